Background: an optimization exercise with open tools, aiming at small area and a short achievable clock period. Do not read the settings as production practice.
Where RTL was checked, it was by simulation tests only, not by an equivalence proof against the original.
Order is by start time. A run may have started before the one above it ended, and the first run may already hold edits.
The series may have gaps, and a smaller design here may also do less where the tests do not look.
No functional check of the RTL was part of runs 2 to 11 and 13.
In runs 6 to 15 the design's own scripts or RTL, not TritonCTS, make the clock network.
No driver is modelled on the clock port, so clock power and skew are understated where the tree is cut down; a real chip needs a root buffer or a tree.

`flow/design.v`:
```
module fibonacci(clk,rstn,val);
input clk;
input rstn;
output reg [31:0] val;
reg [31:0] prev,curr;
always@(posedge clk or negedge rstn)
begin
    if(!rstn)
    begin
        prev <= 32'd0;
        curr <= 32'd1;
        val <= 32'd0;
    end
    else
    begin
        val = prev + curr;
        prev = curr;
        curr = val;
    end
end
endmodule        
```
`flow/run.sh`:
```
#!/bin/bash
# synth_recipe.tcl (not shown) runs the flow's synth.tcl, then flattens the netlist and writes it again
# the make line also repeats each setting of config.mk as NAME=value (left out here)
make -C /OpenROAD-flow-scripts/flow DESIGN_CONFIG=/design/flow/config.mk WORK_HOME=/design/flow/orfs CLKGATE_MAP_FILE= SYNTH_SCRIPT=/design/flow/synth_recipe.tcl finish
```
`flow/config.mk`:
```
export PLATFORM = sky130hd
export DESIGN_NAME = fibonacci
export DESIGN_NICKNAME = fibonacci
export VERILOG_FILES = /design/flow/design.v
export SDC_FILE = /design/flow/constraint.sdc
export NUM_CORES = 4
export LEC_CHECK = 0
export CAP_MARGIN = 20
export CORE_MARGIN = 2
export CORE_UTILIZATION = 40
export SLEW_MARGIN = 20
```
`flow/constraint.sdc`:
```
create_clock -name core_clock -period 5.0 [get_ports {clk}]
set_input_delay 1.0000 -clock core_clock [delete_from_list [all_inputs] [get_ports {clk}]]
set_output_delay 1.0000 -clock core_clock [all_outputs]
set_load 0.01 [all_outputs]
```
==> results_dict.tcl, run 1 <==
set metrics [dict create \
    slowest_stage "dfstp_2" \
    core_sq_um 8721 \
    ys_seq_area_share_pct 45.11 \
    fin_crit_sh_pct 51.61 \
    criticalPathCategory "register to register" \
    dp_hpwl_microns 4703 \
    dieWidth_microns 98.98 \
    wl_per_cell_microns 14.47 \
    syn2layout_area_growth_pct 9.952 \
    cts_resized 0 \
    startpoint_type "register" \
    ff2ff_path_depth 9 \
    maxSlewHeadroom_pct 47.15 \
    hold_depth 0 \
    die_y_microns 98.98 \
    viasPerCell 5.313 \
    rsz0062_at_grt "false" \
    drive_above_1_share_pct 6.957 \
    synth-edff-count 0 \
    clock_sinks 65 \
    worst_ep_arrival_time_ps 2840 \
    finClkSkew_ps 10.28 \
    grt_pass1_vias 2437 \
    synth_area_leader_cell "dfrtp_1" \
    portBuffers 33 \
    setup_tns_ps 0 \
    avgSynthCellArea_sq_um 10.74 \
    synth_ff_type "dfrtp_1" \
    cpPeakStageDelay_ps 530 \
    cts.path.max_buffers 2 \
    synth_area_sq_um 3608 \
    start_util_pct 41.38 \
    rows 34 \
    synth_area_leaders "dfrtp_1 44%, ha_1 11%, buf_4 6.4%" \
    clk_pin_slew_ps 70 \
    cp_max_fo 4 \
    vias 2407 \
    status "complete, no violations" \
    routed_wl_microns 6554 \
    yosysWarnings 1 \
    cts_buffers 9 \
    slew_violations 0 \
    critPathTopFamily "compound AO/OA/AOI/OAI gates" \
    io-pin-count 34 \
    worst_path_most_repeated_cell "nand3_1" \
    cts_hold_buffers 0 \
    post_cts_buffers 0 \
    dr.pass1.iters 4 \
    diodes 0 \
    cts_tree "built" \
    min_path_type "register to register" \
    path_cells "ha_1 -> fa_1 -> a21o_1 -> a31o_1 -> nand3_1 -> a21oi_1 -> nand3_1 -> a311oi_1 -> xor2_1" \
    die_area_sq_um 9797 \
    final_nets 374 \
    clk_latency_ps 340 \
    fin_crit_ps 2580 \
    cap_viol_max_count 0 \
    synth_seq_cells 65 \
    synthDistinctLibCells 54 \
    syn_nets 370 \
    netlist_instances 336 \
    grt_max_degree 66 \
    path_depth 9 \
    grt_first_pass_wirelength_microns 11540 \
    setup_viol 0 \
    grt_overflow_total 0 \
    end_kind "register" \
    critical_path_buf_inv_count 0 \
    max_freq_mhz 387.5 \
    drcViolationCount 0 \
    drtAntennaViolNets 0 \
    hold_viol 0 \
    worst_slew_pin_slew_ps 792.7 \
    antenna_found_initial 0 \
    required_ps 5250 \
    drt_iter0_markers 84 \
    synth_top_area_share_pct 44.38 \
    synthArstFlopShare_pct 100.0 \
    gp_congestion 0.8127 \
    root_buffer "clkbuf_8" \
    grt_use_total_pct 14.81 \
    htree_num_levels 3 \
]
[registers in the layout, summed over array words and instances (netlist names)]
name	flops
curr	31
val	2
prev	32
[per-layer routing]
metal,global-route usage (%),share of wire (%),up-vias
met1,21.24,52,1161
met2,20.84,42,41
met4,6.533,2.0,0
met5,0,0,-
met3,4.113,3.6,11
li1,-,-,1194
[final cells by class]
class	instances	area, sq um
Tap cell	108	135.1
Clock inverter	3	17.52
Multi-Input combinational cell	224	1683
Inverter	6	22.52
Clock buffer	13	148.9
Fill cell	801	4753
Timing Repair Buffer	34	332.8
Sequential cell	65	1628
[layout by cell type, fill, tap and decap left out, types with 3 or more instances in the layout]
cell type and instances:
nor3_1 4, nor2_1 12, inv_1 5, a21oi_1 29, nand4_1 7, a21o_1 19, a31oi_1 3, o21ai_0 7
dfrtp_1 64, xnor2_1 13, clkbuf_1 3, xor2_1 15, a211oi_1 3, nand3_1 10, o21bai_1 4, nand2_1 19
o21ai_1 7, clkdlybuf4s50_1 32, ha_1 31, clkbuf_8 10
[worst register-to-register path, cell delays in order (launching register included)]
cell and delay (ps):
dfstp_2 530, ha_1 190, fa_1 220, a21o_1 170, a31o_1 240, nand3_1 120
a21oi_1 340, nand3_1 160, a311oi_1 340, xor2_1 190
[synthesized netlist by cell type (all sizes together), types with 2 or more instances]
cell type / count
clkbuf: 6
xnor2: 13
buf: 35
nand4: 7
mux2i: 2
a211oi: 3
and3: 2
nor3: 4
nand2b: 2
nand2: 19
a311oi: 2
or2: 3
o21bai: 5
nand3: 10
ha: 31
dfrtp: 64
a21o: 19
a21oi: 29
o211ai: 3
o311ai: 2
nor2: 12
inv: 6
o21a: 2
a31oi: 4
o221ai: 2
o21ai: 15
xor2: 15
[worst paths after layout]
kind	slack (ps)	from	endpoint
min in group asynchronous	830	rstn	curr[9]
worst min-delay path	400	curr[30]	prev[30]
worst max register to register	2420	curr[0]	curr[18]
max in group asynchronous	3650	rstn	prev[17]
worst min register to register	400	curr[30]	prev[30]
worst max-delay path	2420	curr[0]	curr[18]
[stage by stage]
stage	hold slack (ps)	std cells	utilization [%]	setup slack, ps	cell area (sq um)
2_1_floorplan	381.0	336	-	2712	3608
3_3_place_gp	385.2	437	43.59	2482	3801
3_5_place_dp	393.3	437	43.59	2433	3801
4_1_cts	407.9	453	45.50	2398	3968
5_1_grt	418.2	453	45.50	2204	3968
6_report	404.2	453	45.50	2420	3968
[cells by family after synthesis]
kind of cell,share of synthesized area (%)
AO/OA/AOI/OAI,19.21
XOR/XNOR,6.796
adder cells (fa/ha/maj),11.30
buffers and inverters,8.252
flip-flops,45.11
multiplexers,0.5548
AND/OR/NAND/NOR,8.773
Power of run 1 is not shown: the default activity estimate is doubtful for this run.
==> run 2: changes to the inputs <==
==> flow/design.v (replaced) <==
module fibonacci(clk,rstn,val);
input clk;
input rstn;
output [31:0] val;
reg [15:0] pl, vl, vh, ph;
reg c, f;
wire [16:0] lo = {1'b0, vl} + {1'b0, pl} + {16'd0, f};
wire [15:0] hi = vh + ph + {15'd0, c};
assign val = {vh, pl};
always @(posedge clk or negedge rstn)
begin
    if (!rstn) begin
        pl <= 16'd0;
        vl <= 16'd1;
        vh <= 16'd0;
        ph <= 16'd0;
        c  <= 1'b0;
        f  <= 1'b1;
    end else begin
        vl <= lo[15:0];
        c  <= lo[16];
        pl <= vl;
        vh <= hi;
        ph <= vh;
        f  <= 1'b0;
    end
end
endmodule
==> run 2 against run 1 <==
Net effect: first-iteration DRC count is 27% higher; count of clock-buffer cells in the layout unchanged; sequential share of layout area increased by 0.57 points; synthesized cell count shrank 8.0%; critical path depth fell by 1; global-route usage increased by 0.75 points; critical path type unchanged; critical endpoint is now vh[14]; highest routed layer unchanged.
==> results_dict.tcl, run 2 <==
set metrics [dict create \
    status "complete, no violations" \
    hold_depth 0 \
    syn2layout_area_growth_pct 18.85 \
    drcViolationCount 0 \
    worst_ep_arrival_time_ps 2770 \
    cts.path.max_buffers 2 \
    min_path_type "register to register" \
    dp_hpwl_microns 4608 \
    slew_violations 0 \
    setup_viol 0 \
    synth_most_common_cell "dfrtp_1" \
    grt_use_total_pct 15.56 \
    drive_above_1_share_pct 5.158 \
    ys_seq_area_share_pct 49.44 \
    stdcell_area_sq_um 3976 \
    core_sq_um 8175 \
    final_cell_mix "64 x dfrtp_1, 32 x clkdlybuf4s50_1, 30 x a21oi_1, 29 x ha_1, 18 x nor2_1" \
    vias 2405 \
    die_area_sq_um 9112 \
    viasPerCell 5.297 \
    postLayoutCoreUtil_pct 48.64 \
    synth_area_sq_um 3346 \
    start_util_pct 40.92 \
    synth_seq_cells 66 \
    synth_ff_type "dfrtp_1" \
    cts_hold_buffers 0 \
    cts_resized 0 \
    worst_slew_pin_slew_ps 942.7 \
    cp_max_fo 4 \
    antenna_found_initial 0 \
    rows 33 \
    cts_buffers 9 \
    avgSynthCellArea_sq_um 10.83 \
    layout_commonest_cell "dfrtp_1" \
    synth-edff-count 0 \
    synth_top_area_share_pct 47.87 \
    final_nets 379 \
    criticalPathCategory "register to register" \
    routed_wl_microns 6369 \
    drt_iter0_markers 107 \
    yosysWarnings 1 \
    clk_latency_ps 330 \
    diodes 0 \
    finClkSkew_ps 10.29 \
    die_y_microns 95.46 \
    wl_per_cell_microns 14.03 \
    root_buffer "clkbuf_8" \
    grt_first_pass_wirelength_microns 10920 \
    cts_tree "built" \
    ff2ff_path_depth 8 \
    portBuffers 33 \
    post_cts_buffers 0 \
    synthArstFlopShare_pct 100.0 \
    synth_area_leader_cell "dfrtp_1" \
    gp_congestion 0.7889 \
    fin_crit_sh_pct 50.14 \
    clk_pin_slew_ps 70 \
    syn_nets 344 \
    io-pin-count 34 \
    hold_ws_ps 374.3 \
    grt_max_degree 44 \
    max_freq_mhz 398.9 \
    synth_common_cells "64 x dfrtp_1, 30 x a21oi_1, 29 x ha_1" \
    synthDistinctLibCells 46 \
    dieWidth_microns 95.46 \
    grt_pass1_vias 2305 \
    dr.pass1.iters 4 \
    drtAntennaViolNets 0 \
    fin_crit_ps 2507 \
    cap_viol_max_count 0 \
    startpoint_type "register" \
    htree_num_levels 3 \
    netlist_instances 309 \
    place_area_sq_um 3772 \
    rsz0062_at_grt "false" \
    end_kind "register" \
    grt_overflow_total 0 \
    synth_area_leaders "dfrtp_1 48%, ha_1 11%, a21oi_1 4.5%" \
    maxSlewHeadroom_pct 37.15 \
    hold_viol 0 \
    required_ps 5270 \
    setup_tns_ps 0 \
    clock_sinks 66 \
]
-- run 2: cell types whose count changed after synthesis, moves of 5 or more --
| cell | change |
|---|---|
| inv_1 | +5 |
| xor2_1 | -8 |
| nand2_1 | -5 |
| o21ai_1 | -7 |
| buf_4 | -31 |
| o21ai_0 | +10 |
| a21o_1 | -13 |
| nor2_1 | +6 |
-- run 2: logic make-up after synthesis --
group,count (synthesis),share of synthesized area (%)
compound gates,88,16.68
simple gates,79,12.42
flops,66,49.44
fa+ha+maj,33,13.24
buf+inv,20,2.244
xor+xnor,19,4.974
mux,3,0.8976
other cells,1,0.1121
-- run 2: worst paths after layout --
check | slack, ps | to | start
max | 2490 | vh[14] | vh[0]
min | 370 | pl[13] | vl[13]
max reg2reg | 2490 | vh[14] | vh[0]
min reg2reg | 370 | pl[13] | vl[13]
max in group asynchronous | 3310 | vl[6] | rstn
min in group asynchronous | 810 | pl[4] | rstn
-- run 2: critical path, cell delays in order (launching register included) --
cell	delay, ps
dfrtp_1	410
fa_1	450
inv_1	90
fa_1	250
nor2b_4	60
o31a_1	290
o31a_1	290
or4_1	510
nand3_1	90
-- run 2: layout make-up --
cell class	instances	area [sq um]
Clock inverter	3	65.06
Inverter	10	37.54
Sequential cell	66	1654
Fill cell	758	4199
Multi-Input combinational cell	223	1617
Clock buffer	13	138.9
Tap cell	105	131.4
Timing Repair Buffer	34	332.8
-- run 2: stage by stage --
| step | cells | setup slack, ps |
|---|---|---|
| after floorplan | 309 | 2627 |
| after global placement | 438 | 2582 |
| after detailed placement | 438 | 2529 |
| after CTS | 454 | 2493 |
| after global routing | 454 | 2338 |
| final | 454 | 2493 |
-- run 2: routing by layer --
metal	wire, microns	vias up	track usage [%]
met5	0	-	0
met4	86	0	5.357
met3	351	8	4.822
met2	2737	51	22.54
met1	3194	1145	22.10
li1	-	1201	-
Power of run 2 is left out: the tool's default activity adds up to more than one toggle a clock period on the data nets, which glitch-free logic cannot reach.
==> run 3: changes to the inputs <==
==> flow/flow/run.sh (new file) <==
#!/bin/bash
# Own layout flow: the standard ORFS flow (standard.sh, standard synthesis),
# with small fast buffers on the ports and no CTS dummy loads.
# ORFS writes each step's full log under orfs/logs/; make's own output goes to
# flow_make.log here.
set -euo pipefail
cd "$(dirname "$0")/.."
bash standard.sh \
  "BUFFER_PORTS_ARGS=-buffer_cell sky130_fd_sc_hd__buf_1" \
  "CTS_ARGS=-sink_clustering_enable -repair_clock_nets -dont_use_dummy_load" \
  finish > flow_make.log 2>&1
==> flow/standard.sh (new file) <==
#!/bin/bash
# synth_recipe.tcl (not shown) runs the flow's synth.tcl, then flattens the netlist and writes it again
# the make line also repeats each setting of config.mk as NAME=value (left out here)
make -C /OpenROAD-flow-scripts/flow DESIGN_CONFIG=/design/flow/config.mk WORK_HOME=/design/flow/orfs CLKGATE_MAP_FILE= SYNTH_SCRIPT=/design/flow/synth_recipe.tcl "${@:-finish}"
--- a/flow/config.mk
+++ b/flow/config.mk
@@ -8,4 +8,5 @@
 export CAP_MARGIN = 20
 export CORE_MARGIN = 2
 export CORE_UTILIZATION = 40
+export SETUP_SLACK_MARGIN = 3.0
 export SLEW_MARGIN = 20
removed: flow/run.sh
==> run 3 against run 2 <==
Net effect: global-route usage up 0.051 points; die area unchanged; via count up 4.6%; sequential share of layout area up 0.21 points; synthesized area unchanged; setup slack better by 290 ps; non-clock buffer count up 14; critical path type unchanged.
==> results_dict.tcl, run 3 <==
set metrics [dict create \
    status "complete, no violations" \
    setup_viol 0 \
    hold_depth 0 \
    root_buffer "clkbuf_8" \
    synth_area_sq_um 3346 \
    slew_violations 0 \
    final_nets 393 \
    io-pin-count 34 \
    synthDistinctLibCells 46 \
    rsz0062_at_grt "true" \
    grt_max_degree 35 \
    stdcell_area_sq_um 3956 \
    hold_ws_ps 365.9 \
    dieWidth_microns 95.46 \
    synth_top_area_share_pct 47.87 \
    min_path_type "register to register" \
    grt_pass1_vias 2463 \
    hold_end "pl[2]" \
    reg2reg_to "vh[14]" \
    end_kind "register" \
    clk_pin_slew_ps 70 \
    drt_iter0_markers 85 \
    drtAntennaViolNets 0 \
    multiInputGateArea_sq_um 1753 \
    cts.path.max_buffers 2 \
    cts_hold_buffers 0 \
    routed_wl_microns 6712 \
    max_freq_mhz 451.0 \
    worstHoldStart "vl[2]" \
    synth_area_leaders "dfrtp_1 48%, ha_1 11%, a21oi_1 4.5%" \
    htree_num_levels 3 \
    cts_buffers 9 \
    hold_viol 0 \
    rr_startpoint "c" \
    synth_area_leader_cell "dfrtp_1" \
    grt_first_pass_wirelength_microns 10990 \
    setup_ws_ps 2783 \
    synth_ff_type "dfrtp_1" \
    final_cell_mix "64 x dfrtp_1, 32 x buf_1, 29 x ha_1, 24 x a21oi_1, 16 x nor2_1" \
    die_y_microns 95.46 \
    dr.pass1.iters 4 \
    setup_tns_ps 0 \
    maxSlewHeadroom_pct 49.97 \
    layout_commonest_cell "dfrtp_1" \
    cap_viol_max_count 0 \
    synth_most_common_cell "dfrtp_1" \
    antenna_found_initial 0 \
    ff2ff_path_depth 8 \
    fillers 777 \
    portBuffers 33 \
    worst_slew_pin_slew_ps 750.4 \
    ys_seq_area_share_pct 49.44 \
    clk_latency_ps 340 \
    core_sq_um 8175 \
    fin_crit_sh_pct 44.34 \
    place_area_sq_um 3586 \
    diodes 0 \
    grt_overflow_total 0 \
    required_ps 5270 \
    syn_nets 344 \
    drive_above_1_share_pct 16.01 \
    vias 2516 \
    start_util_pct 40.92 \
    synth-edff-count 0 \
    die_area_sq_um 9112 \
    place_ws_ps 2661 \
    worst_ep_arrival_time_ps 2480 \
    criticalPathCategory "register to register" \
    dp_hpwl_microns 4514 \
    syn2layout_area_growth_pct 18.25 \
    wl_per_cell_microns 14.56 \
    regArea_sq_um 1654 \
    startpoint_type "register" \
    finClkSkew_ps 23.77 \
    cts_tree "built" \
    clock_sinks 66 \
    gp_congestion 0.8077 \
    yosysWarnings 1 \
    synthArstFlopShare_pct 100.0 \
    synth_common_cells "64 x dfrtp_1, 30 x a21oi_1, 29 x ha_1" \
    avgSynthCellArea_sq_um 10.83 \
    viasPerCell 5.458 \
    fin_crit_ps 2217 \
    rows 33 \
    synth_seq_cells 66 \
    grt_use_total_pct 15.61 \
    r2r_setup_slack_ps 2780 \
    netlist_instances 309 \
    cp_max_fo 2 \
    drcViolationCount 0 \
]
## run 3: cell types whose count changed in the layout (fill, tap and decap cells not counted), moves of 4 or more
cell	previous run	this run
a21oi_1	30	24
a21oi_2	0	5
buf_1	0	32
buf_4	1	10
buf_6	0	5
clkbuf_1	4	0
clkdlybuf4s50_1	32	0
fa_1	4	0
fa_2	0	4
## run 3: kinds of logic (layout without fill, tap and decap cells)
logic type	Yosys count	in the layout	synth area share (%)
flip-flops	66	66	49.44
AO/OA/AOI/OAI	88	88	16.68
AND/OR/NAND/NOR	79	79	12.42
XOR/XNOR	19	19	4.974
other	1	1	0.1121
multiplexers	3	3	0.8976
buffers and inverters	20	67	2.244
adder cells (fa/ha/maj)	33	33	13.24
## run 3: area by class of cell
cell class / count / area share (%)
tap: 105 / 3.321
clock buffer: 9 / 3.131
timing repair buffer: 48 / 6.483
sequential: 66 / 41.81
inverter: 10 / 0.9488
multi-input combinational: 223 / 44.31
## run 3: worst max-delay path by stage
stage | from | end | depth (start not counted)
after floorplan | vh[0] | vh[14] | 8
after global placement | c | vh[14] | 8
after detailed placement | c | vh[14] | 8
after CTS | ph[0] | vh[14] | 8
after global routing | ph[0] | vh[10] | 10
final | c | vh[14] | 8
## run 3: timing repair
| item | in CTS | in global routing |
|---|---|---|
| pin swaps | 9 | 13 |
| setup buffers | 8 | 6 |
| setup endpoints to repair | 11 | 20 |
| gates resized for setup | 14 | 20 |
## run 3: critical path: stages (launching register included)
cell and delay, ps:
dfrtp_1 390, fa_2 410, inv_2 60, fa_2 220, nor2b_4 50, o31a_1 270
o31a_1 280, or4_1 400, nand3_1 80
## run 3: per-stage QoR
stage | utilization [%] | instances
6_report | 48.39 | 461
5_1_grt | 48.39 | 461
4_1_cts | 46.82 | 455
3_5_place_dp | 43.86 | 438
3_3_place_gp | 43.86 | 438
2_1_floorplan | - | 309
## run 3: layer usage
| metal | global-route usage [%] | share of wire, % | vias up | wire length [microns] |
|---|---|---|---|---|
| li1 | - | - | 1230 | - |
| met5 | 0 | 0 | - | 0 |
| met2 | 24.53 | 47 | 53 | 3133 |
| met4 | 6.905 | 2.8 | 0 | 185 |
| met1 | 19.68 | 46 | 1214 | 3084 |
| met3 | 5.059 | 4.6 | 19 | 309 |
Power of run 3 is left out for the same reason.
==> run 4: changes to the inputs <==
==> flow/design.v (replaced) <==
module fibonacci(clk, rstn, val);
input clk;
input rstn;
output [31:0] val;
reg [15:0] pl, vl;
reg [15:0] vh, ph;
reg c, f;
wire [15:0] lo;
wire lo_c;
wire [15:0] hi;
wire hi_c;
fib_add_lo u_lo (.a(vl), .b(pl), .ci(f), .s(lo), .co(lo_c));
fib_add_lo u_hi (.a(vh), .b(ph), .ci(c), .s(hi), .co(hi_c));
assign val = {vh, pl};
always @(posedge clk or negedge rstn)
begin
    if (!rstn) begin
        pl <= 16'd0;
        vl <= 16'd1;
        vh <= 16'd0;
        ph <= 16'd0;
        c  <= 1'b0;
        f  <= 1'b1;
    end else begin
        vl <= lo;
        c  <= lo_c;
        pl <= vl;
        vh <= hi;
        ph <= vh;
        f  <= 1'b0;
    end
end
endmodule
module fib_add_lo(a, b, ci, s, co);
    input [15:0] a, b;
    input ci;
    output [15:0] s;
    output co;
    wire w1, w2, w3, w4, w5, w6, w7, w8, w9, w10, w11, w12, w13, w14, w15, w16, w17, w18, w19, w20, w21, w22, w23, w24, w25, w26, w27, w28, w29, w30, w31, w32, w33, w34, w35, w36, w37, w38, w39, w40, w41, w42, w43, w44, w45, w46, w47, w48, w49, w50, w51, w52, w53, w54, w55, w56, w57, w58, w59, w60, w61, w62, w63, w64, w65, w66, w67, w68, w69, w70, w71, w72, w73, w74, w75, w76, w77, w78, w79, w80, w81, w82, w83, w84, w85, w86, w87, w88, w89, w90, w91, w92, w93, w94, w95, w96, w97, w98, w99, w100, w101, w102, w103, w104, w105, w106, w107, w108, w109, w110, w111, w112, w113, w114, w115, w116;
    fib_nand2 g1 (.a(a[0]), .b(b[0]), .y(w1));
    fib_nor2 g2 (.a(a[0]), .b(b[0]), .y(w2));
    fib_xor2 g3 (.a(a[0]), .b(b[0]), .y(w3));
    fib_nand2 g4 (.a(a[1]), .b(b[1]), .y(w4));
    fib_nor2 g5 (.a(a[1]), .b(b[1]), .y(w5));
    fib_xor2 g6 (.a(a[1]), .b(b[1]), .y(w6));
    fib_nand2 g7 (.a(a[2]), .b(b[2]), .y(w7));
    fib_nor2 g8 (.a(a[2]), .b(b[2]), .y(w8));
    fib_xor2 g9 (.a(a[2]), .b(b[2]), .y(w9));
    fib_nand2 g10 (.a(a[3]), .b(b[3]), .y(w10));
    fib_nor2 g11 (.a(a[3]), .b(b[3]), .y(w11));
    fib_xor2 g12 (.a(a[3]), .b(b[3]), .y(w12));
    fib_nand2 g13 (.a(a[4]), .b(b[4]), .y(w13));
    fib_nor2 g14 (.a(a[4]), .b(b[4]), .y(w14));
    fib_xor2 g15 (.a(a[4]), .b(b[4]), .y(w15));
    fib_nand2 g16 (.a(a[5]), .b(b[5]), .y(w16));
    fib_nor2 g17 (.a(a[5]), .b(b[5]), .y(w17));
    fib_xor2 g18 (.a(a[5]), .b(b[5]), .y(w18));
    fib_nand2 g19 (.a(a[6]), .b(b[6]), .y(w19));
    fib_nor2 g20 (.a(a[6]), .b(b[6]), .y(w20));
    fib_xor2 g21 (.a(a[6]), .b(b[6]), .y(w21));
    fib_nand2 g22 (.a(a[7]), .b(b[7]), .y(w22));
    fib_nor2 g23 (.a(a[7]), .b(b[7]), .y(w23));
    fib_xor2 g24 (.a(a[7]), .b(b[7]), .y(w24));
    fib_nand2 g25 (.a(a[8]), .b(b[8]), .y(w25));
    fib_nor2 g26 (.a(a[8]), .b(b[8]), .y(w26));
    fib_xor2 g27 (.a(a[8]), .b(b[8]), .y(w27));
    fib_nand2 g28 (.a(a[9]), .b(b[9]), .y(w28));
    fib_nor2 g29 (.a(a[9]), .b(b[9]), .y(w29));
    fib_xor2 g30 (.a(a[9]), .b(b[9]), .y(w30));
    fib_nand2 g31 (.a(a[10]), .b(b[10]), .y(w31));
    fib_nor2 g32 (.a(a[10]), .b(b[10]), .y(w32));
    fib_xor2 g33 (.a(a[10]), .b(b[10]), .y(w33));
    fib_nand2 g34 (.a(a[11]), .b(b[11]), .y(w34));
    fib_nor2 g35 (.a(a[11]), .b(b[11]), .y(w35));
    fib_xor2 g36 (.a(a[11]), .b(b[11]), .y(w36));
    fib_nand2 g37 (.a(a[12]), .b(b[12]), .y(w37));
    fib_nor2 g38 (.a(a[12]), .b(b[12]), .y(w38));
    fib_xor2 g39 (.a(a[12]), .b(b[12]), .y(w39));
    fib_nand2 g40 (.a(a[13]), .b(b[13]), .y(w40));
    fib_nor2 g41 (.a(a[13]), .b(b[13]), .y(w41));
    fib_xor2 g42 (.a(a[13]), .b(b[13]), .y(w42));
    fib_nand2 g43 (.a(a[14]), .b(b[14]), .y(w43));
    fib_nor2 g44 (.a(a[14]), .b(b[14]), .y(w44));
    fib_xor2 g45 (.a(a[14]), .b(b[14]), .y(w45));
    fib_nand2 g46 (.a(a[15]), .b(b[15]), .y(w46));
    fib_nor2 g47 (.a(a[15]), .b(b[15]), .y(w47));
    fib_xor2 g48 (.a(a[15]), .b(b[15]), .y(w48));
    fib_inv g49 (.a(ci), .y(w49));
    fib_oai21 g50 (.a(w2), .b(w49), .c(w1), .y(w50));
    fib_oai21 g51 (.a(w8), .b(w4), .c(w7), .y(w51));
    fib_nor2 g52 (.a(w8), .b(w5), .y(w52));
    fib_oai21 g53 (.a(w14), .b(w10), .c(w13), .y(w53));
    fib_nor2 g54 (.a(w14), .b(w11), .y(w54));
    fib_oai21 g55 (.a(w20), .b(w16), .c(w19), .y(w55));
    fib_nor2 g56 (.a(w20), .b(w17), .y(w56));
    fib_oai21 g57 (.a(w26), .b(w22), .c(w25), .y(w57));
    fib_nor2 g58 (.a(w26), .b(w23), .y(w58));
    fib_oai21 g59 (.a(w32), .b(w28), .c(w31), .y(w59));
    fib_nor2 g60 (.a(w32), .b(w29), .y(w60));
    fib_oai21 g61 (.a(w38), .b(w34), .c(w37), .y(w61));
    fib_nor2 g62 (.a(w38), .b(w35), .y(w62));
    fib_oai21 g63 (.a(w44), .b(w40), .c(w43), .y(w63));
    fib_nor2 g64 (.a(w44), .b(w41), .y(w64));
    fib_inv g65 (.a(w50), .y(w65));
    fib_oai21 g66 (.a(w5), .b(w65), .c(w4), .y(w66));
    fib_aoi21 g67 (.a(w52), .b(w50), .c(w51), .y(w67));
    fib_inv g68 (.a(w53), .y(w68));
    fib_inv g69 (.a(w54), .y(w69));
    fib_oai21 g70 (.a(w17), .b(w68), .c(w16), .y(w70));
    fib_nor2 g71 (.a(w17), .b(w69), .y(w71));
    fib_aoi21 g72 (.a(w56), .b(w53), .c(w55), .y(w72));
    fib_nand2 g73 (.a(w56), .b(w54), .y(w73));
    fib_inv g74 (.a(w57), .y(w74));
    fib_inv g75 (.a(w58), .y(w75));
    fib_oai21 g76 (.a(w29), .b(w74), .c(w28), .y(w76));
    fib_nor2 g77 (.a(w29), .b(w75), .y(w77));
    fib_aoi21 g78 (.a(w60), .b(w57), .c(w59), .y(w78));
    fib_nand2 g79 (.a(w60), .b(w58), .y(w79));
    fib_inv g80 (.a(w61), .y(w80));
    fib_inv g81 (.a(w62), .y(w81));
    fib_oai21 g82 (.a(w41), .b(w80), .c(w40), .y(w82));
    fib_nor2 g83 (.a(w41), .b(w81), .y(w83));
    fib_aoi21 g84 (.a(w64), .b(w61), .c(w63), .y(w84));
    fib_nand2 g85 (.a(w64), .b(w62), .y(w85));
    fib_oai21 g86 (.a(w11), .b(w67), .c(w10), .y(w86));
    fib_inv g87 (.a(w67), .y(w87));
    fib_aoi21 g88 (.a(w54), .b(w87), .c(w53), .y(w88));
    fib_inv g89 (.a(w67), .y(w89));
    fib_aoi21 g90 (.a(w71), .b(w89), .c(w70), .y(w90));
    fib_oai21 g91 (.a(w73), .b(w67), .c(w72), .y(w91));
    fib_oai21 g92 (.a(w35), .b(w78), .c(w34), .y(w92));
    fib_nor2 g93 (.a(w35), .b(w79), .y(w93));
    fib_inv g94 (.a(w78), .y(w94));
    fib_inv g95 (.a(w79), .y(w95));
    fib_aoi21 g96 (.a(w62), .b(w94), .c(w61), .y(w96));
    fib_nand2 g97 (.a(w62), .b(w95), .y(w97));
    fib_inv g98 (.a(w78), .y(w98));
    fib_inv g99 (.a(w79), .y(w99));
    fib_aoi21 g100 (.a(w83), .b(w98), .c(w82), .y(w100));
    fib_nand2 g101 (.a(w83), .b(w99), .y(w101));
    fib_oai21 g102 (.a(w85), .b(w78), .c(w84), .y(w102));
    fib_nor2 g103 (.a(w85), .b(w79), .y(w103));
    fib_inv g104 (.a(w91), .y(w104));
    fib_oai21 g105 (.a(w23), .b(w104), .c(w22), .y(w105));
    fib_aoi21 g106 (.a(w58), .b(w91), .c(w57), .y(w106));
    fib_aoi21 g107 (.a(w77), .b(w91), .c(w76), .y(w107));
    fib_inv g108 (.a(w91), .y(w108));
    fib_oai21 g109 (.a(w79), .b(w108), .c(w78), .y(w109));
    fib_aoi21 g110 (.a(w93), .b(w91), .c(w92), .y(w110));
    fib_inv g111 (.a(w91), .y(w111));
    fib_oai21 g112 (.a(w97), .b(w111), .c(w96), .y(w112));
    fib_inv g113 (.a(w91), .y(w113));
    fib_oai21 g114 (.a(w101), .b(w113), .c(w100), .y(w114));
    fib_aoi21 g115 (.a(w103), .b(w91), .c(w102), .y(w115));
    fib_oai21 g116 (.a(w47), .b(w115), .c(w46), .y(w116));
    fib_xor2 g117 (.a(w3), .b(ci), .y(s[0]));
    fib_xor2 g118 (.a(w6), .b(w50), .y(s[1]));
    fib_xor2 g119 (.a(w9), .b(w66), .y(s[2]));
    fib_xnor2 g120 (.a(w12), .b(w67), .y(s[3]));
    fib_xor2 g121 (.a(w15), .b(w86), .y(s[4]));
    fib_xnor2 g122 (.a(w18), .b(w88), .y(s[5]));
    fib_xnor2 g123 (.a(w21), .b(w90), .y(s[6]));
    fib_xor2 g124 (.a(w24), .b(w91), .y(s[7]));
    fib_xor2 g125 (.a(w27), .b(w105), .y(s[8]));
    fib_xnor2 g126 (.a(w30), .b(w106), .y(s[9]));
    fib_xnor2 g127 (.a(w33), .b(w107), .y(s[10]));
    fib_xor2 g128 (.a(w36), .b(w109), .y(s[11]));
    fib_xnor2 g129 (.a(w39), .b(w110), .y(s[12]));
    fib_xor2 g130 (.a(w42), .b(w112), .y(s[13]));
    fib_xor2 g131 (.a(w45), .b(w114), .y(s[14]));
    fib_xnor2 g132 (.a(w48), .b(w115), .y(s[15]));
    assign co = w116;
endmodule
module fib_inv(a, y);
    input a;
    output y;
    assign y = ~a;
endmodule
module fib_nand2(a, b, y);
    input a, b;
    output y;
    assign y = ~(a & b);
endmodule
module fib_nor2(a, b, y);
    input a, b;
    output y;
    assign y = ~(a | b);
endmodule
module fib_xor2(a, b, y);
    input a, b;
    output y;
    assign y = a ^ b;
endmodule
module fib_xnor2(a, b, y);
    input a, b;
    output y;
    assign y = ~(a ^ b);
endmodule
module fib_aoi21(a, b, c, y);
    input a, b, c;
    output y;
    assign y = ~((a & b) | c);
endmodule
module fib_oai21(a, b, c, y);
    input a, b, c;
    output y;
    assign y = ~((a | b) & c);
endmodule
--- a/flow/config.mk
+++ b/flow/config.mk
@@ -8,5 +8,6 @@
 export CAP_MARGIN = 20
 export CORE_MARGIN = 2
 export CORE_UTILIZATION = 40
-export SETUP_SLACK_MARGIN = 3.0
+export SETUP_SLACK_MARGIN = 3.1
 export SLEW_MARGIN = 20
+export SYNTH_HIERARCHICAL = 1
==> run 4 against run 3 <==
Net effect: largest cell class is now registers; die area shrank 6.2%; fmax grew 18%; critical path type is now register to output pin; final area shrank 2.9%; worst hold slack gained 50 ps; first-iteration DRC count shrank 49%; setup slack gained 350 ps; global-route usage shrank 1.1 points; still clean on timing, DRC and antenna.
==> results_dict.tcl, run 4 <==
set metrics [dict create \
    status "complete, no violations" \
    fin_crit_ps 1872 \
    finClkSkew_ps 18.93 \
    dieWidth_microns 92.45 \
    hold_viol 0 \
    htree_num_levels 3 \
    final_cell_mix "64 x dfrtp_1, 55 x nor2_1, 50 x xor2_1, 41 x nand2_1, 38 x o21ai_1" \
    routed_wl_microns 5475 \
    slew_violations 0 \
    grt_first_pass_wirelength_microns 9915 \
    rr_startpoint "pl[0]" \
    portBuffers 33 \
    diodes 0 \
    critical_path_buf_inv_count 1 \
    netlist_instances 328 \
    criticalPathCategory "register to output pin" \
    viasPerCell 4.534 \
    startpoint_type "register" \
    layout_commonest_cell "dfrtp_1" \
    critPathTopFamily "flip-flops" \
    cap_viol_max_count 0 \
    root_buffer "clkbuf_8" \
    final_nets 408 \
    cts.path.max_buffers 2 \
    maxSlewHeadroom_pct 46.25 \
    slowest_stage "dfrtp_1" \
    worstHoldStart "vh[15]" \
    end_kind "output pin" \
    synth_area_sq_um 3129 \
    cts_tree "built" \
    cts_hold_buffers 0 \
    worst_ep_arrival_time_ps 870 \
    drt_iter0_markers 43 \
    grt_use_total_pct 14.56 \
    drcViolationCount 0 \
    clk_pin_slew_ps 60 \
    cp_max_fo 4 \
    fin_crit_sh_pct 37.44 \
    syn_nets 330 \
    drive_above_1_share_pct 23.51 \
    gp_congestion 0.7864 \
    grt_overflow_total 0 \
    cts_buffers 9 \
    drtAntennaViolNets 0 \
    max_freq_mhz 534.2 \
    path_cells "clkbuf_2" \
    die_y_microns 92.45 \
    vias 2294 \
    start_util_pct 40.92 \
    r2r_setup_slack_ps 3240 \
    worst_slew_pin_slew_ps 806.2 \
    grt_pass1_vias 2261 \
    io-pin-count 34 \
    grt_max_degree 67 \
    clock_sinks 66 \
    clk_latency_ps 330 \
    dp_hpwl_microns 3551 \
    cp-startpoint "pl[6]" \
    cpPeakStageDelay_ps 410 \
    syn2layout_area_growth_pct 22.71 \
    wl_per_cell_microns 10.82 \
    die_area_sq_um 8547 \
    avgSynthCellArea_sq_um 9.540 \
    rsz0062_at_grt "true" \
    core_sq_um 7647 \
    yosysWarnings 7 \
    min_path_type "register to register" \
    setup_tns_ps 0 \
    required_ps 4000 \
    dr.pass1.iters 4 \
    setup_viol 0 \
    antenna_found_initial 0 \
    rows 32 \
]
run 4: per-layer routing:
layer	track usage [%]	routed length [microns]
met1	17.52	2484
met2	24.27	2684
met3	5.452	275
met4	4.478	29
met5	0	0
run 4: layout make-up:
cell class	instances	area, sq um
Clock buffer	9	123.9
Fill cell	714	3807
Inverter	36	135.1
Multi-Input combinational cell	226	1366
Sequential cell	66	1654
Tap cell	102	127.6
Timing Repair Buffer	67	432.9
run 4: what timing repair did:
item | in CTS | in global routing
pin swaps | 1 | 1
gates resized for setup | 18 | 12
setup buffers | 29 | 4
setup endpoints to repair | 48 | 20
run 4: worst reg2reg max path: cells and delay by family (launching register included):
family / cells / cell delay, ps
buf+inv: 2 / 310
simple gates: 1 / 120
compound gates: 5 / 830
flops: 1 / 380
run 4: final timing paths:
path | depth (start not counted) | to
min in group asynchronous | 2 | vh[5]
max in group asynchronous | 2 | pl[10]
min reg2reg | 0 | ph[15]
max reg2reg | 8 | c
min | 0 | ph[15]
max | 1 | val[6]
run 4: through the flow:
stage,worst slack (ps),util [%],hold WS [ps],cells,area [sq um]
after detailed placement,2951,44.37,403.4,464,3393
after global routing,3071,50.21,434.5,506,3840
after CTS,3080,49.25,416.7,502,3766
final,3128,50.21,415.7,506,3840
after floorplan,3186,-,409.2,328,3133
after global placement,3012,44.37,397.5,464,3393
Power of run 4 is left out for the same reason.
==> run 5: changes to the inputs <==
==> flow/design.v (replaced) <==
module fibonacci(clk, rstn, val);
input clk;
input rstn;
output [31:0] val;
reg [15:0] pl, vl;
reg [15:0] vh, ph;
reg c, f;
wire [15:0] lo;
wire lo_c;
wire [15:0] hi;
wire hi_c;
fib_add_lo u_lo (.a(vl), .b(pl), .ci(f), .s(lo), .co(lo_c));
fib_add_lo u_hi (.a(vh), .b(ph), .ci(c), .s(hi), .co(hi_c));
assign val = {vh, pl};
always @(posedge clk or negedge rstn)
begin
    if (!rstn) begin
        pl <= 16'd0;
        vl <= 16'd1;
        vh <= 16'd0;
        ph <= 16'd0;
        c  <= 1'b0;
        f  <= 1'b1;
    end else begin
        vl <= lo;
        c  <= lo_c;
        pl <= vl;
        vh <= hi;
        ph <= vh;
        f  <= 1'b0;
    end
end
endmodule
module fib_add_lo(a, b, ci, s, co);
    input [15:0] a, b;
    input ci;
    output [15:0] s;
    output co;
    wire w1, w2, w3, w4, w5, w6, w7, w8, w9, w10, w11, w12, w13, w14, w15, w16, w17, w18, w19, w20, w21, w22, w23, w24, w25, w26, w27, w28, w29, w30, w31, w32, w33, w34, w35, w36, w37, w38, w39, w40, w41, w42, w43, w44, w45, w46, w47, w48, w49, w50, w51, w52, w53, w54, w55, w56, w57, w58, w59, w60, w61, w62, w63, w64, w65, w66, w67, w68, w69, w70, w71, w72, w73, w74, w75, w76;
    fib_nand2 g1 (.a(a[0]), .b(b[0]), .y(w1));
    fib_xnor2 g2 (.a(a[0]), .b(b[0]), .y(w2));
    fib_nand2 g3 (.a(a[1]), .b(b[1]), .y(w3));
    fib_xnor2 g4 (.a(a[1]), .b(b[1]), .y(w4));
    fib_nand2 g5 (.a(a[2]), .b(b[2]), .y(w5));
    fib_xnor2 g6 (.a(a[2]), .b(b[2]), .y(w6));
    fib_nand2 g7 (.a(a[3]), .b(b[3]), .y(w7));
    fib_xnor2 g8 (.a(a[3]), .b(b[3]), .y(w8));
    fib_nand2 g9 (.a(a[4]), .b(b[4]), .y(w9));
    fib_xnor2 g10 (.a(a[4]), .b(b[4]), .y(w10));
    fib_nand2 g11 (.a(a[5]), .b(b[5]), .y(w11));
    fib_xnor2 g12 (.a(a[5]), .b(b[5]), .y(w12));
    fib_nand2 g13 (.a(a[6]), .b(b[6]), .y(w13));
    fib_xnor2 g14 (.a(a[6]), .b(b[6]), .y(w14));
    fib_nand2 g15 (.a(a[7]), .b(b[7]), .y(w15));
    fib_xnor2 g16 (.a(a[7]), .b(b[7]), .y(w16));
    fib_nand2 g17 (.a(a[8]), .b(b[8]), .y(w17));
    fib_xnor2 g18 (.a(a[8]), .b(b[8]), .y(w18));
    fib_nand2 g19 (.a(a[9]), .b(b[9]), .y(w19));
    fib_xnor2 g20 (.a(a[9]), .b(b[9]), .y(w20));
    fib_nand2 g21 (.a(a[10]), .b(b[10]), .y(w21));
    fib_xnor2 g22 (.a(a[10]), .b(b[10]), .y(w22));
    fib_nand2 g23 (.a(a[11]), .b(b[11]), .y(w23));
    fib_xnor2 g24 (.a(a[11]), .b(b[11]), .y(w24));
    fib_nand2 g25 (.a(a[12]), .b(b[12]), .y(w25));
    fib_xnor2 g26 (.a(a[12]), .b(b[12]), .y(w26));
    fib_nand2 g27 (.a(a[13]), .b(b[13]), .y(w27));
    fib_xnor2 g28 (.a(a[13]), .b(b[13]), .y(w28));
    fib_nand2 g29 (.a(a[14]), .b(b[14]), .y(w29));
    fib_xnor2 g30 (.a(a[14]), .b(b[14]), .y(w30));
    fib_nand2 g31 (.a(a[15]), .b(b[15]), .y(w31));
    fib_xnor2 g32 (.a(a[15]), .b(b[15]), .y(w32));
    fib_inv g33 (.a(ci), .y(w33));
    fib_oai21 g34 (.a(w2), .b(w33), .c(w1), .y(w34));
    fib_oai21 g35 (.a(w6), .b(w3), .c(w5), .y(w35));
    fib_nor2 g36 (.a(w6), .b(w4), .y(w36));
    fib_oai21 g37 (.a(w10), .b(w7), .c(w9), .y(w37));
    fib_nor2 g38 (.a(w10), .b(w8), .y(w38));
    fib_oai21 g39 (.a(w14), .b(w11), .c(w13), .y(w39));
    fib_nor2 g40 (.a(w14), .b(w12), .y(w40));
    fib_oai21 g41 (.a(w18), .b(w15), .c(w17), .y(w41));
    fib_nor2 g42 (.a(w18), .b(w16), .y(w42));
    fib_oai21 g43 (.a(w22), .b(w19), .c(w21), .y(w43));
    fib_nor2 g44 (.a(w22), .b(w20), .y(w44));
    fib_oai21 g45 (.a(w26), .b(w23), .c(w25), .y(w45));
    fib_nor2 g46 (.a(w26), .b(w24), .y(w46));
    fib_oai21 g47 (.a(w30), .b(w27), .c(w29), .y(w47));
    fib_nor2 g48 (.a(w30), .b(w28), .y(w48));
    fib_aoi21 g49 (.a(w36), .b(w34), .c(w35), .y(w49));
    fib_aoi21 g50 (.a(w40), .b(w37), .c(w39), .y(w50));
    fib_nand2 g51 (.a(w40), .b(w38), .y(w51));
    fib_aoi21 g52 (.a(w44), .b(w41), .c(w43), .y(w52));
    fib_nand2 g53 (.a(w44), .b(w42), .y(w53));
    fib_aoi21 g54 (.a(w48), .b(w45), .c(w47), .y(w54));
    fib_nand2 g55 (.a(w48), .b(w46), .y(w55));
    fib_oai21 g56 (.a(w51), .b(w49), .c(w50), .y(w56));
    fib_oai21 g57 (.a(w55), .b(w52), .c(w54), .y(w57));
    fib_nor2 g58 (.a(w55), .b(w53), .y(w58));
    fib_aoi21 g59 (.a(w58), .b(w56), .c(w57), .y(w59));
    fib_inv g60 (.a(w56), .y(w60));
    fib_oai21 g61 (.a(w53), .b(w60), .c(w52), .y(w61));
    fib_inv g62 (.a(w49), .y(w62));
    fib_aoi21 g63 (.a(w38), .b(w62), .c(w37), .y(w63));
    fib_aoi21 g64 (.a(w42), .b(w56), .c(w41), .y(w64));
    fib_aoi21 g65 (.a(w46), .b(w61), .c(w45), .y(w65));
    fib_inv g66 (.a(w34), .y(w66));
    fib_oai21 g67 (.a(w4), .b(w66), .c(w3), .y(w67));
    fib_oai21 g68 (.a(w8), .b(w49), .c(w7), .y(w68));
    fib_oai21 g69 (.a(w12), .b(w63), .c(w11), .y(w69));
    fib_inv g70 (.a(w56), .y(w70));
    fib_oai21 g71 (.a(w16), .b(w70), .c(w15), .y(w71));
    fib_oai21 g72 (.a(w20), .b(w64), .c(w19), .y(w72));
    fib_inv g73 (.a(w61), .y(w73));
    fib_oai21 g74 (.a(w24), .b(w73), .c(w23), .y(w74));
    fib_oai21 g75 (.a(w28), .b(w65), .c(w27), .y(w75));
    fib_oai21 g76 (.a(w32), .b(w59), .c(w31), .y(w76));
    fib_xnor2 g77 (.a(w2), .b(ci), .y(s[0]));
    fib_xnor2 g78 (.a(w4), .b(w34), .y(s[1]));
    fib_xnor2 g79 (.a(w6), .b(w67), .y(s[2]));
    fib_xor2 g80 (.a(w8), .b(w49), .y(s[3]));
    fib_xnor2 g81 (.a(w10), .b(w68), .y(s[4]));
    fib_xor2 g82 (.a(w12), .b(w63), .y(s[5]));
    fib_xnor2 g83 (.a(w14), .b(w69), .y(s[6]));
    fib_xnor2 g84 (.a(w16), .b(w56), .y(s[7]));
    fib_xnor2 g85 (.a(w18), .b(w71), .y(s[8]));
    fib_xor2 g86 (.a(w20), .b(w64), .y(s[9]));
    fib_xnor2 g87 (.a(w22), .b(w72), .y(s[10]));
    fib_xnor2 g88 (.a(w24), .b(w61), .y(s[11]));
    fib_xnor2 g89 (.a(w26), .b(w74), .y(s[12]));
    fib_xor2 g90 (.a(w28), .b(w65), .y(s[13]));
    fib_xnor2 g91 (.a(w30), .b(w75), .y(s[14]));
    fib_xor2 g92 (.a(w32), .b(w59), .y(s[15]));
    assign co = w76;
endmodule
module fib_inv(a, y);
    input a;
    output y;
    assign y = ~a;
endmodule
module fib_nand2(a, b, y);
    input a, b;
    output y;
    assign y = ~(a & b);
endmodule
module fib_nor2(a, b, y);
    input a, b;
    output y;
    assign y = ~(a | b);
endmodule
module fib_xor2(a, b, y);
    input a, b;
    output y;
    assign y = a ^ b;
endmodule
module fib_xnor2(a, b, y);
    input a, b;
    output y;
    assign y = ~(a ^ b);
endmodule
module fib_aoi21(a, b, c, y);
    input a, b, c;
    output y;
    assign y = ~((a & b) | c);
endmodule
module fib_oai21(a, b, c, y);
    input a, b, c;
    output y;
    assign y = ~((a | b) & c);
endmodule
==> run 5 against run 4 <==
Net effect: utilization is 2.4 points higher; count of clock-buffer cells in the layout unchanged; fmax is 1.5% lower; die area shrank 10%; final area down 7.5%; still clean; wire length is 16% lower; register-to-register slack lost 50 ps; non-clock buffer count is 2 lower; highest routed layer unchanged; critical path depth unchanged; critical path type unchanged; first-iteration DRC count down 33%; global-route usage decreased by 0.92 points; sequential share of layout area increased by 3.5 points.
==> results_dict.tcl, run 5 <==
set metrics [dict create \
    dpl.cell_count 363 \
    dp_hpwl_microns 2999 \
    required_ps 4000 \
    maxSlewHeadroom_pct 52.61 \
    gp_congestion 0.7477 \
    status "complete, no violations" \
    io-pin-count 34 \
    dieWidth_microns 87.48 \
    cts_hold_buffers 0 \
    grt_pass1_vias 1903 \
    start_util_pct 41.26 \
    clk_latency_ps 330 \
    die_area_sq_um 7653 \
    critical_path_buf_inv_count 1 \
    die_y_microns 87.48 \
    critPathTopFamily "flip-flops" \
    root_buffer "clkbuf_8" \
    routed_wl_microns 4613 \
    clk_pin_slew_ps 70 \
    slew_violations 0 \
    grt_max_degree 35 \
    vias 1871 \
    final_cell_mix "64 x dfrtp_1, 47 x xnor2_1, 37 x nand2_1, 32 x buf_4, 29 x o21ai_1" \
    layout_commonest_cell "dfrtp_1" \
    worst_slew_pin_slew_ps 710.9 \
    final_nets 327 \
    cts_tree "built" \
    hold_viol 0 \
    wl_per_cell_microns 11.45 \
    htree_num_levels 3 \
    fin_crit_ps 1901 \
    min_path_type "register to register" \
    cpPeakStageDelay_ps 420 \
    slowest_stage "dfrtp_1" \
    grt_first_pass_wirelength_microns 8038 \
    drtAntennaViolNets 0 \
    cts_buffers 9 \
    viasPerCell 4.643 \
    setup_viol 0 \
    yosysWarnings 7 \
    netlist_instances 249 \
    clock_sinks 66 \
    path_cells "buf_2" \
    core_sq_um 6756 \
    antenna_found_initial 0 \
    syn_nets 251 \
    portBuffers 33 \
    cts.path.max_buffers 2 \
    startpoint_type "register" \
    avgSynthCellArea_sq_um 11.20 \
    postLayoutCoreUtil_pct 52.59 \
    drt_iter0_markers 29 \
    finClkSkew_ps 18.84 \
    drive_above_1_share_pct 32.20 \
    dr.pass1.iters 4 \
    setup_tns_ps 0 \
    cap_viol_max_count 0 \
    synth_area_sq_um 2788 \
    grt_use_total_pct 13.64 \
    worst_ep_arrival_time_ps 900 \
    stdcell_area_sq_um 3553 \
    max_freq_mhz 526.1 \
    diodes 0 \
    drcViolationCount 0 \
    syn2layout_area_growth_pct 27.47 \
    criticalPathCategory "register to output pin" \
    fin_crit_sh_pct 38.02 \
    instances_no_fill 403 \
    end_kind "output pin" \
    rsz0062_at_grt "true" \
    grt_overflow_total 0 \
    cp_max_fo 4 \
    rows 30 \
    place_area_sq_um 3035 \
]
run 5: routing by layer:
| metal | global-route usage, % | routed length [microns] |
|---|---|---|
| met5 | 0 | 0 |
| met4 | 4.336 | 55 |
| met3 | 6.161 | 253 |
| met2 | 22.45 | 2211 |
| met1 | 15.91 | 2093 |
run 5: stage by stage:
stage / setup WS (ps) / hold slack (ps)
2_1_floorplan: 3076 / 393.2
3_3_place_gp: 2880 / 395.6
3_5_place_dp: 2861 / 404.0
4_1_cts: 3061 / 406.7
5_1_grt: 3043 / 427.5
6_report: 3099 / 411.8
run 5: worst paths after layout:
path,depth (start not counted),endpoint,start,slack [ps]
setup / recovery,1,val[27],vh[11],3100
hold / removal,0,pl[13],vl[13],410
setup reg to reg,9,vl[14],vl[0],3190
hold reg to reg,0,pl[13],vl[13],410
max in group asynchronous,2,vl[0],rstn,3360
min in group asynchronous,1,ph[10],rstn,720
run 5: area by class of cell:
class,instances,area [sq um]
Sequential cell,66,1654
Timing Repair Buffer,65,419.2
Inverter,12,45.04
Fill cell,625,3203
Tap cell,80,100.1
Multi-Input combinational cell,171,1211
Clock buffer,9,123.9
run 5: what timing repair did:
action,in CTS,in global routing
resized for setup,19,31
endpoints found under the setup margin,25,64
pin swaps,2,7
cloned,0,0
hold endpoints to repair,0,0
setup buffers,18,13
Power of run 5 is left out for the same reason.
==> run 6: changes to the inputs <==
==> flow/flow/run.sh (replaced) <==
#!/bin/bash
# Own layout flow: the standard ORFS flow (standard.sh, with the standard
# synthesis), with these changes:
#  - ports get the small buffer buf_1 (timing repair may size it up);
#  - after floorplan, logic cells start at their smallest size (downsize.tcl),
#    so that timing repair sizes up only what needs it;
#  - after CTS, the clock tree is replaced with a flat one (clock.tcl): the
#    clock port drives a few clock buffers, each driving a group of flip-flops.
# ORFS writes each step's full log under orfs/logs/; make's own output goes to
# flow_make.log in the work folder.
set -euo pipefail
cd "$(dirname "$0")/.."
W=$PWD
export CLK_PORT=clk
export CLK_NBUF=${CLK_NBUF:-4}
export CLK_BUF=${CLK_BUF:-sky130_fd_sc_hd__clkbuf_16}
bash standard.sh \
  "BUFFER_PORTS_ARGS=-buffer_cell sky130_fd_sc_hd__buf_1" \
  "CTS_ARGS=-sink_clustering_enable -repair_clock_nets -dont_use_dummy_load" \
  "POST_FLOORPLAN_TCL=$W/flow/downsize.tcl" \
  "POST_CTS_TCL=$W/flow/clock.tcl" \
  finish > flow_make.log 2>&1
==> flow/flow/clock.tcl (new file) <==
# POST_CTS hook: replace the clock tree that CTS built with a flat one.
# The clock port drives CLK_NBUF buffers (CLK_BUF) straight, each of which
# drives the clock pins of one group of flip-flops; the groups split the
# flip-flops by place, by halving the longer side in turn. Every flip-flop is
# one buffer from the port, the same number of stages as all the others.
set block [ord::get_db_block]
set db [ord::get_db]
set nbuf [expr {[info exists ::env(CLK_NBUF)] ? $::env(CLK_NBUF) : 4}]
set bufname [expr {[info exists ::env(CLK_BUF)] ? $::env(CLK_BUF) : "sky130_fd_sc_hd__clkbuf_16"}]
set bufm [$db findMaster $bufname]
set clknet [[$block findBTerm $::env(CLK_PORT)] getNet]

# the flip-flops' clock pins
set sinks {}
foreach inst [$block getInsts] {
  if {[[$inst getMaster] isSequential]} {
    set it [$inst findITerm CLK]
    if {$it ne "NULL"} { lappend sinks $it }
  }
}
# the clock tree's cells: everything reachable from the port net that is not a flip-flop
set tree {}
set nets [list $clknet]
set seen [dict create]
while {[llength $nets]} {
  set net [lindex $nets 0]
  set nets [lrange $nets 1 end]
  foreach it [$net getITerms] {
    set inst [$it getInst]
    if {[[$inst getMaster] isSequential]} continue
    if {![$it isInputSignal]} continue
    set n [$inst getName]
    if {[dict exists $seen $n]} continue
    dict set seen $n 1
    lappend tree $inst
    foreach o [$inst getITerms] {
      if {[$o isOutputSignal] && [$o getNet] ne "NULL"} { lappend nets [$o getNet] }
    }
  }
}
puts "clock.tcl: [llength $sinks] flip-flops, removing [llength $tree] clock tree cells"
foreach it $sinks { $it disconnect }
set oldnets {}
foreach inst $tree {
  foreach o [$inst getITerms] {
    if {[$o isOutputSignal] && [$o getNet] ne "NULL"} { lappend oldnets [$o getNet] }
  }
  odb::dbInst_destroy $inst
}
foreach net [lsort -unique $oldnets] {
  if {$net ne $clknet && [llength [$net getITerms]] == 0 && [llength [$net getBTerms]] == 0} { odb::dbNet_destroy $net }
}

proc loc {it} {
  set b [[$it getInst] getBBox]
  return [list [expr {([$b xMin] + [$b xMax]) / 2}] [expr {([$b yMin] + [$b yMax]) / 2}]]
}
# split groups by halving until there are nbuf of them
set groups [list $sinks]
while {[llength $groups] < $nbuf} {
  # split the largest group
  set bi 0
  for {set i 0} {$i < [llength $groups]} {incr i} {
    if {[llength [lindex $groups $i]] > [llength [lindex $groups $bi]]} { set bi $i }
  }
  set g [lindex $groups $bi]
  set pts {}
  foreach it $g { lappend pts [concat [loc $it] [list $it]] }
  set xs [lsort -integer [lmap p $pts {lindex $p 0}]]
  set ys [lsort -integer [lmap p $pts {lindex $p 1}]]
  set dx [expr {[lindex $xs end] - [lindex $xs 0]}]
  set dy [expr {[lindex $ys end] - [lindex $ys 0]}]
  set k [expr {$dx >= $dy ? 0 : 1}]
  set pts [lsort -integer -index $k $pts]
  set h [expr {[llength $pts] / 2}]
  set a [lmap p [lrange $pts 0 [expr {$h - 1}]] {lindex $p 2}]
  set b [lmap p [lrange $pts $h end] {lindex $p 2}]
  set groups [lreplace $groups $bi $bi $a $b]
}
set i 0
foreach g $groups {
  set sx 0; set sy 0
  foreach it $g { lassign [loc $it] x y; incr sx $x; incr sy $y }
  set cx [expr {$sx / [llength $g]}]
  set cy [expr {$sy / [llength $g]}]
  set inst [odb::dbInst_create $block $bufm "clkbuf_flat_$i"]
  set net [odb::dbNet_create $block "clknet_flat_$i"]
  $net setSigType CLOCK
  $inst setLocation [expr {$cx - [$bufm getWidth] / 2}] [expr {$cy - [$bufm getHeight] / 2}]
  $inst setPlacementStatus PLACED
  [$inst findITerm A] connect $clknet
  [$inst findITerm X] connect $net
  foreach it $g { $it connect $net }
  puts "clock.tcl: buffer $i drives [llength $g] flip-flops at ($cx, $cy)"
  incr i
}
$clknet setSigType CLOCK
detailed_placement
check_placement -verbose
estimate_parasitics -placement
set_propagated_clock [all_clocks]
report_clock_skew
report_checks -path_delay max -format end -group_path_count 5
==> flow/flow/downsize.tcl (new file) <==
# POST_FLOORPLAN hook: set every logic cell to the smallest cell of its kind
# (same function, other drive strength), so that later timing repair sizes up
# only the cells that need it.
set db [ord::get_db]
set block [ord::get_db_block]
set masters [dict create]
foreach lib [$db getLibs] {
  foreach m [$lib getMasters] {
    set n [$m getName]
    if {[regexp {^(sky130_fd_sc_hd__[a-z0-9]+)_([0-9]+)$} $n -> base drive]} {
      dict lappend masters $base $m
    }
  }
}
set dont [expr {[info exists ::env(DONT_USE_CELLS)] ? $::env(DONT_USE_CELLS) : ""}]
set changed 0
foreach inst [$block getInsts] {
  set m [$inst getMaster]
  if {[$m isSequential]} continue
  set n [$m getName]
  if {![regexp {^(sky130_fd_sc_hd__[a-z0-9]+)_([0-9]+)$} $n -> base drive]} continue
  if {![dict exists $masters $base]} continue
  set best $m
  foreach c [dict get $masters $base] {
    if {[lsearch -exact $dont [$c getName]] >= 0} continue
    if {[$c getWidth] < [$best getWidth]} { set best $c }
  }
  if {$best ne $m} {
    $inst swapMaster $best
    incr changed
  }
}
puts "downsize.tcl: $changed cells set to their smallest size"
==> run 6 against run 5 <==
Net effect: register-to-register slack about the same; clock skew down 13 ps; largest cell class unchanged; critical path depth is 7 higher; utilization down 1.7 points; sequential share of layout area up 1.6 points; worst hold slack improved by 4.4 ps; wire length grew 2.9%; critical path type is now register to register; synthesized area is the same; still clean on timing, DRC and antenna; setup slack better by 81 ps; first-iteration DRC count increased by 140%.
==> results_dict.tcl, run 6 <==
set metrics [dict create \
    gp_congestion 0.7329 \
    fin_crit_ps 1820 \
    grt_pass1_vias 1854 \
    rsz0062_at_grt "true" \
    fin_crit_sh_pct 36.40 \
    grt_max_degree 35 \
    end_kind "register" \
    diodes 0 \
    setup_tns_ps 0 \
    start_util_pct 41.26 \
    max_freq_mhz 549.5 \
    grt_use_met1_pct 16.83 \
    antenna_found_initial 0 \
    clk_pin_slew_ps 70 \
    drcViolationCount 0 \
    setup_ws_ps 3180 \
    criticalPathCategory "register to register" \
    avgSynthCellArea_sq_um 11.20 \
    clock_sinks 66 \
    required_ps 5020 \
    die_y_microns 87.48 \
    syn_nets 251 \
    min_path_type "register to register" \
    io-pin-count 34 \
    viasPerCell 4.772 \
    grt_first_pass_wirelength_microns 7921 \
    portBuffers 33 \
    vias 1861 \
    grt_overflow_total 0 \
    met2_usage_pct 21.69 \
    status "complete, no violations" \
    wl_per_cell_microns 12.18 \
    clk_latency_ps 140 \
    busiest_layer "met2" \
    grt_use_total_pct 13.01 \
    netlist_instances 249 \
    core_sq_um 6756 \
    final_cell_mix "64 x dfrtp_1, 40 x xnor2_1, 37 x nand2_1, 28 x o21ai_1, 24 x buf_4" \
    drtAntennaViolNets 0 \
    layout_commonest_cell "dfrtp_1" \
    dieWidth_microns 87.48 \
    cap_viol_max_count 0 \
    place_ws_ps 2434 \
    drt_iter0_markers 70 \
    syn2layout_area_growth_pct 23.29 \
    met3_usage_pct 2.749 \
    worst_ep_arrival_time_ps 1830 \
    dr.pass1.iters 4 \
    finClkSkew_ps 6.039 \
    hold_viol 0 \
    setup_viol 0 \
    slew_violations 0 \
    yosysWarnings 7 \
    routed_wl_microns 4749 \
    rows 30 \
    startpoint_type "register" \
    final_nets 314 \
    die_area_sq_um 7653 \
    dp_hpwl_microns 3058 \
    synth_area_sq_um 2788 \
    cp_max_fo 3 \
    drive_above_1_share_pct 25.48 \
]
run 6: layer usage:
metal  vias to the layer above  wire [microns]
met4                         0              70
met5                         -               0
met2                        28            2366
li1                        932               -
met1                       896            2131
met3                         5             181
run 6: worst paths after layout:
check	start	endpoint	slack, ps	depth (start not counted)
worst max-delay path	vh[8]	vh[14]	3180	8
worst min-delay path	vl[12]	pl[12]	420	0
worst max register to register	vh[8]	vh[14]	3180	8
worst min register to register	vl[12]	pl[12]	420	0
max in group asynchronous	rstn	f	3350	2
min in group asynchronous	rstn	vh[5]	830	1
run 6: final cells by class:
type / count / area [sq um]
repair buffers: 57 / 329.1
well taps: 80 / 100.1
flip-flops and latches: 66 / 1654
inverters: 12 / 45.04
plain buffers: 4 / 100.1
multi-input cells: 171 / 1209
fillers: 613 / 3319
run 6: worst max-delay path, stage by stage, from the launching register on:
cell	delay, ps
dfrtp_1	370
buf_4	140
xnor2_1	280
o21ai_1	160
a21oi_2	240
o21ai_4	100
a21oi_2	200
o21ai_2	70
xnor2_1	140
run 6: metrics by stage:
step	area, sq um	cells	utilization [%]	hold WS, ps
6_report	3437	390	50.87	416.3
5_1_grt	3437	390	50.87	431.3
3_5_place_dp	2960	363	43.81	400.9
3_3_place_gp	2960	363	43.81	394.8
2_1_floorplan	2803	249	-	393.2
Power of run 6 is left out for the same reason.
==> run 7: changes to the inputs <==
--- a/flow/design.v
+++ b/flow/design.v
@@ -2,36 +2,139 @@
 input clk;
 input rstn;
 output [31:0] val;
-reg [15:0] pl, vl;
+reg [15:0] pl;
+reg [15:1] vl;
+reg vl0_n;
 reg [15:0] vh, ph;
-reg c, f;
-wire [15:0] lo;
+reg c, f_n;
+wire [15:0] lo;   
 wire lo_c;
 wire [15:0] hi;
 wire hi_c;
-fib_add_lo u_lo (.a(vl), .b(pl), .ci(f), .s(lo), .co(lo_c));
-fib_add_lo u_hi (.a(vh), .b(ph), .ci(c), .s(hi), .co(hi_c));
+fib_add_lo u_lo (.a({vl, vl0_n}), .b(pl), .ci(f_n), .s(lo), .co(lo_c));
+fib_add_hi u_hi (.a(vh), .b(ph), .ci(c), .s(hi), .co(hi_c));
 assign val = {vh, pl};
 always @(posedge clk or negedge rstn)
 begin
     if (!rstn) begin
-        pl <= 16'd0;
-        vl <= 16'd1;
-        vh <= 16'd0;
-        ph <= 16'd0;
-        c  <= 1'b0;
-        f  <= 1'b1;
+        pl    <= 16'd0;
+        vl    <= 15'd0;
+        vl0_n <= 1'b0;
+        vh    <= 16'd0;
+        ph    <= 16'd0;
+        c     <= 1'b0;
+        f_n   <= 1'b0;
     end else begin
-        vl <= lo;
-        c  <= lo_c;
-        pl <= vl;
-        vh <= hi;
-        ph <= vh;
-        f  <= 1'b0;
+        vl    <= lo[15:1];
+        vl0_n <= lo[0];
+        c     <= lo_c;
+        pl    <= {vl, ~vl0_n};
+        vh    <= hi;
+        ph    <= vh;
+        f_n   <= 1'b1;
     end
 end
 endmodule
 module fib_add_lo(a, b, ci, s, co);
+    input [15:0] a, b;
+    input ci;
+    output [15:0] s;
+    output co;
+    wire w1, w2, w3, w4, w5, w6, w7, w8, w9, w10, w11, w12, w13, w14, w15, w16, w17, w18, w19, w20, w21, w22, w23, w24, w25, w26, w27, w28, w29, w30, w31, w32, w33, w34, w35, w36, w37, w38, w39, w40, w41, w42, w43, w44, w45, w46, w47, w48, w49, w50, w51, w52, w53, w54, w55, w56, w57, w58, w59, w60, w61, w62, w63, w64, w65, w66, w67, w68, w69, w70, w71, w72, w73, w74, w75;
+    fib_nand2b g1 (.a(a[0]), .b(b[0]), .y(w1));
+    fib_xor2 g2 (.a(a[0]), .b(b[0]), .y(w2));
+    fib_nand2 g3 (.a(a[1]), .b(b[1]), .y(w3));
+    fib_xnor2 g4 (.a(a[1]), .b(b[1]), .y(w4));
+    fib_nand2 g5 (.a(a[2]), .b(b[2]), .y(w5));
+    fib_xnor2 g6 (.a(a[2]), .b(b[2]), .y(w6));
+    fib_nand2 g7 (.a(a[3]), .b(b[3]), .y(w7));
+    fib_xnor2 g8 (.a(a[3]), .b(b[3]), .y(w8));
+    fib_nand2 g9 (.a(a[4]), .b(b[4]), .y(w9));
+    fib_xnor2 g10 (.a(a[4]), .b(b[4]), .y(w10));
+    fib_nand2 g11 (.a(a[5]), .b(b[5]), .y(w11));
+    fib_xnor2 g12 (.a(a[5]), .b(b[5]), .y(w12));
+    fib_nand2 g13 (.a(a[6]), .b(b[6]), .y(w13));
+    fib_xnor2 g14 (.a(a[6]), .b(b[6]), .y(w14));
+    fib_nand2 g15 (.a(a[7]), .b(b[7]), .y(w15));
+    fib_xnor2 g16 (.a(a[7]), .b(b[7]), .y(w16));
+    fib_nand2 g17 (.a(a[8]), .b(b[8]), .y(w17));
+    fib_xnor2 g18 (.a(a[8]), .b(b[8]), .y(w18));
+    fib_nand2 g19 (.a(a[9]), .b(b[9]), .y(w19));
+    fib_xnor2 g20 (.a(a[9]), .b(b[9]), .y(w20));
+    fib_nand2 g21 (.a(a[10]), .b(b[10]), .y(w21));
+    fib_xnor2 g22 (.a(a[10]), .b(b[10]), .y(w22));
+    fib_nand2 g23 (.a(a[11]), .b(b[11]), .y(w23));
+    fib_xnor2 g24 (.a(a[11]), .b(b[11]), .y(w24));
+    fib_nand2 g25 (.a(a[12]), .b(b[12]), .y(w25));
+    fib_xnor2 g26 (.a(a[12]), .b(b[12]), .y(w26));
+    fib_nand2 g27 (.a(a[13]), .b(b[13]), .y(w27));
+    fib_xnor2 g28 (.a(a[13]), .b(b[13]), .y(w28));
+    fib_nand2 g29 (.a(a[14]), .b(b[14]), .y(w29));
+    fib_xnor2 g30 (.a(a[14]), .b(b[14]), .y(w30));
+    fib_nand2 g31 (.a(a[15]), .b(b[15]), .y(w31));
+    fib_xnor2 g32 (.a(a[15]), .b(b[15]), .y(w32));
+    fib_oai21 g33 (.a(w2), .b(ci), .c(w1), .y(w33));
+    fib_oai21 g34 (.a(w6), .b(w3), .c(w5), .y(w34));
+    fib_nor2 g35 (.a(w6), .b(w4), .y(w35));
+    fib_oai21 g36 (.a(w10), .b(w7), .c(w9), .y(w36));
+    fib_nor2 g37 (.a(w10), .b(w8), .y(w37));
+    fib_oai21 g38 (.a(w14), .b(w11), .c(w13), .y(w38));
+    fib_nor2 g39 (.a(w14), .b(w12), .y(w39));
+    fib_oai21 g40 (.a(w18), .b(w15), .c(w17), .y(w40));
+    fib_nor2 g41 (.a(w18), .b(w16), .y(w41));
+    fib_oai21 g42 (.a(w22), .b(w19), .c(w21), .y(w42));
+    fib_nor2 g43 (.a(w22), .b(w20), .y(w43));
+    fib_oai21 g44 (.a(w26), .b(w23), .c(w25), .y(w44));
+    fib_nor2 g45 (.a(w26), .b(w24), .y(w45));
+    fib_oai21 g46 (.a(w30), .b(w27), .c(w29), .y(w46));
+    fib_nor2 g47 (.a(w30), .b(w28), .y(w47));
+    fib_aoi21 g48 (.a(w35), .b(w33), .c(w34), .y(w48));
+    fib_aoi21 g49 (.a(w39), .b(w36), .c(w38), .y(w49));
+    fib_nand2 g50 (.a(w39), .b(w37), .y(w50));
+    fib_aoi21 g51 (.a(w43), .b(w40), .c(w42), .y(w51));
+    fib_nand2 g52 (.a(w43), .b(w41), .y(w52));
+    fib_aoi21 g53 (.a(w47), .b(w44), .c(w46), .y(w53));
+    fib_nand2 g54 (.a(w47), .b(w45), .y(w54));
+    fib_oai21 g55 (.a(w50), .b(w48), .c(w49), .y(w55));
+    fib_oai21 g56 (.a(w54), .b(w51), .c(w53), .y(w56));
+    fib_nor2 g57 (.a(w54), .b(w52), .y(w57));
+    fib_aoi21 g58 (.a(w57), .b(w55), .c(w56), .y(w58));
+    fib_inv g59 (.a(w55), .y(w59));
+    fib_oai21 g60 (.a(w52), .b(w59), .c(w51), .y(w60));
+    fib_inv g61 (.a(w48), .y(w61));
+    fib_aoi21 g62 (.a(w37), .b(w61), .c(w36), .y(w62));
+    fib_aoi21 g63 (.a(w41), .b(w55), .c(w40), .y(w63));
+    fib_aoi21 g64 (.a(w45), .b(w60), .c(w44), .y(w64));
+    fib_inv g65 (.a(w33), .y(w65));
+    fib_oai21 g66 (.a(w4), .b(w65), .c(w3), .y(w66));
+    fib_oai21 g67 (.a(w8), .b(w48), .c(w7), .y(w67));
+    fib_oai21 g68 (.a(w12), .b(w62), .c(w11), .y(w68));
+    fib_inv g69 (.a(w55), .y(w69));
+    fib_oai21 g70 (.a(w16), .b(w69), .c(w15), .y(w70));
+    fib_oai21 g71 (.a(w20), .b(w63), .c(w19), .y(w71));
+    fib_inv g72 (.a(w60), .y(w72));
+    fib_oai21 g73 (.a(w24), .b(w72), .c(w23), .y(w73));
+    fib_oai21 g74 (.a(w28), .b(w64), .c(w27), .y(w74));
+    fib_oai21 g75 (.a(w32), .b(w58), .c(w31), .y(w75));
+    fib_xnor2 g76 (.a(w2), .b(ci), .y(s[0]));
+    fib_xnor2 g77 (.a(w4), .b(w33), .y(s[1]));
+    fib_xnor2 g78 (.a(w6), .b(w66), .y(s[2]));
+    fib_xor2 g79 (.a(w8), .b(w48), .y(s[3]));
+    fib_xnor2 g80 (.a(w10), .b(w67), .y(s[4]));
+    fib_xor2 g81 (.a(w12), .b(w62), .y(s[5]));
+    fib_xnor2 g82 (.a(w14), .b(w68), .y(s[6]));
+    fib_xnor2 g83 (.a(w16), .b(w55), .y(s[7]));
+    fib_xnor2 g84 (.a(w18), .b(w70), .y(s[8]));
+    fib_xor2 g85 (.a(w20), .b(w63), .y(s[9]));
+    fib_xnor2 g86 (.a(w22), .b(w71), .y(s[10]));
+    fib_xnor2 g87 (.a(w24), .b(w60), .y(s[11]));
+    fib_xnor2 g88 (.a(w26), .b(w73), .y(s[12]));
+    fib_xor2 g89 (.a(w28), .b(w64), .y(s[13]));
+    fib_xnor2 g90 (.a(w30), .b(w74), .y(s[14]));
+    fib_xor2 g91 (.a(w32), .b(w58), .y(s[15]));
+    assign co = w75;
+endmodule
+module fib_add_hi(a, b, ci, s, co);
     input [15:0] a, b;
     input ci;
     output [15:0] s;
@@ -156,6 +259,11 @@
     output y;
     assign y = ~(a ^ b);
 endmodule
+module fib_nand2b(a, b, y);
+    input a, b;
+    output y;
+    assign y = ~(~a & b);
+endmodule
 module fib_aoi21(a, b, c, y);
     input a, b, c;
     output y;
--- a/flow/config.mk
+++ b/flow/config.mk
@@ -8,6 +8,6 @@
 export CAP_MARGIN = 20
 export CORE_MARGIN = 2
 export CORE_UTILIZATION = 40
-export SETUP_SLACK_MARGIN = 3.1
+export SETUP_SLACK_MARGIN = 3.3
 export SLEW_MARGIN = 20
 export SYNTH_HIERARCHICAL = 1
==> run 7 against run 6 <==
Net effect: clock skew down 0.92 ps; critical path type unchanged; critical endpoint is now vl[12]; final area up 13%; fmax down 2.4%; die area unchanged.
==> results_dict.tcl, run 7 <==
set metrics [dict create \
    path_cells "buf_6 -> xor2_4 -> o21ai_2 -> a21oi_2 -> o21ai_2 -> inv_1 -> o21ai_2 -> buf_4 -> inv_2 -> o21ai_2 -> xnor2_1" \
    worst_path_most_repeated_cell "o21ai_2" \
    cap_viol_max_count 0 \
    netlist_instances 249 \
    ff2ff_path_depth 11 \
    yosysWarnings 7 \
    status "complete, no violations" \
    worst_ep_arrival_time_ps 1880 \
    avgSynthCellArea_sq_um 11.20 \
    max_freq_mhz 536.3 \
    grt_pass1_vias 1899 \
    end_kind "register" \
    die_area_sq_um 7653 \
    wl_met3_microns 179 \
    portBuffers 33 \
    r2r_setup_slack_ps 3140 \
    min_path_type "register to register" \
    top_layer "met4" \
    syn_nets 251 \
    startpoint_type "register" \
    grt_first_pass_wirelength_microns 8169 \
    diodes 0 \
    clock_sinks 66 \
    final_cell_mix "61 x dfrtp_1, 37 x buf_4, 35 x nand2_1, 32 x xnor2_1, 20 x o21ai_1" \
    fin_crit_sh_pct 37.29 \
    clk_pin_slew_ps 70 \
    drcViolationCount 0 \
    dp_hpwl_microns 3132 \
    worstHoldStart "vh[15]" \
    slew_violations 0 \
    vias 1942 \
    rsz0062_at_grt "true" \
    rr_startpoint "pl[0]" \
    reg2reg_to "vl[12]" \
    grt_overflow_total 0 \
    critical_path_buf_inv_count 4 \
    wl_per_cell_microns 13.09 \
    grt_use_total_pct 13.65 \
    start_util_pct 41.26 \
    drt_iter0_markers 23 \
    antenna_found_initial 0 \
    required_ps 5020 \
    cp-startpoint "pl[0]" \
    dr.pass1.iters 3 \
    fin_crit_ps 1865 \
    io-pin-count 34 \
    layout_commonest_cell "dfrtp_1" \
    hold_end "ph[15]" \
    drive_above_1_share_pct 43.33 \
    regArea_sq_um 1658 \
    fillers 570 \
    viasPerCell 4.737 \
    core_sq_um 6756 \
    routed_wl_microns 5368 \
    final_nets 334 \
    synth_area_sq_um 2788 \
    die_y_microns 87.48 \
    multiInputGateArea_sq_um 1421 \
    gp_congestion 0.7860 \
    grt_max_degree 35 \
    setup_viol 0 \
    drt-met1-wl_microns 2393 \
    slowest_stage "dfrtp_2" \
    criticalPathCategory "register to register" \
    rows 30 \
    cpPeakStageDelay_ps 420 \
    clk_latency_ps 140 \
    critPathTopFamily "compound AO/OA/AOI/OAI gates" \
    top_regs "ph: 16 flops, pl: 16 flops, vh: 16 flops" \
    finClkSkew_ps 5.121 \
    hold_depth 0 \
    route.met2.wl_microns 2710 \
    dieWidth_microns 87.48 \
    setup_tns_ps 0 \
    syn2layout_area_growth_pct 39.81 \
    cp_max_fo 3 \
    drtAntennaViolNets 0 \
    hold_viol 0 \
]
-- run 7: per-stage QoR --
stage | std cells | worst slack, ps | utilization, % | hold WS, ps | area [sq um]
floorplan | 249 | 3187 | - | 393.2 | 2828
global placement | 363 | 2503 | 43.85 | 395.6 | 2963
detailed placement | 363 | 2406 | 43.85 | 404.1 | 2963
global route | 410 | 3064 | 57.69 | 433.4 | 3897
finish | 410 | 3135 | 57.69 | 422.1 | 3897
-- run 7: area by class of cell --
class	count	area share, %
inverters	12	1.156
well taps	80	2.568
plain buffers	4	2.568
multi-input cells	171	36.47
flip-flops and latches	66	42.54
repair buffers	77	14.70
-- run 7: metal layers --
metal | vias to the layer above | GRT usage (%)
li1 | 967 | -
met1 | 945 | 17.38
met2 | 23 | 22.66
met3 | 7 | 2.844
met4 | 0 | 5.455
met5 | - | 0
-- run 7: how the worst max path moves through the flow --
stage                     endpoint  cells after the start
final                       vl[12]                     11
after global routing        vl[12]                     11
after detailed placement    vh[14]                      9
after global placement      vh[14]                      9
after floorplan             vl[14]                      9
Power of run 7 is left out for the same reason.
==> run 8: changes to the inputs <==
==> flow/design.v (replaced) <==
    module fibonacci(clk, rstn, val);
    input clk;
    input rstn;
    output [31:0] val;
    reg [15:0] pl, vl;
    reg [15:0] vh, ph;
    reg c, f;
    wire [15:0] lo;
    wire lo_c;
    wire [15:0] hi;
    wire hi_c;
    fib_add_lo u_lo (.a(vl), .b(pl), .ci(f), .s(lo), .co(lo_c));
    fib_add_lo u_hi (.a(vh), .b(ph), .ci(c), .s(hi), .co(hi_c));
    assign val = {vh, pl};
    always @(posedge clk or negedge rstn)
    begin
        if (!rstn) begin
            pl <= 16'd0;
            vl <= 16'd1;
            vh <= 16'd0;
            ph <= 16'd0;
            c  <= 1'b0;
            f  <= 1'b1;
        end else begin
            vl <= lo;
            c  <= lo_c;
            pl <= vl;
            vh <= hi;
            ph <= vh;
            f  <= 1'b0;
        end
    end
    endmodule
module fib_add_lo(a, b, ci, s, co);
    input [15:0] a, b;
    input ci;
    output [15:0] s;
    output co;
    wire w1, w2, w3, w4, w5, w6, w7, w8, w9, w10, w11, w12, w13, w14, w15, w16, w17, w18, w19, w20, w21, w22, w23, w24, w25, w26, w27, w28, w29, w30, w31, w32, w33, w34, w35, w36, w37, w38, w39, w40, w41, w42, w43, w44, w45, w46, w47, w48, w49, w50, w51, w52, w53, w54, w55, w56, w57, w58, w59, w60, w61, w62, w63, w64, w65, w66, w67, w68, w69, w70, w71, w72, w73, w74, w75, w76, w77, w78, w79, w80, w81, w82, w83, w84, w85, w86, w87, w88, w89, w90, w91, w92;
    fib_nand2 g1 (.a(a[0]), .b(b[0]), .y(w1));
    fib_nor2 g2 (.a(a[0]), .b(b[0]), .y(w2));
    fib_xor2 g3 (.a(a[0]), .b(b[0]), .y(w3));
    fib_nand2 g4 (.a(a[1]), .b(b[1]), .y(w4));
    fib_nor2 g5 (.a(a[1]), .b(b[1]), .y(w5));
    fib_xor2 g6 (.a(a[1]), .b(b[1]), .y(w6));
    fib_nand2 g7 (.a(a[2]), .b(b[2]), .y(w7));
    fib_nor2 g8 (.a(a[2]), .b(b[2]), .y(w8));
    fib_xor2 g9 (.a(a[2]), .b(b[2]), .y(w9));
    fib_nand2 g10 (.a(a[3]), .b(b[3]), .y(w10));
    fib_nor2 g11 (.a(a[3]), .b(b[3]), .y(w11));
    fib_xor2 g12 (.a(a[3]), .b(b[3]), .y(w12));
    fib_nand2 g13 (.a(a[4]), .b(b[4]), .y(w13));
    fib_nor2 g14 (.a(a[4]), .b(b[4]), .y(w14));
    fib_xor2 g15 (.a(a[4]), .b(b[4]), .y(w15));
    fib_nand2 g16 (.a(a[5]), .b(b[5]), .y(w16));
    fib_nor2 g17 (.a(a[5]), .b(b[5]), .y(w17));
    fib_xor2 g18 (.a(a[5]), .b(b[5]), .y(w18));
    fib_nand2 g19 (.a(a[6]), .b(b[6]), .y(w19));
    fib_nor2 g20 (.a(a[6]), .b(b[6]), .y(w20));
    fib_xor2 g21 (.a(a[6]), .b(b[6]), .y(w21));
    fib_nand2 g22 (.a(a[7]), .b(b[7]), .y(w22));
    fib_nor2 g23 (.a(a[7]), .b(b[7]), .y(w23));
    fib_xor2 g24 (.a(a[7]), .b(b[7]), .y(w24));
    fib_nand2 g25 (.a(a[8]), .b(b[8]), .y(w25));
    fib_nor2 g26 (.a(a[8]), .b(b[8]), .y(w26));
    fib_xor2 g27 (.a(a[8]), .b(b[8]), .y(w27));
    fib_nand2 g28 (.a(a[9]), .b(b[9]), .y(w28));
    fib_nor2 g29 (.a(a[9]), .b(b[9]), .y(w29));
    fib_xor2 g30 (.a(a[9]), .b(b[9]), .y(w30));
    fib_nand2 g31 (.a(a[10]), .b(b[10]), .y(w31));
    fib_nor2 g32 (.a(a[10]), .b(b[10]), .y(w32));
    fib_xor2 g33 (.a(a[10]), .b(b[10]), .y(w33));
    fib_nand2 g34 (.a(a[11]), .b(b[11]), .y(w34));
    fib_nor2 g35 (.a(a[11]), .b(b[11]), .y(w35));
    fib_xor2 g36 (.a(a[11]), .b(b[11]), .y(w36));
    fib_nand2 g37 (.a(a[12]), .b(b[12]), .y(w37));
    fib_nor2 g38 (.a(a[12]), .b(b[12]), .y(w38));
    fib_xor2 g39 (.a(a[12]), .b(b[12]), .y(w39));
    fib_nand2 g40 (.a(a[13]), .b(b[13]), .y(w40));
    fib_nor2 g41 (.a(a[13]), .b(b[13]), .y(w41));
    fib_xor2 g42 (.a(a[13]), .b(b[13]), .y(w42));
    fib_nand2 g43 (.a(a[14]), .b(b[14]), .y(w43));
    fib_nor2 g44 (.a(a[14]), .b(b[14]), .y(w44));
    fib_xor2 g45 (.a(a[14]), .b(b[14]), .y(w45));
    fib_nand2 g46 (.a(a[15]), .b(b[15]), .y(w46));
    fib_nor2 g47 (.a(a[15]), .b(b[15]), .y(w47));
    fib_xor2 g48 (.a(a[15]), .b(b[15]), .y(w48));
    fib_inv g49 (.a(ci), .y(w49));
    fib_oai21 g50 (.a(w2), .b(w49), .c(w1), .y(w50));
    fib_oai21 g51 (.a(w8), .b(w4), .c(w7), .y(w51));
    fib_nor2 g52 (.a(w8), .b(w5), .y(w52));
    fib_oai21 g53 (.a(w14), .b(w10), .c(w13), .y(w53));
    fib_nor2 g54 (.a(w14), .b(w11), .y(w54));
    fib_oai21 g55 (.a(w20), .b(w16), .c(w19), .y(w55));
    fib_nor2 g56 (.a(w20), .b(w17), .y(w56));
    fib_oai21 g57 (.a(w26), .b(w22), .c(w25), .y(w57));
    fib_nor2 g58 (.a(w26), .b(w23), .y(w58));
    fib_oai21 g59 (.a(w32), .b(w28), .c(w31), .y(w59));
    fib_nor2 g60 (.a(w32), .b(w29), .y(w60));
    fib_oai21 g61 (.a(w38), .b(w34), .c(w37), .y(w61));
    fib_nor2 g62 (.a(w38), .b(w35), .y(w62));
    fib_oai21 g63 (.a(w44), .b(w40), .c(w43), .y(w63));
    fib_nor2 g64 (.a(w44), .b(w41), .y(w64));
    fib_aoi21 g65 (.a(w52), .b(w50), .c(w51), .y(w65));
    fib_aoi21 g66 (.a(w56), .b(w53), .c(w55), .y(w66));
    fib_nand2 g67 (.a(w56), .b(w54), .y(w67));
    fib_aoi21 g68 (.a(w60), .b(w57), .c(w59), .y(w68));
    fib_nand2 g69 (.a(w60), .b(w58), .y(w69));
    fib_aoi21 g70 (.a(w64), .b(w61), .c(w63), .y(w70));
    fib_nand2 g71 (.a(w64), .b(w62), .y(w71));
    fib_oai21 g72 (.a(w67), .b(w65), .c(w66), .y(w72));
    fib_oai21 g73 (.a(w71), .b(w68), .c(w70), .y(w73));
    fib_nor2 g74 (.a(w71), .b(w69), .y(w74));
    fib_aoi21 g75 (.a(w74), .b(w72), .c(w73), .y(w75));
    fib_inv g76 (.a(w72), .y(w76));
    fib_oai21 g77 (.a(w69), .b(w76), .c(w68), .y(w77));
    fib_inv g78 (.a(w65), .y(w78));
    fib_aoi21 g79 (.a(w54), .b(w78), .c(w53), .y(w79));
    fib_aoi21 g80 (.a(w58), .b(w72), .c(w57), .y(w80));
    fib_aoi21 g81 (.a(w62), .b(w77), .c(w61), .y(w81));
    fib_inv g82 (.a(w50), .y(w82));
    fib_oai21 g83 (.a(w5), .b(w82), .c(w4), .y(w83));
    fib_oai21 g84 (.a(w11), .b(w65), .c(w10), .y(w84));
    fib_oai21 g85 (.a(w17), .b(w79), .c(w16), .y(w85));
    fib_inv g86 (.a(w72), .y(w86));
    fib_oai21 g87 (.a(w23), .b(w86), .c(w22), .y(w87));
    fib_oai21 g88 (.a(w29), .b(w80), .c(w28), .y(w88));
    fib_inv g89 (.a(w77), .y(w89));
    fib_oai21 g90 (.a(w35), .b(w89), .c(w34), .y(w90));
    fib_oai21 g91 (.a(w41), .b(w81), .c(w40), .y(w91));
    fib_oai21 g92 (.a(w47), .b(w75), .c(w46), .y(w92));
    fib_xor2 g93 (.a(w3), .b(ci), .y(s[0]));
    fib_xor2 g94 (.a(w6), .b(w50), .y(s[1]));
    fib_xor2 g95 (.a(w9), .b(w83), .y(s[2]));
    fib_xnor2 g96 (.a(w12), .b(w65), .y(s[3]));
    fib_xor2 g97 (.a(w15), .b(w84), .y(s[4]));
    fib_xnor2 g98 (.a(w18), .b(w79), .y(s[5]));
    fib_xor2 g99 (.a(w21), .b(w85), .y(s[6]));
    fib_xor2 g100 (.a(w24), .b(w72), .y(s[7]));
    fib_xor2 g101 (.a(w27), .b(w87), .y(s[8]));
    fib_xnor2 g102 (.a(w30), .b(w80), .y(s[9]));
    fib_xor2 g103 (.a(w33), .b(w88), .y(s[10]));
    fib_xor2 g104 (.a(w36), .b(w77), .y(s[11]));
    fib_xor2 g105 (.a(w39), .b(w90), .y(s[12]));
    fib_xnor2 g106 (.a(w42), .b(w81), .y(s[13]));
    fib_xor2 g107 (.a(w45), .b(w91), .y(s[14]));
    fib_xnor2 g108 (.a(w48), .b(w75), .y(s[15]));
    assign co = w92;
endmodule
module fib_inv(a, y);
    input a;
    output y;
    assign y = ~a;
endmodule
module fib_nand2(a, b, y);
    input a, b;
    output y;
    assign y = ~(a & b);
endmodule
module fib_nor2(a, b, y);
    input a, b;
    output y;
    assign y = ~(a | b);
endmodule
module fib_xor2(a, b, y);
    input a, b;
    output y;
    assign y = a ^ b;
endmodule
module fib_xnor2(a, b, y);
    input a, b;
    output y;
    assign y = ~(a ^ b);
endmodule
module fib_nand2b(a, b, y);
    input a, b;
    output y;
    assign y = ~(~a & b);
endmodule
module fib_aoi21(a, b, c, y);
    input a, b, c;
    output y;
    assign y = ~((a & b) | c);
endmodule
module fib_oai21(a, b, c, y);
    input a, b, c;
    output y;
    assign y = ~((a | b) & c);
endmodule
==> run 8 against run 7 <==
Net effect: still clean on timing, DRC and antenna; sequential share of layout area up 0.19 points; synthesized cell count up 12%; worst hold slack better by 3.7 ps; setup slack better by 84 ps.
==> results_dict.tcl, run 8 <==
set metrics [dict create \
    core_sq_um 7137 \
    drcViolationCount 0 \
    dr.pass1.iters 4 \
    rows 31 \
    die_area_sq_um 7958 \
    status "complete, no violations" \
    place_ws_ps 2388 \
    setup_viol 0 \
    fin_crit_sh_pct 35.61 \
    worst_slew_pin_slew_ps 582.5 \
    die_y_microns 89.21 \
    setup_ws_ps 3220 \
    gp_congestion 0.7349 \
    grt_pass1_vias 2000 \
    portBuffers 33 \
    cp_max_fo 2 \
    criticalPathCategory "register to output pin" \
    cap_viol_max_count 0 \
    antenna_found_initial 0 \
    end_kind "output pin" \
    syn2layout_area_growth_pct 33.30 \
    drive_above_1_share_pct 32.98 \
    start_util_pct 40.69 \
    maxSlewHeadroom_pct 61.17 \
    required_ps 4000 \
    worstHoldStart "vl[0]" \
    reg2reg_to "vl[12]" \
    r2r_setup_slack_ps 3280 \
    viasPerCell 4.428 \
    syn_nets 282 \
    worst_ep_arrival_time_ps 780 \
    rr_startpoint "pl[3]" \
    hold_end "pl[0]" \
    grt_max_degree 67 \
    rsz0062_at_grt "true" \
    drtAntennaViolNets 0 \
    hold_viol 0 \
    finClkSkew_ps 3.920 \
    grt_overflow_total 0 \
    slew_violations 0 \
    fin_crit_ps 1780 \
    wl_per_cell_microns 11.45 \
    setup_tns_ps 0 \
    drt_iter0_markers 56 \
    max_freq_mhz 561.7 \
    dp_hpwl_microns 3138 \
    min_path_type "register to register" \
    io-pin-count 34 \
    final_nets 377 \
    final_cell_mix "64 x dfrtp_1, 54 x xor2_1, 50 x buf_4, 37 x nand2_1, 31 x nor2_1" \
    yosysWarnings 7 \
    routed_wl_microns 5405 \
    grt_first_pass_wirelength_microns 8638 \
    startpoint_type "register" \
    clk_latency_ps 140 \
    ff2ff_path_depth 11 \
    clk_pin_slew_ps 70 \
    vias 2090 \
    synth_area_sq_um 2904 \
    clock_sinks 66 \
    grt_use_total_pct 14.02 \
    diodes 0 \
    avgSynthCellArea_sq_um 10.37 \
    hold_depth 0 \
    netlist_instances 280 \
    dieWidth_microns 89.21 \
    layout_commonest_cell "dfrtp_1" \
]
==> run 8: cell types whose count changed in the layout (fill, tap and decap cells not counted), moves of 5 or more <==
cell     change
buf_1        +7
buf_4       +13
buf_6        -6
dfrtp_2      -5
nor2_1      +20
nor2_2       +5
nor2_4       +6
o21ai_1      +5
xnor2_1     -23
xnor2_2     -17
xor2_1      +44
==> run 8: how the worst max path moves through the flow <==
| stage | slack [ps] | cells past startpoint | start | end |
|---|---|---|---|---|
| 2_1_floorplan | 3220 | 9 | vl[0] | vl[14] |
| 3_3_place_gp | 2470 | 9 | vl[0] | vl[14] |
| 3_5_place_dp | 2390 | 9 | vl[0] | vl[14] |
| 5_1_grt | 3110 | 10 | pl[3] | vl[14] |
| 6_report | 3220 | 2 | vh[3] | val[19] |
==> run 8: area by class of cell <==
cell class / instances / area, sq um
Fill cell: 636 / 3266
Sequential cell: 66 / 1654
Multi-Input combinational cell: 202 / 1331
Timing Repair Buffer: 89 / 616.8
Tap cell: 99 / 123.9
Buffer: 4 / 100.1
Inverter: 12 / 45.04
==> run 8: critical path, stage by stage, from the launching register on <==
cell     delay [ps]
dfrtp_1         400
buf_4           130
buf_1           110
==> run 8: through the flow <==
| step | hold WS, ps | instance area [sq um] | util (%) | instances |
|---|---|---|---|---|
| floorplan | 411.6 | 2929 | - | 280 |
| global placement | 395.1 | 3100 | 43.44 | 413 |
| detailed placement | 407.6 | 3100 | 43.44 | 413 |
| global route | 436.3 | 3871 | 54.24 | 472 |
| finish | 425.7 | 3871 | 54.24 | 472 |
==> run 8: metal layers <==
metal	part of all wire, %	track usage, %	vias to the layer above	routed length (microns)
li1	-	-	1077	-
met1	45	17.51	985	2424
met2	51	24.24	23	2772
met3	2.2	2.216	5	117
met4	1.7	5.699	0	91
met5	0	0	-	0
Power of run 8 is left out for the same reason.
==> run 9: changes to the inputs <==
==> flow/design.v (replaced) <==
    module fibonacci(clk, rstn, val);
    input clk;
    input rstn;
    output [31:0] val;
    reg [15:0] pl, vl;
    reg [15:0] vh, ph;
    reg c, f;
    wire [15:0] lo;
    wire lo_c;
    wire [15:0] hi;
    wire hi_c;
    fib_add_lo u_lo (.a(vl), .b(pl), .ci(f), .s(lo), .co(lo_c));
    fib_add_lo u_hi (.a(vh), .b(ph), .ci(c), .s(hi), .co(hi_c));
    assign val = {vh, pl};
    always @(posedge clk or negedge rstn)
    begin
        if (!rstn) begin
            pl <= 16'd0;
            vl <= 16'd1;
            vh <= 16'd0;
            ph <= 16'd0;
            c  <= 1'b0;
            f  <= 1'b1;
        end else begin
            vl <= lo;
            c  <= lo_c;
            pl <= vl;
            vh <= hi;
            ph <= vh;
            f  <= 1'b0;
        end
    end
    endmodule
module fib_add_lo(a, b, ci, s, co);
    input [15:0] a, b;
    input ci;
    output [15:0] s;
    output co;
    wire w1, w2, w3, w4, w5, w6, w7, w8, w9, w10, w11, w12, w13, w14, w15, w16, w17, w18, w19, w20, w21, w22, w23, w24, w25, w26, w27, w28, w29, w30, w31, w32, w33, w34, w35, w36, w37, w38, w39, w40, w41, w42, w43, w44, w45, w46, w47, w48, w49, w50, w51, w52, w53, w54, w55, w56, w57, w58, w59, w60, w61, w62, w63, w64, w65, w66, w67, w68, w69, w70, w71, w72, w73, w74, w75, w76;
    fib_nand2 g1 (.a(a[0]), .b(b[0]), .y(w1));
    fib_xnor2 g2 (.a(a[0]), .b(b[0]), .y(w2));
    fib_nand2 g3 (.a(a[1]), .b(b[1]), .y(w3));
    fib_xnor2 g4 (.a(a[1]), .b(b[1]), .y(w4));
    fib_nand2 g5 (.a(a[2]), .b(b[2]), .y(w5));
    fib_xnor2 g6 (.a(a[2]), .b(b[2]), .y(w6));
    fib_nand2 g7 (.a(a[3]), .b(b[3]), .y(w7));
    fib_xnor2 g8 (.a(a[3]), .b(b[3]), .y(w8));
    fib_nand2 g9 (.a(a[4]), .b(b[4]), .y(w9));
    fib_xnor2 g10 (.a(a[4]), .b(b[4]), .y(w10));
    fib_nand2 g11 (.a(a[5]), .b(b[5]), .y(w11));
    fib_xnor2 g12 (.a(a[5]), .b(b[5]), .y(w12));
    fib_nand2 g13 (.a(a[6]), .b(b[6]), .y(w13));
    fib_xnor2 g14 (.a(a[6]), .b(b[6]), .y(w14));
    fib_nand2 g15 (.a(a[7]), .b(b[7]), .y(w15));
    fib_xnor2 g16 (.a(a[7]), .b(b[7]), .y(w16));
    fib_nand2 g17 (.a(a[8]), .b(b[8]), .y(w17));
    fib_xnor2 g18 (.a(a[8]), .b(b[8]), .y(w18));
    fib_nand2 g19 (.a(a[9]), .b(b[9]), .y(w19));
    fib_xnor2 g20 (.a(a[9]), .b(b[9]), .y(w20));
    fib_nand2 g21 (.a(a[10]), .b(b[10]), .y(w21));
    fib_xnor2 g22 (.a(a[10]), .b(b[10]), .y(w22));
    fib_nand2 g23 (.a(a[11]), .b(b[11]), .y(w23));
    fib_xnor2 g24 (.a(a[11]), .b(b[11]), .y(w24));
    fib_nand2 g25 (.a(a[12]), .b(b[12]), .y(w25));
    fib_xnor2 g26 (.a(a[12]), .b(b[12]), .y(w26));
    fib_nand2 g27 (.a(a[13]), .b(b[13]), .y(w27));
    fib_xnor2 g28 (.a(a[13]), .b(b[13]), .y(w28));
    fib_nand2 g29 (.a(a[14]), .b(b[14]), .y(w29));
    fib_xnor2 g30 (.a(a[14]), .b(b[14]), .y(w30));
    fib_nand2 g31 (.a(a[15]), .b(b[15]), .y(w31));
    fib_xnor2 g32 (.a(a[15]), .b(b[15]), .y(w32));
    fib_inv g33 (.a(ci), .y(w33));
    fib_oai21 g34 (.a(w2), .b(w33), .c(w1), .y(w34));
    fib_oai21 g35 (.a(w6), .b(w3), .c(w5), .y(w35));
    fib_nor2 g36 (.a(w6), .b(w4), .y(w36));
    fib_oai21 g37 (.a(w10), .b(w7), .c(w9), .y(w37));
    fib_nor2 g38 (.a(w10), .b(w8), .y(w38));
    fib_oai21 g39 (.a(w14), .b(w11), .c(w13), .y(w39));
    fib_nor2 g40 (.a(w14), .b(w12), .y(w40));
    fib_oai21 g41 (.a(w18), .b(w15), .c(w17), .y(w41));
    fib_nor2 g42 (.a(w18), .b(w16), .y(w42));
    fib_oai21 g43 (.a(w22), .b(w19), .c(w21), .y(w43));
    fib_nor2 g44 (.a(w22), .b(w20), .y(w44));
    fib_oai21 g45 (.a(w26), .b(w23), .c(w25), .y(w45));
    fib_nor2 g46 (.a(w26), .b(w24), .y(w46));
    fib_oai21 g47 (.a(w30), .b(w27), .c(w29), .y(w47));
    fib_nor2 g48 (.a(w30), .b(w28), .y(w48));
    fib_aoi21 g49 (.a(w36), .b(w34), .c(w35), .y(w49));
    fib_aoi21 g50 (.a(w40), .b(w37), .c(w39), .y(w50));
    fib_nand2 g51 (.a(w40), .b(w38), .y(w51));
    fib_aoi21 g52 (.a(w44), .b(w41), .c(w43), .y(w52));
    fib_nand2 g53 (.a(w44), .b(w42), .y(w53));
    fib_aoi21 g54 (.a(w48), .b(w45), .c(w47), .y(w54));
    fib_nand2 g55 (.a(w48), .b(w46), .y(w55));
    fib_oai21 g56 (.a(w51), .b(w49), .c(w50), .y(w56));
    fib_oai21 g57 (.a(w55), .b(w52), .c(w54), .y(w57));
    fib_nor2 g58 (.a(w55), .b(w53), .y(w58));
    fib_aoi21 g59 (.a(w58), .b(w56), .c(w57), .y(w59));
    fib_inv g60 (.a(w56), .y(w60));
    fib_oai21 g61 (.a(w53), .b(w60), .c(w52), .y(w61));
    fib_inv g62 (.a(w49), .y(w62));
    fib_aoi21 g63 (.a(w38), .b(w62), .c(w37), .y(w63));
    fib_aoi21 g64 (.a(w42), .b(w56), .c(w41), .y(w64));
    fib_aoi21 g65 (.a(w46), .b(w61), .c(w45), .y(w65));
    fib_inv g66 (.a(w34), .y(w66));
    fib_oai21 g67 (.a(w4), .b(w66), .c(w3), .y(w67));
    fib_oai21 g68 (.a(w8), .b(w49), .c(w7), .y(w68));
    fib_oai21 g69 (.a(w12), .b(w63), .c(w11), .y(w69));
    fib_inv g70 (.a(w56), .y(w70));
    fib_oai21 g71 (.a(w16), .b(w70), .c(w15), .y(w71));
    fib_oai21 g72 (.a(w20), .b(w64), .c(w19), .y(w72));
    fib_inv g73 (.a(w61), .y(w73));
    fib_oai21 g74 (.a(w24), .b(w73), .c(w23), .y(w74));
    fib_oai21 g75 (.a(w28), .b(w65), .c(w27), .y(w75));
    fib_oai21 g76 (.a(w32), .b(w59), .c(w31), .y(w76));
    fib_xnor2 g77 (.a(w2), .b(ci), .y(s[0]));
    fib_xnor2 g78 (.a(w4), .b(w34), .y(s[1]));
    fib_xnor2 g79 (.a(w6), .b(w67), .y(s[2]));
    fib_xor2 g80 (.a(w8), .b(w49), .y(s[3]));
    fib_xnor2 g81 (.a(w10), .b(w68), .y(s[4]));
    fib_xor2 g82 (.a(w12), .b(w63), .y(s[5]));
    fib_xnor2 g83 (.a(w14), .b(w69), .y(s[6]));
    fib_xnor2 g84 (.a(w16), .b(w56), .y(s[7]));
    fib_xnor2 g85 (.a(w18), .b(w71), .y(s[8]));
    fib_xor2 g86 (.a(w20), .b(w64), .y(s[9]));
    fib_xnor2 g87 (.a(w22), .b(w72), .y(s[10]));
    fib_xnor2 g88 (.a(w24), .b(w61), .y(s[11]));
    fib_xnor2 g89 (.a(w26), .b(w74), .y(s[12]));
    fib_xor2 g90 (.a(w28), .b(w65), .y(s[13]));
    fib_xnor2 g91 (.a(w30), .b(w75), .y(s[14]));
    fib_xor2 g92 (.a(w32), .b(w59), .y(s[15]));
    assign co = w76;
endmodule
module fib_inv(a, y);
    input a;
    output y;
    assign y = ~a;
endmodule
module fib_nand2(a, b, y);
    input a, b;
    output y;
    assign y = ~(a & b);
endmodule
module fib_nor2(a, b, y);
    input a, b;
    output y;
    assign y = ~(a | b);
endmodule
module fib_xor2(a, b, y);
    input a, b;
    output y;
    assign y = a ^ b;
endmodule
module fib_xnor2(a, b, y);
    input a, b;
    output y;
    assign y = ~(a ^ b);
endmodule
module fib_nand2b(a, b, y);
    input a, b;
    output y;
    assign y = ~(~a & b);
endmodule
module fib_nor2b(a, b, y);
    input a, b;
    output y;
    assign y = ~(a | ~b);
endmodule
module fib_aoi21(a, b, c, y);
    input a, b, c;
    output y;
    assign y = ~((a & b) | c);
endmodule
module fib_oai21(a, b, c, y);
    input a, b, c;
    output y;
    assign y = ~((a | b) & c);
endmodule
--- a/flow/flow/run.sh
+++ b/flow/flow/run.sh
@@ -2,6 +2,7 @@
 # Own layout flow: the standard ORFS flow (standard.sh, with the standard
 # synthesis), with these changes:
 #  - ports get the small buffer buf_1 (timing repair may size it up);
+#  - timing repair only sizes cells up and swaps pins (SETUP_MOVE_SEQUENCE);
 #  - after floorplan, logic cells start at their smallest size (downsize.tcl),
 #    so that timing repair sizes up only what needs it;
 #  - after CTS, the clock tree is replaced with a flat one (clock.tcl): the
@@ -14,9 +15,12 @@
 export CLK_PORT=clk
 export CLK_NBUF=${CLK_NBUF:-4}
 export CLK_BUF=${CLK_BUF:-sky130_fd_sc_hd__clkbuf_16}
+# timing repair only resizes cells and swaps pins: no new buffers
+SEQ=${SEQ:-sizeup,swap}
 bash standard.sh \
   "BUFFER_PORTS_ARGS=-buffer_cell sky130_fd_sc_hd__buf_1" \
   "CTS_ARGS=-sink_clustering_enable -repair_clock_nets -dont_use_dummy_load" \
   "POST_FLOORPLAN_TCL=$W/flow/downsize.tcl" \
   "POST_CTS_TCL=$W/flow/clock.tcl" \
+  "SETUP_MOVE_SEQUENCE=$SEQ" \
   finish > flow_make.log 2>&1
==> run 9 against run 8 <==
Net effect: first-iteration DRC count is 48% lower; via count shrank 16%; cell count decreased by 22%; still clean; die area is 3.8% lower; critical path depth up 7.
==> results_dict.tcl, run 9 <==
set metrics [dict create \
    clk_latency_ps 140 \
    drive_above_1_share_pct 29.62 \
    dieWidth_microns 87.48 \
    avgSynthCellArea_sq_um 11.20 \
    netlist_instances 249 \
    hold_depth 0 \
    dp_hpwl_microns 3016 \
    rsz0062_at_grt "true" \
    die_area_sq_um 7653 \
    grt_overflow_total 0 \
    min_path_type "register to register" \
    clock_sinks 66 \
    path_cells "xnor2_2 -> o21ai_2 -> a21oi_4 -> o21ai_4 -> inv_1 -> o21ai_2 -> a21oi_2 -> o21ai_1 -> xnor2_1" \
    final_nets 291 \
    yosysWarnings 7 \
    grt_pass1_vias 1718 \
    cap_viol_max_count 0 \
    syn2layout_area_growth_pct 22.22 \
    cpPeakStageDelay_ps 560 \
    rows 30 \
    diodes 0 \
    status "complete, no violations" \
    routed_wl_microns 4389 \
    viasPerCell 4.782 \
    criticalPathCategory "register to register" \
    io-pin-count 34 \
    fillers 606 \
    slew_violations 0 \
    synth_area_sq_um 2788 \
    drtAntennaViolNets 0 \
    syn_nets 251 \
    die_y_microns 87.48 \
    layout_commonest_cell "dfrtp_1" \
    fin_crit_ps 1926 \
    worst_path_most_repeated_cell "o21ai_2" \
    grt_first_pass_wirelength_microns 7500 \
    grt_use_total_pct 12.54 \
    critical_path_buf_inv_count 1 \
    worst_ep_arrival_time_ps 1940 \
    finClkSkew_ps 3.822 \
    startpoint_type "register" \
    drcViolationCount 0 \
    grt_max_degree 40 \
    start_util_pct 41.26 \
    required_ps 5020 \
    setup_viol 0 \
    antenna_found_initial 0 \
    setup_tns_ps 0 \
    gp_congestion 0.7674 \
    vias 1755 \
    clk_pin_slew_ps 70 \
    dr.pass1.iters 4 \
    max_freq_mhz 519.2 \
    drt_iter0_markers 29 \
    fin_crit_sh_pct 38.52 \
    end_kind "register" \
    path_depth 9 \
    ff2ff_path_depth 9 \
    critPathTopFamily "compound AO/OA/AOI/OAI gates" \
    hold_viol 0 \
    final_cell_mix "60 x dfrtp_1, 37 x nand2_1, 37 x xnor2_1, 24 x o21ai_1, 20 x buf_2" \
    cp_max_fo 5 \
    slowest_stage "dfstp_2" \
    wl_per_cell_microns 11.96 \
    portBuffers 33 \
    core_sq_um 6756 \
]
run 9: path summary, 6_finish.rpt:
kind | end | startpoint | slack (ps)
max in group asynchronous | f | rstn | 3500
worst min-delay path | pl[11] | vl[11] | 420
worst max-delay path | vl[14] | vl[0] | 3070
min in group asynchronous | ph[2] | rstn | 800
worst max register to register | vl[14] | vl[0] | 3070
worst min register to register | pl[11] | vl[11] | 420
run 9: layer usage:
metal | share of wire (%) | global-route usage (%) | vias to the layer above
li1 | - | - | 884
met5 | 0 | 0 | -
met3 | 4.3 | 4.171 | 3
met1 | 46 | 16.08 | 845
met2 | 48 | 20.39 | 23
met4 | 0.98 | 3.357 | 0
run 9: final cells by class:
type	instances	area (sq um)	share of cell area, %
flip-flops and latches	66	1659	48.70
repair buffers	34	222.7	6.537
plain buffers	4	100.1	2.938
multi-input cells	171	1280	37.57
inverters	12	45.04	1.322
well taps	80	100.1	2.938
run 9: stage by stage:
stage	hold slack, ps	worst slack, ps	cell area, sq um	cells	utilization (%)
after global routing	429.8	2963	3407	367	50.43
after detailed placement	403.0	2318	2962	363	43.83
after global placement	395.2	2454	2962	363	43.83
after floorplan	393.2	3162	2826	249	-
final	415.6	3074	3407	367	50.43
Power of run 9 is left out for the same reason.
==> run 10: changes to the inputs <==
==> flow/design.v (replaced) <==
    module fibonacci(clk, rstn, val);
    input clk;
    input rstn;
    output [31:0] val;
    reg [15:0] pl, vl;
    reg [15:0] vh, ph;
    reg c, f;
    wire [15:0] lo;
    wire lo_c;
    wire [15:0] hi;
    wire hi_c;
    fib_add_lo u_lo (.a(vl), .b(pl), .ci(f), .s(lo), .co(lo_c));
    fib_add_lo u_hi (.a(vh), .b(ph), .ci(c), .s(hi), .co(hi_c));
    assign val = {vh, pl};
    always @(posedge clk or negedge rstn)
    begin
        if (!rstn) begin
            pl <= 16'd0;
            vl <= 16'd1;
            vh <= 16'd0;
            ph <= 16'd0;
            c  <= 1'b0;
            f  <= 1'b1;
        end else begin
            vl <= lo;
            c  <= lo_c;
            pl <= vl;
            vh <= hi;
            ph <= vh;
            f  <= 1'b0;
        end
    end
    endmodule
module fib_add_lo(a, b, ci, s, co);
    input [15:0] a, b;
    input ci;
    output [15:0] s;
    output co;
    wire w1, w2, w3, w4, w5, w6, w7, w8, w9, w10, w11, w12, w13, w14, w15, w16, w17, w18, w19, w20, w21, w22, w23, w24, w25, w26, w27, w28, w29, w30, w31, w32, w33, w34, w35, w36, w37, w38, w39, w40, w41, w42, w43, w44, w45, w46, w47, w48, w49, w50, w51, w52, w53, w54, w55, w56, w57, w58, w59, w60, w61, w62, w63, w64, w65, w66, w67, w68, w69, w70, w71, w72, w73, w74, w75, w76, w77, w78, w79, w80, w81, w82, w83, w84, w85, w86, w87, w88, w89, w90, w91, w92;
    fib_nand2 g1 (.a(a[0]), .b(b[0]), .y(w1));
    fib_nor2 g2 (.a(a[0]), .b(b[0]), .y(w2));
    fib_xor2 g3 (.a(a[0]), .b(b[0]), .y(w3));
    fib_nand2 g4 (.a(a[1]), .b(b[1]), .y(w4));
    fib_nor2 g5 (.a(a[1]), .b(b[1]), .y(w5));
    fib_xor2 g6 (.a(a[1]), .b(b[1]), .y(w6));
    fib_nand2 g7 (.a(a[2]), .b(b[2]), .y(w7));
    fib_nor2 g8 (.a(a[2]), .b(b[2]), .y(w8));
    fib_xor2 g9 (.a(a[2]), .b(b[2]), .y(w9));
    fib_nand2 g10 (.a(a[3]), .b(b[3]), .y(w10));
    fib_nor2 g11 (.a(a[3]), .b(b[3]), .y(w11));
    fib_xor2 g12 (.a(a[3]), .b(b[3]), .y(w12));
    fib_nand2 g13 (.a(a[4]), .b(b[4]), .y(w13));
    fib_nor2 g14 (.a(a[4]), .b(b[4]), .y(w14));
    fib_xor2 g15 (.a(a[4]), .b(b[4]), .y(w15));
    fib_nand2 g16 (.a(a[5]), .b(b[5]), .y(w16));
    fib_nor2 g17 (.a(a[5]), .b(b[5]), .y(w17));
    fib_xor2 g18 (.a(a[5]), .b(b[5]), .y(w18));
    fib_nand2 g19 (.a(a[6]), .b(b[6]), .y(w19));
    fib_nor2 g20 (.a(a[6]), .b(b[6]), .y(w20));
    fib_xor2 g21 (.a(a[6]), .b(b[6]), .y(w21));
    fib_nand2 g22 (.a(a[7]), .b(b[7]), .y(w22));
    fib_nor2 g23 (.a(a[7]), .b(b[7]), .y(w23));
    fib_xor2 g24 (.a(a[7]), .b(b[7]), .y(w24));
    fib_nand2 g25 (.a(a[8]), .b(b[8]), .y(w25));
    fib_nor2 g26 (.a(a[8]), .b(b[8]), .y(w26));
    fib_xor2 g27 (.a(a[8]), .b(b[8]), .y(w27));
    fib_nand2 g28 (.a(a[9]), .b(b[9]), .y(w28));
    fib_nor2 g29 (.a(a[9]), .b(b[9]), .y(w29));
    fib_xor2 g30 (.a(a[9]), .b(b[9]), .y(w30));
    fib_nand2 g31 (.a(a[10]), .b(b[10]), .y(w31));
    fib_nor2 g32 (.a(a[10]), .b(b[10]), .y(w32));
    fib_xor2 g33 (.a(a[10]), .b(b[10]), .y(w33));
    fib_nand2 g34 (.a(a[11]), .b(b[11]), .y(w34));
    fib_nor2 g35 (.a(a[11]), .b(b[11]), .y(w35));
    fib_xor2 g36 (.a(a[11]), .b(b[11]), .y(w36));
    fib_nand2 g37 (.a(a[12]), .b(b[12]), .y(w37));
    fib_nor2 g38 (.a(a[12]), .b(b[12]), .y(w38));
    fib_xor2 g39 (.a(a[12]), .b(b[12]), .y(w39));
    fib_nand2 g40 (.a(a[13]), .b(b[13]), .y(w40));
    fib_nor2 g41 (.a(a[13]), .b(b[13]), .y(w41));
    fib_xor2 g42 (.a(a[13]), .b(b[13]), .y(w42));
    fib_nand2 g43 (.a(a[14]), .b(b[14]), .y(w43));
    fib_nor2 g44 (.a(a[14]), .b(b[14]), .y(w44));
    fib_xor2 g45 (.a(a[14]), .b(b[14]), .y(w45));
    fib_nand2 g46 (.a(a[15]), .b(b[15]), .y(w46));
    fib_nor2 g47 (.a(a[15]), .b(b[15]), .y(w47));
    fib_xor2 g48 (.a(a[15]), .b(b[15]), .y(w48));
    fib_inv g49 (.a(ci), .y(w49));
    fib_oai21 g50 (.a(w2), .b(w49), .c(w1), .y(w50));
    fib_oai21 g51 (.a(w8), .b(w4), .c(w7), .y(w51));
    fib_nor2 g52 (.a(w8), .b(w5), .y(w52));
    fib_oai21 g53 (.a(w14), .b(w10), .c(w13), .y(w53));
    fib_nor2 g54 (.a(w14), .b(w11), .y(w54));
    fib_oai21 g55 (.a(w20), .b(w16), .c(w19), .y(w55));
    fib_nor2 g56 (.a(w20), .b(w17), .y(w56));
    fib_oai21 g57 (.a(w26), .b(w22), .c(w25), .y(w57));
    fib_nor2 g58 (.a(w26), .b(w23), .y(w58));
    fib_oai21 g59 (.a(w32), .b(w28), .c(w31), .y(w59));
    fib_nor2 g60 (.a(w32), .b(w29), .y(w60));
    fib_oai21 g61 (.a(w38), .b(w34), .c(w37), .y(w61));
    fib_nor2 g62 (.a(w38), .b(w35), .y(w62));
    fib_oai21 g63 (.a(w44), .b(w40), .c(w43), .y(w63));
    fib_nor2 g64 (.a(w44), .b(w41), .y(w64));
    fib_aoi21 g65 (.a(w52), .b(w50), .c(w51), .y(w65));
    fib_aoi21 g66 (.a(w56), .b(w53), .c(w55), .y(w66));
    fib_nand2 g67 (.a(w56), .b(w54), .y(w67));
    fib_aoi21 g68 (.a(w60), .b(w57), .c(w59), .y(w68));
    fib_nand2 g69 (.a(w60), .b(w58), .y(w69));
    fib_aoi21 g70 (.a(w64), .b(w61), .c(w63), .y(w70));
    fib_nand2 g71 (.a(w64), .b(w62), .y(w71));
    fib_oai21 g72 (.a(w67), .b(w65), .c(w66), .y(w72));
    fib_oai21 g73 (.a(w71), .b(w68), .c(w70), .y(w73));
    fib_nor2 g74 (.a(w71), .b(w69), .y(w74));
    fib_aoi21 g75 (.a(w74), .b(w72), .c(w73), .y(w75));
    fib_inv g76 (.a(w72), .y(w76));
    fib_oai21 g77 (.a(w69), .b(w76), .c(w68), .y(w77));
    fib_inv g78 (.a(w65), .y(w78));
    fib_aoi21 g79 (.a(w54), .b(w78), .c(w53), .y(w79));
    fib_aoi21 g80 (.a(w58), .b(w72), .c(w57), .y(w80));
    fib_aoi21 g81 (.a(w62), .b(w77), .c(w61), .y(w81));
    fib_inv g82 (.a(w50), .y(w82));
    fib_oai21 g83 (.a(w5), .b(w82), .c(w4), .y(w83));
    fib_oai21 g84 (.a(w11), .b(w65), .c(w10), .y(w84));
    fib_oai21 g85 (.a(w17), .b(w79), .c(w16), .y(w85));
    fib_inv g86 (.a(w72), .y(w86));
    fib_oai21 g87 (.a(w23), .b(w86), .c(w22), .y(w87));
    fib_oai21 g88 (.a(w29), .b(w80), .c(w28), .y(w88));
    fib_inv g89 (.a(w77), .y(w89));
    fib_oai21 g90 (.a(w35), .b(w89), .c(w34), .y(w90));
    fib_oai21 g91 (.a(w41), .b(w81), .c(w40), .y(w91));
    fib_oai21 g92 (.a(w47), .b(w75), .c(w46), .y(w92));
    fib_xor2 g93 (.a(w3), .b(ci), .y(s[0]));
    fib_xor2 g94 (.a(w6), .b(w50), .y(s[1]));
    fib_xor2 g95 (.a(w9), .b(w83), .y(s[2]));
    fib_xnor2 g96 (.a(w12), .b(w65), .y(s[3]));
    fib_xor2 g97 (.a(w15), .b(w84), .y(s[4]));
    fib_xnor2 g98 (.a(w18), .b(w79), .y(s[5]));
    fib_xor2 g99 (.a(w21), .b(w85), .y(s[6]));
    fib_xor2 g100 (.a(w24), .b(w72), .y(s[7]));
    fib_xor2 g101 (.a(w27), .b(w87), .y(s[8]));
    fib_xnor2 g102 (.a(w30), .b(w80), .y(s[9]));
    fib_xor2 g103 (.a(w33), .b(w88), .y(s[10]));
    fib_xor2 g104 (.a(w36), .b(w77), .y(s[11]));
    fib_xor2 g105 (.a(w39), .b(w90), .y(s[12]));
    fib_xnor2 g106 (.a(w42), .b(w81), .y(s[13]));
    fib_xor2 g107 (.a(w45), .b(w91), .y(s[14]));
    fib_xnor2 g108 (.a(w48), .b(w75), .y(s[15]));
    assign co = w92;
endmodule
module fib_inv(a, y);
    input a;
    output y;
    assign y = ~a;
endmodule
module fib_nand2(a, b, y);
    input a, b;
    output y;
    assign y = ~(a & b);
endmodule
module fib_nor2(a, b, y);
    input a, b;
    output y;
    assign y = ~(a | b);
endmodule
module fib_xor2(a, b, y);
    input a, b;
    output y;
    assign y = a ^ b;
endmodule
module fib_xnor2(a, b, y);
    input a, b;
    output y;
    assign y = ~(a ^ b);
endmodule
module fib_nand2b(a, b, y);
    input a, b;
    output y;
    assign y = ~(~a & b);
endmodule
module fib_nor2b(a, b, y);
    input a, b;
    output y;
    assign y = ~(a | ~b);
endmodule
module fib_aoi21(a, b, c, y);
    input a, b, c;
    output y;
    assign y = ~((a & b) | c);
endmodule
module fib_oai21(a, b, c, y);
    input a, b, c;
    output y;
    assign y = ~((a | b) & c);
endmodule
==> run 10 against run 9 <==
Net effect: first-iteration DRC count is 130% higher; critical endpoint unchanged; via count is 7.1% higher; critical path depth stayed put; final area is 2.6% higher.
==> results_dict.tcl, run 10 <==
set metrics [dict create \
    criticalPathCategory "register to register" \
    status "complete, no violations" \
    rsz0062_at_grt "true" \
    final_nets 322 \
    ff2ff_path_depth 9 \
    end_kind "register" \
    final_cell_mix "54 x xor2_1, 52 x dfrtp_1, 39 x nor2_1, 37 x nand2_1, 26 x o21ai_1" \
    grt_pass1_vias 1748 \
    die_area_sq_um 7958 \
    required_ps 5060 \
    startpoint_type "register" \
    hold_viol 0 \
    drt_iter0_markers 66 \
    grt_first_pass_wirelength_microns 7831 \
    critical_path_buf_inv_count 1 \
    clk_latency_ps 140 \
    grt_overflow_total 0 \
    synth_area_sq_um 2904 \
    clk_pin_slew_ps 70 \
    place_area_sq_um 3100 \
    netlist_instances 280 \
    place_ws_ps 2388 \
    rows 31 \
    max_freq_mhz 540.9 \
    fin_crit_sh_pct 36.98 \
    core_sq_um 7137 \
    slew_violations 0 \
    setup_tns_ps 0 \
    grt_use_total_pct 12.70 \
    drtAntennaViolNets 0 \
    clock_sinks 66 \
    reg2reg_to "vl[14]" \
    cpPeakStageDelay_ps 570 \
    gp_congestion 0.7349 \
    min_path_type "register to register" \
    avgSynthCellArea_sq_um 10.37 \
    drive_above_1_share_pct 25.47 \
    rr_startpoint "vl[0]" \
    cp-startpoint "vl[0]" \
    dr.pass1.iters 2 \
    drcViolationCount 0 \
    stdcell_area_sq_um 3497 \
    die_y_microns 89.21 \
    fillers 690 \
    critPathTopFamily "compound AO/OA/AOI/OAI gates" \
    fin_crit_ps 1849 \
    path_cells "nor2_2 -> o21ai_2 -> a21oi_4 -> o21ai_4 -> inv_2 -> o21ai_4 -> a21oi_2 -> o21ai_2 -> xor2_1" \
    slowest_stage "dfstp_2" \
    cp_max_fo 5 \
    antenna_found_initial 0 \
    hold_depth 0 \
    yosysWarnings 7 \
    dieWidth_microns 89.21 \
    diodes 0 \
    worst_slew_pin_slew_ps 577.8 \
    r2r_setup_slack_ps 3150 \
    vias 1879 \
    layout_commonest_cell "xor2_1" \
    setup_ws_ps 3151 \
    routed_wl_microns 4786 \
    grt_max_degree 67 \
    wl_per_cell_microns 11.48 \
    viasPerCell 4.506 \
    io-pin-count 34 \
    maxSlewHeadroom_pct 61.48 \
    worst_ep_arrival_time_ps 1910 \
    syn_nets 282 \
    setup_viol 0 \
    syn2layout_area_growth_pct 20.42 \
    start_util_pct 40.69 \
    hold_end "ph[15]" \
    hold_ws_ps 421.2 \
    worstHoldStart "vh[15]" \
    portBuffers 33 \
    dp_hpwl_microns 3138 \
    cap_viol_max_count 0 \
    finClkSkew_ps 4.060 \
]
-- run 10: per-layer routing --
layer / up-vias / GRT usage [%] / wire length [microns]
met4: 0 / 3.664 / 59
met1: 882 / 16.58 / 2293
li1: 969 / - / -
met2: 23 / 20.54 / 2272
met3: 5 / 3.878 / 160
met5: - / 0 / 0
-- run 10: worst max-delay path by stage --
| stage | endpoint | slack [ps] | cells after the start |
|---|---|---|---|
| floorplan | vl[14] | 3220 | 9 |
| global placement | vl[14] | 2470 | 9 |
| detailed placement | vl[14] | 2390 | 9 |
| global route | vl[14] | 2980 | 9 |
| finish | vl[14] | 3150 | 9 |
-- run 10: final cells by class --
class	count	area (sq um)	area share, %
sequential	66	1669	47.73
timing repair buffer	34	270.3	7.728
inverter	12	45.04	1.288
tap	99	123.9	3.542
buffer	4	100.1	2.862
multi-input combinational	202	1289	36.85
-- run 10: per-stage QoR --
stage / util [%] / std cells
final: 49.00 / 417
after global routing: 49.00 / 417
after detailed placement: 43.44 / 413
after global placement: 43.44 / 413
after floorplan: - / 280
Power of run 10 is not shown: the default activity estimate is doubtful for this run.
==> run 11: changes to the inputs <==
==> flow/design.v (replaced) <==
module fibonacci(clk, rstn, val);
input clk;
input rstn;
output [31:0] val;
reg [15:0] pl;
reg [15:1] vl;
reg vl0_n;
reg [15:0] vh, ph;
reg c, f_n;
wire [15:0] lo;   
wire lo_c;
wire [15:0] hi;
wire hi_c;
fib_add_lo u_lo (.a({vl, vl0_n}), .b(pl), .ci(f_n), .s(lo), .co(lo_c));
fib_add_hi u_hi (.a(vh), .b(ph), .ci(c), .s(hi), .co(hi_c));
assign val = {vh, pl};
always @(posedge clk or negedge rstn)
begin
    if (!rstn) begin
        pl    <= 16'd0;
        vl    <= 15'd0;
        vl0_n <= 1'b0;
        vh    <= 16'd0;
        ph    <= 16'd0;
        c     <= 1'b0;
        f_n   <= 1'b0;
    end else begin
        vl    <= lo[15:1];
        vl0_n <= lo[0];
        c     <= lo_c;
        pl    <= {vl, ~vl0_n};
        vh    <= hi;
        ph    <= vh;
        f_n   <= 1'b1;
    end
end
endmodule
module fib_add_lo(a, b, ci, s, co);
    input [15:0] a, b;
    input ci;
    output [15:0] s;
    output co;
    wire w1, w2, w3, w4, w5, w6, w7, w8, w9, w10, w11, w12, w13, w14, w15, w16, w17, w18, w19, w20, w21, w22, w23, w24, w25, w26, w27, w28, w29, w30, w31, w32, w33, w34, w35, w36, w37, w38, w39, w40, w41, w42, w43, w44, w45, w46, w47, w48, w49, w50, w51, w52, w53, w54, w55, w56, w57, w58, w59, w60, w61, w62, w63, w64, w65, w66, w67, w68, w69, w70, w71, w72, w73, w74, w75, w76, w77, w78, w79, w80, w81, w82, w83, w84, w85, w86, w87, w88, w89, w90, w91, w92, w93, w94, w95, w96, w97, w98, w99, w100, w101, w102, w103, w104, w105, w106, w107, w108, w109, w110, w111, w112, w113, w114, w115;
    fib_nand2b g1 (.a(a[0]), .b(b[0]), .y(w1));
    fib_nor2b g2 (.a(b[0]), .b(a[0]), .y(w2));
    fib_xnor2 g3 (.a(a[0]), .b(b[0]), .y(w3));
    fib_nand2 g4 (.a(a[1]), .b(b[1]), .y(w4));
    fib_nor2 g5 (.a(a[1]), .b(b[1]), .y(w5));
    fib_xor2 g6 (.a(a[1]), .b(b[1]), .y(w6));
    fib_nand2 g7 (.a(a[2]), .b(b[2]), .y(w7));
    fib_nor2 g8 (.a(a[2]), .b(b[2]), .y(w8));
    fib_xor2 g9 (.a(a[2]), .b(b[2]), .y(w9));
    fib_nand2 g10 (.a(a[3]), .b(b[3]), .y(w10));
    fib_nor2 g11 (.a(a[3]), .b(b[3]), .y(w11));
    fib_xor2 g12 (.a(a[3]), .b(b[3]), .y(w12));
    fib_nand2 g13 (.a(a[4]), .b(b[4]), .y(w13));
    fib_nor2 g14 (.a(a[4]), .b(b[4]), .y(w14));
    fib_xor2 g15 (.a(a[4]), .b(b[4]), .y(w15));
    fib_nand2 g16 (.a(a[5]), .b(b[5]), .y(w16));
    fib_nor2 g17 (.a(a[5]), .b(b[5]), .y(w17));
    fib_xor2 g18 (.a(a[5]), .b(b[5]), .y(w18));
    fib_nand2 g19 (.a(a[6]), .b(b[6]), .y(w19));
    fib_nor2 g20 (.a(a[6]), .b(b[6]), .y(w20));
    fib_xor2 g21 (.a(a[6]), .b(b[6]), .y(w21));
    fib_nand2 g22 (.a(a[7]), .b(b[7]), .y(w22));
    fib_nor2 g23 (.a(a[7]), .b(b[7]), .y(w23));
    fib_xor2 g24 (.a(a[7]), .b(b[7]), .y(w24));
    fib_nand2 g25 (.a(a[8]), .b(b[8]), .y(w25));
    fib_nor2 g26 (.a(a[8]), .b(b[8]), .y(w26));
    fib_xor2 g27 (.a(a[8]), .b(b[8]), .y(w27));
    fib_nand2 g28 (.a(a[9]), .b(b[9]), .y(w28));
    fib_nor2 g29 (.a(a[9]), .b(b[9]), .y(w29));
    fib_xor2 g30 (.a(a[9]), .b(b[9]), .y(w30));
    fib_nand2 g31 (.a(a[10]), .b(b[10]), .y(w31));
    fib_nor2 g32 (.a(a[10]), .b(b[10]), .y(w32));
    fib_xor2 g33 (.a(a[10]), .b(b[10]), .y(w33));
    fib_nand2 g34 (.a(a[11]), .b(b[11]), .y(w34));
    fib_nor2 g35 (.a(a[11]), .b(b[11]), .y(w35));
    fib_xor2 g36 (.a(a[11]), .b(b[11]), .y(w36));
    fib_nand2 g37 (.a(a[12]), .b(b[12]), .y(w37));
    fib_nor2 g38 (.a(a[12]), .b(b[12]), .y(w38));
    fib_xor2 g39 (.a(a[12]), .b(b[12]), .y(w39));
    fib_nand2 g40 (.a(a[13]), .b(b[13]), .y(w40));
    fib_nor2 g41 (.a(a[13]), .b(b[13]), .y(w41));
    fib_xor2 g42 (.a(a[13]), .b(b[13]), .y(w42));
    fib_nand2 g43 (.a(a[14]), .b(b[14]), .y(w43));
    fib_nor2 g44 (.a(a[14]), .b(b[14]), .y(w44));
    fib_xor2 g45 (.a(a[14]), .b(b[14]), .y(w45));
    fib_nand2 g46 (.a(a[15]), .b(b[15]), .y(w46));
    fib_nor2 g47 (.a(a[15]), .b(b[15]), .y(w47));
    fib_xor2 g48 (.a(a[15]), .b(b[15]), .y(w48));
    fib_oai21 g49 (.a(w2), .b(ci), .c(w1), .y(w49));
    fib_oai21 g50 (.a(w8), .b(w4), .c(w7), .y(w50));
    fib_nor2 g51 (.a(w8), .b(w5), .y(w51));
    fib_oai21 g52 (.a(w14), .b(w10), .c(w13), .y(w52));
    fib_nor2 g53 (.a(w14), .b(w11), .y(w53));
    fib_oai21 g54 (.a(w20), .b(w16), .c(w19), .y(w54));
    fib_nor2 g55 (.a(w20), .b(w17), .y(w55));
    fib_oai21 g56 (.a(w26), .b(w22), .c(w25), .y(w56));
    fib_nor2 g57 (.a(w26), .b(w23), .y(w57));
    fib_oai21 g58 (.a(w32), .b(w28), .c(w31), .y(w58));
    fib_nor2 g59 (.a(w32), .b(w29), .y(w59));
    fib_oai21 g60 (.a(w38), .b(w34), .c(w37), .y(w60));
    fib_nor2 g61 (.a(w38), .b(w35), .y(w61));
    fib_oai21 g62 (.a(w44), .b(w40), .c(w43), .y(w62));
    fib_nor2 g63 (.a(w44), .b(w41), .y(w63));
    fib_inv g64 (.a(w49), .y(w64));
    fib_oai21 g65 (.a(w5), .b(w64), .c(w4), .y(w65));
    fib_aoi21 g66 (.a(w51), .b(w49), .c(w50), .y(w66));
    fib_inv g67 (.a(w52), .y(w67));
    fib_inv g68 (.a(w53), .y(w68));
    fib_oai21 g69 (.a(w17), .b(w67), .c(w16), .y(w69));
    fib_nor2 g70 (.a(w17), .b(w68), .y(w70));
    fib_aoi21 g71 (.a(w55), .b(w52), .c(w54), .y(w71));
    fib_nand2 g72 (.a(w55), .b(w53), .y(w72));
    fib_inv g73 (.a(w56), .y(w73));
    fib_inv g74 (.a(w57), .y(w74));
    fib_oai21 g75 (.a(w29), .b(w73), .c(w28), .y(w75));
    fib_nor2 g76 (.a(w29), .b(w74), .y(w76));
    fib_aoi21 g77 (.a(w59), .b(w56), .c(w58), .y(w77));
    fib_nand2 g78 (.a(w59), .b(w57), .y(w78));
    fib_inv g79 (.a(w60), .y(w79));
    fib_inv g80 (.a(w61), .y(w80));
    fib_oai21 g81 (.a(w41), .b(w79), .c(w40), .y(w81));
    fib_nor2 g82 (.a(w41), .b(w80), .y(w82));
    fib_aoi21 g83 (.a(w63), .b(w60), .c(w62), .y(w83));
    fib_nand2 g84 (.a(w63), .b(w61), .y(w84));
    fib_oai21 g85 (.a(w11), .b(w66), .c(w10), .y(w85));
    fib_inv g86 (.a(w66), .y(w86));
    fib_aoi21 g87 (.a(w53), .b(w86), .c(w52), .y(w87));
    fib_inv g88 (.a(w66), .y(w88));
    fib_aoi21 g89 (.a(w70), .b(w88), .c(w69), .y(w89));
    fib_oai21 g90 (.a(w72), .b(w66), .c(w71), .y(w90));
    fib_oai21 g91 (.a(w35), .b(w77), .c(w34), .y(w91));
    fib_nor2 g92 (.a(w35), .b(w78), .y(w92));
    fib_inv g93 (.a(w77), .y(w93));
    fib_inv g94 (.a(w78), .y(w94));
    fib_aoi21 g95 (.a(w61), .b(w93), .c(w60), .y(w95));
    fib_nand2 g96 (.a(w61), .b(w94), .y(w96));
    fib_inv g97 (.a(w77), .y(w97));
    fib_inv g98 (.a(w78), .y(w98));
    fib_aoi21 g99 (.a(w82), .b(w97), .c(w81), .y(w99));
    fib_nand2 g100 (.a(w82), .b(w98), .y(w100));
    fib_oai21 g101 (.a(w84), .b(w77), .c(w83), .y(w101));
    fib_nor2 g102 (.a(w84), .b(w78), .y(w102));
    fib_inv g103 (.a(w90), .y(w103));
    fib_oai21 g104 (.a(w23), .b(w103), .c(w22), .y(w104));
    fib_aoi21 g105 (.a(w57), .b(w90), .c(w56), .y(w105));
    fib_aoi21 g106 (.a(w76), .b(w90), .c(w75), .y(w106));
    fib_inv g107 (.a(w90), .y(w107));
    fib_oai21 g108 (.a(w78), .b(w107), .c(w77), .y(w108));
    fib_aoi21 g109 (.a(w92), .b(w90), .c(w91), .y(w109));
    fib_inv g110 (.a(w90), .y(w110));
    fib_oai21 g111 (.a(w96), .b(w110), .c(w95), .y(w111));
    fib_inv g112 (.a(w90), .y(w112));
    fib_oai21 g113 (.a(w100), .b(w112), .c(w99), .y(w113));
    fib_aoi21 g114 (.a(w102), .b(w90), .c(w101), .y(w114));
    fib_oai21 g115 (.a(w47), .b(w114), .c(w46), .y(w115));
    fib_xor2 g116 (.a(w3), .b(ci), .y(s[0]));
    fib_xor2 g117 (.a(w6), .b(w49), .y(s[1]));
    fib_xor2 g118 (.a(w9), .b(w65), .y(s[2]));
    fib_xnor2 g119 (.a(w12), .b(w66), .y(s[3]));
    fib_xor2 g120 (.a(w15), .b(w85), .y(s[4]));
    fib_xnor2 g121 (.a(w18), .b(w87), .y(s[5]));
    fib_xnor2 g122 (.a(w21), .b(w89), .y(s[6]));
    fib_xor2 g123 (.a(w24), .b(w90), .y(s[7]));
    fib_xor2 g124 (.a(w27), .b(w104), .y(s[8]));
    fib_xnor2 g125 (.a(w30), .b(w105), .y(s[9]));
    fib_xnor2 g126 (.a(w33), .b(w106), .y(s[10]));
    fib_xor2 g127 (.a(w36), .b(w108), .y(s[11]));
    fib_xnor2 g128 (.a(w39), .b(w109), .y(s[12]));
    fib_xor2 g129 (.a(w42), .b(w111), .y(s[13]));
    fib_xor2 g130 (.a(w45), .b(w113), .y(s[14]));
    fib_xnor2 g131 (.a(w48), .b(w114), .y(s[15]));
    assign co = w115;
endmodule
module fib_add_hi(a, b, ci, s, co);
    input [15:0] a, b;
    input ci;
    output [15:0] s;
    output co;
    wire w1, w2, w3, w4, w5, w6, w7, w8, w9, w10, w11, w12, w13, w14, w15, w16, w17, w18, w19, w20, w21, w22, w23, w24, w25, w26, w27, w28, w29, w30, w31, w32, w33, w34, w35, w36, w37, w38, w39, w40, w41, w42, w43, w44, w45, w46, w47, w48, w49, w50, w51, w52, w53, w54, w55, w56, w57, w58, w59, w60, w61, w62, w63, w64, w65, w66, w67, w68, w69, w70, w71, w72, w73, w74, w75, w76, w77, w78, w79, w80, w81, w82, w83, w84, w85, w86, w87, w88, w89, w90, w91, w92, w93, w94, w95, w96, w97, w98, w99, w100, w101, w102, w103, w104, w105, w106, w107, w108, w109, w110, w111, w112, w113, w114, w115, w116;
    fib_nand2 g1 (.a(a[0]), .b(b[0]), .y(w1));
    fib_nor2 g2 (.a(a[0]), .b(b[0]), .y(w2));
    fib_xor2 g3 (.a(a[0]), .b(b[0]), .y(w3));
    fib_nand2 g4 (.a(a[1]), .b(b[1]), .y(w4));
    fib_nor2 g5 (.a(a[1]), .b(b[1]), .y(w5));
    fib_xor2 g6 (.a(a[1]), .b(b[1]), .y(w6));
    fib_nand2 g7 (.a(a[2]), .b(b[2]), .y(w7));
    fib_nor2 g8 (.a(a[2]), .b(b[2]), .y(w8));
    fib_xor2 g9 (.a(a[2]), .b(b[2]), .y(w9));
    fib_nand2 g10 (.a(a[3]), .b(b[3]), .y(w10));
    fib_nor2 g11 (.a(a[3]), .b(b[3]), .y(w11));
    fib_xor2 g12 (.a(a[3]), .b(b[3]), .y(w12));
    fib_nand2 g13 (.a(a[4]), .b(b[4]), .y(w13));
    fib_nor2 g14 (.a(a[4]), .b(b[4]), .y(w14));
    fib_xor2 g15 (.a(a[4]), .b(b[4]), .y(w15));
    fib_nand2 g16 (.a(a[5]), .b(b[5]), .y(w16));
    fib_nor2 g17 (.a(a[5]), .b(b[5]), .y(w17));
    fib_xor2 g18 (.a(a[5]), .b(b[5]), .y(w18));
    fib_nand2 g19 (.a(a[6]), .b(b[6]), .y(w19));
    fib_nor2 g20 (.a(a[6]), .b(b[6]), .y(w20));
    fib_xor2 g21 (.a(a[6]), .b(b[6]), .y(w21));
    fib_nand2 g22 (.a(a[7]), .b(b[7]), .y(w22));
    fib_nor2 g23 (.a(a[7]), .b(b[7]), .y(w23));
    fib_xor2 g24 (.a(a[7]), .b(b[7]), .y(w24));
    fib_nand2 g25 (.a(a[8]), .b(b[8]), .y(w25));
    fib_nor2 g26 (.a(a[8]), .b(b[8]), .y(w26));
    fib_xor2 g27 (.a(a[8]), .b(b[8]), .y(w27));
    fib_nand2 g28 (.a(a[9]), .b(b[9]), .y(w28));
    fib_nor2 g29 (.a(a[9]), .b(b[9]), .y(w29));
    fib_xor2 g30 (.a(a[9]), .b(b[9]), .y(w30));
    fib_nand2 g31 (.a(a[10]), .b(b[10]), .y(w31));
    fib_nor2 g32 (.a(a[10]), .b(b[10]), .y(w32));
    fib_xor2 g33 (.a(a[10]), .b(b[10]), .y(w33));
    fib_nand2 g34 (.a(a[11]), .b(b[11]), .y(w34));
    fib_nor2 g35 (.a(a[11]), .b(b[11]), .y(w35));
    fib_xor2 g36 (.a(a[11]), .b(b[11]), .y(w36));
    fib_nand2 g37 (.a(a[12]), .b(b[12]), .y(w37));
    fib_nor2 g38 (.a(a[12]), .b(b[12]), .y(w38));
    fib_xor2 g39 (.a(a[12]), .b(b[12]), .y(w39));
    fib_nand2 g40 (.a(a[13]), .b(b[13]), .y(w40));
    fib_nor2 g41 (.a(a[13]), .b(b[13]), .y(w41));
    fib_xor2 g42 (.a(a[13]), .b(b[13]), .y(w42));
    fib_nand2 g43 (.a(a[14]), .b(b[14]), .y(w43));
    fib_nor2 g44 (.a(a[14]), .b(b[14]), .y(w44));
    fib_xor2 g45 (.a(a[14]), .b(b[14]), .y(w45));
    fib_nand2 g46 (.a(a[15]), .b(b[15]), .y(w46));
    fib_nor2 g47 (.a(a[15]), .b(b[15]), .y(w47));
    fib_xor2 g48 (.a(a[15]), .b(b[15]), .y(w48));
    fib_inv g49 (.a(ci), .y(w49));
    fib_oai21 g50 (.a(w2), .b(w49), .c(w1), .y(w50));
    fib_oai21 g51 (.a(w8), .b(w4), .c(w7), .y(w51));
    fib_nor2 g52 (.a(w8), .b(w5), .y(w52));
    fib_oai21 g53 (.a(w14), .b(w10), .c(w13), .y(w53));
    fib_nor2 g54 (.a(w14), .b(w11), .y(w54));
    fib_oai21 g55 (.a(w20), .b(w16), .c(w19), .y(w55));
    fib_nor2 g56 (.a(w20), .b(w17), .y(w56));
    fib_oai21 g57 (.a(w26), .b(w22), .c(w25), .y(w57));
    fib_nor2 g58 (.a(w26), .b(w23), .y(w58));
    fib_oai21 g59 (.a(w32), .b(w28), .c(w31), .y(w59));
    fib_nor2 g60 (.a(w32), .b(w29), .y(w60));
    fib_oai21 g61 (.a(w38), .b(w34), .c(w37), .y(w61));
    fib_nor2 g62 (.a(w38), .b(w35), .y(w62));
    fib_oai21 g63 (.a(w44), .b(w40), .c(w43), .y(w63));
    fib_nor2 g64 (.a(w44), .b(w41), .y(w64));
    fib_inv g65 (.a(w50), .y(w65));
    fib_oai21 g66 (.a(w5), .b(w65), .c(w4), .y(w66));
    fib_aoi21 g67 (.a(w52), .b(w50), .c(w51), .y(w67));
    fib_inv g68 (.a(w53), .y(w68));
    fib_inv g69 (.a(w54), .y(w69));
    fib_oai21 g70 (.a(w17), .b(w68), .c(w16), .y(w70));
    fib_nor2 g71 (.a(w17), .b(w69), .y(w71));
    fib_aoi21 g72 (.a(w56), .b(w53), .c(w55), .y(w72));
    fib_nand2 g73 (.a(w56), .b(w54), .y(w73));
    fib_inv g74 (.a(w57), .y(w74));
    fib_inv g75 (.a(w58), .y(w75));
    fib_oai21 g76 (.a(w29), .b(w74), .c(w28), .y(w76));
    fib_nor2 g77 (.a(w29), .b(w75), .y(w77));
    fib_aoi21 g78 (.a(w60), .b(w57), .c(w59), .y(w78));
    fib_nand2 g79 (.a(w60), .b(w58), .y(w79));
    fib_inv g80 (.a(w61), .y(w80));
    fib_inv g81 (.a(w62), .y(w81));
    fib_oai21 g82 (.a(w41), .b(w80), .c(w40), .y(w82));
    fib_nor2 g83 (.a(w41), .b(w81), .y(w83));
    fib_aoi21 g84 (.a(w64), .b(w61), .c(w63), .y(w84));
    fib_nand2 g85 (.a(w64), .b(w62), .y(w85));
    fib_oai21 g86 (.a(w11), .b(w67), .c(w10), .y(w86));
    fib_inv g87 (.a(w67), .y(w87));
    fib_aoi21 g88 (.a(w54), .b(w87), .c(w53), .y(w88));
    fib_inv g89 (.a(w67), .y(w89));
    fib_aoi21 g90 (.a(w71), .b(w89), .c(w70), .y(w90));
    fib_oai21 g91 (.a(w73), .b(w67), .c(w72), .y(w91));
    fib_oai21 g92 (.a(w35), .b(w78), .c(w34), .y(w92));
    fib_nor2 g93 (.a(w35), .b(w79), .y(w93));
    fib_inv g94 (.a(w78), .y(w94));
    fib_inv g95 (.a(w79), .y(w95));
    fib_aoi21 g96 (.a(w62), .b(w94), .c(w61), .y(w96));
    fib_nand2 g97 (.a(w62), .b(w95), .y(w97));
    fib_inv g98 (.a(w78), .y(w98));
    fib_inv g99 (.a(w79), .y(w99));
    fib_aoi21 g100 (.a(w83), .b(w98), .c(w82), .y(w100));
    fib_nand2 g101 (.a(w83), .b(w99), .y(w101));
    fib_oai21 g102 (.a(w85), .b(w78), .c(w84), .y(w102));
    fib_nor2 g103 (.a(w85), .b(w79), .y(w103));
    fib_inv g104 (.a(w91), .y(w104));
    fib_oai21 g105 (.a(w23), .b(w104), .c(w22), .y(w105));
    fib_aoi21 g106 (.a(w58), .b(w91), .c(w57), .y(w106));
    fib_aoi21 g107 (.a(w77), .b(w91), .c(w76), .y(w107));
    fib_inv g108 (.a(w91), .y(w108));
    fib_oai21 g109 (.a(w79), .b(w108), .c(w78), .y(w109));
    fib_aoi21 g110 (.a(w93), .b(w91), .c(w92), .y(w110));
    fib_inv g111 (.a(w91), .y(w111));
    fib_oai21 g112 (.a(w97), .b(w111), .c(w96), .y(w112));
    fib_inv g113 (.a(w91), .y(w113));
    fib_oai21 g114 (.a(w101), .b(w113), .c(w100), .y(w114));
    fib_aoi21 g115 (.a(w103), .b(w91), .c(w102), .y(w115));
    fib_oai21 g116 (.a(w47), .b(w115), .c(w46), .y(w116));
    fib_xor2 g117 (.a(w3), .b(ci), .y(s[0]));
    fib_xor2 g118 (.a(w6), .b(w50), .y(s[1]));
    fib_xor2 g119 (.a(w9), .b(w66), .y(s[2]));
    fib_xnor2 g120 (.a(w12), .b(w67), .y(s[3]));
    fib_xor2 g121 (.a(w15), .b(w86), .y(s[4]));
    fib_xnor2 g122 (.a(w18), .b(w88), .y(s[5]));
    fib_xnor2 g123 (.a(w21), .b(w90), .y(s[6]));
    fib_xor2 g124 (.a(w24), .b(w91), .y(s[7]));
    fib_xor2 g125 (.a(w27), .b(w105), .y(s[8]));
    fib_xnor2 g126 (.a(w30), .b(w106), .y(s[9]));
    fib_xnor2 g127 (.a(w33), .b(w107), .y(s[10]));
    fib_xor2 g128 (.a(w36), .b(w109), .y(s[11]));
    fib_xnor2 g129 (.a(w39), .b(w110), .y(s[12]));
    fib_xor2 g130 (.a(w42), .b(w112), .y(s[13]));
    fib_xor2 g131 (.a(w45), .b(w114), .y(s[14]));
    fib_xnor2 g132 (.a(w48), .b(w115), .y(s[15]));
    assign co = w116;
endmodule
module fib_inv(a, y);
    input a;
    output y;
    assign y = ~a;
endmodule
module fib_nand2(a, b, y);
    input a, b;
    output y;
    assign y = ~(a & b);
endmodule
module fib_nor2(a, b, y);
    input a, b;
    output y;
    assign y = ~(a | b);
endmodule
module fib_xor2(a, b, y);
    input a, b;
    output y;
    assign y = a ^ b;
endmodule
module fib_xnor2(a, b, y);
    input a, b;
    output y;
    assign y = ~(a ^ b);
endmodule
module fib_nand2b(a, b, y);
    input a, b;
    output y;
    assign y = ~(~a & b);
endmodule
module fib_nor2b(a, b, y);
    input a, b;
    output y;
    assign y = ~(a | ~b);
endmodule
module fib_aoi21(a, b, c, y);
    input a, b, c;
    output y;
    assign y = ~((a & b) | c);
endmodule
module fib_oai21(a, b, c, y);
    input a, b, c;
    output y;
    assign y = ~((a | b) & c);
endmodule
==> run 11 against run 10 <==
Net effect: utilization decreased by 2.0 points; register-to-register slack better by 230 ps; synthesized cell count up 17%; critical endpoint is now val[23]; largest cell class unchanged; highest routed layer unchanged; fmax is 6.5% higher; wire length rose by 7.4%; clock skew is 2.7 ps higher; first-iteration DRC count is 1.5% lower; worst hold slack better by 5.6 ps.
==> results_dict.tcl, run 11 <==
set metrics [dict create \
    fin_crit_sh_pct 34.70 \
    slew_violations 0 \
    portBuffers 33 \
    dr.pass1.iters 4 \
    yosysWarnings 7 \
    drcViolationCount 0 \
    fin_crit_ps 1735 \
    setup_viol 0 \
    setup_tns_ps 0 \
    diodes 0 \
    netlist_instances 328 \
    start_util_pct 41.05 \
    syn_nets 330 \
    startpoint_type "register" \
    routed_wl_microns 5140 \
    drive_above_1_share_pct 16.12 \
    max_freq_mhz 576.3 \
    antenna_found_initial 0 \
    rr_startpoint "vl0_n" \
    avgSynthCellArea_sq_um 9.571 \
    grt_use_total_pct 13.32 \
    finClkSkew_ps 6.801 \
    min_path_type "register to register" \
    cp_max_fo 5 \
    viasPerCell 4.577 \
    cpPeakStageDelay_ps 440 \
    critPathTopFamily "flip-flops" \
    dp_hpwl_microns 3569 \
    die_area_sq_um 8573 \
    rows 32 \
    core_sq_um 7647 \
    gp_congestion 0.7772 \
    final_nets 370 \
    final_cell_mix "60 x dfrtp_1, 53 x nor2_1, 49 x xor2_1, 40 x nand2_1, 35 x inv_1" \
    hold_viol 0 \
    dpl.cell_count 464 \
    grt_overflow_total 0 \
    cp-startpoint "vh[7]" \
    syn2layout_area_growth_pct 14.47 \
    rsz0062_at_grt "true" \
    top_regs "ph: 16 flops, pl: 16 flops, vh: 16 flops" \
    place_area_sq_um 3302 \
    dieWidth_microns 92.59 \
    vias 2142 \
    worstHoldStart "vh[15]" \
    status "complete, no violations" \
    cap_viol_max_count 0 \
    drtAntennaViolNets 0 \
    io-pin-count 34 \
    clk_latency_ps 140 \
    clock_sinks 66 \
    postLayoutCoreUtil_pct 46.99 \
    layout_commonest_cell "dfrtp_1" \
    worst_ep_arrival_time_ps 740 \
    grt_pass1_vias 2109 \
    die_y_microns 92.59 \
    required_ps 4000 \
    fillers 762 \
    path_cells "buf_2" \
    critical_path_buf_inv_count 1 \
    grt_max_degree 39 \
    stdcell_area_sq_um 3593 \
    grt_first_pass_wirelength_microns 9294 \
    clk_pin_slew_ps 70 \
    end_kind "output pin" \
    slowest_stage "dfrtp_1" \
    drt_iter0_markers 65 \
    criticalPathCategory "register to output pin" \
    synth_area_sq_um 3139 \
    wl_per_cell_microns 10.98 \
    instances_no_fill 468 \
]
## run 11: final timing paths
kind	end	slack (ps)	cells past startpoint
min in group asynchronous	ph[4]	800	1
worst max register to register	vl[11]	3380	7
max in group asynchronous	vh[10]	3530	2
worst max-delay path	val[23]	3260	1
worst min-delay path	ph[15]	430	0
worst min register to register	ph[15]	430	0
## run 11: layout make-up
type | instances | area [sq um] | area share (%)
tap | 102 | 127.6 | 3.552
multi-input combinational | 226 | 1343 | 37.36
sequential | 66 | 1659 | 46.17
buffer | 4 | 100.1 | 2.786
timing repair buffer | 34 | 229.0 | 6.372
inverter | 36 | 135.1 | 3.760
## run 11: layer usage
layer | vias up | GRT usage, % | part of all wire, %
met4 | 0 | 2.612 | 0.93
met3 | 3 | 4.150 | 4.6
met2 | 29 | 21.96 | 46
met5 | - | 0 | 0
li1 | 1100 | - | -
met1 | 1010 | 17.42 | 48
## run 11: per-stage QoR
| stage | setup WS [ps] | hold slack, ps |
|---|---|---|
| after floorplan | 3327 | 411.6 |
| after global placement | 2598 | 395.4 |
| after detailed placement | 2607 | 408.9 |
| after global routing | 3223 | 454.0 |
| final | 3265 | 426.9 |
Power of run 11 is left out: the tool's default activity adds up to more than one toggle a clock period on the data nets, which glitch-free logic cannot reach.
==> run 12: changes to the inputs <==
==> flow/design.v (replaced) <==
module fibonacci(clk, rstn, val);
input clk;
input rstn;
output [31:0] val;
reg [15:0] pl;
reg [15:1] vl;
reg vl0_n;
reg [15:0] vh, ph;
reg c, f_n;
wire [15:0] lo;   
wire lo_c;
wire [15:0] hi;
wire hi_c;
fib_add_lo u_lo (.a({vl, vl0_n}), .b(pl), .ci(f_n), .s(lo), .co(lo_c));
fib_add_hi u_hi (.a(vh), .b(ph), .ci(c), .s(hi), .co(hi_c));
assign val = {vh, pl};
always @(posedge clk or negedge rstn)
begin
    if (!rstn) begin
        pl    <= 16'd0;
        vl    <= 15'd0;
        vl0_n <= 1'b0;
        vh    <= 16'd0;
        ph    <= 16'd0;
        c     <= 1'b0;
        f_n   <= 1'b0;
    end else begin
        vl    <= lo[15:1];
        vl0_n <= lo[0];
        c     <= lo_c;
        pl    <= {vl, ~vl0_n};
        vh    <= hi;
        ph    <= vh;
        f_n   <= 1'b1;
    end
end
endmodule
module fib_add_lo(a, b, ci, s, co);
    input [15:0] a, b;
    input ci;
    output [15:0] s;
    output co;
    wire w1, w2, w3, w4, w5, w6, w7, w8, w9, w10, w11, w12, w13, w14, w15, w16, w17, w18, w19, w20, w21, w22, w23, w24, w25, w26, w27, w28, w29, w30, w31, w32, w33, w34, w35, w36, w37, w38, w39, w40, w41, w42, w43, w44, w45, w46, w47, w48, w49, w50, w51, w52, w53, w54, w55, w56, w57, w58, w59, w60, w61, w62, w63, w64, w65, w66, w67, w68, w69, w70, w71, w72, w73, w74, w75, w76, w77, w78, w79, w80, w81, w82, w83, w84, w85, w86, w87, w88, w89, w90, w91;
    fib_nand2b g1 (.a(a[0]), .b(b[0]), .y(w1));
    fib_nor2b g2 (.a(b[0]), .b(a[0]), .y(w2));
    fib_xnor2 g3 (.a(a[0]), .b(b[0]), .y(w3));
    fib_nand2 g4 (.a(a[1]), .b(b[1]), .y(w4));
    fib_nor2 g5 (.a(a[1]), .b(b[1]), .y(w5));
    fib_xor2 g6 (.a(a[1]), .b(b[1]), .y(w6));
    fib_nand2 g7 (.a(a[2]), .b(b[2]), .y(w7));
    fib_nor2 g8 (.a(a[2]), .b(b[2]), .y(w8));
    fib_xor2 g9 (.a(a[2]), .b(b[2]), .y(w9));
    fib_nand2 g10 (.a(a[3]), .b(b[3]), .y(w10));
    fib_nor2 g11 (.a(a[3]), .b(b[3]), .y(w11));
    fib_xor2 g12 (.a(a[3]), .b(b[3]), .y(w12));
    fib_nand2 g13 (.a(a[4]), .b(b[4]), .y(w13));
    fib_nor2 g14 (.a(a[4]), .b(b[4]), .y(w14));
    fib_xor2 g15 (.a(a[4]), .b(b[4]), .y(w15));
    fib_nand2 g16 (.a(a[5]), .b(b[5]), .y(w16));
    fib_nor2 g17 (.a(a[5]), .b(b[5]), .y(w17));
    fib_xor2 g18 (.a(a[5]), .b(b[5]), .y(w18));
    fib_nand2 g19 (.a(a[6]), .b(b[6]), .y(w19));
    fib_nor2 g20 (.a(a[6]), .b(b[6]), .y(w20));
    fib_xor2 g21 (.a(a[6]), .b(b[6]), .y(w21));
    fib_nand2 g22 (.a(a[7]), .b(b[7]), .y(w22));
    fib_nor2 g23 (.a(a[7]), .b(b[7]), .y(w23));
    fib_xor2 g24 (.a(a[7]), .b(b[7]), .y(w24));
    fib_nand2 g25 (.a(a[8]), .b(b[8]), .y(w25));
    fib_nor2 g26 (.a(a[8]), .b(b[8]), .y(w26));
    fib_xor2 g27 (.a(a[8]), .b(b[8]), .y(w27));
    fib_nand2 g28 (.a(a[9]), .b(b[9]), .y(w28));
    fib_nor2 g29 (.a(a[9]), .b(b[9]), .y(w29));
    fib_xor2 g30 (.a(a[9]), .b(b[9]), .y(w30));
    fib_nand2 g31 (.a(a[10]), .b(b[10]), .y(w31));
    fib_nor2 g32 (.a(a[10]), .b(b[10]), .y(w32));
    fib_xor2 g33 (.a(a[10]), .b(b[10]), .y(w33));
    fib_nand2 g34 (.a(a[11]), .b(b[11]), .y(w34));
    fib_nor2 g35 (.a(a[11]), .b(b[11]), .y(w35));
    fib_xor2 g36 (.a(a[11]), .b(b[11]), .y(w36));
    fib_nand2 g37 (.a(a[12]), .b(b[12]), .y(w37));
    fib_nor2 g38 (.a(a[12]), .b(b[12]), .y(w38));
    fib_xor2 g39 (.a(a[12]), .b(b[12]), .y(w39));
    fib_nand2 g40 (.a(a[13]), .b(b[13]), .y(w40));
    fib_nor2 g41 (.a(a[13]), .b(b[13]), .y(w41));
    fib_xor2 g42 (.a(a[13]), .b(b[13]), .y(w42));
    fib_nand2 g43 (.a(a[14]), .b(b[14]), .y(w43));
    fib_nor2 g44 (.a(a[14]), .b(b[14]), .y(w44));
    fib_xor2 g45 (.a(a[14]), .b(b[14]), .y(w45));
    fib_nand2 g46 (.a(a[15]), .b(b[15]), .y(w46));
    fib_nor2 g47 (.a(a[15]), .b(b[15]), .y(w47));
    fib_xor2 g48 (.a(a[15]), .b(b[15]), .y(w48));
    fib_oai21 g49 (.a(w2), .b(ci), .c(w1), .y(w49));
    fib_oai21 g50 (.a(w8), .b(w4), .c(w7), .y(w50));
    fib_nor2 g51 (.a(w8), .b(w5), .y(w51));
    fib_oai21 g52 (.a(w14), .b(w10), .c(w13), .y(w52));
    fib_nor2 g53 (.a(w14), .b(w11), .y(w53));
    fib_oai21 g54 (.a(w20), .b(w16), .c(w19), .y(w54));
    fib_nor2 g55 (.a(w20), .b(w17), .y(w55));
    fib_oai21 g56 (.a(w26), .b(w22), .c(w25), .y(w56));
    fib_nor2 g57 (.a(w26), .b(w23), .y(w57));
    fib_oai21 g58 (.a(w32), .b(w28), .c(w31), .y(w58));
    fib_nor2 g59 (.a(w32), .b(w29), .y(w59));
    fib_oai21 g60 (.a(w38), .b(w34), .c(w37), .y(w60));
    fib_nor2 g61 (.a(w38), .b(w35), .y(w61));
    fib_oai21 g62 (.a(w44), .b(w40), .c(w43), .y(w62));
    fib_nor2 g63 (.a(w44), .b(w41), .y(w63));
    fib_aoi21 g64 (.a(w51), .b(w49), .c(w50), .y(w64));
    fib_aoi21 g65 (.a(w55), .b(w52), .c(w54), .y(w65));
    fib_nand2 g66 (.a(w55), .b(w53), .y(w66));
    fib_aoi21 g67 (.a(w59), .b(w56), .c(w58), .y(w67));
    fib_nand2 g68 (.a(w59), .b(w57), .y(w68));
    fib_aoi21 g69 (.a(w63), .b(w60), .c(w62), .y(w69));
    fib_nand2 g70 (.a(w63), .b(w61), .y(w70));
    fib_oai21 g71 (.a(w66), .b(w64), .c(w65), .y(w71));
    fib_oai21 g72 (.a(w70), .b(w67), .c(w69), .y(w72));
    fib_nor2 g73 (.a(w70), .b(w68), .y(w73));
    fib_aoi21 g74 (.a(w73), .b(w71), .c(w72), .y(w74));
    fib_inv g75 (.a(w71), .y(w75));
    fib_oai21 g76 (.a(w68), .b(w75), .c(w67), .y(w76));
    fib_inv g77 (.a(w64), .y(w77));
    fib_aoi21 g78 (.a(w53), .b(w77), .c(w52), .y(w78));
    fib_aoi21 g79 (.a(w57), .b(w71), .c(w56), .y(w79));
    fib_aoi21 g80 (.a(w61), .b(w76), .c(w60), .y(w80));
    fib_inv g81 (.a(w49), .y(w81));
    fib_oai21 g82 (.a(w5), .b(w81), .c(w4), .y(w82));
    fib_oai21 g83 (.a(w11), .b(w64), .c(w10), .y(w83));
    fib_oai21 g84 (.a(w17), .b(w78), .c(w16), .y(w84));
    fib_inv g85 (.a(w71), .y(w85));
    fib_oai21 g86 (.a(w23), .b(w85), .c(w22), .y(w86));
    fib_oai21 g87 (.a(w29), .b(w79), .c(w28), .y(w87));
    fib_inv g88 (.a(w76), .y(w88));
    fib_oai21 g89 (.a(w35), .b(w88), .c(w34), .y(w89));
    fib_oai21 g90 (.a(w41), .b(w80), .c(w40), .y(w90));
    fib_oai21 g91 (.a(w47), .b(w74), .c(w46), .y(w91));
    fib_xor2 g92 (.a(w3), .b(ci), .y(s[0]));
    fib_xor2 g93 (.a(w6), .b(w49), .y(s[1]));
    fib_xor2 g94 (.a(w9), .b(w82), .y(s[2]));
    fib_xnor2 g95 (.a(w12), .b(w64), .y(s[3]));
    fib_xor2 g96 (.a(w15), .b(w83), .y(s[4]));
    fib_xnor2 g97 (.a(w18), .b(w78), .y(s[5]));
    fib_xor2 g98 (.a(w21), .b(w84), .y(s[6]));
    fib_xor2 g99 (.a(w24), .b(w71), .y(s[7]));
    fib_xor2 g100 (.a(w27), .b(w86), .y(s[8]));
    fib_xnor2 g101 (.a(w30), .b(w79), .y(s[9]));
    fib_xor2 g102 (.a(w33), .b(w87), .y(s[10]));
    fib_xor2 g103 (.a(w36), .b(w76), .y(s[11]));
    fib_xor2 g104 (.a(w39), .b(w89), .y(s[12]));
    fib_xnor2 g105 (.a(w42), .b(w80), .y(s[13]));
    fib_xor2 g106 (.a(w45), .b(w90), .y(s[14]));
    fib_xnor2 g107 (.a(w48), .b(w74), .y(s[15]));
    assign co = w91;
endmodule
module fib_add_hi(a, b, ci, s, co);
    input [15:0] a, b;
    input ci;
    output [15:0] s;
    output co;
    wire w1, w2, w3, w4, w5, w6, w7, w8, w9, w10, w11, w12, w13, w14, w15, w16, w17, w18, w19, w20, w21, w22, w23, w24, w25, w26, w27, w28, w29, w30, w31, w32, w33, w34, w35, w36, w37, w38, w39, w40, w41, w42, w43, w44, w45, w46, w47, w48, w49, w50, w51, w52, w53, w54, w55, w56, w57, w58, w59, w60, w61, w62, w63, w64, w65, w66, w67, w68, w69, w70, w71, w72, w73, w74, w75, w76, w77, w78, w79, w80, w81, w82, w83, w84, w85, w86, w87, w88, w89, w90, w91, w92;
    fib_nand2 g1 (.a(a[0]), .b(b[0]), .y(w1));
    fib_nor2 g2 (.a(a[0]), .b(b[0]), .y(w2));
    fib_xor2 g3 (.a(a[0]), .b(b[0]), .y(w3));
    fib_nand2 g4 (.a(a[1]), .b(b[1]), .y(w4));
    fib_nor2 g5 (.a(a[1]), .b(b[1]), .y(w5));
    fib_xor2 g6 (.a(a[1]), .b(b[1]), .y(w6));
    fib_nand2 g7 (.a(a[2]), .b(b[2]), .y(w7));
    fib_nor2 g8 (.a(a[2]), .b(b[2]), .y(w8));
    fib_xor2 g9 (.a(a[2]), .b(b[2]), .y(w9));
    fib_nand2 g10 (.a(a[3]), .b(b[3]), .y(w10));
    fib_nor2 g11 (.a(a[3]), .b(b[3]), .y(w11));
    fib_xor2 g12 (.a(a[3]), .b(b[3]), .y(w12));
    fib_nand2 g13 (.a(a[4]), .b(b[4]), .y(w13));
    fib_nor2 g14 (.a(a[4]), .b(b[4]), .y(w14));
    fib_xor2 g15 (.a(a[4]), .b(b[4]), .y(w15));
    fib_nand2 g16 (.a(a[5]), .b(b[5]), .y(w16));
    fib_nor2 g17 (.a(a[5]), .b(b[5]), .y(w17));
    fib_xor2 g18 (.a(a[5]), .b(b[5]), .y(w18));
    fib_nand2 g19 (.a(a[6]), .b(b[6]), .y(w19));
    fib_nor2 g20 (.a(a[6]), .b(b[6]), .y(w20));
    fib_xor2 g21 (.a(a[6]), .b(b[6]), .y(w21));
    fib_nand2 g22 (.a(a[7]), .b(b[7]), .y(w22));
    fib_nor2 g23 (.a(a[7]), .b(b[7]), .y(w23));
    fib_xor2 g24 (.a(a[7]), .b(b[7]), .y(w24));
    fib_nand2 g25 (.a(a[8]), .b(b[8]), .y(w25));
    fib_nor2 g26 (.a(a[8]), .b(b[8]), .y(w26));
    fib_xor2 g27 (.a(a[8]), .b(b[8]), .y(w27));
    fib_nand2 g28 (.a(a[9]), .b(b[9]), .y(w28));
    fib_nor2 g29 (.a(a[9]), .b(b[9]), .y(w29));
    fib_xor2 g30 (.a(a[9]), .b(b[9]), .y(w30));
    fib_nand2 g31 (.a(a[10]), .b(b[10]), .y(w31));
    fib_nor2 g32 (.a(a[10]), .b(b[10]), .y(w32));
    fib_xor2 g33 (.a(a[10]), .b(b[10]), .y(w33));
    fib_nand2 g34 (.a(a[11]), .b(b[11]), .y(w34));
    fib_nor2 g35 (.a(a[11]), .b(b[11]), .y(w35));
    fib_xor2 g36 (.a(a[11]), .b(b[11]), .y(w36));
    fib_nand2 g37 (.a(a[12]), .b(b[12]), .y(w37));
    fib_nor2 g38 (.a(a[12]), .b(b[12]), .y(w38));
    fib_xor2 g39 (.a(a[12]), .b(b[12]), .y(w39));
    fib_nand2 g40 (.a(a[13]), .b(b[13]), .y(w40));
    fib_nor2 g41 (.a(a[13]), .b(b[13]), .y(w41));
    fib_xor2 g42 (.a(a[13]), .b(b[13]), .y(w42));
    fib_nand2 g43 (.a(a[14]), .b(b[14]), .y(w43));
    fib_nor2 g44 (.a(a[14]), .b(b[14]), .y(w44));
    fib_xor2 g45 (.a(a[14]), .b(b[14]), .y(w45));
    fib_nand2 g46 (.a(a[15]), .b(b[15]), .y(w46));
    fib_nor2 g47 (.a(a[15]), .b(b[15]), .y(w47));
    fib_xor2 g48 (.a(a[15]), .b(b[15]), .y(w48));
    fib_inv g49 (.a(ci), .y(w49));
    fib_oai21 g50 (.a(w2), .b(w49), .c(w1), .y(w50));
    fib_oai21 g51 (.a(w8), .b(w4), .c(w7), .y(w51));
    fib_nor2 g52 (.a(w8), .b(w5), .y(w52));
    fib_oai21 g53 (.a(w14), .b(w10), .c(w13), .y(w53));
    fib_nor2 g54 (.a(w14), .b(w11), .y(w54));
    fib_oai21 g55 (.a(w20), .b(w16), .c(w19), .y(w55));
    fib_nor2 g56 (.a(w20), .b(w17), .y(w56));
    fib_oai21 g57 (.a(w26), .b(w22), .c(w25), .y(w57));
    fib_nor2 g58 (.a(w26), .b(w23), .y(w58));
    fib_oai21 g59 (.a(w32), .b(w28), .c(w31), .y(w59));
    fib_nor2 g60 (.a(w32), .b(w29), .y(w60));
    fib_oai21 g61 (.a(w38), .b(w34), .c(w37), .y(w61));
    fib_nor2 g62 (.a(w38), .b(w35), .y(w62));
    fib_oai21 g63 (.a(w44), .b(w40), .c(w43), .y(w63));
    fib_nor2 g64 (.a(w44), .b(w41), .y(w64));
    fib_aoi21 g65 (.a(w52), .b(w50), .c(w51), .y(w65));
    fib_aoi21 g66 (.a(w56), .b(w53), .c(w55), .y(w66));
    fib_nand2 g67 (.a(w56), .b(w54), .y(w67));
    fib_aoi21 g68 (.a(w60), .b(w57), .c(w59), .y(w68));
    fib_nand2 g69 (.a(w60), .b(w58), .y(w69));
    fib_aoi21 g70 (.a(w64), .b(w61), .c(w63), .y(w70));
    fib_nand2 g71 (.a(w64), .b(w62), .y(w71));
    fib_oai21 g72 (.a(w67), .b(w65), .c(w66), .y(w72));
    fib_oai21 g73 (.a(w71), .b(w68), .c(w70), .y(w73));
    fib_nor2 g74 (.a(w71), .b(w69), .y(w74));
    fib_aoi21 g75 (.a(w74), .b(w72), .c(w73), .y(w75));
    fib_inv g76 (.a(w72), .y(w76));
    fib_oai21 g77 (.a(w69), .b(w76), .c(w68), .y(w77));
    fib_inv g78 (.a(w65), .y(w78));
    fib_aoi21 g79 (.a(w54), .b(w78), .c(w53), .y(w79));
    fib_aoi21 g80 (.a(w58), .b(w72), .c(w57), .y(w80));
    fib_aoi21 g81 (.a(w62), .b(w77), .c(w61), .y(w81));
    fib_inv g82 (.a(w50), .y(w82));
    fib_oai21 g83 (.a(w5), .b(w82), .c(w4), .y(w83));
    fib_oai21 g84 (.a(w11), .b(w65), .c(w10), .y(w84));
    fib_oai21 g85 (.a(w17), .b(w79), .c(w16), .y(w85));
    fib_inv g86 (.a(w72), .y(w86));
    fib_oai21 g87 (.a(w23), .b(w86), .c(w22), .y(w87));
    fib_oai21 g88 (.a(w29), .b(w80), .c(w28), .y(w88));
    fib_inv g89 (.a(w77), .y(w89));
    fib_oai21 g90 (.a(w35), .b(w89), .c(w34), .y(w90));
    fib_oai21 g91 (.a(w41), .b(w81), .c(w40), .y(w91));
    fib_oai21 g92 (.a(w47), .b(w75), .c(w46), .y(w92));
    fib_xor2 g93 (.a(w3), .b(ci), .y(s[0]));
    fib_xor2 g94 (.a(w6), .b(w50), .y(s[1]));
    fib_xor2 g95 (.a(w9), .b(w83), .y(s[2]));
    fib_xnor2 g96 (.a(w12), .b(w65), .y(s[3]));
    fib_xor2 g97 (.a(w15), .b(w84), .y(s[4]));
    fib_xnor2 g98 (.a(w18), .b(w79), .y(s[5]));
    fib_xor2 g99 (.a(w21), .b(w85), .y(s[6]));
    fib_xor2 g100 (.a(w24), .b(w72), .y(s[7]));
    fib_xor2 g101 (.a(w27), .b(w87), .y(s[8]));
    fib_xnor2 g102 (.a(w30), .b(w80), .y(s[9]));
    fib_xor2 g103 (.a(w33), .b(w88), .y(s[10]));
    fib_xor2 g104 (.a(w36), .b(w77), .y(s[11]));
    fib_xor2 g105 (.a(w39), .b(w90), .y(s[12]));
    fib_xnor2 g106 (.a(w42), .b(w81), .y(s[13]));
    fib_xor2 g107 (.a(w45), .b(w91), .y(s[14]));
    fib_xnor2 g108 (.a(w48), .b(w75), .y(s[15]));
    assign co = w92;
endmodule
module fib_inv(a, y);
    input a;
    output y;
    assign y = ~a;
endmodule
module fib_nand2(a, b, y);
    input a, b;
    output y;
    assign y = ~(a & b);
endmodule
module fib_nor2(a, b, y);
    input a, b;
    output y;
    assign y = ~(a | b);
endmodule
module fib_xor2(a, b, y);
    input a, b;
    output y;
    assign y = a ^ b;
endmodule
module fib_xnor2(a, b, y);
    input a, b;
    output y;
    assign y = ~(a ^ b);
endmodule
module fib_nand2b(a, b, y);
    input a, b;
    output y;
    assign y = ~(~a & b);
endmodule
module fib_nor2b(a, b, y);
    input a, b;
    output y;
    assign y = ~(a | ~b);
endmodule
module fib_aoi21(a, b, c, y);
    input a, b, c;
    output y;
    assign y = ~((a & b) | c);
endmodule
module fib_oai21(a, b, c, y);
    input a, b, c;
    output y;
    assign y = ~((a | b) & c);
endmodule
==> run 12 against run 11 <==
Net effect: synthesized area decreased by 7.2%; cell count decreased by 11%; first-iteration DRC count decreased by 60%; worst hold slack got worse by 4.0 ps; die area decreased by 6.9%; global-route usage decreased by 0.35 points; critical path depth unchanged; register-to-register slack got worse by 100 ps; sequential share of layout area increased by 1.2 points; fmax decreased by 0.17%; sequential cell count unchanged; wire length decreased by 6.2%.
==> results_dict.tcl, run 12 <==
set metrics [dict create \
    final_nets 322 \
    wl_per_cell_microns 11.56 \
    place_ws_ps 2438 \
    grt_pass1_vias 1818 \
    dr.pass1.iters 4 \
    regArea_sq_um 1667 \
    grt_max_degree 35 \
    cp_max_fo 5 \
    grt_overflow_total 0 \
    end_kind "output pin" \
    r2r_setup_slack_ps 3280 \
    path_cells "buf_2" \
    setup_viol 0 \
    fin_crit_sh_pct 34.76 \
    critPathCapture "val[30]" \
    cpPeakStageDelay_ps 430 \
    clk_latency_ps 140 \
    rsz0062_at_grt "true" \
    slowest_stage "dfrtp_1" \
    final_cell_mix "54 x dfrtp_1, 53 x xor2_1, 39 x nor2_1, 36 x nand2_1, 27 x o21ai_1" \
    synth_area_sq_um 2914 \
    reg2reg_to "vl[14]" \
    clk_pin_slew_ps 70 \
    setup_tns_ps 0 \
    path_depth 1 \
    cap_viol_max_count 0 \
    setup_ws_ps 3262 \
    slew_violations 0 \
    die_area_sq_um 7983 \
    core_sq_um 7137 \
    yosysWarnings 7 \
    syn2layout_area_growth_pct 20.70 \
    status "complete, no violations" \
    vias 1913 \
    layout_commonest_cell "dfrtp_1" \
    drive_above_1_share_pct 24.21 \
    drt_iter0_markers 26 \
    critPathTopFamily "flip-flops" \
    grt_use_total_pct 12.97 \
    rr_startpoint "vl0_n" \
    fillers 679 \
    worst_ep_arrival_time_ps 740 \
    hold_viol 0 \
    viasPerCell 4.588 \
    multiInputGateArea_sq_um 1303 \
    fin_crit_ps 1738 \
    cp-startpoint "vh[14]" \
    finClkSkew_ps 7.732 \
    syn_nets 282 \
    dieWidth_microns 89.35 \
    routed_wl_microns 4820 \
    criticalPathCategory "register to output pin" \
    top_regs "ph: 16 flops, pl: 16 flops, vh: 16 flops" \
    clock_sinks 66 \
    io-pin-count 34 \
    ff2ff_path_depth 9 \
    diodes 0 \
    gp_congestion 0.7789 \
    avgSynthCellArea_sq_um 10.41 \
    startpoint_type "register" \
    antenna_found_initial 0 \
    min_path_type "register to register" \
    portBuffers 33 \
    grt_first_pass_wirelength_microns 8045 \
    netlist_instances 280 \
    drcViolationCount 0 \
    required_ps 4000 \
    start_util_pct 40.83 \
    critical_path_buf_inv_count 1 \
    die_y_microns 89.35 \
    dp_hpwl_microns 3230 \
    rows 31 \
    drtAntennaViolNets 0 \
    max_freq_mhz 575.3 \
]
==> run 12: area by class of cell <==
type | count | share of cell area (%)
multi-input cells | 202 | 37.03
flip-flops and latches | 66 | 47.39
well taps | 99 | 3.522
inverters | 12 | 1.281
repair buffers | 34 | 7.933
plain buffers | 4 | 2.846
==> run 12: how the worst min path moves through the flow <==
| stage | start | endpoint | slack, ps | depth (start not counted) |
|---|---|---|---|---|
| after global placement | vh[15] | ph[15] | 400 | 0 |
| after detailed placement | vh[15] | ph[15] | 410 | 0 |
| after global routing | vh[15] | ph[15] | 440 | 0 |
| final | vh[15] | ph[15] | 420 | 0 |
| after floorplan | vl[10] | pl[10] | 410 | 0 |
==> run 12: layer usage <==
| layer | track usage (%) | vias to the layer above | share of wire, % |
|---|---|---|---|
| li1 | - | 975 | - |
| met1 | 17.17 | 913 | 48 |
| met2 | 21.08 | 22 | 47 |
| met3 | 3.693 | 3 | 3.1 |
| met4 | 3.256 | 0 | 1.0 |
| met5 | 0 | - | 0 |
==> run 12: per-stage QoR <==
| stage | std cells | area [sq um] | hold slack (ps) | util, % |
|---|---|---|---|---|
| global placement | 413 | 3103 | 405.0 | 43.48 |
| detailed placement | 413 | 3103 | 414.9 | 43.48 |
| floorplan | 280 | 2937 | 411.6 | - |
| finish | 417 | 3517 | 422.9 | 49.28 |
| global route | 417 | 3517 | 441.9 | 49.28 |
Power of run 12 is not shown: the default activity estimate is doubtful for this run.
==> run 13: changes to the inputs <==
--- a/flow/design.v
+++ b/flow/design.v
@@ -43,52 +43,52 @@
     wire w1, w2, w3, w4, w5, w6, w7, w8, w9, w10, w11, w12, w13, w14, w15, w16, w17, w18, w19, w20, w21, w22, w23, w24, w25, w26, w27, w28, w29, w30, w31, w32, w33, w34, w35, w36, w37, w38, w39, w40, w41, w42, w43, w44, w45, w46, w47, w48, w49, w50, w51, w52, w53, w54, w55, w56, w57, w58, w59, w60, w61, w62, w63, w64, w65, w66, w67, w68, w69, w70, w71, w72, w73, w74, w75, w76, w77, w78, w79, w80, w81, w82, w83, w84, w85, w86, w87, w88, w89, w90, w91;
     fib_nand2b g1 (.a(a[0]), .b(b[0]), .y(w1));
     fib_nor2b g2 (.a(b[0]), .b(a[0]), .y(w2));
-    fib_xnor2 g3 (.a(a[0]), .b(b[0]), .y(w3));
+    fib_nor2b g3 (.a(w2), .b(w1), .y(w3));
     fib_nand2 g4 (.a(a[1]), .b(b[1]), .y(w4));
     fib_nor2 g5 (.a(a[1]), .b(b[1]), .y(w5));
-    fib_xor2 g6 (.a(a[1]), .b(b[1]), .y(w6));
+    fib_nor2b g6 (.a(w5), .b(w4), .y(w6));
     fib_nand2 g7 (.a(a[2]), .b(b[2]), .y(w7));
     fib_nor2 g8 (.a(a[2]), .b(b[2]), .y(w8));
-    fib_xor2 g9 (.a(a[2]), .b(b[2]), .y(w9));
+    fib_nor2b g9 (.a(w8), .b(w7), .y(w9));
     fib_nand2 g10 (.a(a[3]), .b(b[3]), .y(w10));
     fib_nor2 g11 (.a(a[3]), .b(b[3]), .y(w11));
-    fib_xor2 g12 (.a(a[3]), .b(b[3]), .y(w12));
+    fib_nor2b g12 (.a(w11), .b(w10), .y(w12));
     fib_nand2 g13 (.a(a[4]), .b(b[4]), .y(w13));
     fib_nor2 g14 (.a(a[4]), .b(b[4]), .y(w14));
-    fib_xor2 g15 (.a(a[4]), .b(b[4]), .y(w15));
+    fib_nor2b g15 (.a(w14), .b(w13), .y(w15));
     fib_nand2 g16 (.a(a[5]), .b(b[5]), .y(w16));
     fib_nor2 g17 (.a(a[5]), .b(b[5]), .y(w17));
-    fib_xor2 g18 (.a(a[5]), .b(b[5]), .y(w18));
+    fib_nor2b g18 (.a(w17), .b(w16), .y(w18));
     fib_nand2 g19 (.a(a[6]), .b(b[6]), .y(w19));
     fib_nor2 g20 (.a(a[6]), .b(b[6]), .y(w20));
-    fib_xor2 g21 (.a(a[6]), .b(b[6]), .y(w21));
+    fib_nor2b g21 (.a(w20), .b(w19), .y(w21));
     fib_nand2 g22 (.a(a[7]), .b(b[7]), .y(w22));
     fib_nor2 g23 (.a(a[7]), .b(b[7]), .y(w23));
-    fib_xor2 g24 (.a(a[7]), .b(b[7]), .y(w24));
+    fib_nor2b g24 (.a(w23), .b(w22), .y(w24));
     fib_nand2 g25 (.a(a[8]), .b(b[8]), .y(w25));
     fib_nor2 g26 (.a(a[8]), .b(b[8]), .y(w26));
-    fib_xor2 g27 (.a(a[8]), .b(b[8]), .y(w27));
+    fib_nor2b g27 (.a(w26), .b(w25), .y(w27));
     fib_nand2 g28 (.a(a[9]), .b(b[9]), .y(w28));
     fib_nor2 g29 (.a(a[9]), .b(b[9]), .y(w29));
-    fib_xor2 g30 (.a(a[9]), .b(b[9]), .y(w30));
+    fib_nor2b g30 (.a(w29), .b(w28), .y(w30));
     fib_nand2 g31 (.a(a[10]), .b(b[10]), .y(w31));
     fib_nor2 g32 (.a(a[10]), .b(b[10]), .y(w32));
-    fib_xor2 g33 (.a(a[10]), .b(b[10]), .y(w33));
+    fib_nor2b g33 (.a(w32), .b(w31), .y(w33));
     fib_nand2 g34 (.a(a[11]), .b(b[11]), .y(w34));
     fib_nor2 g35 (.a(a[11]), .b(b[11]), .y(w35));
-    fib_xor2 g36 (.a(a[11]), .b(b[11]), .y(w36));
+    fib_nor2b g36 (.a(w35), .b(w34), .y(w36));
     fib_nand2 g37 (.a(a[12]), .b(b[12]), .y(w37));
     fib_nor2 g38 (.a(a[12]), .b(b[12]), .y(w38));
-    fib_xor2 g39 (.a(a[12]), .b(b[12]), .y(w39));
+    fib_nor2b g39 (.a(w38), .b(w37), .y(w39));
     fib_nand2 g40 (.a(a[13]), .b(b[13]), .y(w40));
     fib_nor2 g41 (.a(a[13]), .b(b[13]), .y(w41));
-    fib_xor2 g42 (.a(a[13]), .b(b[13]), .y(w42));
+    fib_nor2b g42 (.a(w41), .b(w40), .y(w42));
     fib_nand2 g43 (.a(a[14]), .b(b[14]), .y(w43));
     fib_nor2 g44 (.a(a[14]), .b(b[14]), .y(w44));
-    fib_xor2 g45 (.a(a[14]), .b(b[14]), .y(w45));
+    fib_nor2b g45 (.a(w44), .b(w43), .y(w45));
     fib_nand2 g46 (.a(a[15]), .b(b[15]), .y(w46));
     fib_nor2 g47 (.a(a[15]), .b(b[15]), .y(w47));
-    fib_xor2 g48 (.a(a[15]), .b(b[15]), .y(w48));
+    fib_nor2b g48 (.a(w47), .b(w46), .y(w48));
     fib_oai21 g49 (.a(w2), .b(ci), .c(w1), .y(w49));
     fib_oai21 g50 (.a(w8), .b(w4), .c(w7), .y(w50));
     fib_nor2 g51 (.a(w8), .b(w5), .y(w51));
@@ -158,52 +158,52 @@
     wire w1, w2, w3, w4, w5, w6, w7, w8, w9, w10, w11, w12, w13, w14, w15, w16, w17, w18, w19, w20, w21, w22, w23, w24, w25, w26, w27, w28, w29, w30, w31, w32, w33, w34, w35, w36, w37, w38, w39, w40, w41, w42, w43, w44, w45, w46, w47, w48, w49, w50, w51, w52, w53, w54, w55, w56, w57, w58, w59, w60, w61, w62, w63, w64, w65, w66, w67, w68, w69, w70, w71, w72, w73, w74, w75, w76, w77, w78, w79, w80, w81, w82, w83, w84, w85, w86, w87, w88, w89, w90, w91, w92;
     fib_nand2 g1 (.a(a[0]), .b(b[0]), .y(w1));
     fib_nor2 g2 (.a(a[0]), .b(b[0]), .y(w2));
-    fib_xor2 g3 (.a(a[0]), .b(b[0]), .y(w3));
+    fib_nor2b g3 (.a(w2), .b(w1), .y(w3));
     fib_nand2 g4 (.a(a[1]), .b(b[1]), .y(w4));
     fib_nor2 g5 (.a(a[1]), .b(b[1]), .y(w5));
-    fib_xor2 g6 (.a(a[1]), .b(b[1]), .y(w6));
+    fib_nor2b g6 (.a(w5), .b(w4), .y(w6));
     fib_nand2 g7 (.a(a[2]), .b(b[2]), .y(w7));
     fib_nor2 g8 (.a(a[2]), .b(b[2]), .y(w8));
-    fib_xor2 g9 (.a(a[2]), .b(b[2]), .y(w9));
+    fib_nor2b g9 (.a(w8), .b(w7), .y(w9));
     fib_nand2 g10 (.a(a[3]), .b(b[3]), .y(w10));
     fib_nor2 g11 (.a(a[3]), .b(b[3]), .y(w11));
-    fib_xor2 g12 (.a(a[3]), .b(b[3]), .y(w12));
+    fib_nor2b g12 (.a(w11), .b(w10), .y(w12));
     fib_nand2 g13 (.a(a[4]), .b(b[4]), .y(w13));
     fib_nor2 g14 (.a(a[4]), .b(b[4]), .y(w14));
-    fib_xor2 g15 (.a(a[4]), .b(b[4]), .y(w15));
+    fib_nor2b g15 (.a(w14), .b(w13), .y(w15));
     fib_nand2 g16 (.a(a[5]), .b(b[5]), .y(w16));
     fib_nor2 g17 (.a(a[5]), .b(b[5]), .y(w17));
-    fib_xor2 g18 (.a(a[5]), .b(b[5]), .y(w18));
+    fib_nor2b g18 (.a(w17), .b(w16), .y(w18));
     fib_nand2 g19 (.a(a[6]), .b(b[6]), .y(w19));
     fib_nor2 g20 (.a(a[6]), .b(b[6]), .y(w20));
-    fib_xor2 g21 (.a(a[6]), .b(b[6]), .y(w21));
+    fib_nor2b g21 (.a(w20), .b(w19), .y(w21));
     fib_nand2 g22 (.a(a[7]), .b(b[7]), .y(w22));
     fib_nor2 g23 (.a(a[7]), .b(b[7]), .y(w23));
-    fib_xor2 g24 (.a(a[7]), .b(b[7]), .y(w24));
+    fib_nor2b g24 (.a(w23), .b(w22), .y(w24));
     fib_nand2 g25 (.a(a[8]), .b(b[8]), .y(w25));
     fib_nor2 g26 (.a(a[8]), .b(b[8]), .y(w26));
-    fib_xor2 g27 (.a(a[8]), .b(b[8]), .y(w27));
+    fib_nor2b g27 (.a(w26), .b(w25), .y(w27));
     fib_nand2 g28 (.a(a[9]), .b(b[9]), .y(w28));
     fib_nor2 g29 (.a(a[9]), .b(b[9]), .y(w29));
-    fib_xor2 g30 (.a(a[9]), .b(b[9]), .y(w30));
+    fib_nor2b g30 (.a(w29), .b(w28), .y(w30));
     fib_nand2 g31 (.a(a[10]), .b(b[10]), .y(w31));
     fib_nor2 g32 (.a(a[10]), .b(b[10]), .y(w32));
-    fib_xor2 g33 (.a(a[10]), .b(b[10]), .y(w33));
+    fib_nor2b g33 (.a(w32), .b(w31), .y(w33));
     fib_nand2 g34 (.a(a[11]), .b(b[11]), .y(w34));
     fib_nor2 g35 (.a(a[11]), .b(b[11]), .y(w35));
-    fib_xor2 g36 (.a(a[11]), .b(b[11]), .y(w36));
+    fib_nor2b g36 (.a(w35), .b(w34), .y(w36));
     fib_nand2 g37 (.a(a[12]), .b(b[12]), .y(w37));
     fib_nor2 g38 (.a(a[12]), .b(b[12]), .y(w38));
-    fib_xor2 g39 (.a(a[12]), .b(b[12]), .y(w39));
+    fib_nor2b g39 (.a(w38), .b(w37), .y(w39));
     fib_nand2 g40 (.a(a[13]), .b(b[13]), .y(w40));
     fib_nor2 g41 (.a(a[13]), .b(b[13]), .y(w41));
-    fib_xor2 g42 (.a(a[13]), .b(b[13]), .y(w42));
+    fib_nor2b g42 (.a(w41), .b(w40), .y(w42));
     fib_nand2 g43 (.a(a[14]), .b(b[14]), .y(w43));
     fib_nor2 g44 (.a(a[14]), .b(b[14]), .y(w44));
-    fib_xor2 g45 (.a(a[14]), .b(b[14]), .y(w45));
+    fib_nor2b g45 (.a(w44), .b(w43), .y(w45));
     fib_nand2 g46 (.a(a[15]), .b(b[15]), .y(w46));
     fib_nor2 g47 (.a(a[15]), .b(b[15]), .y(w47));
-    fib_xor2 g48 (.a(a[15]), .b(b[15]), .y(w48));
+    fib_nor2b g48 (.a(w47), .b(w46), .y(w48));
     fib_inv g49 (.a(ci), .y(w49));
     fib_oai21 g50 (.a(w2), .b(w49), .c(w1), .y(w50));
     fib_oai21 g51 (.a(w8), .b(w4), .c(w7), .y(w51));
==> run 13 against run 12 <==
Net effect: synthesized cell count grew 0.71%; largest cell class unchanged; synthesized area up 5.8%; still clean; critical path type is now register to register; critical path depth is 8 higher.
==> results_dict.tcl, run 13 <==
set metrics [dict create \
    grt_first_pass_wirelength_microns 7941 \
    fin_crit_sh_pct 34.43 \
    synth_area_sq_um 3082 \
    antenna_found_initial 0 \
    fin_crit_ps 1721 \
    final_nets 324 \
    max_freq_mhz 580.9 \
    syn2layout_area_growth_pct 9.501 \
    startpoint_type "register" \
    setup_viol 0 \
    viasPerCell 4.486 \
    grt_use_total_pct 11.58 \
    netlist_instances 282 \
    yosysWarnings 7 \
    layout_commonest_cell "dfrtp_1" \
    clk_pin_slew_ps 70 \
    rr_startpoint "vl0_n" \
    cap_viol_max_count 0 \
    die_area_sq_um 8423 \
    fillers 751 \
    gp_congestion 0.7217 \
    drive_above_1_share_pct 21.25 \
    clock_sinks 66 \
    criticalPathCategory "register to register" \
    start_util_pct 40.51 \
    min_path_type "register to register" \
    slew_violations 0 \
    vias 1893 \
    cp-startpoint "vl0_n" \
    io-pin-count 34 \
    final_cell_mix "63 x dfrtp_1, 42 x nor2_1, 36 x nand2_1, 32 x nor2b_1, 27 x o21ai_1" \
    grt_overflow_total 0 \
    required_ps 5070 \
    setup_tns_ps 0 \
    worst_ep_arrival_time_ps 1790 \
    hold_viol 0 \
    grt_pass1_vias 1826 \
    drt_iter0_markers 66 \
    finClkSkew_ps 5.711 \
    dp_hpwl_microns 3311 \
    status "complete, no violations" \
    rsz0062_at_grt "true" \
    routed_wl_microns 4622 \
    portBuffers 33 \
    wl_per_cell_microns 10.95 \
    end_kind "register" \
    drtAntennaViolNets 0 \
    worstHoldStart "vl[4]" \
    rows 32 \
    top_regs "ph: 16 flops, pl: 16 flops, vh: 16 flops" \
    clk_latency_ps 140 \
    avgSynthCellArea_sq_um 10.93 \
    dr.pass1.iters 2 \
    grt_max_degree 45 \
    drcViolationCount 0 \
    syn_nets 284 \
    dieWidth_microns 91.78 \
    core_sq_um 7607 \
    diodes 0 \
    cp_max_fo 5 \
    die_y_microns 91.78 \
]
==> run 13: changes by cell type in the layout (fill, tap and decap cells not counted), moves of 4 or more <==
cell,previous run,this run
clkbuf_2,2,13
dfrtp_2,12,3
xor2_1,53,22
dfrtp_1,54,63
a21oi_2,3,8
a21oi_1,10,6
nor2b_1,0,32
buf_6,17,8
buf_2,14,9
==> run 13: metal layers <==
layer  track usage (%)  up-vias  wire length [microns]
met2             19.00       21                   2188
met4             4.104        0                     74
met1             15.25      888                   2233
met5                 0        -                      0
met3             2.383        7                    125
li1                  -      977                      -
==> run 13: metrics by stage <==
stage	worst slack [ps]	area (sq um)	hold WS (ps)	cells	utilization, %
6_report	3279	3374	401.0	422	44.36
5_1_grt	3123	3374	409.0	422	44.36
3_5_place_dp	2417	3034	384.7	418	39.88
3_3_place_gp	2573	3034	377.2	418	39.88
2_1_floorplan	3295	3117	375.1	282	-
==> run 13: final timing paths <==
path                       slack [ps]      to  cells after the start
max                              3280  vl[14]                      9
min                               400   pl[4]                      0
max reg2reg                      3280  vl[14]                      9
min reg2reg                       400   pl[4]                      0
max in group asynchronous        3580   vh[2]                      2
min in group asynchronous         770   ph[6]                      1
==> run 13: final cells by class <==
type	instances	area, sq um	share of cell area (%)
inverter	12	45.04	1.335
tap	102	127.6	3.782
buffer	4	100.1	2.966
multi-input combinational	204	1227	36.37
timing repair buffer	34	219.0	6.489
sequential	66	1655	49.05
==> run 13: critical path, cell delays in order (launching register included) <==
cell,delay (ps)
dfrtp_1,390
nor2b_4,140
o21ai_4,170
a21oi_4,100
o21ai_4,210
inv_2,70
o21ai_4,170
a21oi_2,90
o21ai_1,160
xor2_1,140
Power of run 13 is not shown: the default activity estimate is doubtful for this run.
==> run 14: changes to the inputs <==
--- a/flow/design.v
+++ b/flow/design.v
@@ -25,8 +25,8 @@
         c     <= 1'b0;
         f_n   <= 1'b0;
     end else begin
-        vl    <= lo[15:1];
-        vl0_n <= lo[0];
+        vl    <= {lo[15:2], lo[1] | ~f_n};
+        vl0_n <= lo[0] | ~f_n;
         c     <= lo_c;
         pl    <= {vl, ~vl0_n};
         vh    <= hi;
@@ -40,7 +40,7 @@
     input ci;
     output [15:0] s;
     output co;
-    wire w1, w2, w3, w4, w5, w6, w7, w8, w9, w10, w11, w12, w13, w14, w15, w16, w17, w18, w19, w20, w21, w22, w23, w24, w25, w26, w27, w28, w29, w30, w31, w32, w33, w34, w35, w36, w37, w38, w39, w40, w41, w42, w43, w44, w45, w46, w47, w48, w49, w50, w51, w52, w53, w54, w55, w56, w57, w58, w59, w60, w61, w62, w63, w64, w65, w66, w67, w68, w69, w70, w71, w72, w73, w74, w75, w76, w77, w78, w79, w80, w81, w82, w83, w84, w85, w86, w87, w88, w89, w90, w91;
+    wire w1, w2, w3, w4, w5, w6, w7, w8, w9, w10, w11, w12, w13, w14, w15, w16, w17, w18, w19, w20, w21, w22, w23, w24, w25, w26, w27, w28, w29, w30, w31, w32, w33, w34, w35, w36, w37, w38, w39, w40, w41, w42, w43, w44, w45, w46, w47, w48, w49, w50, w51, w52, w53, w54, w55, w56, w57, w58, w59, w60, w61, w62, w63, w64, w65, w66, w67, w68, w69, w70, w71, w72, w73, w74, w75, w76, w77, w78, w79, w80, w81, w82, w83, w84, w85, w86, w87, w88, w89, w90;
     fib_nand2b g1 (.a(a[0]), .b(b[0]), .y(w1));
     fib_nor2b g2 (.a(b[0]), .b(a[0]), .y(w2));
     fib_nor2b g3 (.a(w2), .b(w1), .y(w3));
@@ -89,21 +89,21 @@
     fib_nand2 g46 (.a(a[15]), .b(b[15]), .y(w46));
     fib_nor2 g47 (.a(a[15]), .b(b[15]), .y(w47));
     fib_nor2b g48 (.a(w47), .b(w46), .y(w48));
-    fib_oai21 g49 (.a(w2), .b(ci), .c(w1), .y(w49));
-    fib_oai21 g50 (.a(w8), .b(w4), .c(w7), .y(w50));
-    fib_nor2 g51 (.a(w8), .b(w5), .y(w51));
-    fib_oai21 g52 (.a(w14), .b(w10), .c(w13), .y(w52));
-    fib_nor2 g53 (.a(w14), .b(w11), .y(w53));
-    fib_oai21 g54 (.a(w20), .b(w16), .c(w19), .y(w54));
-    fib_nor2 g55 (.a(w20), .b(w17), .y(w55));
-    fib_oai21 g56 (.a(w26), .b(w22), .c(w25), .y(w56));
-    fib_nor2 g57 (.a(w26), .b(w23), .y(w57));
-    fib_oai21 g58 (.a(w32), .b(w28), .c(w31), .y(w58));
-    fib_nor2 g59 (.a(w32), .b(w29), .y(w59));
-    fib_oai21 g60 (.a(w38), .b(w34), .c(w37), .y(w60));
-    fib_nor2 g61 (.a(w38), .b(w35), .y(w61));
-    fib_oai21 g62 (.a(w44), .b(w40), .c(w43), .y(w62));
-    fib_nor2 g63 (.a(w44), .b(w41), .y(w63));
+    fib_oai21 g49 (.a(w5), .b(w1), .c(w4), .y(w49));
+    fib_oai21 g50 (.a(w11), .b(w7), .c(w10), .y(w50));
+    fib_nor2 g51 (.a(w11), .b(w8), .y(w51));
+    fib_oai21 g52 (.a(w17), .b(w13), .c(w16), .y(w52));
+    fib_nor2 g53 (.a(w17), .b(w14), .y(w53));
+    fib_oai21 g54 (.a(w23), .b(w19), .c(w22), .y(w54));
+    fib_nor2 g55 (.a(w23), .b(w20), .y(w55));
+    fib_oai21 g56 (.a(w29), .b(w25), .c(w28), .y(w56));
+    fib_nor2 g57 (.a(w29), .b(w26), .y(w57));
+    fib_oai21 g58 (.a(w35), .b(w31), .c(w34), .y(w58));
+    fib_nor2 g59 (.a(w35), .b(w32), .y(w59));
+    fib_oai21 g60 (.a(w41), .b(w37), .c(w40), .y(w60));
+    fib_nor2 g61 (.a(w41), .b(w38), .y(w61));
+    fib_oai21 g62 (.a(w47), .b(w43), .c(w46), .y(w62));
+    fib_nor2 g63 (.a(w47), .b(w44), .y(w63));
     fib_aoi21 g64 (.a(w51), .b(w49), .c(w50), .y(w64));
     fib_aoi21 g65 (.a(w55), .b(w52), .c(w54), .y(w65));
     fib_nand2 g66 (.a(w55), .b(w53), .y(w66));
@@ -122,33 +122,32 @@
     fib_aoi21 g79 (.a(w57), .b(w71), .c(w56), .y(w79));
     fib_aoi21 g80 (.a(w61), .b(w76), .c(w60), .y(w80));
     fib_inv g81 (.a(w49), .y(w81));
-    fib_oai21 g82 (.a(w5), .b(w81), .c(w4), .y(w82));
-    fib_oai21 g83 (.a(w11), .b(w64), .c(w10), .y(w83));
-    fib_oai21 g84 (.a(w17), .b(w78), .c(w16), .y(w84));
+    fib_oai21 g82 (.a(w8), .b(w81), .c(w7), .y(w82));
+    fib_oai21 g83 (.a(w14), .b(w64), .c(w13), .y(w83));
+    fib_oai21 g84 (.a(w20), .b(w78), .c(w19), .y(w84));
     fib_inv g85 (.a(w71), .y(w85));
-    fib_oai21 g86 (.a(w23), .b(w85), .c(w22), .y(w86));
-    fib_oai21 g87 (.a(w29), .b(w79), .c(w28), .y(w87));
+    fib_oai21 g86 (.a(w26), .b(w85), .c(w25), .y(w86));
+    fib_oai21 g87 (.a(w32), .b(w79), .c(w31), .y(w87));
     fib_inv g88 (.a(w76), .y(w88));
-    fib_oai21 g89 (.a(w35), .b(w88), .c(w34), .y(w89));
-    fib_oai21 g90 (.a(w41), .b(w80), .c(w40), .y(w90));
-    fib_oai21 g91 (.a(w47), .b(w74), .c(w46), .y(w91));
-    fib_xor2 g92 (.a(w3), .b(ci), .y(s[0]));
-    fib_xor2 g93 (.a(w6), .b(w49), .y(s[1]));
-    fib_xor2 g94 (.a(w9), .b(w82), .y(s[2]));
-    fib_xnor2 g95 (.a(w12), .b(w64), .y(s[3]));
-    fib_xor2 g96 (.a(w15), .b(w83), .y(s[4]));
-    fib_xnor2 g97 (.a(w18), .b(w78), .y(s[5]));
-    fib_xor2 g98 (.a(w21), .b(w84), .y(s[6]));
-    fib_xor2 g99 (.a(w24), .b(w71), .y(s[7]));
-    fib_xor2 g100 (.a(w27), .b(w86), .y(s[8]));
-    fib_xnor2 g101 (.a(w30), .b(w79), .y(s[9]));
-    fib_xor2 g102 (.a(w33), .b(w87), .y(s[10]));
-    fib_xor2 g103 (.a(w36), .b(w76), .y(s[11]));
-    fib_xor2 g104 (.a(w39), .b(w89), .y(s[12]));
-    fib_xnor2 g105 (.a(w42), .b(w80), .y(s[13]));
-    fib_xor2 g106 (.a(w45), .b(w90), .y(s[14]));
-    fib_xnor2 g107 (.a(w48), .b(w74), .y(s[15]));
-    assign co = w91;
+    fib_oai21 g89 (.a(w38), .b(w88), .c(w37), .y(w89));
+    fib_oai21 g90 (.a(w44), .b(w80), .c(w43), .y(w90));
+    fib_inv g91 (.a(w3), .y(s[0]));
+    fib_xnor2 g92 (.a(w6), .b(w1), .y(s[1]));
+    fib_xor2 g93 (.a(w9), .b(w49), .y(s[2]));
+    fib_xor2 g94 (.a(w12), .b(w82), .y(s[3]));
+    fib_xnor2 g95 (.a(w15), .b(w64), .y(s[4]));
+    fib_xor2 g96 (.a(w18), .b(w83), .y(s[5]));
+    fib_xnor2 g97 (.a(w21), .b(w78), .y(s[6]));
+    fib_xor2 g98 (.a(w24), .b(w84), .y(s[7]));
+    fib_xor2 g99 (.a(w27), .b(w71), .y(s[8]));
+    fib_xor2 g100 (.a(w30), .b(w86), .y(s[9]));
+    fib_xnor2 g101 (.a(w33), .b(w79), .y(s[10]));
+    fib_xor2 g102 (.a(w36), .b(w87), .y(s[11]));
+    fib_xor2 g103 (.a(w39), .b(w76), .y(s[12]));
+    fib_xor2 g104 (.a(w42), .b(w89), .y(s[13]));
+    fib_xnor2 g105 (.a(w45), .b(w80), .y(s[14]));
+    fib_xor2 g106 (.a(w48), .b(w90), .y(s[15]));
+    fib_inv g107 (.a(w74), .y(co));
 endmodule
 module fib_add_hi(a, b, ci, s, co);
     input [15:0] a, b;
==> run 14 against run 13 <==
Net effect: wire length grew 1.1%; fmax is essentially flat; still clean; synthesized area grew 0.20%; sequential share of layout area shrank 0.24 points; critical endpoint is now val[16].
==> results_dict.tcl, run 14 <==
set metrics [dict create \
    status "complete, no violations" \
    setup_tns_ps 0 \
    syn2layout_area_growth_pct 9.644 \
    grt_max_degree 36 \
    portBuffers 33 \
    core_sq_um 7607 \
    dieWidth_microns 91.86 \
    start_util_pct 40.59 \
    worst_ep_arrival_time_ps 720 \
    top_regs "ph: 16 flops, pl: 16 flops, vh: 16 flops" \
    cpPeakStageDelay_ps 450 \
    die_area_sq_um 8438 \
    rr_startpoint "vh[1]" \
    hold_end "pl[15]" \
    rsz0062_at_grt "true" \
    final_nets 326 \
    hold_viol 0 \
    routed_wl_microns 4675 \
    viasPerCell 4.531 \
    critPathTopFamily "flip-flops" \
    critical_path_buf_inv_count 1 \
    fin_crit_sh_pct 34.46 \
    dr.pass1.iters 4 \
    netlist_instances 284 \
    die_y_microns 91.86 \
    antenna_found_initial 0 \
    grt_first_pass_wirelength_microns 8293 \
    clk_pin_slew_ps 70 \
    drcViolationCount 0 \
    rows 32 \
    ff2ff_path_depth 9 \
    io-pin-count 34 \
    layout_commonest_cell "dfrtp_1" \
    synth_area_sq_um 3088 \
    r2r_setup_slack_ps 3310 \
    vias 1921 \
    dp_hpwl_microns 3270 \
    grt_use_total_pct 12.00 \
    finClkSkew_ps 10.64 \
    drt_iter0_markers 26 \
    diodes 0 \
    required_ps 4000 \
    yosysWarnings 7 \
    syn_nets 286 \
    clk_latency_ps 140 \
    final_cell_mix "65 x dfrtp_1, 42 x nor2_1, 37 x nand2_1, 33 x nor2b_1, 25 x o21ai_1" \
    slowest_stage "dfrtp_2" \
    path_depth 1 \
    max_freq_mhz 580.4 \
    drive_above_1_share_pct 18.32 \
    startpoint_type "register" \
    reg2reg_to "vh[14]" \
    clock_sinks 66 \
    slew_violations 0 \
    setup_viol 0 \
    end_kind "output pin" \
    avgSynthCellArea_sq_um 10.87 \
    grt_pass1_vias 1923 \
    gp_congestion 0.7707 \
    criticalPathCategory "register to output pin" \
    worstHoldStart "vl[15]" \
    wl_per_cell_microns 11.03 \
    path_cells "buf_6" \
    dpl.cell_count 420 \
    min_path_type "register to register" \
    cap_viol_max_count 0 \
    hold_depth 0 \
    cp_max_fo 4 \
    fin_crit_ps 1723 \
    grt_overflow_total 0 \
    instances_no_fill 424 \
    drtAntennaViolNets 0 \
]
[run 14: through the flow]
| stage | hold slack (ps) | util, % | cell area, sq um | worst slack, ps |
|---|---|---|---|---|
| 2_1_floorplan | 375.1 | - | 3120 | 3227 |
| 3_3_place_gp | 378.4 | 39.97 | 3040 | 2485 |
| 3_5_place_dp | 383.7 | 39.97 | 3040 | 2407 |
| 5_1_grt | 414.4 | 44.51 | 3386 | 3159 |
| 6_report | 397.1 | 44.51 | 3386 | 3277 |
[run 14: worst max path at each step]
stage,startpoint,end
2_1_floorplan,pl[0],vl[15]
3_3_place_gp,vl0_n,vl[15]
3_5_place_dp,vl0_n,vl[15]
5_1_grt,vl0_n,vl[15]
6_report,vh[0],val[16]
[run 14: per-layer routing]
| metal | GRT usage (%) | wire, microns | vias to the layer above |
|---|---|---|---|
| li1 | - | - | 981 |
| met1 | 15.27 | 2151 | 910 |
| met3 | 2.465 | 166 | 5 |
| met2 | 20.40 | 2289 | 25 |
| met5 | 0 | 0 | - |
| met4 | 4.104 | 67 | 0 |
[run 14: area by class of cell]
cell class	instances	area [sq um]
multi-input combinational	204	1232
tap	102	127.6
fill	746	4222
buffer	4	100.1
sequential	66	1653
timing repair buffer	34	220.2
inverter	14	52.55
Power of run 14 is not shown: the default activity estimate is doubtful for this run.
==> run 15: changes to the inputs <==
--- a/flow/config.mk
+++ b/flow/config.mk
@@ -7,7 +7,8 @@
 export LEC_CHECK = 0
 export CAP_MARGIN = 20
 export CORE_MARGIN = 2
-export CORE_UTILIZATION = 40
+export CORE_UTILIZATION = 65
+export PLACE_DENSITY = 0.75
 export SETUP_SLACK_MARGIN = 3.3
 export SLEW_MARGIN = 20
 export SYNTH_HIERARCHICAL = 1
==> run 15 against run 14 <==
Net effect: still clean on timing, DRC and antenna; first-iteration DRC count grew to 2.6 times the previous value; synthesized area did not move; final area shrank 1.1%; fmax shrank 6.1%; die area decreased by 37%; clock skew decreased by 2.0 ps; register-to-register slack got worse by 140 ps; via count rose by 2.8%; sequential share of layout area grew 0.68 points; cell count down 11%; critical path depth grew 8; global-route usage grew 6.8 points; critical path type is now register to register; largest cell class unchanged.
==> results_dict.tcl, run 15 <==
set metrics [dict create \
    status "complete, no violations" \
    rsz0062_at_grt "true" \
    start_util_pct 66.26 \
    regArea_sq_um 1657 \
    cp_max_fo 5 \
    maxSlewHeadroom_pct 61.85 \
    critical_path_buf_inv_count 1 \
    grt_overflow_total 0 \
    setup_ws_ps 3166 \
    grt_use_met1_pct 22.83 \
    slew_violations 0 \
    avgSynthCellArea_sq_um 10.87 \
    gp_congestion 0.7623 \
    met3_usage_pct 3.315 \
    drt_iter0_markers 67 \
    end_kind "register" \
    place_ws_ps 2482 \
    critPathTopFamily "compound AO/OA/AOI/OAI gates" \
    layout_commonest_cell "dfrtp_1" \
    grt_first_pass_wirelength_microns 7741 \
    top_regs "ph: 16 flops, pl: 16 flops, vh: 16 flops" \
    startpoint_type "register" \
    max_freq_mhz 545.2 \
    portBuffers 33 \
    path_cells "nand2b_4 -> o21ai_4 -> a21oi_4 -> o21ai_4 -> inv_2 -> o21ai_4 -> a21oi_2 -> o21ai_1 -> xor2_1" \
    busiest_layer "met2" \
    fin_crit_sh_pct 36.68 \
    hold_ws_ps 398.3 \
    synth_area_sq_um 3088 \
    grt_max_degree 67 \
    final_nets 326 \
    stdcell_area_sq_um 3347 \
    rows 25 \
    worst_ep_arrival_time_ps 1890 \
    fin_crit_ps 1834 \
    syn_nets 286 \
    vias 1975 \
    netlist_instances 284 \
    grt_pass1_vias 1861 \
    wl_per_cell_microns 13.35 \
    drtAntennaViolNets 0 \
    cap_viol_max_count 0 \
    antenna_found_initial 0 \
    viasPerCell 5.253 \
    core_sq_um 4661 \
    hold_viol 0 \
    routed_wl_microns 5021 \
    multiInputGateArea_sq_um 1285 \
    dieWidth_microns 72.93 \
    worst_path_most_repeated_cell "o21ai_4" \
    drcViolationCount 0 \
    dr.pass1.iters 4 \
    clock_sinks 66 \
    final_cell_mix "62 x dfrtp_1, 36 x nor2_1, 35 x nand2_1, 33 x nor2b_1, 26 x o21ai_1" \
    worst_slew_pin_slew_ps 572.2 \
    cpPeakStageDelay_ps 390 \
    syn2layout_area_growth_pct 8.387 \
    setup_tns_ps 0 \
    slowest_stage "dfrtp_1" \
    clk_pin_slew_ps 70 \
    dp_hpwl_microns 3121 \
    fillers 338 \
    io-pin-count 34 \
    yosysWarnings 7 \
    diodes 0 \
    min_path_type "register to register" \
    required_ps 5060 \
    clk_latency_ps 140 \
    die_y_microns 72.93 \
    criticalPathCategory "register to register" \
    finClkSkew_ps 8.602 \
    setup_viol 0 \
    die_area_sq_um 5318 \
    drive_above_1_share_pct 22.05 \
    met2_usage_pct 33.33 \
    place_area_sq_um 2980 \
    grt_use_total_pct 18.77 \
]
run 15: worst register-to-register path, stage by stage (launching register included):
cell	delay, ps
dfrtp_1	390
nand2b_4	170
o21ai_4	210
a21oi_4	110
o21ai_4	210
inv_2	70
o21ai_4	200
a21oi_2	100
o21ai_1	160
xor2_1	160
run 15: stage by stage:
stage | instances | util [%]
floorplan | 284 | -
global placement | 372 | 63.95
detailed placement | 372 | 63.95
global route | 376 | 71.81
finish | 376 | 71.81
run 15: per-layer routing:
| metal | wire length (microns) | vias to the layer above |
|---|---|---|
| li1 | - | 980 |
| met1 | 2097 | 950 |
| met2 | 2696 | 36 |
| met3 | 133 | 9 |
| met4 | 93 | 0 |
| met5 | 0 | - |
run 15: layout make-up:
| cell class | instances | area share [%] |
|---|---|---|
| tap | 54 | 2.019 |
| multi-input combinational | 204 | 38.39 |
| buffer | 4 | 2.991 |
| inverter | 14 | 1.570 |
| sequential | 66 | 49.50 |
| timing repair buffer | 34 | 5.533 |
run 15: path summary, 6_finish.rpt:
check	start	end	slack (ps)	cells after the start
max reg2reg	vl0_n	vl[15]	3170	9
min in group asynchronous	rstn	ph[5]	940	2
min reg2reg	vl[12]	pl[12]	400	0
max	vl0_n	vl[15]	3170	9
min	vl[12]	pl[12]	400	0
max in group asynchronous	rstn	vh[0]	3640	2
Power of run 15 is not shown: the default activity estimate is doubtful for this run.

[afterwards: timing with drivers on the ports]
How much do the figures lean on ideal ports? The routed layouts below were timed once more, with nothing changed but the port constraints. Step 1 sets driving cells, clkbuf_16 on the clock port and buf_2 on the other inputs (assumed; they add their load-dependent delay and slew). Step 2 times the ports against the registers' clock, not the clock port: input delays grow and output delays shrink by t, the midpoint of the rising clock arrivals with the driver on. Three values: ideal, step 1, step 2; two values: the first two.
| run | t (ns) | setup slack, ns | latest minus earliest clock arrival (ns) |
|---|---|---|---|
| run 1 | 0.363 | 2.420 / 2.420 / 2.420 | 0.011 / 0.010 |
| run 2 | 0.359 | 2.493 / 2.493 / 2.493 | 0.010 / 0.010 |
| run 3 | 0.361 | 2.783 / 2.783 / 2.783 | 0.024 / 0.024 |
| run 4 | 0.348 | 3.128 / 3.099 / 3.245 | 0.019 / 0.019 |
| run 5 | 0.348 | 3.099 / 3.072 / 3.017 | 0.019 / 0.019 |
| run 6 | 0.208 | 3.180 / 3.180 / 3.180 | 0.006 / 0.006 |
| run 7 | 0.211 | 3.135 / 3.091 / 3.135 | 0.005 / 0.005 |
| run 8 | 0.211 | 3.220 / 3.144 / 3.280 | 0.005 / 0.004 |
| run 9 | 0.210 | 3.074 / 3.074 / 3.074 | 0.004 / 0.004 |
| run 10 | 0.209 | 3.151 / 3.151 / 3.151 | 0.004 / 0.004 |
| run 11 | 0.211 | 3.265 / 3.189 / 3.366 | 0.007 / 0.007 |
| run 12 | 0.209 | 3.262 / 3.188 / 3.280 | 0.008 / 0.007 |
| run 13 | 0.208 | 3.279 / 3.210 / 3.279 | 0.008 / 0.007 |
| run 14 | 0.209 | 3.277 / 3.204 / 3.307 | 0.011 / 0.011 |
| run 15 | 0.206 | 3.166 / 3.166 / 3.166 | 0.009 / 0.008 |
After both steps every run listed still meets setup and hold. For run 5, which loses most, drivers alone change the setup slack by -0.027 ns; drivers and shift together by -0.082 ns. The worst setup slack also covers recovery checks on asynchronous resets.
